This design comes from an exercise in tuning for small area, a short achievable clock period and few clock cycles per item on the open sky130 flow, not from production work.
Where RTL was checked, it was by simulation tests only, not by an equivalence proof against the original.
Runs are listed by start time; runs that overlapped did not see each other's results, and the first one shown may already differ from the original design.
The series may have gaps, and a smaller design here may also do less where the tests do not look.
Only the layout flow was run in runs 7, 8, 10 and 11; the RTL was not checked for function there.

<file path="design.v">
module max(in0, in1, out);
  input  signed [11:0] in0, in1;
  output reg signed [11:0] out;
  always@ (*) begin
    out = (in0 >= in1) ? in0 : in1;
  end
endmodule
module unsigned_max(in0, in1, out);
  input  [11:0] in0, in1;
  output reg [11:0] out;
  always@ (*) begin
    out = (in0 >= in1) ? in0 : in1;
  end
endmodule
module PE(
    clk, rst, 
    s_in, t_in, max_in, v_in, f_in, valid_in,
    t_out, max_out, v_out, f_out, valid_out
);
input         clk, rst, valid_in;
input  [ 1:0] s_in, t_in;
input  [11:0] max_in, v_in, f_in;
output        valid_out;
output [ 1:0] t_out;
output [11:0] max_out, v_out, f_out;
parameter IDLE = 1'b0;
parameter BUSY = 1'b1;
parameter INVALID = 1'b0;
parameter VALID = 1'b1;
parameter MATCH_SCORE = 12'd8;      
parameter MISMATCH_SCORE = 12'd5;   
parameter OPEN_SCORE = -12'd7;       
parameter EXTENSION_SCORE = -12'd3;  
parameter NINF = 12'b111000000000;
reg         next_valid_out;
reg         state, next_state;
reg  [ 1:0] t_out, s_value, next_s_value;
reg  [11:0] v_diag, next_v_diag;
reg  [11:0] v_out, next_v_out;
reg  signed [11:0] f_out, next_f_out;
reg  signed [11:0] e_out, next_e_out;
reg  [11:0] max_out, next_max_out;
wire [11:0] candidate_0;
wire signed [11:0] result_00, result_01, result_10, result_11;
wire [ 1:0] s_LUT_in;
wire [11:0] max_out_0, max_out_1, max_out_2, max_out_3, max_out_4, max_out_5;
wire valid_out;
assign valid_out = next_valid_out;
assign s_LUT_in = (valid_in == VALID && state == IDLE) ? s_in : s_value;
assign result_00 = e_out + EXTENSION_SCORE;
assign result_01 = v_out + OPEN_SCORE;
assign result_10 = f_in + EXTENSION_SCORE;
assign result_11 = v_in + OPEN_SCORE;
LUT lut(
    .s(s_LUT_in),
    .t(t_in),
    .v_diag(v_diag),
    .out(candidate_0)
);
max max00(
    .in0 (max_in),
    .in1 (v_in),
    .out (max_out_0)
);
max max01(
    .in0 (max_out_0),
    .in1 (max_out),
    .out (max_out_1)
);
max max02(
    .in0 (result_00),
    .in1 (result_01),
    .out (max_out_2)
);
max max03(
    .in0 (result_10),
    .in1 (result_11),
    .out (max_out_3)
);
max max_04(
    .in0 (next_e_out),
    .in1 (next_f_out),
    .out (max_out_4)
);
max max_05(
    .in0 (candidate_0),
    .in1 (max_out_4),
    .out (max_out_5)
);
always@ (*) begin
    next_state = valid_in;
    next_v_diag = valid_in ? v_in : 12'd0;
    next_v_out = valid_in ? max_out_5 : 12'd0;
    next_f_out = valid_in ? max_out_3 : 12'd0;
    next_e_out = valid_in ? max_out_2 : 12'd0;
    next_max_out = valid_in ? max_out_1 : 12'd0;
    next_s_value = s_value;
    if (valid_in & !state) begin
        next_s_value = s_in;
        next_e_out = NINF;  
    end
end
always@ ( posedge clk or posedge rst ) begin
    if (rst) begin
        next_valid_out <= INVALID;
        state <= IDLE;
        t_out <= 2'd0;
        s_value <= 2'd0;
        v_diag <= 12'd0;
        v_out  <= 12'd0;
        f_out <= 12'd0;
        e_out <= 12'd0;
        max_out <= 12'd0;
    end
    else begin
        next_valid_out <= valid_in;
        state <= next_state;
        t_out <= t_in;
        s_value <= next_s_value;
        v_diag <= next_v_diag;
        v_out <= next_v_out;
        f_out <= next_f_out;
        e_out <= next_e_out;
        max_out <= next_max_out;
    end
end
endmodule
module LUT (
    s, t, v_diag, out
);
input      [ 1:0] s, t;
input      [11:0] v_diag;
output reg [11:0] out;
parameter MATCH_SCORE = 12'd8;      
parameter MISMATCH_SCORE = 12'd5;   
always@ (*) begin
    if (s == t) begin
        out = v_diag + MATCH_SCORE;
    end
    else begin
        if (v_diag < MISMATCH_SCORE) out = 12'd0;
        else out = v_diag - MISMATCH_SCORE;
    end
end
endmodule
module PE_array(
  clk, rst,
  s_in, t_in, max_in, v_in, f_in, valid_in,
  t_out, max_out, v_out, f_out, valid_out
);
input         clk, rst, valid_in;
input  [ 1:0] s_in, t_in;
input  [11:0] max_in, v_in, f_in;
output        valid_out;
output [ 1:0] t_out;
output [11:0] max_out, v_out, f_out;
parameter PE_LENGTH = 128;
wire        valid_outs [PE_LENGTH:0];
wire [ 1:0] t_outs     [PE_LENGTH:0];
wire [11:0] max_outs   [PE_LENGTH:0];
wire [11:0] v_outs     [PE_LENGTH:0];
wire [11:0] f_outs     [PE_LENGTH:0];
assign valid_outs[0] = valid_in;
assign t_outs[0] = t_in;
assign max_outs[0] = max_in;
assign v_outs[0] = v_in;
assign f_outs[0] = f_in;
assign valid_out = valid_outs[PE_LENGTH];
assign t_out = t_outs[PE_LENGTH];
assign max_out = max_outs[PE_LENGTH];
assign v_out = v_outs[PE_LENGTH];
assign f_out = f_outs[PE_LENGTH];
genvar i;
generate
  for (i = 1; i <= PE_LENGTH; i = i + 1) begin:pe_array
    PE pe(
      .clk(clk),
      .rst(rst),
      .s_in(s_in),
      .t_in(t_outs[i-1]),
      .f_in(f_outs[i-1]),
      .max_in(max_outs[i-1]),
      .v_in(v_outs[i-1]),
      .valid_in(valid_outs[i-1]),
      .t_out(t_outs[i]),
      .max_out(max_outs[i]),
      .v_out(v_outs[i]),
      .f_out(f_outs[i]),
      .valid_out(valid_outs[i])
    );
  end
endgenerate
endmodule
module sw(
    clk,
    reset,
    valid,
    data_s,
    data_t,
    finish,
    max
);
input  clk;
input  reset;
input  valid;
input  [1:0] data_t, data_s;
output finish;
output [11:0] max;
parameter INPUT_LENGTH = 256;
parameter PE_LENGTH = 32;
parameter MATCH_SCORE = 8;
parameter MISMATCH_SCORE = -5;
parameter OPEN_SCORE = -7;
parameter EXTENSION_SCORE = -3;
parameter IDLE = 3'd0;
parameter PROC = 3'd1;
parameter WAIT = 3'd2;
parameter END  = 3'd3;
reg  [1:0]  s_in, next_s_in;
reg  [1:0]  t_in, next_t_in;
reg         valid_in, next_valid_in;
reg  [ 2:0] state, next_state;
reg  [11:0] max, next_max, final_max, next_final_max;
wire [11:0] max_final_out, max_col_out;
wire        valid_pe_out, valid_sr_out;
wire [ 1:0] s_pe_out, t_pe_out, s_sr_out, t_sr_out;
wire [11:0] max_pe_out, v_pe_out, f_pe_out, max_sr_out, v_sr_out, f_sr_out;
reg  [15:0] counter, next_counter;
assign finish = (state == END);
PE_array #(.PE_LENGTH(PE_LENGTH)) pe_array(
    .clk(clk),
    .rst(reset),
    .valid_in(valid_in),
    .s_in(s_in),
    .t_in(t_in),
    .f_in(OPEN_SCORE),
    .max_in(0),
    .v_in(0),
    .t_out(t_pe_out),
    .max_out(max_pe_out),
    .v_out(v_pe_out),
    .f_out(f_pe_out),
    .valid_out(valid_pe_out)
);
unsigned_max max_final(
    .in0(v_pe_out),
    .in1(max_pe_out),
    .out(max_col_out)
);
unsigned_max max_running(
    .in0(max_col_out),
    .in1(max),
    .out(max_final_out)
);
always @(*) begin
    next_s_in = data_s;
    next_t_in = data_t;
    next_valid_in = valid;
end
always @(*) begin
    if (state == PROC || (state == IDLE && valid)) begin
        next_counter = counter + 1;
    end
    else begin
        next_counter = counter;
    end
end
always@(*) begin
    next_final_max = max_final_out;
    next_max = max_final_out;
    case (state)
        IDLE: begin
            if (valid) begin  
                next_state = PROC;
            end
            else next_state = IDLE;
        end
        PROC: begin  
            if (counter == 2*PE_LENGTH) begin  
                next_state = END;
            end
            else next_state = PROC;
        end
        END: begin
            next_max = max;
            next_state = END;
        end
        default: begin
            next_state = IDLE;
        end
    endcase
end
always@( posedge clk or posedge reset) begin
  if (reset) begin
    state <= IDLE;
    counter <= 0;
    final_max <= 12'd0;
    max <= 12'd0;
    s_in <= 0;
    t_in <= 0;
    valid_in <= 0;
  end
  else begin
    state <= next_state;
    counter <= next_counter;
    final_max <= next_final_max;
    max <= next_max;
    s_in <= next_s_in;
    t_in <= next_t_in;
    valid_in <= next_valid_in;
  end
end
endmodule
</file>
<file path="run.sh">
#!/bin/bash
# synth_recipe.tcl (not shown) runs the flow's synth.tcl, then flattens the netlist and writes it again
# the make line also repeats each setting of config.mk as NAME=value (left out here)
make -C /OpenROAD-flow-scripts/flow DESIGN_CONFIG=/design/flow/config.mk WORK_HOME=/design/flow/orfs CLKGATE_MAP_FILE= SYNTH_SCRIPT=/design/flow/synth_recipe.tcl finish
</file>
<file path="config.mk">
export PLATFORM = sky130hd
export DESIGN_NAME = sw
export DESIGN_NICKNAME = sw
export VERILOG_FILES = /design/flow/design.v
export SDC_FILE = /design/flow/constraint.sdc
export NUM_CORES = 4
export LEC_CHECK = 0
export CAP_MARGIN = 20
export CORE_MARGIN = 2
export CORE_UTILIZATION = 40
export SLEW_MARGIN = 20
</file>
<file path="constraint.sdc">
create_clock -name core_clock -period 11.0 [get_ports {clk}]
set_input_delay 2.2000 -clock core_clock [delete_from_list [all_inputs] [get_ports {clk}]]
set_output_delay 2.2000 -clock core_clock [all_outputs]
set_load 0.01 [all_outputs]
</file>
==> out/metrics.cfg, run 1 <==
[worst_setup_path]
slowest_stage=a2111oi_0
r2r_setup_slack_ns=1.29
critPathMaxFanout=20
r2r_end=pe_array.pe_array[16].pe.v_out[8]$_DFF_PP0_
cpMostUsedCell=ha_1
startpoint=pe_array.pe_array[15].pe.v_out[0]$_DFF_PP0_
rr_startpoint=pe_array.pe_array[15].pe.v_out[0]$_DFF_PP0_
critPathRequiredTime_ns=11.80
crit_type=reg2reg
start_kind=flip-flop
ff2ff_path_depth=35
setup.worst_path.end=pe_array.pe_array[16].pe.v_out[8]$_DFF_PP0_
worstPathArrival_ns=10.51
max_stage_delay_ns=0.82
end_kind=flip-flop

[floorplanning]
fp.dieArea_um2=423000
start_util_pct=40.2
ios=20
fp.dieH_um=651
core_um2=417000
die_w_um=651
rows=237

[clock_tree]
cts_resized=0
cts_buffer_depth=4
cts.sinks=2065
cts_buffers=263
ctsHoldBuffers=0
cts_root_buf=clkbuf_16
postCtsSetupBuffers=0
clk-insertion-delay-late_ns=0.94
cts_tree=yes
htree_levels=5
clk_pin_slew_ns=0.06

[synth]
synth_area_um2=167000
synth_warnings=9
synth-async-reset-ratio_pct=100
synth-simple-area-share_pct=15.4
synth.distinct_cells=106
synth_seq_area_share_pct=30.9
synth_edf_count=0
synth_top_family_by_area=compound AO/OA/AOI/OAI gates
ys.flop_type=dfrtp_1
synthXorXnorAreaFrac_pct=6.21
synthAdderAreaFrac_pct=17.9
muxShareOfSynthArea_pct=5.86
synth-compound-area-share_pct=18.5
syn_area_per_cell_um2=8.90
synth-seq-cells=2065
syn_inst=18800

[grt]
grt_pass1_vias=133000
grt_pass1_wl_mm=737
antenna_found_initial=6
grt_max_degree=171
overflow=0
grt_use_total_pct=21.2

[final_layout]
fillCellCount=40400
area_growth_pct=9.99
nets=21200
top_regs=pe_array.pe_array.pe.e_out: 384 flops, pe_array.pe_array.pe.v_out: 384 flops
ff_latch_area_um2=51700
multi_input_area_um2=107000
layout-drive-gt1-share_pct=5.70
final_common_cell=ha_1
final_cell_mix=ha_1 (2372), dfrtp_1 (2063), inv_1 (1774)

[placed_design]
place_ws_ns=1.36
post-dp-hpwl_mm=356
place.gp.congestion=0.877
port_buffers=19

[sta]
timing.final.crit_share_pct=88.3
rsz0062_at_grt=no
finalHoldViolations=0
period_needed_ns=9.71
setup_violations=0
slew_headroom_pct=18.7
drv_slew=0
fin_ws_ns=1.29
worst_pin_slew_ns=1.20
finalClockSkew_ns=0.0865
fmax_ghz=0.103
fin_tns_setup_ns=0

[routing]
wl_per_cell_um=18.7
antenna_left=0
viasPerCell=5.51
totalWireLength_mm=459
drc=0
firstDrtPassIters=6
first_iter_violations=8815
vias=135000

[hold_path]
hold_path.class=reg2reg

[outcome]
status=complete, no violations

[job]
max-cap-violations=0

cells by family after synthesis:
group,Yosys count
AO/OA/AOI/OAI,4621
XOR/XNOR,1185
adder cells (fa/ha/maj),2391
buffers and inverters,2350
flip-flops,2065
multiplexers,952
other,1
AND/OR/NAND/NOR,5239
metrics by stage:
| stage | instance area [um^2] | hold WS, ns | std cells | util, % |
|---|---|---|---|---|
| floorplan | 167000 | 0.352 | 18800 | - |
| global placement | 175000 | 0.380 | 24100 | 41.9 |
| detailed placement | 175000 | 0.380 | 24100 | 41.9 |
| CTS | 184000 | 0.393 | 24500 | 44.2 |
| global route | 184000 | 0.403 | 24500 | 44.2 |
| finish | 184000 | 0.390 | 24500 | 44.2 |
critical path: cells and delay by family, from the launching register on:
family	cells	cell delay [ns]
buf+inv	3	0.47
fa+ha+maj	5	1.53
flops	1	0.47
mux	2	0.70
simple gates	8	1.55
xor+xnor	1	0.41
compound gates	16	4.46
Yosys cell counts, types with 437 or more instances:
| cell | instances | area [um^2] |
|---|---|---|
| nand2_1 | 1004 | 3770 |
| inv_1 | 1775 | 6660 |
| xnor2_1 | 676 | 5920 |
| a21oi_1 | 1131 | 5660 |
| a21o_1 | 734 | 5510 |
| dfrtp_1 | 2065 | 51700 |
| xor2_1 | 507 | 4440 |
| o21ai_0 | 830 | 4150 |
| clkbuf_1 | 491 | 1840 |
| nand2b_1 | 437 | 2730 |
| mux2i_1 | 745 | 7460 |
| nor2_1 | 1599 | 6000 |
| ha_1 | 2372 | 29700 |
final cells by class:
class | count | share of cell area [%]
Multi-Input combinational cell | 14400 | 58.0
Sequential cell | 2065 | 28.1
Clock buffer | 341 | 3.98
Tap cell | 5497 | 3.74
Inverter | 1785 | 3.64
Timing Repair Buffer | 334 | 1.48
Clock inverter | 127 | 1.02
Antenna cell | 3 | 0.00408
layer usage:
layer / GRT usage, % / vias to the layer above / wire length, um
li1: - / 67300 / -
met1: 28.6 / 64700 / 212000
met2: 36.2 / 2473 / 218000
met3: 1.78 / 696 / 15900
met4: 6.14 / 2 / 13700
met5: 0 / - / 19
how the worst min path moves through the flow:
stage               slack [ns]                                                 to                                               from  depth (start not counted)
global placement          0.38        pe_array.pe_array[31].pe.t_out[0]$_DFF_PP0_        pe_array.pe_array[30].pe.t_out[0]$_DFF_PP0_                          0
floorplan                 0.35  pe_array.pe_array[13].pe.next_valid_out$_DFF_PP0_  pe_array.pe_array[12].pe.next_valid_out$_DFF_PP0_                          0
detailed placement        0.38        pe_array.pe_array[31].pe.t_out[0]$_DFF_PP0_        pe_array.pe_array[30].pe.t_out[0]$_DFF_PP0_                          0
finish                    0.39        pe_array.pe_array[31].pe.t_out[0]$_DFF_PP0_        pe_array.pe_array[30].pe.t_out[0]$_DFF_PP0_                          0
global route              0.40        pe_array.pe_array[30].pe.t_out[1]$_DFF_PP0_        pe_array.pe_array[29].pe.t_out[1]$_DFF_PP0_                          0
CTS                       0.39        pe_array.pe_array[31].pe.t_out[0]$_DFF_PP0_        pe_array.pe_array[30].pe.t_out[0]$_DFF_PP0_                          0
Testbench counts, summed over its fixed seeds: cycles 24,960, jobs 384.
Power of run 1 is left out: the tool's default activity adds up to more than one toggle a clock period on the data nets, which glitch-free logic cannot reach.
==> run 2: changes to the inputs <==
==> design.v (replaced) <==
module max2 #(parameter W = 9) (in0, in1, out);
  input  [W-1:0] in0, in1;
  output [W-1:0] out;
  assign out = (in0 >= in1) ? in0 : in1;
endmodule
module PE #(parameter J = 1) (
  input        clk,
  input        load,       
  input  [1:0] t_in,       
  input  [1:0] s_port,     
  input  [8:0] v_in,       
  input  [8:0] e_in,       
  input  [8:0] r_in,       
  output [8:0] v_out,
  output [8:0] e_out,
  output [8:0] r_out,
  output [8:0] v_comb      
);
  localparam W  = (J <= 1) ? 4 : (J <= 3) ? 5 : (J <= 7) ? 6 : (J <= 15) ? 7 : (J <= 31) ? 8 : 9;
  localparam WI = (J <= 2) ? 4 : (J <= 4) ? 5 : (J <= 8) ? 6 : (J <= 16) ? 7 : (J <= 32) ? 8 : 9;
  reg  [1:0]    s;
  reg  [W-1:0]  d, f, eo, vo;
  reg  [WI-1:0] ro;
  wire [W-1:0]  vi = (J == 1) ? {W{1'b0}} : v_in[W-1:0];
  wire [W-1:0]  e  = (J == 1) ? {W{1'b0}} : e_in[W-1:0];
  wire [WI-1:0] ri = (J == 1) ? {WI{1'b0}} : r_in[WI-1:0];
  wire [WI-1:0] vr = (J == 1) ? {WI{1'b0}} : v_in[WI-1:0];
  wire          m  = (t_in == s);
  wire [W-1:0]  dn = m ? vi + 4'd8 : ((vi > 3'd5) ? vi - 3'd5 : {W{1'b0}});
  wire [W-1:0]  h, v, de, e3, h7, f3, de7, en, fn;
  max2 #(W) mx_h (.in0(d),  .in1(f),  .out(h));
  max2 #(W) mx_v (.in0(h),  .in1(e),  .out(v));
  max2 #(W) mx_de(.in0(d),  .in1(e),  .out(de));
  assign e3  = (e  > 3'd3) ? e  - 3'd3 : {W{1'b0}};
  assign h7  = (h  > 3'd7) ? h  - 3'd7 : {W{1'b0}};
  assign f3  = (f  > 3'd3) ? f  - 3'd3 : {W{1'b0}};
  assign de7 = (de > 3'd7) ? de - 3'd7 : {W{1'b0}};
  max2 #(W) mx_e (.in0(e3), .in1(h7), .out(en));
  max2 #(W) mx_f (.in0(f3), .in1(de7), .out(fn));
  wire [WI-1:0] rn;
  max2 #(WI) mx_r (.in0(ri), .in1(vr), .out(rn));
  always @(posedge clk) begin
    if (load) begin
      s <= s_port;
      d <= (t_in == s_port) ? 4'd8 : 4'd0;
      f <= {W{1'b0}};
    end else begin
      d <= dn;
      f <= fn;
    end
    eo <= en;
    vo <= v;
    ro <= rn;
  end
  assign v_out  = vo;
  assign e_out  = eo;
  assign r_out  = ro;
  assign v_comb = v;
endmodule
module PE_array #(parameter N = 32) (
  input        clk,
  input        rst,
  input        valid,       
  input  [1:0] data_s,
  input  [1:0] data_t,
  output       act_last,    
  output       done_last,   
  output [8:0] r_last,      
  output [8:0] vin_last,    
  output [8:0] v_last       
);
  reg  [N:1] vr;
  wire [N:0] vr_w = {vr, valid};
  reg  [1:0] tp [1:N-1];
  wire [1:0] tw [0:N-1];
  wire [8:0] vw [0:N];
  wire [8:0] ew [0:N];
  wire [8:0] rw [0:N];
  wire [8:0] vc [1:N];
  assign tw[0] = data_t;
  assign vw[0] = 9'd0;
  assign ew[0] = 9'd0;
  assign rw[0] = 9'd0;
  always @(posedge clk or posedge rst) begin
    if (rst) vr <= {N{1'b0}};
    else     vr <= vr_w[N-1:0];
  end
  genvar j;
  generate
    for (j = 1; j <= N-1; j = j + 1) begin : tpipe
      always @(posedge clk) tp[j] <= tw[j-1];
      assign tw[j] = tp[j];
    end
    for (j = 1; j <= N; j = j + 1) begin : pe
      PE #(.J(j)) u (
        .clk(clk),
        .load(vr_w[j-1] & ~vr_w[j]),
        .t_in(tw[j-1]),
        .s_port(data_s),
        .v_in(vw[j-1]), .e_in(ew[j-1]), .r_in(rw[j-1]),
        .v_out(vw[j]), .e_out(ew[j]), .r_out(rw[j]),
        .v_comb(vc[j])
      );
    end
  endgenerate
  assign act_last  = vr[N];
  assign done_last = vr[N] & ~vr[N-1];
  assign r_last    = rw[N-1];
  assign vin_last  = vw[N-1];
  assign v_last    = vc[N];
endmodule
module sw(
    clk,
    reset,
    valid,
    data_s,
    data_t,
    finish,
    max
);
input  clk;
input  reset;
input  valid;
input  [1:0] data_t, data_s;
output finish;
output [11:0] max;
parameter PE_LENGTH = 32;
wire       act_last, done_last;
wire [8:0] r_last, vin_last, v_last;
PE_array #(.N(PE_LENGTH)) pe_array(
    .clk(clk),
    .rst(reset),
    .valid(valid),
    .data_s(data_s),
    .data_t(data_t),
    .act_last(act_last),
    .done_last(done_last),
    .r_last(r_last),
    .vin_last(vin_last),
    .v_last(v_last)
);
reg  [8:0] best;
reg        fin;
wire [8:0] m0, m1, m2;
max2 #(9) mx0 (.in0(r_last), .in1(vin_last), .out(m0));
max2 #(9) mx1 (.in0(m0),     .in1(best),     .out(m1));
max2 #(9) mx2 (.in0(m1),     .in1(v_last),   .out(m2));
always @(posedge clk or posedge reset) begin
    if (reset) begin
        best <= 9'd0;
        fin  <= 1'b0;
    end else begin
        if (act_last) best <= m2;
        if (done_last) fin <= 1'b1;
    end
end
assign finish = fin;
assign max    = {3'd0, best};
endmodule
==> run 2 against run 1 <==
  * Still clean on timing, DRC and antenna
  * Wire length fell by 44%
  * Core utilization fell by 0.32 points
  * Non-clock buffer count fell by 271
==> out/metrics.cfg, run 2 <==
[synth]
ys.flop_type=dfxtp_1
yosysMostFrequentCell=ha_1
synth_seq_area_share_pct=25.7  ; -5.2 points
synth_top_area_share_pct=22.8  ; -8.1 points
synth_area_um2=103000  ; -38%
synth-async-reset-ratio_pct=3.27  ; -97 points
synth_top_cells_by_count=ha_1 (1600), dfxtp_1 (1179), nand2_1 (999), nor2_1 (964), inv_1 (938)
synth-compound-area-share_pct=17.8  ; -0.65 points
muxShareOfSynthArea_pct=9.64  ; +3.8 points
synth_top_area_cell=dfxtp_1
synth-seq-cells=1285  ; -38%
synthTopCellsByArea=dfxtp_1 (23%), ha_1 (19%), mux2_2 (5.8%), mux2i_1 (3.8%), a21oi_1 (3.8%)
synth.distinct_cells=107  ; +0.94%
synthXorXnorAreaFrac_pct=4.59  ; -1.6 points
synth_warnings=36  ; +27
synthAdderAreaFrac_pct=19.4  ; +1.5 points
syn_area_per_cell_um2=8.31  ; -6.6%
synth_top_family_by_area=adder cells
syn_inst=12400  ; -34%
synth-simple-area-share_pct=18.0  ; +2.7 points
synth_edf_count=64  ; +64

[hold_path]
hp-start=pe_array.vr[5]$_DFF_PP0_
hold_end=pe_array.vr[6]$_DFF_PP0_
whs_path_depth=0  ; unchanged
hold_path.class=reg2reg

[final_layout]
ff_latch_area_um2=26600  ; -49%
nets=13900  ; -34%
top_register=pe_array.pe.u.f
area_growth_pct=8.96
final_cell_mix=ha_1 (1600), dfxtp_1 (1179), nand2_1 (999)
layout-drive-gt1-share_pct=8.54  ; +2.8 points
stdcell_count=15900  ; -35%
final_common_cell=ha_1
fillCellCount=25600  ; -37%
multi_input_area_um2=72000  ; -33%
postLayoutCoreUtil_pct=43.8  ; -0.32 points
top_regs=pe_array.pe.u.f: 231 flops, pe_array.pe.u.d: 228 flops
largest_reg_flops=231

[sta]
fin_tns_setup_ns=0  ; unchanged
timing.final.crit_share_pct=55.6  ; -33 points
slew_headroom_pct=32.4  ; +14 points
period_needed_ns=6.12  ; -3.59 ns
finalClockSkew_ns=0.0392  ; -0.0472 ns
fmax_ghz=0.163  ; +59%
rsz0062_at_grt=no
setup_violations=0  ; unchanged
fin_hold_ws_ns=0.386  ; -0.00471 ns
worst_pin_slew_ns=1.00  ; -0.200 ns
drv_slew=0  ; unchanged
finalHoldViolations=0  ; unchanged

[grt]
grt_pass1_vias=82600  ; -38%
overflow=0  ; unchanged
grt_max_degree=36  ; -79%
grt_use_total_pct=19.1  ; -2.1 points
grt_pass1_wl_mm=427  ; -42%
antenna_found_initial=1  ; -5

[worst_setup_path]
critPathMaxFanout=15  ; -25%
end_kind=flip-flop
crit_type=reg2reg
r2r_end=best[0]$_DFFE_PP0P_
worstPathArrival_ns=6.89  ; -3.62 ns
critPathRequiredTime_ns=11.77  ; -0.03 ns
ff2ff_path_depth=23  ; -34%
rr_startpoint=pe_array.pe[32].u.f[4]$_SDFF_PP0_
start_kind=flip-flop
r2r_setup_slack_ns=4.88  ; +3.59 ns

[routing]
first_iter_violations=4934  ; -44%
drc=0  ; unchanged
firstDrtPassIters=8  ; +2
vias=85900  ; -36%
wl_per_cell_um=16.1  ; -14%
totalWireLength_mm=256  ; -44%
viasPerCell=5.42  ; -1.6%
antenna_left=0  ; unchanged

[clock_tree]
clk-insertion-delay-late_ns=0.84  ; -0.10 ns
ctsHoldBuffers=0  ; unchanged
postCtsSetupBuffers=0  ; unchanged
clk_pin_slew_ns=0.06  ; about the same
cts_tree=yes
cts_buffer_depth=3  ; -1
cts_buffers=159  ; -40%
cts.sinks=1285  ; -38%
htree_levels=4  ; -1
cts_resized=0  ; unchanged
cts_root_buf=clkbuf_16

[floorplanning]
core_um2=257000  ; -38%
ios=20  ; unchanged
start_util_pct=40.2  ; +0.091 points
fp.dieH_um=512  ; -21%
rows=186  ; -22%
die_w_um=512  ; -21%
fp.dieArea_um2=263000  ; -38%

[placed_design]
post-dp-hpwl_mm=198  ; -44%
port_buffers=16  ; -3
place.gp.congestion=0.883  ; +0.74%
dp_cells=15600  ; -35%

[job]
max-cap-violations=0  ; unchanged

[outcome]
status=complete, no violations

run 2: cell count changes in the layout (fill, tap and decap cells not counted), sizes merged, moves of 266 or more:
| cell | delta |
|---|---|
| mux2 | +326 |
| ha | -772 |
| dfrtp | -2023 |
| xnor2 | -315 |
| dfxtp | +1179 |
| buf | -266 |
| mux2i | -352 |
| a21o | -379 |
| nor2 | -635 |
| a21oi | -331 |
| xor2 | -328 |
| a22o | -325 |
| inv | -836 |
run 2: kinds of logic (layout without fill, tap and decap cells):
logic type,after synthesis,in the layout
buf+inv,1298,1311
fa+ha+maj,1600,1600
flops,1285,1285
simple gates,3884,3884
compound gates,2912,2912
mux,927,927
xor+xnor,542,542
other cells,1,8
run 2: per-stage QoR:
stage / worst slack, ns / cell area, um^2
detailed placement: 4.96 / 107000
global placement: 4.96 / 107000
global route: 4.42 / 113000
CTS: 4.90 / 113000
floorplan: 5.52 / 103000
finish: 4.88 / 113000
run 2: critical path: stages, from the launching register on:
cell       delay [ns]
dfxtp_1          0.38
inv_1            0.09
ha_1             0.29
and4_1           0.20
a2111oi_2        0.37
o21ai_1          0.18
a21oi_2          0.45
mux2i_1          0.33
ha_1             0.27
nand2b_1         0.15
a21o_1           0.18
a21o_1           0.17
a21o_1           0.17
a31oi_1          0.17
o211a_2          0.38
mux2i_1          0.32
ha_1             0.28
nand2b_1         0.14
a21o_1           0.17
a21o_1           0.18
a21oi_1          0.19
o31ai_1          0.13
nor2_1           0.57
a221o_1          0.27
run 2: worst max-delay path by stage:
stage / cells past startpoint / start / endpoint
2_1_floorplan: 27 / pe_array.pe[31].u.vo[5]$_DFF_P_ / best[1]$_DFFE_PP0P_
3_3_place_gp: 23 / pe_array.pe[32].u.f[4]$_SDFF_PP0_ / best[0]$_DFFE_PP0P_
3_5_place_dp: 23 / pe_array.pe[32].u.f[4]$_SDFF_PP0_ / best[0]$_DFFE_PP0P_
4_1_cts: 23 / pe_array.pe[32].u.f[4]$_SDFF_PP0_ / best[0]$_DFFE_PP0P_
5_1_grt: 24 / pe_array.pe[32].u.f[4]$_SDFF_PP0_ / best[8]$_DFFE_PP0P_
6_report: 23 / pe_array.pe[32].u.f[4]$_SDFF_PP0_ / best[0]$_DFFE_PP0P_
run 2: layout make-up:
| class | instances | share of cell area [%] |
|---|---|---|
| clock inverter | 77 | 1.11 |
| multi-input combinational | 9870 | 63.9 |
| antenna | 3 | 0.00666 |
| inverter | 953 | 3.18 |
| timing repair buffer | 63 | 0.451 |
| clock buffer | 218 | 4.03 |
| sequential | 1285 | 23.6 |
| tap | 3384 | 3.76 |
run 2: per-layer routing:
metal  vias to the layer above  global-route usage [%]  wire length (um)  share of wire, %
met2                      1483                    31.8            117000                46
met1                     39700                    26.0            124000                49
li1                      44300                       -                 -                 -
met4                         0                    4.83              5610               2.2
met5                         -                       0                 0                 0
met3                       379                    2.23              9230               3.6
Testbench counts for the RTL of run 2, summed over its fixed seeds: cycles 24,576, jobs 384.
Power of run 2 is left out for the same reason.
==> run 3: changes to the inputs <==
==> design.v (replaced) <==
module ge #(parameter W = 8, parameter K = 0) (a, b, out);
  input  [W-1:0] a, b;
  output         out;
  function automatic cout16(input [15:0] g, input [15:0] p, input cin);
    reg [15:0] gg, pp;
    integer l, i;
    begin
      gg = g; pp = p;
      for (l = 1; l < 16; l = l * 2)
        for (i = 0; i < 16; i = i + 2 * l) begin
          gg[i+2*l-1] = gg[i+2*l-1] | (pp[i+2*l-1] & gg[i+l-1]);
          pp[i+2*l-1] = pp[i+2*l-1] & pp[i+l-1];
        end
      cout16 = gg[15] | (pp[15] & cin);
    end
  endfunction
  generate
    if (K == 0) begin : k0
      wire [15:0] g = {{(16-W){1'b0}}, a & ~b};
      wire [15:0] p = {{(16-W){1'b1}}, a | ~b};
      assign out = cout16(g, p, 1'b1);
    end else begin : k4
      wire [W:0] x = {1'b0, a};
      wire [W:0] y = {1'b1, ~b};
      wire [W:0] k = 5;
      wire [W:0]   s  = x ^ y ^ k;
      wire [W+1:0] cc = {(x & y) | (k & (x | y)), 1'b0};
      wire [15:0] g = {{(15-W){1'b0}}, s & cc[W:0]};
      wire [15:0] p = {{(15-W){1'b1}}, s | cc[W:0]};
      assign out = cc[W+1] | cout16(g, p, 1'b0);
    end
  endgenerate
endmodule
module PE #(parameter J = 1) (
  input        clk,
  input        load,       
  input  [1:0] t_in,       
  input  [1:0] s_port,     
  input  [8:0] v_in,       
  input  [8:0] e_in,       
  input  [8:0] r_in,       
  output [8:0] v_out,
  output [8:0] e_out,
  output [8:0] r_out,
  output [8:0] d_reg,      
  output [8:0] f_reg       
);
  localparam W  = (J <= 1) ? 4 : (J <= 3) ? 5 : (J <= 7) ? 6 : (J <= 15) ? 7 : (J <= 31) ? 8 : 9;
  localparam WI = (J <= 2) ? 4 : (J <= 4) ? 5 : (J <= 8) ? 6 : (J <= 16) ? 7 : (J <= 32) ? 8 : 9;
  function automatic [8:0] subsat(input [8:0] x, input integer k);
    reg [8:0] y;
    reg       lt;
    integer   n;
    begin
      lt = (x < k);
      y  = x;
      subsat = lt ? 9'd0 : (x - k[8:0]);
    end
  endfunction
  reg  [1:0]    s;
  reg  [W-1:0]  d, f, eo, vo;
  reg  [WI-1:0] ro;
  wire [W-1:0]  vi = (J == 1) ? {W{1'b0}} : v_in[W-1:0];
  wire [W-1:0]  e  = (J == 1) ? {W{1'b0}} : e_in[W-1:0];
  wire [WI-1:0] ri = (J == 1) ? {WI{1'b0}} : r_in[WI-1:0];
  wire [WI-1:0] vr = (J == 1) ? {WI{1'b0}} : v_in[WI-1:0];
  wire c_de, c_df, c_ef, c_e4d, c_e4f, c_f4d, c_f4e, c_r;
  ge #(W, 0) g_de (.a(d), .b(e), .out(c_de));
  ge #(W, 0) g_df (.a(d), .b(f), .out(c_df));
  ge #(W, 0) g_ef (.a(e), .b(f), .out(c_ef));
  ge #(W, 4) g_e4d(.a(e), .b(d), .out(c_e4d));
  ge #(W, 4) g_e4f(.a(e), .b(f), .out(c_e4f));
  ge #(W, 4) g_f4d(.a(f), .b(d), .out(c_f4d));
  ge #(W, 4) g_f4e(.a(f), .b(e), .out(c_f4e));
  ge #(WI, 0) g_r (.a(ri), .b(vr), .out(c_r));
  wire sel_d = c_de & c_df;
  wire sel_e = ~c_de & c_ef;
  wire sel_f = ~c_df & ~c_ef;
  wire [W-1:0] v = ({W{sel_d}} & d) | ({W{sel_e}} & e) | ({W{sel_f}} & f);
  wire [W-1:0] e3 = subsat(e, 3);
  wire [W-1:0] f3 = subsat(f, 3);
  wire [W-1:0] d7 = subsat(d, 7);
  wire [W-1:0] e7 = subsat(e, 7);
  wire [W-1:0] f7 = subsat(f, 7);
  wire keep_e = c_e4d & c_e4f;
  wire keep_f = c_f4d & c_f4e;
  wire [W-1:0] en = keep_e ? e3 : (c_df ? d7 : f7);
  wire [W-1:0] fn = keep_f ? f3 : (c_de ? d7 : e7);
  wire          m  = (t_in == s);
  wire [W-1:0]  dn = m ? vi + 4'd8 : subsat(vi, 5);
  wire [WI-1:0] rn = c_r ? ri : vr;
  always @(posedge clk) begin
    if (load) begin
      s <= s_port;
      d <= (t_in == s_port) ? 4'd8 : 4'd0;
      f <= {W{1'b0}};
    end else begin
      d <= dn;
      f <= fn;
    end
    eo <= en;
    vo <= v;
    ro <= rn;
  end
  assign v_out  = vo;
  assign e_out  = eo;
  assign r_out  = ro;
  assign d_reg  = d;
  assign f_reg  = f;
endmodule
module PE_array #(parameter N = 32) (
  input        clk,
  input        rst,
  input        valid,       
  input  [1:0] data_s,
  input  [1:0] data_t,
  output       act_last,    
  output       done_last,   
  output [8:0] r_last,      
  output [8:0] vin_last,    
  output [8:0] e_last,      
  output [8:0] d_last,      
  output [8:0] f_last       
);
  reg  [N:1] vr;
  wire [N:0] vr_w = {vr, valid};
  reg  [1:0] tp [1:N-1];
  wire [1:0] tw [0:N-1];
  wire [8:0] vw [0:N];
  wire [8:0] ew [0:N];
  wire [8:0] rw [0:N];
  wire [8:0] dr [1:N];
  wire [8:0] fr [1:N];
  assign tw[0] = data_t;
  assign vw[0] = 9'd0;
  assign ew[0] = 9'd0;
  assign rw[0] = 9'd0;
  always @(posedge clk or posedge rst) begin
    if (rst) vr <= {N{1'b0}};
    else     vr <= vr_w[N-1:0];
  end
  genvar j;
  generate
    for (j = 1; j <= N-1; j = j + 1) begin : tpipe
      always @(posedge clk) tp[j] <= tw[j-1];
      assign tw[j] = tp[j];
    end
    for (j = 1; j <= N; j = j + 1) begin : pe
      PE #(.J(j)) u (
        .clk(clk),
        .load(vr_w[j-1] & ~vr_w[j]),
        .t_in(tw[j-1]),
        .s_port(data_s),
        .v_in(vw[j-1]), .e_in(ew[j-1]), .r_in(rw[j-1]),
        .v_out(vw[j]), .e_out(ew[j]), .r_out(rw[j]),
        .d_reg(dr[j]), .f_reg(fr[j])
      );
    end
  endgenerate
  assign act_last  = vr[N];
  assign done_last = vr[N] & ~vr[N-1];
  assign r_last    = rw[N-1];
  assign vin_last  = vw[N-1];
  assign e_last    = ew[N-1];
  assign d_last    = dr[N];
  assign f_last    = fr[N];
endmodule
module sw(
    clk,
    reset,
    valid,
    data_s,
    data_t,
    finish,
    max
);
input  clk;
input  reset;
input  valid;
input  [1:0] data_t, data_s;
output finish;
output [11:0] max;
parameter PE_LENGTH = 32;
wire       act_last, done_last;
wire [8:0] r_last, vin_last, e_last, d_last, f_last;
PE_array #(.N(PE_LENGTH)) pe_array(
    .clk(clk),
    .rst(reset),
    .valid(valid),
    .data_s(data_s),
    .data_t(data_t),
    .act_last(act_last),
    .done_last(done_last),
    .r_last(r_last),
    .vin_last(vin_last),
    .e_last(e_last),
    .d_last(d_last),
    .f_last(f_last)
);
reg  [8:0] best, best_out;
reg        fin;
wire [8:0] x [0:5];
assign x[0] = best;
assign x[1] = r_last;
assign x[2] = vin_last;
assign x[3] = d_last;
assign x[4] = e_last;
assign x[5] = f_last;
wire [5:0] c [0:5];    
wire [5:0] win;
reg  [8:0] m6;
genvar gi, gj;
generate
  for (gi = 0; gi < 6; gi = gi + 1) begin : cmp_i
    for (gj = 0; gj < 6; gj = gj + 1) begin : cmp_j
      if (gi < gj) begin : lt
        ge #(9, 0) u (.a(x[gi]), .b(x[gj]), .out(c[gi][gj]));
      end else begin : nlt
        assign c[gi][gj] = 1'b0;
      end
    end
  end
endgenerate
integer i, j;
reg w;
reg [5:0] win_r;
always @(*) begin
  for (i = 0; i < 6; i = i + 1) begin
    w = 1'b1;
    for (j = 0; j < 6; j = j + 1) begin
      if (j > i) w = w & c[i][j];
      if (j < i) w = w & ~c[j][i];
    end
    win_r[i] = w;
  end
  m6 = 9'd0;
  for (i = 0; i < 6; i = i + 1)
    m6 = m6 | ({9{win_r[i]}} & x[i]);
end
always @(posedge clk or posedge reset) begin
    if (reset) begin
        best     <= 9'd0;
        best_out <= 9'd0;
        fin      <= 1'b0;
    end else begin
        if (act_last) begin
            best     <= m6;
            best_out <= m6;
        end
        if (done_last) fin <= 1'b1;
    end
end
assign finish = fin;
assign max    = {3'd0, best_out};
endmodule
==> run 3 against run 2 <==
  * Core utilization shrank 0.31 points
  * Non-clock buffer count up 10
  * Area after synthesis up 3.0%
  * Wire length up 15%
  * Via count grew 7.4%
  * Global-route usage increased by 1.9 points
  * Cell count grew 5.2%
  * Die area up 3.0%
  * Maximum frequency grew 41%
  * First-iteration DRC count up 47%
  * Critical path type is now reg2out
  * Critical endpoint is now max[4]
  * Largest cell class unchanged
  * Highest routed layer is now met5
==> out/metrics.cfg, run 3 <==
[clock_tree]
cts_buffer_depth=3  ; unchanged
cts_buffers=154  ; -3.1%
postCtsSetupBuffers=0  ; unchanged
cts.sinks=1285  ; unchanged
clk-insertion-delay-late_ns=0.82  ; -0.02 ns
cts_root_buf=clkbuf_16
cts_tree=yes
htree_levels=4  ; unchanged
cts_resized=0  ; unchanged
ctsHoldBuffers=0  ; unchanged
clk_pin_slew_ns=0.06  ; about the same

[sta]
finalClockSkew_ns=0.0416  ; +0.00238 ns
worst_pin_slew_ns=1.17  ; +0.167 ns
period_needed_ns=4.34  ; -1.78 ns
drv_slew=0  ; unchanged
timing.final.crit_share_pct=39.4  ; -16 points
fin_ws_ns=6.66  ; +1.78 ns
fin_tns_setup_ns=0  ; unchanged
slew_headroom_pct=21.9  ; -11 points
rsz0062_at_grt=no
setup_violations=0  ; unchanged
finalHoldViolations=0  ; unchanged
fmax_ghz=0.231  ; +41%

[final_layout]
final_cell_mix=inv_1 (1425), ha_1 (1363), dfxtp_1 (1179)
layout-drive-gt1-share_pct=6.43  ; -2.1 points
fillCellCount=26600  ; +3.8%
multi_input_area_um2=72800  ; +1.2%
postLayoutCoreUtil_pct=43.5  ; -0.31 points
ff_latch_area_um2=26600  ; unchanged
final_common_cell=inv_1
nets=14400  ; +3.1%
area_growth_pct=8.29
largest_reg_flops=231  ; unchanged
finalInstanceArea_um2=115000  ; +2.4%

[hold_path]
hold_path.class=reg2reg

[synth]
synth_edf_count=64  ; unchanged
synth_top_area_cell=dfxtp_1
synth_area_um2=106000  ; +3.0%
synth_warnings=48  ; +33%
synth_seq_area_share_pct=25.0  ; -0.74 points
synth.distinct_cells=109  ; +1.9%
synth_top_area_share_pct=22.2  ; -0.66 points
synth-seq-cells=1285  ; unchanged
synth_top_cells_by_count=inv_1 (1426), ha_1 (1363), dfxtp_1 (1179), a21oi_1 (1064), nor2_1 (1024)
synth-async-reset-ratio_pct=3.27  ; unchanged
synthTopCellsByArea=dfxtp_1 (22%), ha_1 (16%), inv_1 (5.0%), a21oi_1 (5.0%), mux2i_1 (4.5%)
ys.flop_type=dfxtp_1
syn_area_per_cell_um2=8.07  ; -2.8%
yosysMostFrequentCell=inv_1
syn_inst=13200  ; +5.9%

[grt]
grt_max_degree=44  ; +22%
grt_pass1_vias=87500  ; +5.9%
grt_use_total_pct=21.0  ; +1.9 points
antenna_found_initial=3  ; +2
grt_pass1_wl_mm=474  ; +11%
overflow=0  ; unchanged

[worst_setup_path]
start_kind=flip-flop
critPathRequiredTime_ns=8.80  ; -2.97 ns
end_kind=output port
path_delay_family=flip-flops
crit_path_cell_trace=clkdlybuf4s50_1
max_stage_delay_ns=0.67  ; +0.10 ns
worst-path-buf-inv=1  ; unchanged
critPathMaxFanout=12  ; -3
crit_type=reg2out
slowest_stage=dfrtp_1
worstPathArrival_ns=2.14  ; -4.75 ns

[placed_design]
place_ws_ns=7.04  ; +2.08 ns
post-dp-hpwl_mm=223  ; +13%
port_buffers=16  ; unchanged
dpl_cell_area_um2=110000  ; +2.8%
place.gp.congestion=0.926  ; +4.9%

[routing]
first_iter_violations=7254  ; +47%
totalWireLength_mm=294  ; +15%
antenna_left=0  ; unchanged
wl_per_cell_um=17.6  ; +9.3%
viasPerCell=5.53  ; +2.1%
drc=0  ; unchanged
firstDrtPassIters=9  ; +1
vias=92200  ; +7.4%

[floorplanning]
die_w_um=520  ; +1.5%
start_util_pct=40.2  ; -0.041 points
rows=189  ; +1.6%
core_um2=265000  ; +3.1%
fp.dieArea_um2=270000  ; +3.0%
fp.dieH_um=520  ; +1.5%
ios=20  ; unchanged

[outcome]
status=complete, no violations

[job]
max-cap-violations=0  ; unchanged

[run 3: cells by family after synthesis]
kind of cell,count (synthesis),synth area share (%)
and+or+nand+nor,3785,16.7
AOI/OAI and AO/OA,3198,19.9
buffers and inverters,1867,6.70
adders and majority gates,1768,19.9
DFF,1285,25.0
muxes,727,7.25
xor gates and xnor gates,558,4.59
other,1,0.00352
[run 3: final cells by class]
| type | instances | area share, % |
|---|---|---|
| antenna | 2 | 0.00434 |
| clock buffer | 212 | 3.85 |
| clock inverter | 76 | 0.875 |
| inverter | 1452 | 4.73 |
| multi-input combinational | 10000 | 63.2 |
| sequential | 1285 | 23.0 |
| tap | 3533 | 3.83 |
| timing repair buffer | 73 | 0.506 |
[run 3: path summary, 6_finish.rpt]
check / start / end / slack [ns] / cells past startpoint
max reg2reg: pe_array.pe[10].u.f[2]$_SDFF_PP0_ / pe_array.pe[10].u.f[5]$_SDFF_PP0_ / 7.19 / 11
min: pe_array.vr[11]$_DFF_PP0_ / pe_array.vr[12]$_DFF_PP0_ / 0.37 / 0
max in group asynchronous: reset / pe_array.vr[6]$_DFF_PP0_ / 8.20 / 3
min in group asynchronous: reset / pe_array.vr[24]$_DFF_PP0_ / 1.75 / 2
max: best_out[4]$_DFFE_PP0P_ / max[4] / 6.66 / 1
min reg2reg: pe_array.vr[11]$_DFF_PP0_ / pe_array.vr[12]$_DFF_PP0_ / 0.37 / 0
[run 3: metal layers]
metal | track usage, % | vias up | share of wire (%)
li1 | - | 46500 | -
met1 | 29.2 | 42800 | 48
met2 | 34.4 | 2427 | 45
met3 | 2.24 | 442 | 4.8
met4 | 5.30 | 2 | 2.1
met5 | 0 | - | 0.0041
[run 3: worst reg2reg max path, delay by kind of cell, from the launching register on]
family / cells / cell delay [ns]
buffers and inverters: 2 / 0.25
DFF: 1 / 0.59
adders and majority gates: 4 / 1.41
AOI/OAI and AO/OA: 5 / 1.48
[run 3: per-stage QoR]
| step | instances | hold WS [ns] |
|---|---|---|
| 3_3_place_gp | 16400 | 0.371 |
| 2_1_floorplan | 13200 | 0.359 |
| 6_report | 16700 | 0.370 |
| 4_1_cts | 16700 | 0.376 |
| 5_1_grt | 16700 | 0.395 |
| 3_5_place_dp | 16400 | 0.372 |
Testbench counts for the RTL of run 3, summed over its fixed seeds: cycles 24,576, jobs 384.
Power of run 3 is not shown: the default activity estimate is doubtful for this run.
==> run 4: changes to the inputs <==
==> flow/run.sh (new file) <==
#!/bin/bash
# The standard layout, with port buffers of a fixed, stronger cell
# (buffer_ports otherwise picks a slow delay buffer for every port).
set -euo pipefail
export BUFFER_PORTS_ARGS="-buffer_cell sky130_fd_sc_hd__buf_4"
bash standard.sh > standard.log 2>&1
==> standard.sh (new file) <==
#!/bin/bash
# synth_recipe.tcl (not shown) runs the flow's synth.tcl, then flattens the netlist and writes it again
# the make line also repeats each setting of config.mk as NAME=value (left out here)
make -C /OpenROAD-flow-scripts/flow DESIGN_CONFIG=/design/flow/config.mk WORK_HOME=/design/flow/orfs CLKGATE_MAP_FILE= SYNTH_SCRIPT=/design/flow/synth_recipe.tcl "${@:-finish}"
removed: run.sh
==> run 4 against run 3 <==
  * Critical endpoint unchanged
  * Sequential share of layout area about the same
  * Worst hold slack lost 0.0096 ns
  * Highest routed layer unchanged
  * Clock-buffer cell count increased by 9
  * Cell count barely moved
==> out/metrics.cfg, run 4 <==
[placed_design]
post-dp-hpwl_mm=224  ; +0.58%
port_buffers=16  ; unchanged
place.gp.congestion=0.932  ; +0.63%

[routing]
drc=0  ; unchanged
viasPerCell=5.55  ; +0.44%
first_iter_violations=7307  ; +0.73%
wl_per_cell_um=17.7  ; +0.36%
totalWireLength_mm=295  ; +0.38%
antenna_left=0  ; unchanged
firstDrtPassIters=6  ; -3
vias=92600  ; +0.46%

[sta]
period_needed_ns=3.90  ; -0.435 ns
fin_tns_setup_ns=0  ; unchanged
fmax_ghz=0.256  ; +11%
worst_pin_slew_ns=1.09  ; -0.0786 ns
finalClockSkew_ns=0.0889  ; +0.0473 ns
setup_violations=0  ; unchanged
drv_slew=0  ; unchanged
rsz0062_at_grt=no
finalHoldViolations=0  ; unchanged
slew_headroom_pct=26.2  ; +4.3 points
timing.final.crit_share_pct=35.5  ; -4.0 points

[synth]
yosysMostFrequentCell=inv_1
synth_seq_area_share_pct=25.0  ; unchanged
synth-seq-cells=1285  ; unchanged
synth.distinct_cells=109  ; unchanged
syn_area_per_cell_um2=8.07  ; unchanged
synth_edf_count=64  ; unchanged
synthTopCellsByArea=dfxtp_1 (22%), ha_1 (16%), inv_1 (5.0%), a21oi_1 (5.0%), mux2i_1 (4.5%)
synth_area_um2=106000  ; unchanged
synth_top_cells_by_count=inv_1 (1426), ha_1 (1363), dfxtp_1 (1179), a21oi_1 (1064), nor2_1 (1024)
synth_top_area_cell=dfxtp_1
synth_top_area_share_pct=22.2  ; unchanged
synth_warnings=48  ; unchanged
ys.flop_type=dfxtp_1
synth-async-reset-ratio_pct=3.27  ; unchanged
syn_inst=13200  ; unchanged

[clock_tree]
cts.sinks=1285  ; unchanged
cts_buffers=164  ; +6.5%
clk-insertion-delay-late_ns=0.84  ; +0.02 ns
htree_levels=4  ; unchanged
cts_resized=0  ; unchanged
cts_root_buf=clkbuf_16
cts_tree=yes
postCtsSetupBuffers=0  ; unchanged
cts_buffer_depth=4  ; +1
clk_pin_slew_ns=0.06  ; about the same
ctsHoldBuffers=0  ; unchanged

[final_layout]
largest_reg_flops=231  ; unchanged
nets=14400  ; +0.042%
area_growth_pct=8.16
final_common_cell=inv_1
layout-drive-gt1-share_pct=6.41  ; -0.023 points
final_cell_mix=inv_1 (1425), ha_1 (1363), dfxtp_1 (1179)

[worst_setup_path]
crit_path_cell_trace=buf_4
critPathRequiredTime_ns=8.80  ; about the same
critPathMaxFanout=12  ; unchanged
path_delay_family=flip-flops
path_depth=1  ; unchanged
ff2ff_path_depth=11  ; unchanged
start_kind=flip-flop
slowest_stage=dfrtp_1
max_stage_delay_ns=0.65  ; -0.02 ns
worst-path-buf-inv=1  ; unchanged
crit_type=reg2out
worstPathArrival_ns=1.70  ; -0.44 ns
end_kind=output port

[floorplanning]
core_um2=265000  ; unchanged
ios=20  ; unchanged
fp.dieArea_um2=270000  ; unchanged
fp.dieH_um=520  ; unchanged
start_util_pct=40.2  ; unchanged
rows=189  ; unchanged
die_w_um=520  ; unchanged

[grt]
grt_use_total_pct=21.0  ; about the same
antenna_found_initial=5  ; +2
overflow=0  ; unchanged
grt_max_degree=48  ; +9.1%
grt_pass1_wl_mm=477  ; +0.50%
grt_pass1_vias=88600  ; +1.2%

[hold_path]
hold_path.class=reg2reg
whs_path_depth=0  ; unchanged

[job]
max-cap-violations=0  ; unchanged

[outcome]
status=complete, no violations

## run 4: cell counts after synthesis
No cell type changed its count.
## run 4: layout make-up
| type | instances | area, um^2 |
|---|---|---|
| Clock inverter | 71 | 790 |
| Tap cell | 3533 | 4420 |
| Antenna cell | 5 | 12.5 |
| Fill cell | 26700 | 150000 |
| Multi-Input combinational cell | 10000 | 72800 |
| Inverter | 1452 | 5450 |
| Timing Repair Buffer | 69 | 515 |
| Clock buffer | 221 | 4560 |
| Sequential cell | 1285 | 26600 |
## run 4: cell families after synthesis
family | after synthesis | share of synthesized area [%]
AOI/OAI and AO/OA | 3198 | 19.9
xor gates and xnor gates | 558 | 4.59
adders and majority gates | 1768 | 19.9
buffers and inverters | 1867 | 6.70
DFF | 1285 | 25.0
muxes | 727 | 7.25
other | 1 | 0.00352
and+or+nand+nor | 3785 | 16.7
## run 4: final timing paths
| check | startpoint | end | slack [ns] |
|---|---|---|---|
| setup / recovery | best_out[4]$_DFFE_PP0P_ | max[4] | 7.10 |
| setup reg to reg | pe_array.pe[29].u.f[2]$_SDFF_PP0_ | pe_array.pe[29].u.eo[7]$_DFF_P_ | 7.29 |
| min in group asynchronous | reset | pe_array.vr[22]$_DFF_PP0_ | 1.64 |
| max in group asynchronous | reset | pe_array.vr[8]$_DFF_PP0_ | 8.64 |
| hold / removal | pe_array.tp[13][1]$_DFF_P_ | pe_array.tp[14][1]$_DFF_P_ | 0.36 |
| hold reg to reg | pe_array.tp[13][1]$_DFF_P_ | pe_array.tp[14][1]$_DFF_P_ | 0.36 |
## run 4: stage by stage
step	setup slack, ns	instances	hold WS (ns)	cell area, um^2	util [%]
after global placement	7.11	16400	0.370	110000	41.4
after CTS	7.03	16700	0.345	115000	43.5
after global routing	6.98	16700	0.356	115000	43.5
after floorplan	7.63	13200	0.359	106000	-
final	7.10	16700	0.360	115000	43.5
after detailed placement	7.11	16400	0.370	110000	41.4
## run 4: routing by layer
layer | vias to the layer above | part of all wire [%] | GRT usage (%)
met4 | 4 | 2.5 | 5.74
li1 | 46500 | - | -
met2 | 2512 | 46 | 34.9
met5 | - | 0.013 | 0
met1 | 43200 | 47 | 28.8
met3 | 493 | 4.8 | 2.03
Power of run 4 is not shown: the default activity estimate is doubtful for this run.
==> run 5: changes to the inputs <==
--- a/design.v
+++ b/design.v
@@ -197,10 +197,10 @@
     .d_last(d_last),
     .f_last(f_last)
 );
-reg  [8:0] best, best_out;
+reg  [8:0] best_n, best_out;    
 reg        fin;
 wire [8:0] x [0:5];
-assign x[0] = best;
+assign x[0] = ~best_n;
 assign x[1] = r_last;
 assign x[2] = vin_last;
 assign x[3] = d_last;
@@ -239,12 +239,12 @@
 end
 always @(posedge clk or posedge reset) begin
     if (reset) begin
-        best     <= 9'd0;
+        best_n   <= 9'h1ff;
         best_out <= 9'd0;
         fin      <= 1'b0;
     end else begin
         if (act_last) begin
-            best     <= m6;
+            best_n   <= ~m6;
             best_out <= m6;
         end
         if (done_last) fin <= 1'b1;
==> run 5 against run 4 <==
  * Via count is 3.5% higher
  * First-iteration DRC count is 7.4% higher
  * Cell count is 1.6% higher
  * Global-route usage is 0.62 points higher
  * Synthesized cell count is 2.4% higher
  * Register-to-register slack hardly changed
  * Clock-buffer cell count is 16 lower
  * Final area is 1.3% higher
  * Critical endpoint is now best_n[7]$_DFFE_PP1P_
  * Highest routed layer is now met4
==> out/metrics.cfg, run 5 <==
[final_layout]
final_common_cell=inv_1
postLayoutCoreUtil_pct=43.5  ; about the same
layout-drive-gt1-share_pct=5.59  ; -0.82 points
nets=14600  ; +1.8%
largest_reg_flops=231  ; unchanged
area_growth_pct=7.94
final_cell_mix=inv_1 (1408), ha_1 (1363), nor2_1 (1197)

[synth]
synth-async-reset-ratio_pct=3.94  ; +0.67 points
synth_top_cells_by_count=inv_1 (1409), ha_1 (1363), nor2_1 (1197), dfxtp_1 (1179), a21oi_1 (1031)
synth_warnings=48  ; unchanged
syn_area_per_cell_um2=8.00  ; -0.86%
synth_edf_count=64  ; unchanged
synthTopCellsByArea=dfxtp_1 (22%), ha_1 (16%), inv_1 (4.9%), a21oi_1 (4.8%), mux2i_1 (4.7%)
synth.distinct_cells=102  ; -6.4%
synth-seq-cells=1294  ; +0.70%
synth_seq_area_share_pct=24.8  ; -0.14 points
syn_inst=13500  ; +2.4%
ys.flop_type=dfxtp_1
synth_top_area_cell=dfxtp_1
yosysMostFrequentCell=inv_1
synth_area_um2=108000  ; +1.5%
synth_top_area_share_pct=21.8  ; -0.32 points

[clock_tree]
cts_root_buf=clkbuf_16
cts_buffers=160  ; -2.4%
cts_tree=yes
cts_buffer_depth=4  ; unchanged
clk_pin_slew_ns=0.06  ; about the same
clk-insertion-delay-late_ns=0.85  ; about the same
cts.sinks=1294  ; +0.70%
postCtsSetupBuffers=0  ; unchanged
cts_resized=0  ; unchanged
ctsHoldBuffers=0  ; unchanged
htree_levels=4  ; unchanged

[routing]
first_iter_violations=7850  ; +7.4%
antenna_left=0  ; unchanged
drc=0  ; unchanged
totalWireLength_mm=308  ; +4.2%
viasPerCell=5.66  ; +1.8%
vias=95800  ; +3.5%
wl_per_cell_um=18.2  ; +2.6%
firstDrtPassIters=9  ; +3

[floorplanning]
core_um2=268000  ; +1.3%
fp.dieArea_um2=274000  ; +1.5%
fp.dieH_um=524  ; +0.73%
start_util_pct=40.3  ; +0.055 points
rows=190  ; +0.53%
ios=20  ; unchanged
die_w_um=524  ; +0.73%

[worst_setup_path]
end_kind=flip-flop
start_kind=flip-flop
critPathRequiredTime_ns=11.76  ; +2.96 ns
worstPathArrival_ns=4.47  ; +2.77 ns
critPathMaxFanout=14  ; +2
crit_type=reg2reg

[sta]
setup_violations=0  ; unchanged
slew_headroom_pct=21.1  ; -5.1 points
fmax_ghz=0.270  ; +5.2%
fin_tns_setup_ns=0  ; unchanged
drv_slew=0  ; unchanged
finalClockSkew_ns=0.0480  ; -0.0408 ns
timing.final.crit_share_pct=33.7  ; -1.8 points
worst_pin_slew_ns=1.18  ; +0.0823 ns
finalHoldViolations=0  ; unchanged
period_needed_ns=3.71  ; -0.193 ns
rsz0062_at_grt=no

[grt]
grt_pass1_vias=90800  ; +2.5%
overflow=0  ; unchanged
antenna_found_initial=3  ; -2
grt_pass1_wl_mm=493  ; +3.5%
grt_max_degree=52  ; +8.3%
grt_use_total_pct=21.6  ; +0.62 points

[hold_path]
hold_path.class=reg2reg

[placed_design]
port_buffers=16  ; unchanged
place.gp.congestion=0.952  ; +2.2%
post-dp-hpwl_mm=231  ; +3.2%

[outcome]
status=complete, no violations

[job]
max-cap-violations=0  ; unchanged

## run 5: worst paths after layout
path | start | end | slack (ns) | depth (start not counted)
setup / recovery | pe_array.pe[32].u.f[6]$_SDFF_PP0_ | best_n[7]$_DFFE_PP1P_ | 7.29 | 8
hold / removal | pe_array.tp[29][0]$_DFF_P_ | pe_array.tp[30][0]$_DFF_P_ | 0.36 | 0
setup reg to reg | pe_array.pe[32].u.f[6]$_SDFF_PP0_ | best_n[7]$_DFFE_PP1P_ | 7.29 | 8
hold reg to reg | pe_array.tp[29][0]$_DFF_P_ | pe_array.tp[30][0]$_DFF_P_ | 0.36 | 0
max in group asynchronous | reset | pe_array.vr[6]$_DFF_PP0_ | 9.01 | 3
min in group asynchronous | reset | best_out[0]$_DFFE_PP0P_ | 1.33 | 2
## run 5: layout make-up
cell class	instances	area, um^2
Fill cell	26800	152000
Multi-Input combinational cell	10300	74200
Sequential cell	1294	26800
Inverter	1424	5350
Tap cell	3552	4440
Clock buffer	205	4340
Clock inverter	77	915
Timing Repair Buffer	68	532
Antenna cell	6	15.0
## run 5: kinds of logic (layout without fill, tap and decap cells)
logic type	after synthesis	in the layout	share of synthesized area, %
multiplexers	766	766	7.42
flip-flops	1294	1294	24.8
other	1	9	0.00347
XOR/XNOR	560	560	4.54
adder cells (fa/ha/maj)	1620	1620	18.2
AO/OA/AOI/OAI	3322	3322	20.7
buffers and inverters	1885	1774	6.58
AND/OR/NAND/NOR	4052	4052	17.8
## run 5: metal layers
layer | up-vias | track usage, % | share of wire, %
li1 | 47700 | - | -
met1 | 44800 | 29.2 | 46
met2 | 2741 | 35.9 | 46
met3 | 608 | 2.40 | 5.2
met4 | 0 | 6.59 | 3.0
met5 | - | 0 | 0
## run 5: worst max-delay path: stages (launching register included)
cell      delay [ns]
dfxtp_1         0.74
inv_1           0.18
ha_1            0.24
a2111o_1        0.40
o32ai_1         0.60
nor4b_2         0.84
a32oi_1         0.21
o2111a_1        0.23
a22o_1          0.19
## run 5: per-stage QoR
step / instances / area, um^2 / hold WS, ns / setup slack [ns]
2_1_floorplan: 13500 / 108000 / 0.359 / 7.59
3_3_place_gp: 16700 / 111000 / 0.367 / 7.06
3_5_place_dp: 16700 / 111000 / 0.370 / 7.03
4_1_cts: 16900 / 117000 / 0.358 / 7.31
5_1_grt: 16900 / 117000 / 0.369 / 7.13
6_report: 16900 / 117000 / 0.356 / 7.29
Testbench counts for the RTL of run 5, summed over its fixed seeds: cycles 24,576, jobs 384.
Power of run 5 is not shown: the default activity estimate is doubtful for this run.
==> run 6: changes to the inputs <==
--- a/config.mk
+++ b/config.mk
@@ -8,4 +8,6 @@
 export CAP_MARGIN = 20
 export CORE_MARGIN = 2
 export CORE_UTILIZATION = 40
+export CTS_CLUSTER_DIAMETER = 100
+export CTS_CLUSTER_SIZE = 24
 export SLEW_MARGIN = 20
==> run 6 against run 5 <==
  * Final area shrank 2.1%
  * Still clean on timing, DRC and antenna
  * Global-route usage shrank 0.15 points
  * Core utilization shrank 0.90 points
  * Largest cell class unchanged
  * Worst hold slack gained 0.032 ns
  * First-iteration DRC count shrank 1.3%
  * Die area is the same
  * Cell count shrank 0.80%
  * Critical path depth is the same
  * Clock-buffer cell count shrank 98
  * Register-to-register slack gained 0.03 ns
==> out/metrics.cfg, run 6 <==
[worst_setup_path]
path_depth=8  ; unchanged
setup.worst_path.end=best_n[6]$_DFFE_PP1P_
start_kind=flip-flop
ff2ff_path_depth=8  ; unchanged
critPathMaxFanout=14  ; unchanged
critPathRequiredTime_ns=11.71  ; -0.05 ns
path_delay_family=compound AO/OA/AOI/OAI gates
worstPathArrival_ns=4.39  ; -0.08 ns
r2r_end=best_n[6]$_DFFE_PP1P_
worst-path-buf-inv=1  ; unchanged
crit_path_cell_trace=inv_1, ha_1, a2111o_1, o32ai_1, nor4b_2, a31oi_1, o311a_1, a32o_1
max_stage_delay_ns=0.84  ; about the same
slowest_stage=nor4b_2
crit_type=reg2reg
r2r_setup_slack_ns=7.32  ; +0.03 ns
startpoint=pe_array.pe[32].u.f[6]$_SDFF_PP0_
rr_startpoint=pe_array.pe[32].u.f[6]$_SDFF_PP0_
end_kind=flip-flop

[grt]
overflow=0  ; unchanged
grt_use_total_pct=21.4  ; -0.15 points
grt_max_degree=52  ; unchanged
antenna_found_initial=3  ; unchanged
grt_pass1_wl_mm=490  ; -0.66%
grt_pass1_vias=90000  ; -0.85%

[floorplanning]
die_w_um=524  ; unchanged
start_util_pct=40.3  ; unchanged
ios=20  ; unchanged
rows=190  ; unchanged
fp.dieH_um=524  ; unchanged
core_um2=268000  ; unchanged
fp.dieArea_um2=274000  ; unchanged

[synth]
synth-simple-area-share_pct=17.8  ; unchanged
synth-compound-area-share_pct=20.7  ; unchanged
synth-async-reset-ratio_pct=3.94  ; unchanged
ys.flop_type=dfxtp_1
synthAdderAreaFrac_pct=18.2  ; unchanged
synth_top_family_by_area=compound AO/OA/AOI/OAI gates
synth_top_area_share_pct=21.8  ; unchanged
yosysMostFrequentCell=inv_1
synthXorXnorAreaFrac_pct=4.54  ; unchanged
synth_top_cells_by_count=inv_1 (1409), ha_1 (1363), nor2_1 (1197), dfxtp_1 (1179), a21oi_1 (1031)
synth_warnings=48  ; unchanged
synth.distinct_cells=102  ; unchanged
synthTopCellsByArea=dfxtp_1 (22%), ha_1 (16%), inv_1 (4.9%), a21oi_1 (4.8%), mux2i_1 (4.7%)
synth-seq-cells=1294  ; unchanged
synth_edf_count=64  ; unchanged
synth_top_area_cell=dfxtp_1
syn_inst=13500  ; unchanged
muxShareOfSynthArea_pct=7.42  ; unchanged
synth_seq_area_share_pct=24.8  ; unchanged
synth_area_um2=108000  ; unchanged
syn_area_per_cell_um2=8.00  ; unchanged

[clock_tree]
cts_resized=0  ; unchanged
cts_buffer_depth=3  ; -1
clk-insertion-delay-late_ns=0.77  ; -0.08 ns
cts_root_buf=clkbuf_16
postCtsSetupBuffers=0  ; unchanged
ctsHoldBuffers=0  ; unchanged
cts_tree=yes
clk_pin_slew_ns=0.10  ; +0.04 ns
cts_buffers=82  ; -49%
cts.sinks=1294  ; unchanged
htree_levels=3  ; -1

[final_layout]
final_common_cell=inv_1
largest_reg_flops=231  ; unchanged
nets=14600  ; -0.54%
fillCellCount=27100  ; +0.85%
area_growth_pct=5.70
layout-drive-gt1-share_pct=4.74  ; -0.85 points
final_cell_mix=inv_1 (1408), ha_1 (1363), nor2_1 (1197)

[routing]
drc=0  ; unchanged
vias=95200  ; -0.68%
wl_per_cell_um=18.2  ; about the same
antenna_left=0  ; unchanged
viasPerCell=5.66  ; +0.13%
firstDrtPassIters=10  ; +1
first_iter_violations=7751  ; -1.3%
totalWireLength_mm=305  ; -0.75%

[sta]
drv_slew=0  ; unchanged
fin_tns_setup_ns=0  ; unchanged
finalHoldViolations=0  ; unchanged
finalClockSkew_ns=0.0397  ; -0.00833 ns
worst_pin_slew_ns=1.20  ; +0.0214 ns
timing.final.crit_share_pct=33.5  ; -0.25 points
slew_headroom_pct=19.7  ; -1.4 points
period_needed_ns=3.68  ; -0.0274 ns
setup_violations=0  ; unchanged
rsz0062_at_grt=no
fmax_ghz=0.272  ; +0.74%

[hold_path]
hold_path.class=reg2reg

[placed_design]
post-dp-hpwl_mm=231  ; unchanged
port_buffers=16  ; unchanged
place.gp.congestion=0.952  ; unchanged

[job]
max-cap-violations=0  ; unchanged

[outcome]
status=complete, no violations

[run 6: cell counts after synthesis]
No cell type changed its count.
[run 6: metrics by stage]
stage	hold slack (ns)	instances	utilization, %	worst slack [ns]	area [um^2]
global placement	0.367	16700	41.5	7.06	111000
global route	0.403	16800	42.6	7.12	114000
floorplan	0.359	13500	-	7.59	108000
finish	0.388	16800	42.6	7.32	114000
CTS	0.390	16800	42.5	7.35	114000
detailed placement	0.370	16700	41.5	7.03	111000
[run 6: cell type report]
cell class | count | area [um^2] | share of cell area [%]
clock buffers | 107 | 2220 | 1.94
well taps | 3552 | 4440 | 3.89
diodes | 2 | 5.00 | 0.00438
clock inverters | 44 | 642 | 0.562
multi-input cells | 10300 | 74200 | 65.0
flip-flops and latches | 1294 | 26800 | 23.5
repair buffers | 67 | 527 | 0.461
inverters | 1424 | 5350 | 4.68
[run 6: worst min-delay path by stage]
stage                               startpoint                    endpoint  cells after the start
CTS                 pe_array.tp[29][0]$_DFF_P_  pe_array.tp[30][0]$_DFF_P_                      0
finish              pe_array.tp[29][0]$_DFF_P_  pe_array.tp[30][0]$_DFF_P_                      0
global placement     pe_array.vr[12]$_DFF_PP0_   pe_array.vr[13]$_DFF_PP0_                      0
global route        pe_array.tp[29][0]$_DFF_P_  pe_array.tp[30][0]$_DFF_P_                      0
floorplan             pe_array.vr[9]$_DFF_PP0_   pe_array.vr[10]$_DFF_PP0_                      0
detailed placement   pe_array.vr[12]$_DFF_PP0_   pe_array.vr[13]$_DFF_PP0_                      0
[run 6: layer usage]
metal	vias to the layer above	track usage, %	routed length, um
met5	-	0	0
li1	47500	-	-
met4	0	5.86	7880
met2	2650	36.0	140000
met3	522	2.18	15300
met1	44500	29.1	142000
[run 6: kinds of logic after synthesis]
group / after synthesis
AND/OR/NAND/NOR: 4052
AO/OA/AOI/OAI: 3322
buffers and inverters: 1885
adder cells (fa/ha/maj): 1620
flip-flops: 1294
multiplexers: 766
XOR/XNOR: 560
other: 1
Power of run 6 is not shown: the default activity estimate is doubtful for this run.
==> run 7: changes to the inputs <==
--- a/design.v
+++ b/design.v
@@ -20,14 +20,19 @@
       wire [15:0] p = {{(16-W){1'b1}}, a | ~b};
       assign out = cout16(g, p, 1'b1);
     end else begin : k4
-      wire [W:0] x = {1'b0, a};
-      wire [W:0] y = {1'b1, ~b};
-      wire [W:0] k = 5;
-      wire [W:0]   s  = x ^ y ^ k;
-      wire [W+1:0] cc = {(x & y) | (k & (x | y)), 1'b0};
-      wire [15:0] g = {{(15-W){1'b0}}, s & cc[W:0]};
-      wire [15:0] p = {{(15-W){1'b1}}, s | cc[W:0]};
-      assign out = cc[W+1] | cout16(g, p, 1'b0);
+      wire [W-3:0] ah = a[W-1:2], bh = b[W-1:2];
+      wire [15:0] g = {{(18-W){1'b0}}, ah & ~bh};
+      wire [15:0] p = {{(18-W){1'b1}}, ah | ~bh};
+      wire hge = cout16(g, p, 1'b1);
+      reg  [W-3:0] t;
+      integer n;
+      always @(*) begin
+        t[0] = 1'b1;
+        for (n = 1; n < W-2; n = n + 1) t[n] = t[n-1] & ah[n-1];
+      end
+      wire inc = &((ah ^ bh) ~^ t);
+      wire lge = (a[1] & ~b[1]) | ((a[1] | ~b[1]) & (a[0] | ~b[0]));
+      assign out = hge | (inc & lge);
     end
   endgenerate
 endmodule
--- a/config.mk
+++ b/config.mk
@@ -8,6 +8,4 @@
 export CAP_MARGIN = 20
 export CORE_MARGIN = 2
 export CORE_UTILIZATION = 40
-export CTS_CLUSTER_DIAMETER = 100
-export CTS_CLUSTER_SIZE = 24
 export SLEW_MARGIN = 20
==> run 7 against run 6 <==
  * Critical path type is now reg2out
  * Setup slack gained 0.095 ns
  * Clock skew grew 0.027 ns
  * Die area shrank 0.26%
  * Area after synthesis decreased by 0.26%
  * Synthesized cell count up 5.6%
  * Via count increased by 5.4%
  * Register-to-register slack gained 0.12 ns
  * Worst hold slack lost 0.021 ns
==> out/metrics.cfg, run 7 <==
[routing]
vias=100000  ; +5.4%
antenna_left=0  ; unchanged
first_iter_violations=9078  ; +17%
firstDrtPassIters=10  ; unchanged
totalWireLength_mm=320  ; +4.9%
wl_per_cell_um=18.3  ; +0.52%
drc=0  ; unchanged
viasPerCell=5.72  ; +1.0%

[synth]
synthXorXnorAreaFrac_pct=6.74  ; +2.2 points
synth_edf_count=64  ; unchanged
synth.distinct_cells=99  ; -2.9%
yosysMostFrequentCell=a21oi_1
synth_top_area_share_pct=21.9  ; +0.057 points
synth-simple-area-share_pct=19.8  ; +2.0 points
synth_area_um2=108000  ; -0.26%
synthAdderAreaFrac_pct=15.2  ; -3.0 points
synth_top_cells_by_count=a21oi_1 (1411), nor2_1 (1279), inv_1 (1253), dfxtp_1 (1179), ha_1 (1148)
synth_warnings=48  ; unchanged
synth-compound-area-share_pct=22.4  ; +1.8 points
synth_seq_area_share_pct=24.9  ; +0.065 points
muxShareOfSynthArea_pct=3.88  ; -3.5 points
synth_top_area_cell=dfxtp_1
ys.flop_type=dfxtp_1
syn_inst=14300  ; +5.6%
synth-async-reset-ratio_pct=3.94  ; unchanged
synth_top_family_by_area=compound AO/OA/AOI/OAI gates
synthTopCellsByArea=dfxtp_1 (22%), ha_1 (13%), a21oi_1 (6.6%), xnor2_1 (5.6%), nor2_1 (4.5%)
synth-seq-cells=1294  ; unchanged
syn_area_per_cell_um2=7.56  ; -5.6%

[floorplanning]
fp.dieArea_um2=274000  ; -0.26%
start_util_pct=40.2  ; about the same
die_w_um=523  ; -0.13%
core_um2=268000  ; -0.18%
ios=20  ; unchanged
rows=190  ; unchanged
fp.dieH_um=523  ; -0.13%

[placed_design]
place.gp.congestion=0.935  ; -1.8%
port_buffers=16  ; unchanged
post-dp-hpwl_mm=238  ; +3.2%

[grt]
overflow=0  ; unchanged
antenna_found_initial=3  ; unchanged
grt_pass1_vias=93900  ; +4.4%
grt_max_degree=40  ; -23%
grt_use_total_pct=22.4  ; +1.0 points
grt_pass1_wl_mm=512  ; +4.5%

[clock_tree]
cts_tree=yes
clk-insertion-delay-late_ns=0.85  ; +0.08 ns
cts_resized=0  ; unchanged
htree_levels=4  ; +1
cts_buffer_depth=4  ; +1
cts.sinks=1294  ; unchanged
clk_pin_slew_ns=0.06  ; -0.04 ns
cts_buffers=161  ; +96%
ctsHoldBuffers=0  ; unchanged
postCtsSetupBuffers=0  ; unchanged
cts_root_buf=clkbuf_16

[worst_setup_path]
worst-path-buf-inv=1  ; unchanged
critPathMaxFanout=2  ; -12
worstPathArrival_ns=1.39  ; -3.00 ns
start_kind=flip-flop
end_kind=output port
crit_type=reg2out
slowest_stage=dfrtp_1
max_stage_delay_ns=0.40  ; -0.44 ns
path_delay_family=flip-flops
crit_path_cell_trace=buf_4
critPathRequiredTime_ns=8.80  ; -2.91 ns

[final_layout]
nets=15000  ; +3.2%
area_growth_pct=7.63
layout-drive-gt1-share_pct=4.43  ; -0.31 points
fillCellCount=27200  ; +0.61%
postLayoutCoreUtil_pct=43.3  ; +0.74 points
final_common_cell=a21oi_1
multi_input_area_um2=73500  ; -0.99%
ff_latch_area_um2=26800  ; unchanged
largest_reg_flops=231  ; unchanged
final_cell_mix=a21oi_1 (1406), nor2_1 (1279), inv_1 (1252)

[sta]
worst_pin_slew_ns=1.10  ; -0.0945 ns
period_needed_ns=3.59  ; -0.0951 ns
fmax_ghz=0.279  ; +2.7%
finalClockSkew_ns=0.0664  ; +0.0267 ns
fin_tns_setup_ns=0  ; unchanged
rsz0062_at_grt=no
timing.final.crit_share_pct=32.6  ; -0.86 points
slew_headroom_pct=26.5  ; +6.8 points
setup_violations=0  ; unchanged
drv_slew=0  ; unchanged
finalHoldViolations=0  ; unchanged

[job]
max-cap-violations=0  ; unchanged

[hold_path]
hold_path.class=reg2reg

[outcome]
status=complete, no violations

run 7: changes by cell type after synthesis, sizes merged, moves of 170 or more:
cell and change:
mux2i -237, a221o -207, ha -215, o21ai +170
a21oi +379, nand2 +183, clkbuf +172, xnor2 +203
run 7: cells by family after synthesis:
group | after synthesis
AOI/OAI and AO/OA | 3851
and+or+nand+nor | 4505
xor gates and xnor gates | 829
DFF | 1294
muxes | 399
other | 1
adders and majority gates | 1347
buffers and inverters | 2035
run 7: stage by stage:
| stage | cell area (um^2) | std cells | setup slack, ns | hold slack, ns |
|---|---|---|---|---|
| 2_1_floorplan | 108000 | 14300 | 7.59 | 0.359 |
| 3_3_place_gp | 111000 | 17300 | 7.05 | 0.366 |
| 3_5_place_dp | 111000 | 17300 | 7.06 | 0.379 |
| 4_1_cts | 116000 | 17500 | 7.34 | 0.373 |
| 5_1_grt | 116000 | 17500 | 7.21 | 0.392 |
| 6_report | 116000 | 17500 | 7.41 | 0.367 |
run 7: final timing paths:
path / endpoint / startpoint / slack (ns) / cells after the start
max: max[2] / best_out[2]$_DFFE_PP0P_ / 7.41 / 1
min: pe_array.vr[30]$_DFF_PP0_ / pe_array.vr[29]$_DFF_PP0_ / 0.37 / 0
max reg2reg: best_n[1]$_DFFE_PP1P_ / pe_array.pe[32].u.f[6]$_SDFF_PP0_ / 7.44 / 8
min reg2reg: pe_array.vr[30]$_DFF_PP0_ / pe_array.vr[29]$_DFF_PP0_ / 0.37 / 0
max in group asynchronous: pe_array.vr[29]$_DFF_PP0_ / reset / 8.57 / 3
min in group asynchronous: pe_array.vr[2]$_DFF_PP0_ / reset / 1.31 / 2
run 7: final cells by class:
cell class	count	area share [%]
multi-input combinational	10900	63.4
clock buffer	194	3.71
timing repair buffer	90	0.582
antenna	1	0.00216
inverter	1388	4.49
clock inverter	88	0.914
sequential	1294	23.1
tap	3552	3.83
run 7: metal layers:
metal | wire (um) | global-route usage, % | part of all wire [%]
met1 | 148000 | 31.1 | 46
met2 | 146000 | 36.9 | 45
met3 | 18500 | 2.34 | 5.8
met4 | 8160 | 6.24 | 2.5
met5 | 0 | 0 | 0
Power of run 7 is not shown: the default activity estimate is doubtful for this run.
==> run 8: changes to the inputs <==
==> flow/run.sh (replaced) <==
#!/bin/bash
# The standard layout, with two changes to how it is optimised (the SDC, and
# so the clock period and I/O constraints, stay as given):
#  - port buffers of a fixed, stronger cell (buffer_ports otherwise picks a
#    slow delay buffer for every port);
#  - timing repair aims for a setup slack margin of 7.6 ns instead of 0, so
#    the resizer works on the paths that set the achieved period.
set -euo pipefail
export BUFFER_PORTS_ARGS="-buffer_cell sky130_fd_sc_hd__buf_4"
export SETUP_SLACK_MARGIN=7.6
bash standard.sh > standard.log 2>&1
==> run 8 against run 7 <==
  * Register-to-register slack improved by 0.24 ns
  * Maximum frequency increased by 0.21%
  * Highest routed layer unchanged
  * Still clean
  * Non-clock buffer count increased by 14
  * Via count about the same
==> out/metrics.cfg, run 8 <==
[outcome]
status=complete, no violations

[sta]
finalHoldViolations=0  ; unchanged
fin_ws_ns=7.42  ; +0.00736 ns
worst_pin_slew_ns=1.12  ; +0.0176 ns
finalClockSkew_ns=0.0326  ; -0.0338 ns
setup_violations=0  ; unchanged
fin_tns_setup_ns=0  ; unchanged
fmax_ghz=0.279  ; +0.21%
period_needed_ns=3.58  ; -0.00736 ns
timing.final.crit_share_pct=32.5  ; -0.067 points
slew_headroom_pct=25.1  ; -1.4 points
drv_slew=0  ; unchanged
rsz0062_at_grt=yes

[floorplanning]
start_util_pct=40.2  ; unchanged
rows=190  ; unchanged
ios=20  ; unchanged
core_um2=268000  ; unchanged
fp.dieH_um=523  ; unchanged
die_w_um=523  ; unchanged
fp.dieArea_um2=274000  ; unchanged

[clock_tree]
clk-insertion-delay-late_ns=0.81  ; -0.04 ns
clk_pin_slew_ns=0.06  ; about the same
cts_root_buf=clkbuf_16
cts_buffer_depth=3  ; -1
cts_buffers=152  ; -5.6%
ctsHoldBuffers=0  ; unchanged
cts_tree=yes
cts.sinks=1294  ; unchanged
htree_levels=4  ; unchanged

[routing]
antenna_left=0  ; unchanged
vias=100000  ; +0.0060%
firstDrtPassIters=10  ; unchanged
wl_per_cell_um=18.2  ; -0.32%
first_iter_violations=9325  ; +2.7%
viasPerCell=5.72  ; about the same
totalWireLength_mm=320  ; -0.22%
drc=0  ; unchanged

[hold_path]
whs_path_depth=0  ; unchanged
hold_end=pe_array.tp[31][0]$_DFF_P_
hp-start=pe_array.tp[30][0]$_DFF_P_
hold_path.class=reg2reg

[synth]
synth-async-reset-ratio_pct=3.94  ; unchanged
synth_warnings=48  ; unchanged
synth_top_area_share_pct=21.9  ; unchanged
yosysMostFrequentCell=a21oi_1
synth_edf_count=64  ; unchanged
synth.distinct_cells=99  ; unchanged
syn_area_per_cell_um2=7.56  ; unchanged
synth_top_cells_by_count=a21oi_1 (1411), nor2_1 (1279), inv_1 (1253), dfxtp_1 (1179), ha_1 (1148)
synth_seq_area_share_pct=24.9  ; unchanged
syn_inst=14300  ; unchanged
synth_top_area_cell=dfxtp_1
synth_area_um2=108000  ; unchanged
ys.flop_type=dfxtp_1
synthTopCellsByArea=dfxtp_1 (22%), ha_1 (13%), a21oi_1 (6.6%), xnor2_1 (5.6%), nor2_1 (4.5%)
synth-seq-cells=1294  ; unchanged

[final_layout]
nets=15000  ; +0.033%
area_growth_pct=7.78
finalInstanceArea_um2=116000  ; +0.14%
layout-drive-gt1-share_pct=4.63  ; +0.21 points
largest_reg_flops=231  ; unchanged
final_cell_mix=a21oi_1 (1404), nor2_1 (1279), inv_1 (1252)
final_common_cell=a21oi_1
stdcell_count=17600  ; +0.097%

[placed_design]
place.gp.congestion=0.938  ; +0.30%
dpl_cell_area_um2=111000  ; about the same
dp_cells=17300  ; +0.023%
port_buffers=16  ; unchanged
post-dp-hpwl_mm=238  ; -0.24%
place_ws_ns=7.11  ; +0.0554 ns

[worst_setup_path]
crit_type=reg2out
ff2ff_path_depth=9  ; +1
worst-path-buf-inv=1  ; unchanged
critPathRequiredTime_ns=8.80  ; about the same
slowest_stage=dfrtp_1
crit_path_cell_trace=buf_6
rr_startpoint=pe_array.pe[31].u.vo[4]$_DFF_P_
worstPathArrival_ns=1.38  ; about the same
max_stage_delay_ns=0.42  ; +0.02 ns
start_kind=flip-flop
r2r_setup_slack_ns=7.68  ; +0.24 ns
startpoint=best_out[0]$_DFFE_PP0P_
path_delay_family=flip-flops
critPathMaxFanout=2  ; unchanged
r2r_end=best_n[2]$_DFFE_PP1P_
end_kind=output port

[grt]
grt_use_total_pct=22.5  ; about the same
grt_pass1_wl_mm=512  ; about the same
overflow=0  ; unchanged
antenna_found_initial=1  ; -2
grt_max_degree=40  ; unchanged
grt_pass1_vias=94300  ; +0.46%

[job]
max-cap-violations=0  ; unchanged

## run 8: cell type report
cell class,count,area [um^2]
diodes,1,2.50
flip-flops and latches,1294,26800
fillers,27200,152000
inverters,1388,5210
clock buffers,195,4220
well taps,3552,4440
repair buffers,104,818
multi-input cells,10900,73500
clock inverters,90,1100
## run 8: timing repair
item	in CTS	in global routing
buffers inserted	7	3
endpoints found under the setup margin	20	121
gates resized for setup	15	26
## run 8: kinds of logic after synthesis
kind of cell    Yosys count  share of synthesized area [%]
fa+ha+maj              1347                           15.2
xor+xnor                829                           6.74
other cells               1                        0.00348
buf+inv                2035                           7.10
flops                  1294                           24.9
compound gates         3851                           22.4
mux                     399                           3.88
simple gates           4505                           19.8
## run 8: metrics by stage
step	hold WS, ns	utilization (%)
after floorplan	0.359	-
after global placement	0.366	41.3
after detailed placement	0.370	41.3
after CTS	0.374	43.3
after global routing	0.382	43.4
final	0.373	43.4
## run 8: worst max path at each step
stage | endpoint | slack [ns] | cells past startpoint
2_1_floorplan | pe_array.pe[1].u.d[3]$_DFF_P_ | 7.72 | 5
3_3_place_gp | pe_array.pe[29].u.d[3]$_DFF_P_ | 7.11 | 5
3_5_place_dp | pe_array.pe[30].u.d[3]$_DFF_P_ | 7.11 | 5
4_1_cts | max[0] | 7.37 | 1
5_1_grt | max[1] | 7.36 | 1
6_report | max[0] | 7.42 | 1
## run 8: metal layers
metal | routed length (um) | up-vias | track usage, %
met1 | 146000 | 46500 | 30.5
met5 | 0 | - | 0
met3 | 19500 | 581 | 2.76
met2 | 146000 | 3324 | 37.0
li1 | - | 49900 | -
met4 | 8620 | 0 | 6.62
Power of run 8 is not shown: the default activity estimate is doubtful for this run.
==> run 9: changes to the inputs <==
--- a/design.v
+++ b/design.v
@@ -52,23 +52,13 @@
 );
   localparam W  = (J <= 1) ? 4 : (J <= 3) ? 5 : (J <= 7) ? 6 : (J <= 15) ? 7 : (J <= 31) ? 8 : 9;
   localparam WI = (J <= 2) ? 4 : (J <= 4) ? 5 : (J <= 8) ? 6 : (J <= 16) ? 7 : (J <= 32) ? 8 : 9;
-  function automatic [8:0] subsat(input [8:0] x, input integer k);
-    reg [8:0] y;
-    reg       lt;
-    integer   n;
-    begin
-      lt = (x < k);
-      y  = x;
-      subsat = lt ? 9'd0 : (x - k[8:0]);
-    end
-  endfunction
   reg  [1:0]    s;
   reg  [W-1:0]  d, f, eo, vo;
   reg  [WI-1:0] ro;
-  wire [W-1:0]  vi = (J == 1) ? {W{1'b0}} : v_in[W-1:0];
-  wire [W-1:0]  e  = (J == 1) ? {W{1'b0}} : e_in[W-1:0];
-  wire [WI-1:0] ri = (J == 1) ? {WI{1'b0}} : r_in[WI-1:0];
-  wire [WI-1:0] vr = (J == 1) ? {WI{1'b0}} : v_in[WI-1:0];
+  wire [W-1:0]  vi = (J == 1) ? 7 : v_in[W-1:0];
+  wire [W-1:0]  e  = (J == 1) ? 0 : e_in[W-1:0];
+  wire [WI-1:0] ri = (J == 1) ? 7 : r_in[WI-1:0];
+  wire [WI-1:0] vr = (J == 1) ? 7 : v_in[WI-1:0];
   wire c_de, c_df, c_ef, c_e4d, c_e4f, c_f4d, c_f4e, c_r;
   ge #(W, 0) g_de (.a(d), .b(e), .out(c_de));
   ge #(W, 0) g_df (.a(d), .b(f), .out(c_df));
@@ -82,22 +72,22 @@
   wire sel_e = ~c_de & c_ef;
   wire sel_f = ~c_df & ~c_ef;
   wire [W-1:0] v = ({W{sel_d}} & d) | ({W{sel_e}} & e) | ({W{sel_f}} & f);
-  wire [W-1:0] e3 = subsat(e, 3);
-  wire [W-1:0] f3 = subsat(f, 3);
-  wire [W-1:0] d7 = subsat(d, 7);
-  wire [W-1:0] e7 = subsat(e, 7);
-  wire [W-1:0] f7 = subsat(f, 7);
+  wire [W-1:0] e3 = e - 2'd3;
+  wire [W-1:0] f3 = f - 2'd3;
+  wire [W-1:0] d7 = d - 3'd7;
+  wire [W-1:0] e7 = e - 3'd7;
+  wire [W-1:0] f7 = f - 3'd7;
   wire keep_e = c_e4d & c_e4f;
   wire keep_f = c_f4d & c_f4e;
   wire [W-1:0] en = keep_e ? e3 : (c_df ? d7 : f7);
   wire [W-1:0] fn = keep_f ? f3 : (c_de ? d7 : e7);
   wire          m  = (t_in == s);
-  wire [W-1:0]  dn = m ? vi + 4'd8 : subsat(vi, 5);
+  wire [W-1:0]  dn = m ? vi + 4'd8 : ((vi > 4'd12) ? vi - 3'd5 : 4'd7);
   wire [WI-1:0] rn = c_r ? ri : vr;
   always @(posedge clk) begin
     if (load) begin
       s <= s_port;
-      d <= (t_in == s_port) ? 4'd8 : 4'd0;
+      d <= (t_in == s_port) ? 4'd15 : 4'd7;
       f <= {W{1'b0}};
     end else begin
       d <= dn;
@@ -107,11 +97,11 @@
     vo <= v;
     ro <= rn;
   end
-  assign v_out  = vo;
-  assign e_out  = eo;
-  assign r_out  = ro;
-  assign d_reg  = d;
-  assign f_reg  = f;
+  assign v_out = vo;
+  assign e_out = eo;
+  assign r_out = ro;
+  assign d_reg = d;
+  assign f_reg = f;
 endmodule
 module PE_array #(parameter N = 32) (
   input        clk,
@@ -137,9 +127,9 @@
   wire [8:0] dr [1:N];
   wire [8:0] fr [1:N];
   assign tw[0] = data_t;
-  assign vw[0] = 9'd0;
+  assign vw[0] = 9'd7;
   assign ew[0] = 9'd0;
-  assign rw[0] = 9'd0;
+  assign rw[0] = 9'd7;
   always @(posedge clk or posedge rst) begin
     if (rst) vr <= {N{1'b0}};
     else     vr <= vr_w[N-1:0];
@@ -202,10 +192,10 @@
     .d_last(d_last),
     .f_last(f_last)
 );
-reg  [8:0] best_n, best_out;    
+reg  [8:0] best, best_out;
 reg        fin;
 wire [8:0] x [0:5];
-assign x[0] = ~best_n;
+assign x[0] = best;
 assign x[1] = r_last;
 assign x[2] = vin_last;
 assign x[3] = d_last;
@@ -213,7 +203,7 @@
 assign x[5] = f_last;
 wire [5:0] c [0:5];    
 wire [5:0] win;
-reg  [8:0] m6;
+reg  [8:0] m6, m6u;
 genvar gi, gj;
 generate
   for (gi = 0; gi < 6; gi = gi + 1) begin : cmp_i
@@ -239,18 +229,21 @@
     win_r[i] = w;
   end
   m6 = 9'd0;
-  for (i = 0; i < 6; i = i + 1)
-    m6 = m6 | ({9{win_r[i]}} & x[i]);
+  m6u = 9'd0;
+  for (i = 0; i < 6; i = i + 1) begin
+    m6  = m6  | ({9{win_r[i]}} & x[i]);
+    m6u = m6u | ({9{win_r[i]}} & (x[i] - 9'd7));    
+  end
 end
 always @(posedge clk or posedge reset) begin
     if (reset) begin
-        best_n   <= 9'h1ff;
+        best     <= 9'd7;
         best_out <= 9'd0;
         fin      <= 1'b0;
     end else begin
         if (act_last) begin
-            best_n   <= ~m6;
-            best_out <= m6;
+            best     <= m6;
+            best_out <= m6u;
         end
         if (done_last) fin <= 1'b1;
     end
--- a/config.mk
+++ b/config.mk
@@ -8,4 +8,6 @@
 export CAP_MARGIN = 20
 export CORE_MARGIN = 2
 export CORE_UTILIZATION = 40
+export CTS_CLUSTER_DIAMETER = 100
+export CTS_CLUSTER_SIZE = 24
 export SLEW_MARGIN = 20
==> run 9 against run 8 <==
  * Still clean on timing, DRC and antenna
  * Non-clock buffer count decreased by 2
  * Register-to-register slack improved by 0.09 ns
  * Global-route usage decreased by 1.5 points
  * Sequential share of layout area increased by 1.6 points
  * Cell count decreased by 9.8%
  * Synthesized cell count decreased by 10%
  * Critical endpoint is now max[2]
  * Largest cell class unchanged
==> out/metrics.cfg, run 9 <==
[floorplanning]
start_util_pct=40.2  ; about the same
ios=20  ; unchanged
fp.dieArea_um2=263000  ; -4.0%
fp.dieH_um=512  ; -2.0%
rows=186  ; -2.1%
die_w_um=512  ; -2.0%
core_um2=257000  ; -4.1%

[clock_tree]
htree_levels=3  ; -1
cts_buffer_depth=3  ; unchanged
cts_tree=yes
clk_pin_slew_ns=0.10  ; +0.04 ns
cts_root_buf=clkbuf_16
cts_buffers=70  ; -54%
clk-insertion-delay-late_ns=0.75  ; -0.06 ns
cts.sinks=1294  ; unchanged

[grt]
grt_max_degree=44  ; +10%
antenna_found_initial=2  ; +1
overflow=0  ; unchanged
grt_use_total_pct=21.0  ; -1.5 points
grt_pass1_wl_mm=460  ; -10%
grt_pass1_vias=84200  ; -11%

[worst_setup_path]
rr_startpoint=pe_array.pe[31].u.eo[4]$_DFF_P_
worstPathArrival_ns=1.34  ; -0.04 ns
start_kind=flip-flop
slowest_stage=dfrtp_2
r2r_setup_slack_ns=7.77  ; +0.09 ns
critPathMaxFanout=2  ; unchanged
crit_path_cell_trace=buf_6
crit_type=reg2out
max_stage_delay_ns=0.46  ; +0.04 ns
critPathRequiredTime_ns=8.80  ; about the same
startpoint=best_out[2]$_DFFE_PP0P_
end_kind=output port
path_delay_family=flip-flops
worst-path-buf-inv=1  ; unchanged

[sta]
slew_headroom_pct=25.7  ; +0.61 points
finalHoldViolations=0  ; unchanged
worst_pin_slew_ns=1.11  ; -0.00569 ns
timing.final.crit_share_pct=32.2  ; -0.33 points
fin_tns_setup_ns=0  ; unchanged
period_needed_ns=3.54  ; -0.0367 ns
finalClockSkew_ns=0.0322  ; -0.000437 ns
rsz0062_at_grt=yes
fmax_ghz=0.282  ; +1.0%
drv_slew=0  ; unchanged
setup_violations=0  ; unchanged

[synth]
synth_area_um2=103000  ; -4.1%
syn_inst=12800  ; -10%
synth.distinct_cells=100  ; +1.0%
yosysMostFrequentCell=inv_1
synth_top_cells_by_count=inv_1 (1335), ha_1 (1183), dfxtp_1 (1179), xnor2_1 (1104), nor2_1 (1012)
synthTopCellsByArea=dfxtp_1 (23%), ha_1 (14%), xnor2_1 (9.4%), inv_1 (4.8%), a21oi_1 (4.5%)
synth_edf_count=64  ; unchanged
synth-async-reset-ratio_pct=3.94  ; unchanged
syn_area_per_cell_um2=8.07  ; +6.8%
synth-seq-cells=1294  ; unchanged
synth_seq_area_share_pct=25.9  ; +1.1 points
synth_top_area_cell=dfxtp_1
synth_top_area_share_pct=22.8  ; +0.93 points
synth_warnings=48  ; unchanged
ys.flop_type=dfxtp_1

[placed_design]
post-dp-hpwl_mm=213  ; -10%
place.gp.congestion=0.927  ; -1.1%
port_buffers=16  ; unchanged

[final_layout]
nets=13600  ; -9.6%
final_common_cell=inv_1
multi_input_area_um2=69300  ; -5.8%
area_growth_pct=4.94
final_cell_mix=inv_1 (1334), ha_1 (1183), dfxtp_1 (1163)
fillCellCount=26200  ; -3.6%
largest_reg_flops=231  ; unchanged
ff_latch_area_um2=26800  ; about the same
layout-drive-gt1-share_pct=4.47  ; -0.17 points

[hold_path]
hold_path.class=reg2reg
hp-start=pe_array.vr[15]$_DFF_PP0_

[routing]
antenna_left=0  ; unchanged
firstDrtPassIters=10  ; unchanged
drc=0  ; unchanged
first_iter_violations=7574  ; -19%
wl_per_cell_um=18.1  ; -0.72%
viasPerCell=5.55  ; -2.9%
vias=87900  ; -12%
totalWireLength_mm=286  ; -10%

[job]
max-cap-violations=0  ; unchanged

[outcome]
status=complete, no violations

[run 9: changes by cell type in the layout (fill, tap and decap cells not counted), sizes merged, moves of 69 or more]
cell    previous run  this run
nor2            1279      1022
nand3            416       320
nand2           1056       848
or3              121        52
a31oi            315       150
a211oi           130       209
xnor2            687      1104
clkbuf           195       100
nor3             626       373
o21ai            674       545
a21oi           1411       937
mux2i            274       387
[run 9: logic make-up after synthesis]
logic type	count (synthesis)	share of synthesized area, %
XOR/XNOR	1228	10.4
multiplexers	544	5.51
AO/OA/AOI/OAI	3022	19.3
flip-flops	1294	25.9
other	1	0.00363
adder cells (fa/ha/maj)	1380	16.3
buffers and inverters	1945	7.21
AND/OR/NAND/NOR	3395	15.4
[run 9: area by class of cell]
| class | count | share of cell area [%] |
|---|---|---|
| clock buffers | 99 | 1.79 |
| flip-flops and latches | 1294 | 24.7 |
| inverters | 1353 | 4.69 |
| multi-input cells | 9572 | 63.9 |
| well taps | 3384 | 3.90 |
| clock inverters | 25 | 0.262 |
| repair buffers | 102 | 0.756 |
| diodes | 1 | 0.00231 |
[run 9: routing by layer]
| metal | global-route usage [%] | vias to the layer above | wire length (um) |
|---|---|---|---|
| li1 | - | 43900 | - |
| met1 | 28.2 | 40900 | 130000 |
| met2 | 35.6 | 2588 | 134000 |
| met3 | 1.89 | 505 | 14300 |
| met4 | 5.91 | 0 | 7800 |
| met5 | 0 | - | 0 |
[run 9: worst paths after layout]
check	end	depth (start not counted)
max in group asynchronous	best_out[2]$_DFFE_PP0P_	3
max	max[2]	1
min	pe_array.vr[16]$_DFF_PP0_	0
min in group asynchronous	pe_array.vr[22]$_DFF_PP0_	2
min reg2reg	pe_array.vr[16]$_DFF_PP0_	0
max reg2reg	best[6]$_DFFE_PP0P_	8
[run 9: stage by stage]
step	cell area, um^2	util, %	worst slack [ns]	hold slack [ns]	instances
3_5_place_dp	106000	41.2	6.84	0.378	15700
5_1_grt	108000	42.2	7.39	0.403	15800
2_1_floorplan	103000	-	7.68	0.354	12800
3_3_place_gp	106000	41.2	6.87	0.368	15700
6_report	108000	42.2	7.46	0.394	15800
4_1_cts	108000	42.2	7.38	0.393	15800
[run 9: repair_timing]
action	in CTS	in global routing
resized for setup	20	29
setup buffers	6	5
pin swaps	1	0
endpoints found under the setup margin	36	99
hold buffers	0	0
Testbench counts for the RTL of run 9, summed over its fixed seeds: cycles 24,576, jobs 384.
Power of run 9 is not shown: default switching activity piles up to over one toggle a cycle in this logic, so the estimate is an artifact.
==> run 10: changes to the inputs <==
--- a/design.v
+++ b/design.v
@@ -193,7 +193,7 @@
     .f_last(f_last)
 );
 reg  [8:0] best, best_out;
-reg        fin;
+reg        fin_n, fin;    
 wire [8:0] x [0:5];
 assign x[0] = best;
 assign x[1] = r_last;
@@ -238,15 +238,16 @@
 always @(posedge clk or posedge reset) begin
     if (reset) begin
         best     <= 9'd7;
-        best_out <= 9'd0;
+        fin_n    <= 1'b1;
         fin      <= 1'b0;
     end else begin
-        if (act_last) begin
-            best     <= m6;
-            best_out <= m6u;
-        end
-        if (done_last) fin <= 1'b1;
-    end
+        if (act_last) best <= m6;
+        fin_n <= ~done_last & fin_n;
+        fin   <= done_last | ~fin_n;
+    end
+end
+always @(posedge clk) begin
+    if (act_last) best_out <= m6u;
 end
 assign finish = fin;
 assign max    = {3'd0, best_out};
==> run 10 against run 9 <==
  * Clock skew increased by 0.0093 ns
  * Wire length increased by 6.0%
  * Global-route usage increased by 1.1 points
  * Still clean
  * Sequential share of layout area decreased by 0.32 points
  * Flip-flop and latch count increased by 1
  * Clock-buffer cell count increased by 2
  * Synthesized cell count increased by 0.68%
==> out/metrics.cfg, run 10 <==
[routing]
antenna_left=0  ; unchanged
first_iter_violations=7735  ; +2.1%
totalWireLength_mm=303  ; +6.0%
firstDrtPassIters=10  ; unchanged
wl_per_cell_um=18.9  ; +4.8%
vias=90300  ; +2.8%
drc=0  ; unchanged
viasPerCell=5.64  ; +1.6%

[synth]
synth_top_area_cell=dfxtp_1
synth_edf_count=73  ; +14%
synth_top_family_by_area=compound AO/OA/AOI/OAI gates
syn_inst=12900  ; +0.68%
synth-async-reset-ratio_pct=3.32  ; -0.62 points
synthTopCellsByArea=dfxtp_1 (23%), ha_1 (14%), xnor2_1 (9.1%), a21oi_1 (4.9%), inv_1 (4.6%)
synth_seq_area_share_pct=25.7  ; -0.19 points
synth_top_cells_by_count=inv_1 (1293), ha_1 (1183), dfxtp_1 (1179), xnor2_1 (1086), a21oi_1 (1027)
synth-compound-area-share_pct=20.0  ; +0.72 points
synth_area_um2=104000  ; +1.0%
synthAdderAreaFrac_pct=16.1  ; -0.14 points
synth_warnings=48  ; unchanged
synth_top_area_share_pct=22.6  ; -0.23 points
yosysMostFrequentCell=inv_1
syn_area_per_cell_um2=8.10  ; +0.32%
synth.distinct_cells=93  ; -7.0%
synth-simple-area-share_pct=15.3  ; -0.023 points
ys.flop_type=dfxtp_1
synthXorXnorAreaFrac_pct=10.2  ; -0.16 points
synth-seq-cells=1295  ; +0.077%
muxShareOfSynthArea_pct=5.82  ; +0.31 points

[clock_tree]
cts.sinks=1295  ; +0.077%
htree_levels=3  ; unchanged
ctsHoldBuffers=0  ; unchanged
clk_pin_slew_ns=0.10  ; about the same
cts_tree=yes
cts_buffers=75  ; +7.1%
cts_root_buf=clkbuf_16
clk-insertion-delay-late_ns=0.74  ; about the same
cts_buffer_depth=3  ; unchanged

[worst_setup_path]
max_stage_delay_ns=0.59  ; +0.13 ns
worst-path-buf-inv=1  ; unchanged
critPathRequiredTime_ns=8.80  ; about the same
path_delay_family=flip-flops
worstPathArrival_ns=1.54  ; +0.20 ns
slowest_stage=edfxtp_1
end_kind=output port
critPathMaxFanout=1  ; -1
start_kind=flip-flop
crit_type=reg2out
crit_path_cell_trace=buf_6

[sta]
finalHoldViolations=0  ; unchanged
period_needed_ns=3.74  ; +0.195 ns
setup_violations=0  ; unchanged
fin_tns_setup_ns=0  ; unchanged
worst_pin_slew_ns=1.12  ; +0.00861 ns
fmax_ghz=0.268  ; -5.2%
rsz0062_at_grt=yes
finalClockSkew_ns=0.0415  ; +0.00929 ns
drv_slew=0  ; unchanged
slew_headroom_pct=25.1  ; -0.57 points
timing.final.crit_share_pct=34.0  ; +1.8 points

[final_layout]
multi_input_area_um2=70800  ; +2.1%
layout-drive-gt1-share_pct=4.73  ; +0.26 points
finalInstanceArea_um2=110000  ; +1.6%
area_growth_pct=5.54
final_common_cell=inv_1
ff_latch_area_um2=26900  ; +0.28%
final_cell_mix=inv_1 (1292), ha_1 (1183), dfxtp_1 (1160)
largest_reg_flops=231  ; unchanged
fillCellCount=26200  ; -0.10%
nets=13700  ; +1.2%

[floorplanning]
start_util_pct=40.2  ; about the same
die_w_um=515  ; +0.50%
fp.dieH_um=515  ; +0.50%
fp.dieArea_um2=265000  ; +1.0%
rows=187  ; +0.54%
ios=20  ; unchanged
core_um2=260000  ; +1.1%

[hold_path]
hold_path.class=reg2reg

[grt]
antenna_found_initial=4  ; +2
grtUsageMet1_pct=28.9  ; +0.66 points
grt_use_total_pct=22.1  ; +1.1 points
met2_usage_pct=37.7  ; +2.1 points
grt_pass1_wl_mm=481  ; +4.7%
use_met3_pct=2.26  ; +0.37 points
grt_pass1_vias=86100  ; +2.3%
grt_max_degree=34  ; -23%
grt-busiest-layer=met2
overflow=0  ; unchanged

[outcome]
status=complete, no violations

[job]
max-cap-violations=0  ; unchanged

[placed_design]
dpl_cell_area_um2=107000  ; +1.4%
port_buffers=16  ; unchanged
place.gp.congestion=0.936  ; +0.93%
post-dp-hpwl_mm=228  ; +7.0%

==> run 10: cell type report <==
type                       count  area share [%]
tap                         3402            3.86
clock buffer                 101            1.85
clock inverter                32           0.393
multi-input combinational   9759            64.2
timing repair buffer         108           0.793
inverter                    1313            4.48
antenna                        2         0.00454
sequential                  1295            24.4
==> run 10: per-stage QoR <==
stage | hold WS (ns) | util [%] | cells | setup slack [ns]
after CTS | 0.394 | 42.4 | 16000 | 7.23
after floorplan | 0.359 | - | 12900 | 7.68
after global routing | 0.404 | 42.4 | 16000 | 7.21
after detailed placement | 0.380 | 41.4 | 15900 | 6.95
after global placement | 0.378 | 41.4 | 15900 | 6.94
final | 0.393 | 42.4 | 16000 | 7.26
==> run 10: final timing paths <==
check	startpoint	to	slack, ns	cells after the start
max reg2reg	pe_array.pe[31].u.eo[3]$_DFF_P_	best_out[2]$_DFFE_PP_	7.72	8
max in group asynchronous	reset	best[6]$_DFFE_PP0P_	8.48	3
max	best_out[8]$_DFFE_PP_	max[8]	7.26	1
min in group asynchronous	reset	pe_array.vr[9]$_DFF_PP0_	1.39	2
min reg2reg	pe_array.vr[16]$_DFF_PP0_	pe_array.vr[17]$_DFF_PP0_	0.39	0
min	pe_array.vr[16]$_DFF_PP0_	pe_array.vr[17]$_DFF_PP0_	0.39	0
==> run 10: timing repair <==
item                                    in CTS  in global routing
resized for setup                           22                 30
setup buffers                                2                  1
pin swaps                                    1                  1
endpoints found under the setup margin      28                 68
==> run 10: cells by family after synthesis <==
logic type	count (synthesis)
simple gates	3370
mux	584
fa+ha+maj	1377
compound gates	3204
buf+inv	1844
other cells	1
flops	1295
xor+xnor	1221
==> run 10: metal layers <==
layer	vias up	share of wire [%]
met1	42400	45
met3	556	4.9
li1	44700	-
met2	2666	47
met5	-	0.0043
met4	2	3.3
Power of run 10 is left out for the same reason.
==> run 11: changes to the inputs <==
--- a/config.mk
+++ b/config.mk
@@ -7,7 +7,7 @@
 export LEC_CHECK = 0
 export CAP_MARGIN = 20
 export CORE_MARGIN = 2
-export CORE_UTILIZATION = 40
+export CORE_UTILIZATION = 55
 export CTS_CLUSTER_DIAMETER = 100
 export CTS_CLUSTER_SIZE = 24
 export SLEW_MARGIN = 20
==> run 11 against run 10 <==
  * Setup slack improved by 0.22 ns
  * Via count rose by 2.5%
  * Cell count fell by 5.7%
  * Wire length rose by 1.7%
  * Register-to-register slack barely moved
  * Area after synthesis did not move
  * First-iteration DRC count rose by 3.6%
  * Global-route usage rose by 8.7 points
  * Sequential share of layout area rose by 0.30 points
  * Clock skew fell by 0.011 ns
  * Critical path depth did not move
==> out/metrics.cfg, run 11 <==
[grt]
grt_pass1_vias=89400  ; +3.9%
grt_max_degree=44  ; +29%
grt_pass1_wl_mm=490  ; +1.9%
antenna_found_initial=5  ; +1
grt_use_total_pct=30.8  ; +8.7 points
overflow=0  ; unchanged

[worst_setup_path]
path_delay_family=flip-flops
worstPathArrival_ns=1.32  ; -0.22 ns
startpoint=best_out[0]$_DFFE_PP_
critPathRequiredTime_ns=8.80  ; about the same
crit_path_cell_trace=buf_6
rr_startpoint=pe_array.pe[32].u.d[3]$_DFF_P_
crit_type=reg2out
slowest_stage=edfxtp_1
start_kind=flip-flop
worst-path-buf-inv=1  ; unchanged
end_kind=output port
critPathMaxFanout=1  ; unchanged
r2r_setup_slack_ns=7.71  ; about the same
max_stage_delay_ns=0.43  ; -0.16 ns

[clock_tree]
cts.sinks=1295  ; unchanged
clk_pin_slew_ns=0.09  ; about the same
htree_levels=3  ; unchanged
cts_buffers=74  ; -1.3%
clk-insertion-delay-late_ns=0.73  ; about the same
cts_tree=yes
cts_root_buf=clkbuf_16
cts_buffer_depth=3  ; unchanged

[placed_design]
port_buffers=16  ; unchanged
post-dp-hpwl_mm=230  ; +0.88%
place.gp.congestion=0.975  ; +4.2%

[floorplanning]
start_util_pct=55.5  ; +15 points
rows=159  ; -15%
fp.dieArea_um2=193000  ; -27%
ios=20  ; unchanged
core_um2=188000  ; -28%
fp.dieH_um=440  ; -15%
die_w_um=440  ; -15%

[synth]
ys.flop_type=dfxtp_1
synth.distinct_cells=93  ; unchanged
synth_warnings=48  ; unchanged
syn_area_per_cell_um2=8.10  ; unchanged
synth-seq-cells=1295  ; unchanged
synthTopCellsByArea=dfxtp_1 (23%), ha_1 (14%), xnor2_1 (9.1%), a21oi_1 (4.9%), inv_1 (4.6%)
synth_seq_area_share_pct=25.7  ; unchanged
yosysMostFrequentCell=inv_1
synth_top_area_cell=dfxtp_1
synth-async-reset-ratio_pct=3.32  ; unchanged
synth_top_cells_by_count=inv_1 (1293), ha_1 (1183), dfxtp_1 (1179), xnor2_1 (1086), a21oi_1 (1027)
syn_inst=12900  ; unchanged
synth_edf_count=73  ; unchanged
synth_area_um2=104000  ; unchanged
synth_top_area_share_pct=22.6  ; unchanged

[outcome]
status=complete, no violations

[routing]
antenna_left=0  ; unchanged
viasPerCell=6.14  ; +8.8%
drc=0  ; unchanged
vias=92600  ; +2.5%
first_iter_violations=8014  ; +3.6%
firstDrtPassIters=14  ; +4
totalWireLength_mm=308  ; +1.7%
wl_per_cell_um=20.4  ; +7.9%

[sta]
fmax_ghz=0.284  ; +6.1%
period_needed_ns=3.52  ; -0.216 ns
fin_tns_setup_ns=0  ; unchanged
worst_pin_slew_ns=1.18  ; +0.0537 ns
timing.final.crit_share_pct=32.0  ; -2.0 points
drv_slew=0  ; unchanged
setup_violations=0  ; unchanged
finalClockSkew_ns=0.0305  ; -0.0110 ns
slew_headroom_pct=20.8  ; -4.3 points
finalHoldViolations=0  ; unchanged
rsz0062_at_grt=yes

[job]
max-cap-violations=0  ; unchanged

[hold_path]
hold_path.class=reg2reg
hp-start=pe_array.tp[13][1]$_DFF_P_

[final_layout]
area_growth_pct=4.27
nets=13700  ; -0.073%
final_common_cell=inv_1
largest_reg_flops=231  ; unchanged
layout-drive-gt1-share_pct=4.66  ; -0.067 points
final_cell_mix=inv_1 (1292), ha_1 (1183), dfxtp_1 (1160)

run 11: cell counts after synthesis:
Identical to the previous run, type by type.
run 11: stage by stage:
step / area, um^2 / hold slack (ns) / util, % / setup slack (ns) / cells
finish: 109000 / 0.390 / 57.8 / 7.48 / 15100
global route: 109000 / 0.403 / 57.8 / 7.41 / 15100
CTS: 109000 / 0.391 / 57.8 / 7.42 / 15100
detailed placement: 106000 / 0.382 / 56.5 / 6.88 / 15000
global placement: 106000 / 0.378 / 56.5 / 6.91 / 15000
floorplan: 104000 / 0.359 / - / 7.68 / 12900
run 11: logic make-up (layout without fill, tap and decap cells):
kind of cell	Yosys count	in the layout	synth area share, %
DFF	1295	1295	25.7
other	1	4	0.00359
and+or+nand+nor	3370	3370	15.3
buffers and inverters	1844	1542	6.70
xor gates and xnor gates	1221	1221	10.2
adders and majority gates	1377	1377	16.1
muxes	584	584	5.82
AOI/OAI and AO/OA	3204	3204	20.0
run 11: final timing paths:
path                                                     end  cells past startpoint
max in group asynchronous          pe_array.vr[23]$_DFF_PP0_                      3
max reg2reg                pe_array.pe[32].u.f[0]$_SDFF_PP0_                     12
min in group asynchronous           pe_array.vr[1]$_DFF_PP0_                      3
min reg2reg                       pe_array.tp[14][1]$_DFF_P_                      0
min                               pe_array.tp[14][1]$_DFF_P_                      0
max                                                   max[0]                      1
run 11: routing by layer:
metal,track usage (%),share of wire (%)
met1,41.3,44
met3,3.31,6.0
met5,0,0.011
met4,9.90,3.3
met2,51.5,46
run 11: final cells by class:
class                           instances  area, um^2
Timing Repair Buffer                   99         793
Clock inverter                         30         360
Clock buffer                          100        2030
Fill cell                           17400       79300
Multi-Input combinational cell       9759       70700
Sequential cell                      1295       26900
Antenna cell                            1        2.50
Tap cell                             2495        3120
Inverter                             1313        4930
run 11: what timing repair did:
item,in CTS,in global routing
resized for setup,27,25
setup buffers,1,1
endpoints found under the setup margin,28,57
pin swaps,1,1
hold buffers,0,0
Power of run 11 is left out for the same reason.
==> run 12: changes to the inputs <==
--- a/design.v
+++ b/design.v
@@ -41,6 +41,7 @@
   input        load,       
   input  [1:0] t_in,       
   input  [1:0] s_port,     
+  input        m_load,     
   input  [8:0] v_in,       
   input  [8:0] e_in,       
   input  [8:0] r_in,       
@@ -87,7 +88,7 @@
   always @(posedge clk) begin
     if (load) begin
       s <= s_port;
-      d <= (t_in == s_port) ? 4'd15 : 4'd7;
+      d <= m_load ? 4'd15 : 4'd7;
       f <= {W{1'b0}};
     end else begin
       d <= dn;
@@ -134,6 +135,10 @@
     if (rst) vr <= {N{1'b0}};
     else     vr <= vr_w[N-1:0];
   end
+  reg  [1:0] t1;
+  always @(posedge clk) if (valid & ~vr[1]) t1 <= data_t;
+  wire m_first = (data_t == data_s);    
+  wire m_rest  = (t1 == data_s);
   genvar j;
   generate
     for (j = 1; j <= N-1; j = j + 1) begin : tpipe
@@ -146,6 +151,7 @@
         .load(vr_w[j-1] & ~vr_w[j]),
         .t_in(tw[j-1]),
         .s_port(data_s),
+        .m_load((j == 1) ? m_first : m_rest),
         .v_in(vw[j-1]), .e_in(ew[j-1]), .r_in(rw[j-1]),
         .v_out(vw[j]), .e_out(ew[j]), .r_out(rw[j]),
         .d_reg(dr[j]), .f_reg(fr[j])
@@ -247,7 +253,7 @@
     end
 end
 always @(posedge clk) begin
-    if (act_last) best_out <= m6u;
+    best_out <= act_last ? m6u : best - 9'd7;
 end
 assign finish = fin;
 assign max    = {3'd0, best_out};
==> flow/run.sh (replaced) <==
#!/bin/bash
# The standard layout, with two changes to how it is optimised (the SDC, and
# so the clock period and I/O constraints, stay as given):
#  - port buffers of a fixed, stronger cell (buffer_ports otherwise picks a
#    slow delay buffer for every port);
#  - timing repair aims for a setup slack margin of 7.8 ns instead of 0, so
#    the resizer works on the paths that set the achieved period.
set -euo pipefail
export BUFFER_PORTS_ARGS="-buffer_cell sky130_fd_sc_hd__buf_4"
export SETUP_SLACK_MARGIN=7.8
bash standard.sh > standard.log 2>&1
==> run 12 against run 11 <==
  * Still clean on timing, DRC and antenna
  * Clock skew shrank 0.0070 ns
  * First-iteration DRC count rose by 5.9%
  * Sequential share of layout area rose by 0.35 points
  * Setup slack barely moved
  * Clock-buffer cell count down 2
  * Global-route usage decreased by 0.66 points
  * Critical path type unchanged
==> out/metrics.cfg, run 12 <==
[outcome]
status=complete, no violations

[grt]
grt_pass1_vias=87300  ; -2.3%
grt_use_total_pct=30.1  ; -0.66 points
overflow=0  ; unchanged
grt_max_degree=44  ; unchanged
antenna_found_initial=2  ; -3
grt_pass1_wl_mm=476  ; -2.9%

[worst_setup_path]
path_delay_family=flip-flops
critPathMaxFanout=1  ; unchanged
end_kind=output port
crit_path_cell_trace=buf_6
critPathRequiredTime_ns=8.80  ; about the same
max_stage_delay_ns=0.46  ; +0.03 ns
worstPathArrival_ns=1.32  ; about the same
worst-path-buf-inv=1  ; unchanged
start_kind=flip-flop
crit_type=reg2out
slowest_stage=dfrtp_2

[clock_tree]
cts.sinks=1297  ; +0.15%
cts_tree=yes
cts_buffers=74  ; unchanged
ctsHoldBuffers=0  ; unchanged
cts_buffer_depth=3  ; unchanged
clk-insertion-delay-late_ns=0.74  ; about the same
clk_pin_slew_ns=0.10  ; about the same
htree_levels=3  ; unchanged
cts_root_buf=clkbuf_16

[sta]
period_needed_ns=3.52  ; -0.000380 ns
drv_slew=0  ; unchanged
timing.final.crit_share_pct=32.0  ; about the same
fmax_ghz=0.284  ; about the same
worst_pin_slew_ns=1.09  ; -0.0881 ns
rsz0062_at_grt=yes
finalHoldViolations=0  ; unchanged
slew_headroom_pct=27.4  ; +6.6 points
fin_tns_setup_ns=0  ; unchanged
setup_violations=0  ; unchanged
fin_ws_ns=7.48  ; +0.000380 ns
fin_hold_ws_ns=0.352  ; -0.0382 ns
finalClockSkew_ns=0.0235  ; -0.00698 ns

[synth]
synth_seq_area_share_pct=26.1  ; +0.31 points
synth_warnings=48  ; unchanged
synthTopCellsByArea=dfxtp_1 (23%), ha_1 (14%), xnor2_1 (8.2%), a21oi_1 (4.9%), inv_1 (4.8%)
synth_top_cells_by_count=inv_1 (1322), dfxtp_1 (1188), ha_1 (1183), a21oi_1 (1002), nor2_1 (992)
synth-seq-cells=1297  ; +0.15%
synth.distinct_cells=85  ; -8.6%
synth_edf_count=66  ; -9.6%
syn_inst=12900  ; -0.31%
yosysMostFrequentCell=inv_1
synth_top_area_cell=dfxtp_1
synth-async-reset-ratio_pct=3.32  ; -0.0051 points
syn_area_per_cell_um2=8.02  ; -1.0%
ys.flop_type=dfxtp_1
synth_top_area_share_pct=23.1  ; +0.47 points
synth_area_um2=103000  ; -1.3%

[floorplanning]
fp.dieH_um=437  ; -0.65%
rows=158  ; -0.63%
ios=20  ; unchanged
fp.dieArea_um2=191000  ; -1.3%
core_um2=186000  ; -1.3%
start_util_pct=55.5  ; about the same
die_w_um=437  ; -0.65%

[routing]
drc=0  ; unchanged
vias=90500  ; -2.3%
viasPerCell=6.04  ; -1.6%
totalWireLength_mm=299  ; -3.1%
first_iter_violations=8490  ; +5.9%
wl_per_cell_um=19.9  ; -2.4%
antenna_left=0  ; unchanged
firstDrtPassIters=13  ; -1

[placed_design]
dp_cells=14800  ; -0.89%
place.gp.congestion=0.988  ; +1.3%
port_buffers=16  ; unchanged
place_ws_ns=7.05  ; +0.171 ns
post-dp-hpwl_mm=223  ; -2.8%

[final_layout]
final_cell_mix=inv_1 (1320), ha_1 (1183), dfxtp_1 (1103)
area_growth_pct=4.44
final_common_cell=inv_1
largest_reg_flops=231  ; unchanged
fillCellCount=17200  ; -1.2%
n_antenna_cell=0  ; -1
nets=13600  ; -0.66%
multi_input_area_um2=69200  ; -2.2%
layout-drive-gt1-share_pct=5.38  ; +0.72 points
ff_latch_area_um2=27000  ; +0.27%
stdcell_count=15000  ; -0.69%

[hold_path]
hold_path.class=reg2reg

[job]
max-cap-violations=0  ; unchanged

run 12: repair_timing:
action | 4_1_cts | 5_1_grt
pin swaps | 6 | 29
cloned | 0 | 0
buffers inserted | 5 | 24
endpoints found under the setup margin | 134 | 280
hold endpoints to repair | 0 | 0
gates resized for setup | 68 | 129
run 12: cell families (layout without fill, tap and decap cells):
group                    after synthesis  after routing  share of synthesized area (%)
AO/OA/AOI/OAI                       3038           3038                           19.0
XOR/XNOR                            1096           1096                           9.32
adder cells (fa/ha/maj)             1396           1396                           16.5
buffers and inverters               1938           1588                           7.07
flip-flops                          1297           1297                           26.1
multiplexers                         639            639                           6.46
other                                  1              3                        0.00364
AND/OR/NAND/NOR                     3451           3451                           15.6
run 12: cell type report:
cell class | count | share of cell area, %
multi-input cells | 9623 | 64.3
inverters | 1344 | 4.71
flip-flops and latches | 1297 | 25.1
repair buffers | 111 | 0.810
clock inverters | 35 | 0.383
well taps | 2480 | 2.88
clock buffers | 98 | 1.87
run 12: routing by layer:
layer | wire (um) | share of wire, % | GRT usage (%)
met1 | 132000 | 44 | 40.2
met2 | 138000 | 46 | 50.5
met3 | 18800 | 6.3 | 3.16
met4 | 10100 | 3.4 | 10.0
met5 | 9 | 0.0030 | 0
run 12: path summary, 6_finish.rpt:
path | start | endpoint | slack [ns] | cells after the start
max | fin$_DFF_PP0_ | finish | 7.48 | 1
min | pe_array.tp[29][0]$_DFF_P_ | pe_array.tp[30][0]$_DFF_P_ | 0.35 | 0
max reg2reg | pe_array.pe[20].u.vo[0]$_DFF_P_ | pe_array.pe[21].u.ro[0]$_DFF_P_ | 7.86 | 9
min reg2reg | pe_array.tp[29][0]$_DFF_P_ | pe_array.tp[30][0]$_DFF_P_ | 0.35 | 0
max in group asynchronous | reset | fin$_DFF_PP0_ | 8.48 | 3
min in group asynchronous | reset | pe_array.vr[26]$_DFF_PP0_ | 1.79 | 3
run 12: per-stage QoR:
step	area (um^2)	util, %
2_1_floorplan	103000	-
6_report	108000	57.9
4_1_cts	107000	57.7
3_3_place_gp	105000	56.3
5_1_grt	108000	57.9
3_5_place_dp	105000	56.3
Testbench counts for the RTL of run 12, summed over its fixed seeds: cycles 24,576, jobs 384.
Power of run 12 is left out for the same reason.
==> run 13: changes to the inputs <==
==> flow/run.sh (replaced) <==
#!/bin/bash
# The standard layout, with two changes to how it is optimised (the SDC, and
# so the clock period and I/O constraints, stay as given):
#  - port buffers of a fixed, stronger cell (buffer_ports otherwise picks a
#    slow delay buffer for every port);
#  - timing repair aims for a setup slack margin of 7.6 ns instead of 0, so
#    the resizer works on the paths that set the achieved period.
set -euo pipefail
export BUFFER_PORTS_ARGS="-buffer_cell sky130_fd_sc_hd__buf_4"
export SETUP_SLACK_MARGIN=7.6
bash standard.sh > standard.log 2>&1
==> run 13 against run 12 <==
  * Still clean
  * Via count decreased by 0.24%
  * Worst hold slack gained 0.0060 ns
  * Register-to-register slack lost 0.18 ns
  * Critical path depth stayed put
  * Maximum frequency decreased by 0.19%
  * Wire length decreased by 0.24%
  * Global-route usage barely moved
  * First-iteration DRC count down 1.1%
  * Setup slack got worse by 0.0067 ns
  * Final area is 0.42% lower
  * Cell count down 0.19%
  * Sequential share of layout area about the same
  * Critical path type unchanged
  * Critical endpoint unchanged
==> out/metrics.cfg, run 13 <==
[worst_setup_path]
path_delay_family=flip-flops
crit_type=reg2out
critPathRequiredTime_ns=8.80  ; about the same
slowest_stage=dfrtp_2
worst-path-buf-inv=1  ; unchanged
start_kind=flip-flop
max_stage_delay_ns=0.47  ; about the same
end_kind=output port
crit_path_cell_trace=buf_6
critPathMaxFanout=1  ; unchanged
worstPathArrival_ns=1.33  ; about the same

[sta]
timing.final.crit_share_pct=32.1  ; +0.061 points
drv_slew=0  ; unchanged
period_needed_ns=3.53  ; +0.00673 ns
fin_tns_setup_ns=0  ; unchanged
slew_headroom_pct=27.5  ; +0.085 points
finalHoldViolations=0  ; unchanged
worst_pin_slew_ns=1.09  ; -0.00127 ns
fmax_ghz=0.283  ; -0.19%
setup_violations=0  ; unchanged
rsz0062_at_grt=yes
finalClockSkew_ns=0.0239  ; +0.000344 ns

[grt]
grtUsageMet1_pct=40.2  ; about the same
grt_max_degree=44  ; unchanged
met2_usage_pct=50.4  ; about the same
grt_pass1_wl_mm=476  ; about the same
grt_use_total_pct=30.1  ; about the same
grt_pass1_vias=87300  ; -0.015%
overflow=0  ; unchanged
use_met3_pct=3.14  ; -0.017 points
grt-busiest-layer=met2
antenna_found_initial=2  ; unchanged

[floorplanning]
die_w_um=437  ; unchanged
rows=158  ; unchanged
core_um2=186000  ; unchanged
start_util_pct=55.5  ; unchanged
ios=20  ; unchanged
fp.dieH_um=437  ; unchanged
fp.dieArea_um2=191000  ; unchanged

[hold_path]
hold_path.class=reg2reg

[synth]
ys.flop_type=dfxtp_1
yosysMostFrequentCell=inv_1
synth_top_cells_by_count=inv_1 (1322), dfxtp_1 (1188), ha_1 (1183), a21oi_1 (1002), nor2_1 (992)
synth_warnings=48  ; unchanged
synth-seq-cells=1297  ; unchanged
syn_area_per_cell_um2=8.02  ; unchanged
syn_inst=12900  ; unchanged
synth-async-reset-ratio_pct=3.32  ; unchanged
synth.distinct_cells=85  ; unchanged
synth_edf_count=66  ; unchanged
synthTopCellsByArea=dfxtp_1 (23%), ha_1 (14%), xnor2_1 (8.2%), a21oi_1 (4.9%), inv_1 (4.8%)
synth_area_um2=103000  ; unchanged
synth_seq_area_share_pct=26.1  ; unchanged
synth_top_area_cell=dfxtp_1
synth_top_area_share_pct=23.1  ; unchanged

[placed_design]
port_buffers=16  ; unchanged
dp_cells=14800  ; unchanged
place.gp.congestion=0.988  ; unchanged
post-dp-hpwl_mm=223  ; unchanged

[clock_tree]
cts_buffers=74  ; unchanged
cts_buffer_depth=3  ; unchanged
clk_pin_slew_ns=0.10  ; about the same
cts_root_buf=clkbuf_16
cts_tree=yes
cts.sinks=1297  ; unchanged
htree_levels=3  ; unchanged
clk-insertion-delay-late_ns=0.73  ; about the same

[final_layout]
area_growth_pct=3.99
stdcell_count=15000  ; -0.19%
final_cell_mix=inv_1 (1321), ha_1 (1183), dfxtp_1 (1154)
largest_reg_flops=231  ; unchanged
fillCellCount=17200  ; +0.19%
layout-drive-gt1-share_pct=4.38  ; -1.0 points
final_common_cell=inv_1
nets=13600  ; -0.21%

[routing]
viasPerCell=6.04  ; about the same
drc=0  ; unchanged
first_iter_violations=8393  ; -1.1%
firstDrtPassIters=14  ; +1
antenna_left=0  ; unchanged
totalWireLength_mm=298  ; -0.24%
vias=90300  ; -0.24%
wl_per_cell_um=19.9  ; about the same

[job]
max-cap-violations=0  ; unchanged

[outcome]
status=complete, no violations

[run 13: changes by cell type in the layout (fill, tap and decap cells not counted), moves of 4 or more]
cell	delta
and2_0	+4
dfxtp_4	-5
dfxtp_2	-46
buf_4	-28
a221o_2	-6
mux2_1	+12
a2111oi_2	-4
o32a_1	+5
dfxtp_1	+51
a221o_1	+6
mux2_4	-12
clkinv_1	+4
o32a_2	-5
[run 13: cell type report]
class                           instances  area (um^2)  area share (%)
Clock inverter                         35          412           0.384
Multi-Input combinational cell       9623        69000            64.4
Tap cell                             2480         3100            2.90
Timing Repair Buffer                   82          651           0.607
Clock buffer                           98         2020            1.88
Antenna cell                            1         2.50         0.00234
Sequential cell                      1297        26900            25.1
Inverter                             1344         5060            4.72
[run 13: cells by family (layout without fill, tap and decap cells)]
logic type	count (synthesis)	after routing	synth area share, %
fa+ha+maj	1396	1396	16.5
mux	639	639	6.46
xor+xnor	1096	1096	9.32
flops	1297	1297	26.1
compound gates	3038	3038	19.0
buf+inv	1938	1559	7.07
simple gates	3451	3451	15.6
other cells	1	4	0.00364
[run 13: metal layers]
metal  vias up  part of all wire, %
li1      43900                    -
met1     42500                   44
met2      3227                   46
met3       631                  6.3
met4         2                  3.4
met5         -               0.0030
[run 13: stage by stage]
stage | hold slack, ns | instance area (um^2) | setup WS [ns] | utilization (%)
finish | 0.358 | 107000 | 7.47 | 57.7
global placement | 0.353 | 105000 | 7.06 | 56.3
global route | 0.362 | 107000 | 7.42 | 57.7
CTS | 0.359 | 107000 | 7.41 | 57.6
detailed placement | 0.354 | 105000 | 7.05 | 56.3
floorplan | 0.349 | 103000 | 7.80 | -
[run 13: what timing repair did]
action	CTS	global route
endpoints found under the setup margin	40	137
resized for setup	34	47
hold buffers	0	0
buffers inserted	0	0
pin swaps	1	1
[run 13: final timing paths]
check                      slack [ns]  depth (start not counted)                               from                          to
max                              7.47                          1                      fin$_DFF_PP0_                      finish
min                              0.36                          0         pe_array.tp[23][1]$_DFF_P_  pe_array.tp[24][1]$_DFF_P_
max reg2reg                      7.68                         12  pe_array.pe[32].u.f[4]$_SDFF_PP0_         best_out[8]$_DFF_P_
min reg2reg                      0.36                          0         pe_array.tp[23][1]$_DFF_P_  pe_array.tp[24][1]$_DFF_P_
max in group asynchronous        8.47                          3                              reset               fin$_DFF_PP0_
min in group asynchronous        1.79                          3                              reset   pe_array.vr[26]$_DFF_PP0_
Power of run 13 is left out for the same reason.
==> run 14: changes to the inputs <==
--- a/config.mk
+++ b/config.mk
@@ -7,7 +7,7 @@
 export LEC_CHECK = 0
 export CAP_MARGIN = 20
 export CORE_MARGIN = 2
-export CORE_UTILIZATION = 55
-export CTS_CLUSTER_DIAMETER = 100
-export CTS_CLUSTER_SIZE = 24
+export CORE_UTILIZATION = 65
+export CTS_CLUSTER_DIAMETER = 90
+export CTS_CLUSTER_SIZE = 30
 export SLEW_MARGIN = 20
==> run 14 against run 13 <==
  * Maximum frequency rose by 3.3%
  * Global-route usage rose by 4.0 points
  * Critical path type unchanged
  * Still clean
  * Cell count fell by 2.8%
  * Core utilization rose by 10 points
  * Area after synthesis did not move
  * Flip-flop and latch count did not move
  * Die area fell by 15%
  * Critical path depth did not move
  * Final area fell by 0.41%
  * Highest routed layer is now met4
==> out/metrics.cfg, run 14 <==
[clock_tree]
cts_tree=yes
clk_pin_slew_ns=0.11  ; about the same
ctsHoldBuffers=0  ; unchanged
cts.sinks=1297  ; unchanged
cts_buffer_depth=3  ; unchanged
postCtsSetupBuffers=0  ; unchanged
cts_buffers=69  ; -6.8%
htree_levels=3  ; unchanged
clk-insertion-delay-late_ns=0.72  ; about the same
cts_root_buf=clkbuf_16

[synth]
synth_top_cells_by_count=inv_1 (1322), dfxtp_1 (1188), ha_1 (1183), a21oi_1 (1002), nor2_1 (992)
synth_area_um2=103000  ; unchanged
synth-simple-area-share_pct=15.6  ; unchanged
synth_edf_count=66  ; unchanged
synthTopCellsByArea=dfxtp_1 (23%), ha_1 (14%), xnor2_1 (8.2%), a21oi_1 (4.9%), inv_1 (4.8%)
ys.flop_type=dfxtp_1
synth_top_area_cell=dfxtp_1
syn_inst=12900  ; unchanged
yosysMostFrequentCell=inv_1
synth.distinct_cells=85  ; unchanged
synth_top_area_share_pct=23.1  ; unchanged
synth_seq_area_share_pct=26.1  ; unchanged
synthAdderAreaFrac_pct=16.5  ; unchanged
muxShareOfSynthArea_pct=6.46  ; unchanged
synth_top_family_by_area=compound AO/OA/AOI/OAI gates
synth-async-reset-ratio_pct=3.32  ; unchanged
syn_area_per_cell_um2=8.02  ; unchanged
synth-seq-cells=1297  ; unchanged
synth-compound-area-share_pct=19.0  ; unchanged
synthXorXnorAreaFrac_pct=9.32  ; unchanged
synth_warnings=48  ; unchanged

[routing]
totalWireLength_mm=286  ; -4.2%
first_iter_violations=8924  ; +6.3%
wl_per_cell_um=19.7  ; -1.4%
vias=91500  ; +1.3%
firstDrtPassIters=10  ; -4
antenna_left=0  ; unchanged
viasPerCell=6.29  ; +4.2%
drc=0  ; unchanged

[sta]
finalHoldViolations=0  ; unchanged
rsz0062_at_grt=yes
finalClockSkew_ns=0.0357  ; +0.0119 ns
setup_violations=0  ; unchanged
fin_ws_ns=7.58  ; +0.111 ns
fin_tns_setup_ns=0  ; unchanged
drv_slew=0  ; unchanged
fin_hold_ws_ns=0.357  ; -0.000648 ns
worst_pin_slew_ns=1.01  ; -0.0766 ns
timing.final.crit_share_pct=31.1  ; -1.0 points
period_needed_ns=3.42  ; -0.111 ns
slew_headroom_pct=32.6  ; +5.1 points
fmax_ghz=0.293  ; +3.3%

[floorplanning]
rows=146  ; -7.6%
die_w_um=402  ; -7.9%
ios=20  ; unchanged
start_util_pct=65.3  ; +9.8 points
fp.dieH_um=402  ; -7.9%
core_um2=158000  ; -15%
fp.dieArea_um2=162000  ; -15%

[grt]
grt_pass1_wl_mm=462  ; -3.0%
overflow=0  ; unchanged
grt_use_total_pct=34.1  ; +4.0 points
grt_max_degree=44  ; unchanged
grt_pass1_vias=88600  ; +1.5%
antenna_found_initial=1  ; -1

[outcome]
status=complete, no violations

[final_layout]
nets=13600  ; -0.081%
layout-drive-gt1-share_pct=4.29  ; -0.098 points
area_growth_pct=3.57
final_common_cell=inv_1
final_cell_mix=inv_1 (1321), ha_1 (1183), dfxtp_1 (1161)
largest_reg_flops=231  ; unchanged

[worst_setup_path]
critPathRequiredTime_ns=8.80  ; about the same
end_kind=output port
worstPathArrival_ns=1.22  ; -0.11 ns
crit_type=reg2out
crit_path_cell_trace=buf_6
start_kind=flip-flop
max_stage_delay_ns=0.39  ; -0.08 ns
worst-path-buf-inv=1  ; unchanged
slowest_stage=dfrtp_1
path_delay_family=flip-flops
critPathMaxFanout=1  ; unchanged

[placed_design]
place.gp.congestion=1.01  ; +2.4%
post-dp-hpwl_mm=215  ; -3.7%
port_buffers=16  ; unchanged
place_ws_ns=6.84  ; -0.209 ns

[hold_path]
hold_path.class=reg2reg

[job]
max-cap-violations=0  ; unchanged

-- run 14: worst paths after layout --
path / start / cells past startpoint / end / slack, ns
worst max-delay path: fin$_DFF_PP0_ / 1 / finish / 7.58
worst min-delay path: pe_array.tp[4][0]$_DFF_P_ / 0 / pe_array.tp[5][0]$_DFF_P_ / 0.36
worst max register to register: pe_array.pe[31].u.eo[6]$_DFF_P_ / 9 / best_out[8]$_DFF_P_ / 7.65
worst min register to register: pe_array.tp[4][0]$_DFF_P_ / 0 / pe_array.tp[5][0]$_DFF_P_ / 0.36
max in group asynchronous: reset / 3 / pe_array.vr[22]$_DFF_PP0_ / 8.54
min in group asynchronous: reset / 3 / pe_array.vr[23]$_DFF_PP0_ / 1.79
-- run 14: final cells by class --
class / instances / area [um^2]
antenna: 2 / 5.00
clock buffer: 83 / 1860
clock inverter: 39 / 656
fill: 13300 / 51100
inverter: 1344 / 5050
multi-input combinational: 9623 / 69100
sequential: 1297 / 26900
tap: 2072 / 2590
timing repair buffer: 76 / 601
-- run 14: per-stage QoR --
stage,cell area (um^2),utilization (%),instances
after global routing,107000,67.6,14500
after global placement,104000,65.9,14400
after CTS,107000,67.5,14500
final,107000,67.6,14500
after floorplan,103000,-,12900
after detailed placement,104000,65.9,14400
-- run 14: per-layer routing --
metal  GRT usage, %  vias to the layer above  routed length, um
met3           3.25                      842              17900
li1               -                    44000                  -
met2           58.7                     3651             135000
met4           15.3                        0              12900
met5              0                        -                  0
met1           43.2                    43000             120000
-- run 14: timing repair --
item	in CTS	in global routing
resized for setup	33	37
endpoints found under the setup margin	28	111
pin swaps	1	0
-- run 14: kinds of logic after synthesis --
logic type	Yosys count
flip-flops	1297
multiplexers	639
AND/OR/NAND/NOR	3451
buffers and inverters	1938
other	1
XOR/XNOR	1096
adder cells (fa/ha/maj)	1396
AO/OA/AOI/OAI	3038
Power of run 14 is left out for the same reason.
==> run 15: changes to the inputs <==
--- a/design.v
+++ b/design.v
@@ -36,6 +36,47 @@
     end
   endgenerate
 endmodule
+module pairc #(parameter W = 8) (a, b, ab, a4b, b4a);
+  input  [W-1:0] a, b;
+  output         ab, a4b, b4a;
+  localparam H = W - 2;
+  wire [H-1:0] ah = a[W-1:2], bh = b[W-1:2];
+  wire [1:0]   al = a[1:0],   bl = b[1:0];
+  reg  gt, eq;
+  reg  [15:0] g, e;
+  integer l, i;
+  always @(*) begin
+    g = 16'd0; e = 16'hffff;
+    for (i = 0; i < H; i = i + 1) begin
+      g[i] = ah[i] & ~bh[i];
+      e[i] = ~(ah[i] ^ bh[i]);
+    end
+    for (l = 1; l < 16; l = l * 2)
+      for (i = 0; i < 16; i = i + 2 * l) begin
+        g[i+2*l-1] = g[i+2*l-1] | (e[i+2*l-1] & g[i+l-1]);
+        e[i+2*l-1] = e[i+2*l-1] & e[i+l-1];
+      end
+    gt = g[15];
+    eq = e[15];
+  end
+  reg [H-1:0] ta, tb;
+  integer n;
+  always @(*) begin
+    ta[0] = 1'b1; tb[0] = 1'b1;
+    for (n = 1; n < H; n = n + 1) begin
+      ta[n] = ta[n-1] & ah[n-1];
+      tb[n] = tb[n-1] & bh[n-1];
+    end
+  end
+  wire [H-1:0] x = ah ^ bh;
+  wire inc_ab = &(x ~^ ta);
+  wire inc_ba = &(x ~^ tb);
+  wire lge = (al[1] & ~bl[1]) | ((al[1] | ~bl[1]) & (al[0] | ~bl[0]));   
+  wire lle = (bl[1] & ~al[1]) | ((bl[1] | ~al[1]) & (bl[0] | ~al[0]));   
+  assign ab  = gt | (eq & lge);
+  assign a4b = gt | eq | (inc_ab & lge);
+  assign b4a = ~gt | (inc_ba & lle);
+endmodule
 module PE #(parameter J = 1) (
   input        clk,
   input        load,       
@@ -61,13 +102,10 @@
   wire [WI-1:0] ri = (J == 1) ? 7 : r_in[WI-1:0];
   wire [WI-1:0] vr = (J == 1) ? 7 : v_in[WI-1:0];
   wire c_de, c_df, c_ef, c_e4d, c_e4f, c_f4d, c_f4e, c_r;
-  ge #(W, 0) g_de (.a(d), .b(e), .out(c_de));
-  ge #(W, 0) g_df (.a(d), .b(f), .out(c_df));
-  ge #(W, 0) g_ef (.a(e), .b(f), .out(c_ef));
-  ge #(W, 4) g_e4d(.a(e), .b(d), .out(c_e4d));
-  ge #(W, 4) g_e4f(.a(e), .b(f), .out(c_e4f));
-  ge #(W, 4) g_f4d(.a(f), .b(d), .out(c_f4d));
-  ge #(W, 4) g_f4e(.a(f), .b(e), .out(c_f4e));
+  wire u_de, u_df;    
+  pairc #(W) p_de (.a(d), .b(e), .ab(c_de), .a4b(u_de), .b4a(c_e4d));
+  pairc #(W) p_df (.a(d), .b(f), .ab(c_df), .a4b(u_df), .b4a(c_f4d));
+  pairc #(W) p_ef (.a(e), .b(f), .ab(c_ef), .a4b(c_e4f), .b4a(c_f4e));
   ge #(WI, 0) g_r (.a(ri), .b(vr), .out(c_r));
   wire sel_d = c_de & c_df;
   wire sel_e = ~c_de & c_ef;
--- a/config.mk
+++ b/config.mk
@@ -7,7 +7,7 @@
 export LEC_CHECK = 0
 export CAP_MARGIN = 20
 export CORE_MARGIN = 2
-export CORE_UTILIZATION = 65
-export CTS_CLUSTER_DIAMETER = 90
-export CTS_CLUSTER_SIZE = 30
+export CORE_UTILIZATION = 55
+export CTS_CLUSTER_DIAMETER = 100
+export CTS_CLUSTER_SIZE = 24
 export SLEW_MARGIN = 20
==> run 15 against run 14 <==
  * Still clean on timing, DRC and antenna
  * Non-clock buffer count down 9
  * Maximum frequency about the same
  * First-iteration DRC count down 11%
  * Core utilization down 10 points
  * Flip-flop and latch count unchanged
  * Clock-buffer cell count up 16
  * Sequential share of layout area up 2.4 points
  * Worst hold slack better by 0.0012 ns
  * Cell count down 6.6%
  * Area after synthesis down 9.0%
  * Synthesized cell count down 8.4%
  * Critical path type unchanged
  * Critical endpoint unchanged
  * Largest cell class unchanged
==> out/metrics.cfg, run 15 <==
[routing]
totalWireLength_mm=270  ; -5.7%
first_iter_violations=7965  ; -11%
antenna_left=0  ; unchanged
drc=0  ; unchanged
wl_per_cell_um=19.9  ; +1.0%
firstDrtPassIters=10  ; unchanged
vias=83500  ; -8.7%
viasPerCell=6.15  ; -2.3%

[worst_setup_path]
worst-path-buf-inv=1  ; unchanged
crit_type=reg2out
critPathMaxFanout=1  ; unchanged
crit_path_cell_trace=buf_6
path_delay_family=flip-flops
end_kind=output port
max_stage_delay_ns=0.38  ; about the same
r2r_setup_slack_ns=7.61  ; -0.04 ns
critPathRequiredTime_ns=8.80  ; about the same
slowest_stage=dfrtp_1
worstPathArrival_ns=1.21  ; about the same
start_kind=flip-flop

[synth]
synth_warnings=48  ; unchanged
synth-async-reset-ratio_pct=3.32  ; unchanged
synth_top_family_by_area=compound AO/OA/AOI/OAI gates
synth-compound-area-share_pct=20.4  ; +1.3 points
synth_top_area_cell=dfxtp_1
muxShareOfSynthArea_pct=5.24  ; -1.2 points
synth_seq_area_share_pct=28.6  ; +2.6 points
synthAdderAreaFrac_pct=11.7  ; -4.8 points
syn_area_per_cell_um2=7.96  ; -0.67%
synthXorXnorAreaFrac_pct=10.1  ; +0.77 points
synth_top_area_share_pct=25.4  ; +2.3 points
yosysMostFrequentCell=dfxtp_1
ys.flop_type=dfxtp_1
synth.distinct_cells=94  ; +11%
synth-seq-cells=1297  ; unchanged
synth-simple-area-share_pct=18.2  ; +2.6 points
syn_inst=11800  ; -8.4%
synth_edf_count=66  ; unchanged
synth_area_um2=93800  ; -9.0%
synth_top_cells_by_count=dfxtp_1 (1188), nand2_1 (1027), a21oi_1 (973), xnor2_1 (927), nor2_1 (847)
synthTopCellsByArea=dfxtp_1 (25%), ha_1 (9.7%), xnor2_1 (8.7%), a21oi_1 (5.2%), mux2i_1 (4.1%)

[placed_design]
place.gp.congestion=0.968  ; -4.3%
place_ws_ns=6.97  ; +0.129 ns
post-dp-hpwl_mm=198  ; -8.1%
dp_cells=13400  ; -6.7%
port_buffers=16  ; unchanged

[sta]
timing.final.crit_share_pct=31.0  ; about the same
finalClockSkew_ns=0.0285  ; -0.00722 ns
fin_ws_ns=7.59  ; +0.00316 ns
worst_pin_slew_ns=1.12  ; +0.105 ns
fmax_ghz=0.293  ; about the same
period_needed_ns=3.41  ; -0.00316 ns
setup_violations=0  ; unchanged
slew_headroom_pct=25.0  ; -7.6 points
drv_slew=0  ; unchanged
rsz0062_at_grt=yes
fin_tns_setup_ns=0  ; unchanged
finalHoldViolations=0  ; unchanged

[final_layout]
final_cell_mix=dfxtp_1 (1160), nand2_1 (1023), a21oi_1 (968)
nets=12000  ; -12%
postLayoutCoreUtil_pct=57.5  ; -10 points
final_common_cell=dfxtp_1
area_growth_pct=3.75
stdcell_count=13600  ; -6.6%
layout-drive-gt1-share_pct=4.05  ; -0.23 points
largest_reg_flops=231  ; unchanged

[grt]
grt_max_degree=44  ; unchanged
grt_pass1_wl_mm=432  ; -6.4%
grt_use_total_pct=29.9  ; -4.2 points
overflow=0  ; unchanged
antenna_found_initial=3  ; +2
grt_pass1_vias=79600  ; -10%

[hold_path]
hold_path.class=reg2reg

[clock_tree]
cts_root_buf=clkbuf_16
clk_pin_slew_ns=0.10  ; about the same
cts_buffers=71  ; +2.9%
ctsHoldBuffers=0  ; unchanged
cts_buffer_depth=3  ; unchanged
htree_levels=3  ; unchanged
clk-insertion-delay-late_ns=0.72  ; about the same
cts_tree=yes
cts.sinks=1297  ; unchanged

[floorplanning]
die_w_um=417  ; +3.7%
core_um2=169000  ; +7.3%
fp.dieArea_um2=174000  ; +7.4%
start_util_pct=55.4  ; -9.9 points
ios=20  ; unchanged
fp.dieH_um=417  ; +3.7%
rows=151  ; +3.4%

[outcome]
status=complete, no violations

[job]
max-cap-violations=0  ; unchanged

## run 15: changes by cell type in the layout (fill, tap and decap cells not counted), sizes merged, moves of 71 or more
cell | before | now
inv | 1348 | 829
ha | 1183 | 728
o21bai | 159 | 4
nor2 | 992 | 847
a21o | 94 | 197
o21ai | 588 | 683
mux2 | 181 | 91
nand2 | 945 | 1030
mux2i | 458 | 387
## run 15: cell families (layout without fill, tap and decap cells)
kind of cell,Yosys count,in the layout
buffers and inverters,1437,1012
DFF,1297,1297
adders and majority gates,911,911
other,1,4
and+or+nand+nor,3560,3560
muxes,478,478
AOI/OAI and AO/OA,3012,3012
xor gates and xnor gates,1080,1080
## run 15: cell type report
| cell class | instances | area, um^2 |
|---|---|---|
| well taps | 2218 | 2780 |
| repair buffers | 67 | 554 |
| diodes | 1 | 2.50 |
| fillers | 15800 | 72000 |
| clock inverters | 27 | 310 |
| inverters | 819 | 3080 |
| clock buffers | 99 | 1970 |
| flip-flops and latches | 1297 | 26900 |
| multi-input cells | 9044 | 61700 |
## run 15: per-stage QoR
stage	instance area, um^2	hold WS [ns]
after floorplan	93800	0.349
after global placement	94600	0.356
after detailed placement	94700	0.355
after CTS	97100	0.359
after global routing	97300	0.367
final	97300	0.358
## run 15: repair_timing
| item | in CTS | in global routing |
|---|---|---|
| pin swaps | 1 | 1 |
| gates resized for setup | 26 | 52 |
| gates cloned | 0 | 0 |
| setup endpoints to repair | 75 | 165 |
| setup buffers | 2 | 0 |
## run 15: worst reg2reg max path, delay by kind of cell (launching register included)
| family | cells | cell delay (ns) |
|---|---|---|
| buffers and inverters | 2 | 0.34 |
| DFF | 1 | 0.63 |
| AOI/OAI and AO/OA | 7 | 1.73 |
| adders and majority gates | 1 | 0.25 |
| and+or+nand+nor | 1 | 0.39 |
## run 15: final timing paths
check                                                    start                        end  cells after the start
worst min-delay path                 pe_array.tp[8][0]$_DFF_P_  pe_array.tp[9][0]$_DFF_P_                      0
worst min register to register       pe_array.tp[8][0]$_DFF_P_  pe_array.tp[9][0]$_DFF_P_                      0
min in group asynchronous                                reset  pe_array.vr[22]$_DFF_PP0_                      3
worst max register to register  pe_array.pe[32].u.d[3]$_DFF_P_        best_out[5]$_DFF_P_                     11
max in group asynchronous                                reset   pe_array.vr[8]$_DFF_PP0_                      4
worst max-delay path                             fin$_DFF_PP0_                     finish                      1
## run 15: per-layer routing
metal  vias to the layer above  global-route usage, %  wire length, um
li1                      40800                      -                -
met1                     39300                   41.0           122000
met2                      2875                   48.9           123000
met3                       538                   3.12            16700
met4                         0                   9.92             7830
met5                         -                      0                0
Testbench counts for the RTL of run 15, summed over its fixed seeds: cycles 24,576, jobs 384.
Power of run 15 is left out for the same reason.
==> run 16: changes to the inputs <==
--- a/config.mk
+++ b/config.mk
@@ -7,7 +7,7 @@
 export LEC_CHECK = 0
 export CAP_MARGIN = 20
 export CORE_MARGIN = 2
-export CORE_UTILIZATION = 55
+export CORE_UTILIZATION = 65
 export CTS_CLUSTER_DIAMETER = 100
 export CTS_CLUSTER_SIZE = 24
 export SLEW_MARGIN = 20
==> run 16 against run 15 <==
  * Highest routed layer unchanged
  * Still clean on timing, DRC and antenna
  * Critical path type unchanged
  * Cell count fell by 2.4%
  * Final area fell by 0.62%
  * Setup slack better by 0.013 ns
  * Global-route usage grew 4.3 points
  * Clock-buffer cell count up 2
  * Flip-flop and latch count did not move
  * Core utilization increased by 10 points
  * Synthesized cell count unchanged
  * Non-clock buffer count increased by 2
  * Maximum frequency up 0.38%
  * Worst hold slack about the same
  * Die area is 15% lower
==> out/metrics.cfg, run 16 <==
[worst_setup_path]
path_delay_family=flip-flops
r2r_setup_slack_ns=7.63  ; +0.02 ns
setup.worst_path.end=finish
crit_type=reg2out
end_kind=output port
worstPathArrival_ns=1.20  ; about the same
r2r_end=best[0]$_DFFE_PP1P_
max_stage_delay_ns=0.39  ; about the same
rr_startpoint=pe_array.pe[32].u.d[5]$_SDFF_PP0_
start_kind=flip-flop
startpoint=fin$_DFF_PP0_
worst-path-buf-inv=1  ; unchanged
critPathRequiredTime_ns=8.80  ; about the same
slowest_stage=dfrtp_1
ff2ff_path_depth=10  ; -1
path_depth=1  ; unchanged
critPathMaxFanout=1  ; unchanged
crit_path_cell_trace=buf_6

[final_layout]
final_common_cell=dfxtp_1
largest_reg_flops=231  ; unchanged
fillCellCount=12200  ; -22%
final_cell_mix=dfxtp_1 (1166), nand2_1 (1022), a21oi_1 (969)
ff_latch_area_um2=26900  ; about the same
multi_input_area_um2=61700  ; about the same
n_antenna_cell=0  ; -1
stdcell_count=13300  ; -2.4%
nets=12000  ; -0.0083%
layout-drive-gt1-share_pct=3.95  ; -0.10 points
finalInstanceArea_um2=96700  ; -0.62%
area_growth_pct=3.10

[grt]
use_met3_pct=3.88  ; +0.76 points
grt-busiest-layer=met2
grt_max_degree=35  ; -20%
grt_pass1_wl_mm=422  ; -2.3%
overflow=0  ; unchanged
antenna_found_initial=2  ; -1
grtUsageMet1_pct=45.9  ; +4.9 points
grt_pass1_vias=80500  ; +1.1%
grt_use_total_pct=34.2  ; +4.3 points
met2_usage_pct=56.6  ; +7.7 points

[synth]
synthTopCellsByArea=dfxtp_1 (25%), ha_1 (9.7%), xnor2_1 (8.7%), a21oi_1 (5.2%), mux2i_1 (4.1%)
synth_area_um2=93800  ; unchanged
synth_edf_count=66  ; unchanged
synth-seq-cells=1297  ; unchanged
synth_warnings=48  ; unchanged
synth_top_cells_by_count=dfxtp_1 (1188), nand2_1 (1027), a21oi_1 (973), xnor2_1 (927), nor2_1 (847)
synth_seq_area_share_pct=28.6  ; unchanged
synth_top_area_cell=dfxtp_1
synth_top_area_share_pct=25.4  ; unchanged
yosysMostFrequentCell=dfxtp_1
syn_area_per_cell_um2=7.96  ; unchanged
syn_inst=11800  ; unchanged
ys.flop_type=dfxtp_1
synth.distinct_cells=94  ; unchanged
synth-async-reset-ratio_pct=3.32  ; unchanged

[routing]
drc=0  ; unchanged
antenna_left=0  ; unchanged
viasPerCell=6.41  ; +4.3%
wl_per_cell_um=19.8  ; -0.25%
totalWireLength_mm=262  ; -2.6%
vias=85000  ; +1.8%
firstDrtPassIters=14  ; +4
first_iter_violations=8350  ; +4.8%

[clock_tree]
htree_levels=3  ; unchanged
ctsHoldBuffers=0  ; unchanged
cts_buffer_depth=3  ; unchanged
cts_buffers=68  ; -4.2%
cts_tree=yes
clk-insertion-delay-late_ns=0.70  ; -0.02 ns
cts_root_buf=clkbuf_16
clk_pin_slew_ns=0.10  ; about the same
cts.sinks=1297  ; unchanged

[placed_design]
port_buffers=16  ; unchanged
post-dp-hpwl_mm=192  ; -3.0%
dp_cells=13100  ; -2.4%
place_ws_ns=6.89  ; -0.0783 ns
dpl_cell_area_um2=94200  ; -0.45%
place.gp.congestion=1.01  ; +4.1%

[hold_path]
hold_path.class=reg2reg

[sta]
fmax_ghz=0.294  ; +0.38%
setup_violations=0  ; unchanged
rsz0062_at_grt=yes
slew_headroom_pct=28.5  ; +3.5 points
period_needed_ns=3.40  ; -0.0129 ns
finalClockSkew_ns=0.0231  ; -0.00539 ns
fin_tns_setup_ns=0  ; unchanged
worst_pin_slew_ns=1.07  ; -0.0448 ns
drv_slew=0  ; unchanged
timing.final.crit_share_pct=30.9  ; -0.12 points
finalHoldViolations=0  ; unchanged
fin_ws_ns=7.60  ; +0.0129 ns

[floorplanning]
die_w_um=384  ; -7.9%
fp.dieH_um=384  ; -7.9%
core_um2=143000  ; -15%
rows=139  ; -7.9%
fp.dieArea_um2=147000  ; -15%
start_util_pct=65.4  ; +10 points
ios=20  ; unchanged

[outcome]
status=complete, no violations

[job]
max-cap-violations=0  ; unchanged

## run 16: metrics by stage
| step | hold slack, ns | utilization, % |
|---|---|---|
| final | 0.358 | 67.5 |
| after global routing | 0.363 | 67.5 |
| after CTS | 0.363 | 67.3 |
| after global placement | 0.353 | 65.8 |
| after floorplan | 0.349 | - |
| after detailed placement | 0.356 | 65.8 |
## run 16: how the worst min path moves through the flow
stage | to | cells after the start | from
final | pe_array.tp[12][1]$_DFF_P_ | 0 | pe_array.tp[11][1]$_DFF_P_
after CTS | pe_array.tp[12][1]$_DFF_P_ | 0 | pe_array.tp[11][1]$_DFF_P_
after detailed placement | pe_array.tp[4][0]$_DFF_P_ | 0 | pe_array.tp[3][0]$_DFF_P_
after floorplan | pe_array.tp[17][0]$_DFF_P_ | 0 | pe_array.tp[16][0]$_DFF_P_
after global placement | pe_array.tp[16][0]$_DFF_P_ | 0 | pe_array.tp[15][0]$_DFF_P_
after global routing | pe_array.tp[12][1]$_DFF_P_ | 0 | pe_array.tp[11][1]$_DFF_P_
## run 16: final cells by class
class	instances	area share (%)
clock buffer	101	2.00
clock inverter	18	0.195
inverter	819	3.19
multi-input combinational	9044	63.8
sequential	1297	27.8
tap	1903	2.46
timing repair buffer	69	0.548
## run 16: logic make-up after synthesis
| logic type | share of synthesized area (%) |
|---|---|
| AOI/OAI and AO/OA | 20.4 |
| xor gates and xnor gates | 10.1 |
| adders and majority gates | 11.7 |
| buffers and inverters | 5.82 |
| DFF | 28.6 |
| muxes | 5.24 |
| other | 0.00400 |
| and+or+nand+nor | 18.2 |
## run 16: metal layers
metal	up-vias	share of wire (%)
met2	3864	46
met4	0	3.6
met5	-	0
li1	40800	-
met1	39600	43
met3	741	7.7
## run 16: repair_timing
item,CTS,global route
setup endpoints to repair,59,189
cloned,0,0
resized for setup,21,46
setup buffers,4,4
hold endpoints to repair,0,0
pin swaps,1,1
Power of run 16 is left out for the same reason.
==> run 17: changes to the inputs <==
--- a/config.mk
+++ b/config.mk
@@ -7,7 +7,7 @@
 export LEC_CHECK = 0
 export CAP_MARGIN = 20
 export CORE_MARGIN = 2
-export CORE_UTILIZATION = 65
+export CORE_UTILIZATION = 70
 export CTS_CLUSTER_DIAMETER = 100
 export CTS_CLUSTER_SIZE = 24
 export SLEW_MARGIN = 20
==> run 17 against run 16 <==
  * Critical endpoint unchanged
  * Largest cell class unchanged
  * Flip-flop and latch count unchanged
  * Non-clock buffer count decreased by 7
  * Critical path type unchanged
  * Via count increased by 1.3%
  * Setup slack got worse by 0.041 ns
  * Worst hold slack got worse by 0.0013 ns
  * Still clean on timing, DRC and antenna
  * Final area decreased by 0.20%
==> out/metrics.cfg, run 17 <==
[routing]
drc=0  ; unchanged
viasPerCell=6.56  ; +2.3%
first_iter_violations=10300  ; +23%
firstDrtPassIters=10  ; -4
vias=86000  ; +1.3%
wl_per_cell_um=19.7  ; -0.31%
antenna_left=0  ; unchanged
totalWireLength_mm=259  ; -1.4%

[grt]
grt_pass1_wl_mm=416  ; -1.4%
overflow=0  ; unchanged
grt_pass1_vias=81000  ; +0.63%
grt_max_degree=44  ; +26%
antenna_found_initial=0  ; -2
grt_use_total_pct=36.3  ; +2.1 points

[placed_design]
post-dp-hpwl_mm=188  ; -2.0%
dpl_cell_area_um2=94100  ; -0.18%
dp_cells=13000  ; -1.0%
port_buffers=16  ; unchanged
place.gp.congestion=1.02  ; +1.2%

[sta]
finalHoldViolations=0  ; unchanged
fin_tns_setup_ns=0  ; unchanged
fmax_ghz=0.291  ; -1.2%
period_needed_ns=3.44  ; +0.0409 ns
slew_headroom_pct=26.8  ; -1.7 points
finalClockSkew_ns=0.0261  ; +0.00300 ns
worst_pin_slew_ns=1.10  ; +0.0280 ns
rsz0062_at_grt=yes
timing.final.crit_share_pct=31.3  ; +0.37 points
setup_violations=0  ; unchanged
drv_slew=0  ; unchanged

[floorplanning]
fp.dieArea_um2=137000  ; -7.1%
fp.dieH_um=370  ; -3.6%
ios=20  ; unchanged
start_util_pct=70.4  ; +5.0 points
core_um2=133000  ; -7.1%
die_w_um=370  ; -3.6%
rows=134  ; -3.6%

[final_layout]
n_antenna_cell=0  ; unchanged
nets=12000  ; -0.058%
finalInstanceArea_um2=96500  ; -0.20%
largest_reg_flops=231  ; unchanged
fillCellCount=10700  ; -13%
layout-drive-gt1-share_pct=3.91  ; -0.033 points
stdcell_count=13100  ; -1.1%
final_common_cell=dfxtp_1
final_cell_mix=dfxtp_1 (1162), nand2_1 (1022), a21oi_1 (970)
area_growth_pct=2.90

[worst_setup_path]
end_kind=output port
critPathRequiredTime_ns=8.80  ; about the same
worstPathArrival_ns=1.24  ; +0.04 ns
worst-path-buf-inv=1  ; unchanged
slowest_stage=dfrtp_1
crit_type=reg2out
start_kind=flip-flop
crit_path_cell_trace=buf_6
path_delay_family=flip-flops
max_stage_delay_ns=0.42  ; +0.03 ns
critPathMaxFanout=1  ; unchanged

[synth]
synth_warnings=48  ; unchanged
synth.distinct_cells=94  ; unchanged
synth-seq-cells=1297  ; unchanged
synth_top_cells_by_count=dfxtp_1 (1188), nand2_1 (1027), a21oi_1 (973), xnor2_1 (927), nor2_1 (847)
synth_top_area_share_pct=25.4  ; unchanged
synthTopCellsByArea=dfxtp_1 (25%), ha_1 (9.7%), xnor2_1 (8.7%), a21oi_1 (5.2%), mux2i_1 (4.1%)
synth_area_um2=93800  ; unchanged
yosysMostFrequentCell=dfxtp_1
synth_seq_area_share_pct=28.6  ; unchanged
syn_area_per_cell_um2=7.96  ; unchanged
ys.flop_type=dfxtp_1
synth-async-reset-ratio_pct=3.32  ; unchanged
synth_edf_count=66  ; unchanged
syn_inst=11800  ; unchanged
synth_top_area_cell=dfxtp_1

[clock_tree]
ctsHoldBuffers=0  ; unchanged
cts_root_buf=clkbuf_16
cts_buffer_depth=3  ; unchanged
htree_levels=3  ; unchanged
clk-insertion-delay-late_ns=0.70  ; about the same
cts_buffers=68  ; unchanged
cts_tree=yes
clk_pin_slew_ns=0.10  ; about the same
cts.sinks=1297  ; unchanged

[outcome]
status=complete, no violations

[job]
max-cap-violations=0  ; unchanged

[hold_path]
hold_path.class=reg2reg

-- run 17: cell counts after synthesis --
No cell type changed its count.
-- run 17: worst paths after layout --
| kind | from | endpoint | slack, ns | depth (start not counted) |
|---|---|---|---|---|
| setup reg to reg | pe_array.pe[31].u.vo[4]$_DFF_P_ | best_out[0]$_DFF_P_ | 7.64 | 9 |
| max in group asynchronous | reset | pe_array.vr[1]$_DFF_PP0_ | 8.49 | 3 |
| setup / recovery | fin$_DFF_PP0_ | finish | 7.56 | 1 |
| hold / removal | pe_array.tp[25][1]$_DFF_P_ | pe_array.tp[26][1]$_DFF_P_ | 0.36 | 0 |
| min in group asynchronous | reset | pe_array.vr[27]$_DFF_PP0_ | 1.83 | 3 |
| hold reg to reg | pe_array.tp[25][1]$_DFF_P_ | pe_array.tp[26][1]$_DFF_P_ | 0.36 | 0 |
-- run 17: layer usage --
| layer | track usage [%] | routed length [um] | vias up |
|---|---|---|---|
| met4 | 14.2 | 9830 | 0 |
| met3 | 4.51 | 21700 | 837 |
| met5 | 0 | 0 | - |
| li1 | - | - | 40700 |
| met2 | 59.4 | 118000 | 4337 |
| met1 | 48.7 | 109000 | 40100 |
-- run 17: cells by family after synthesis --
| family | share of synthesized area (%) |
|---|---|
| DFF | 28.6 |
| AOI/OAI and AO/OA | 20.4 |
| other | 0.00400 |
| adders and majority gates | 11.7 |
| and+or+nand+nor | 18.2 |
| muxes | 5.24 |
| buffers and inverters | 5.82 |
| xor gates and xnor gates | 10.1 |
-- run 17: cell type report --
| type | count | area (um^2) | area share (%) |
|---|---|---|---|
| Timing Repair Buffer | 62 | 508 | 0.527 |
| Multi-Input combinational cell | 9044 | 61700 | 64.0 |
| Sequential cell | 1297 | 26900 | 27.9 |
| Clock inverter | 20 | 239 | 0.248 |
| Clock buffer | 100 | 1850 | 1.92 |
| Inverter | 819 | 3080 | 3.19 |
| Tap cell | 1768 | 2210 | 2.29 |
-- run 17: through the flow --
stage / worst slack (ns) / util, % / hold slack (ns)
after floorplan: 7.80 / - / 0.349
after global placement: 6.94 / 70.7 / 0.353
after detailed placement: 6.89 / 70.7 / 0.356
after CTS: 7.53 / 72.3 / 0.366
after global routing: 7.48 / 72.5 / 0.374
final: 7.56 / 72.5 / 0.357
-- run 17: repair_timing --
action,CTS,global route
gates resized for setup,30,48
setup endpoints to repair,78,180
pin swaps,1,1
setup buffers,2,0
Power of run 17 is left out for the same reason.
==> run 18: changes to the inputs <==
--- a/design.v
+++ b/design.v
@@ -114,8 +114,8 @@
   wire [W-1:0] e3 = e - 2'd3;
   wire [W-1:0] f3 = f - 2'd3;
   wire [W-1:0] d7 = d - 3'd7;
-  wire [W-1:0] e7 = e - 3'd7;
-  wire [W-1:0] f7 = f - 3'd7;
+  wire [W-1:0] e7 = {e3[W-1:2] - 1'b1, e3[1:0]};    
+  wire [W-1:0] f7 = {f3[W-1:2] - 1'b1, f3[1:0]};    
   wire keep_e = c_e4d & c_e4f;
   wire keep_f = c_f4d & c_f4e;
   wire [W-1:0] en = keep_e ? e3 : (c_df ? d7 : f7);
==> run 18 against run 17 <==
  * Flip-flop and latch count did not move
  * Non-clock buffer count is the same
  * Sequential share of layout area about the same
  * Still clean
  * Critical endpoint unchanged
  * Synthesized cell count down 1.4%
  * Maximum frequency is 1.1% higher
==> out/metrics.cfg, run 18 <==
[grt]
grt_max_degree=44  ; unchanged
antenna_found_initial=1  ; +1
overflow=0  ; unchanged
grt_pass1_wl_mm=416  ; about the same
grt_pass1_vias=79900  ; -1.3%
grt_use_total_pct=36.5  ; +0.22 points

[routing]
antenna_left=0  ; unchanged
wl_per_cell_um=20.0  ; +1.1%
firstDrtPassIters=14  ; +4
totalWireLength_mm=260  ; +0.25%
first_iter_violations=8994  ; -12%
viasPerCell=6.51  ; -0.74%
vias=84700  ; -1.6%
drc=0  ; unchanged

[clock_tree]
cts_buffers=67  ; -1.5%
cts_buffer_depth=3  ; unchanged
htree_levels=3  ; unchanged
cts_tree=yes
ctsHoldBuffers=0  ; unchanged
clk-insertion-delay-late_ns=0.72  ; +0.02 ns
clk_pin_slew_ns=0.10  ; about the same
cts.sinks=1297  ; unchanged
cts_root_buf=clkbuf_16

[floorplanning]
ios=20  ; unchanged
core_um2=133000  ; unchanged
fp.dieArea_um2=137000  ; -0.15%
start_util_pct=70.3  ; -0.10 points
fp.dieH_um=370  ; about the same
die_w_um=370  ; about the same
rows=134  ; unchanged

[worst_setup_path]
end_kind=output port
worst-path-buf-inv=1  ; unchanged
slowest_stage=dfrtp_1
start_kind=flip-flop
max_stage_delay_ns=0.39  ; -0.03 ns
critPathRequiredTime_ns=8.80  ; about the same
path_delay_family=flip-flops
crit_type=reg2out
worstPathArrival_ns=1.20  ; -0.04 ns
critPathMaxFanout=1  ; unchanged
crit_path_cell_trace=buf_6

[synth]
synthTopCellsByArea=dfxtp_1 (25%), ha_1 (11%), xnor2_1 (7.0%), a21oi_1 (5.1%), nand2_1 (3.9%)
synth.distinct_cells=98  ; +4.3%
synth_top_cells_by_count=dfxtp_1 (1188), nand2_1 (970), a21oi_1 (948), nor2_1 (798), inv_1 (793)
syn_area_per_cell_um2=8.06  ; +1.3%
synth-seq-cells=1297  ; unchanged
synth_top_area_cell=dfxtp_1
synth_seq_area_share_pct=28.7  ; +0.042 points
synth_area_um2=93600  ; -0.15%
synth-async-reset-ratio_pct=3.32  ; unchanged
syn_inst=11600  ; -1.4%
ys.flop_type=dfxtp_1
synth_warnings=48  ; unchanged
synth_top_area_share_pct=25.4  ; +0.037 points
synth_edf_count=66  ; unchanged
yosysMostFrequentCell=dfxtp_1

[final_layout]
largest_reg_flops=231  ; unchanged
multi_input_area_um2=61700  ; about the same
final_common_cell=dfxtp_1
postLayoutCoreUtil_pct=72.5  ; about the same
fillCellCount=10600  ; -1.1%
ff_latch_area_um2=26900  ; about the same
nets=12000  ; -0.44%
area_growth_pct=3.04
final_cell_mix=dfxtp_1 (1168), nand2_1 (967), a21oi_1 (945)
layout-drive-gt1-share_pct=4.37  ; +0.46 points

[hold_path]
hold_path.class=reg2reg

[sta]
drv_slew=0  ; unchanged
finalHoldViolations=0  ; unchanged
rsz0062_at_grt=yes
fmax_ghz=0.294  ; +1.1%
slew_headroom_pct=22.1  ; -4.7 points
timing.final.crit_share_pct=31.0  ; -0.33 points
fin_hold_ws_ns=0.363  ; +0.00635 ns
worst_pin_slew_ns=1.16  ; +0.0636 ns
setup_violations=0  ; unchanged
finalClockSkew_ns=0.0393  ; +0.0132 ns
fin_tns_setup_ns=0  ; unchanged
period_needed_ns=3.40  ; -0.0365 ns

[outcome]
status=complete, no violations

[placed_design]
place.gp.congestion=1.01  ; -1.4%
port_buffers=16  ; unchanged
post-dp-hpwl_mm=191  ; +1.6%

[job]
max-cap-violations=0  ; unchanged

-- run 18: changes by cell type after synthesis, sizes merged, moves of 46 or more --
cell	before	now
nand3	258	332
ha	728	789
nand2	1030	974
and3	106	60
xnor2	927	745
xor2	153	304
mux2	91	173
nor2	847	799
-- run 18: repair_timing --
item                       CTS  global route
gates cloned                 0             0
pin swaps                    2             0
gates resized for setup     24            32
setup endpoints to repair   51           111
buffers inserted             4             0
-- run 18: cells by family after synthesis --
group	after synthesis	synth area share [%]
muxes	519	5.82
other	1	0.00401
and+or+nand+nor	3521	18.1
adders and majority gates	986	12.7
AOI/OAI and AO/OA	2867	19.3
xor gates and xnor gates	1049	9.81
DFF	1297	28.7
buffers and inverters	1371	5.58
-- run 18: worst paths after layout --
kind	start	to	slack, ns	cells past startpoint
hold reg to reg	pe_array.tp[19][1]$_DFF_P_	pe_array.tp[20][1]$_DFF_P_	0.36	0
hold / removal	pe_array.tp[19][1]$_DFF_P_	pe_array.tp[20][1]$_DFF_P_	0.36	0
setup reg to reg	pe_array.pe[31].u.vo[2]$_DFF_P_	best[1]$_DFFE_PP1P_	7.67	10
min in group asynchronous	reset	pe_array.vr[27]$_DFF_PP0_	1.83	3
max in group asynchronous	reset	pe_array.vr[14]$_DFF_PP0_	8.48	3
setup / recovery	fin$_DFF_PP0_	finish	7.60	1
-- run 18: area by class of cell --
type                            count  area share (%)
Antenna cell                        2         0.00519
Clock buffer                      110            2.04
Clock inverter                      8           0.132
Inverter                          805            3.15
Multi-Input combinational cell   8945            64.0
Sequential cell                  1297            27.9
Tap cell                         1768            2.29
Timing Repair Buffer               62           0.524
-- run 18: layer usage --
layer	vias up	share of wire [%]	global-route usage (%)
met5	-	0	0
met3	726	8.4	4.64
met2	3949	45	59.8
li1	40300	-	-
met4	0	3.5	12.7
met1	39700	43	49.4
-- run 18: through the flow --
step / area (um^2) / setup slack [ns] / instances
after global placement: 94100 / 6.89 / 12900
after detailed placement: 94100 / 6.81 / 12900
final: 96500 / 7.60 / 13000
after CTS: 96300 / 7.57 / 13000
after floorplan: 93600 / 7.80 / 11600
after global routing: 96500 / 7.56 / 13000
Testbench counts for the RTL of run 18, summed over its fixed seeds: cycles 24,576, jobs 384.
Power of run 18 is left out for the same reason.
==> run 19: changes to the inputs <==
--- a/design.v
+++ b/design.v
@@ -114,8 +114,8 @@
   wire [W-1:0] e3 = e - 2'd3;
   wire [W-1:0] f3 = f - 2'd3;
   wire [W-1:0] d7 = d - 3'd7;
-  wire [W-1:0] e7 = {e3[W-1:2] - 1'b1, e3[1:0]};    
-  wire [W-1:0] f7 = {f3[W-1:2] - 1'b1, f3[1:0]};    
+  wire [W-1:0] e7 = e - 3'd7;
+  wire [W-1:0] f7 = f - 3'd7;
   wire keep_e = c_e4d & c_e4f;
   wire keep_f = c_f4d & c_f4e;
   wire [W-1:0] en = keep_e ? e3 : (c_df ? d7 : f7);
--- a/config.mk
+++ b/config.mk
@@ -7,7 +7,7 @@
 export LEC_CHECK = 0
 export CAP_MARGIN = 20
 export CORE_MARGIN = 2
-export CORE_UTILIZATION = 70
+export CORE_UTILIZATION = 75
 export CTS_CLUSTER_DIAMETER = 100
 export CTS_CLUSTER_SIZE = 24
 export SLEW_MARGIN = 20
==> run 19 against run 18 <==
  * Cell count decreased by 0.17%
  * Flip-flop and latch count unchanged
  * Largest cell class unchanged
  * Non-clock buffer count increased by 3
  * First-iteration DRC count increased by 32%
  * Setup slack improved by 0.014 ns
  * Via count increased by 3.8%
  * Worst hold slack got worse by 0.015 ns
==> out/metrics.cfg, run 19 <==
[final_layout]
nets=12000  ; +0.46%
final_cell_mix=dfxtp_1 (1171), nand2_1 (1022), a21oi_1 (970)
final_common_cell=dfxtp_1
layout-drive-gt1-share_pct=3.74  ; -0.63 points
largest_reg_flops=231  ; unchanged
n_antenna_cell=0  ; -2
area_growth_pct=2.63

[sta]
setup_violations=0  ; unchanged
timing.final.crit_share_pct=30.8  ; -0.13 points
slew_headroom_pct=23.0  ; +0.92 points
period_needed_ns=3.39  ; -0.0145 ns
finalHoldViolations=0  ; unchanged
worst_pin_slew_ns=1.16  ; -0.00682 ns
drv_slew=0  ; unchanged
finalClockSkew_ns=0.0273  ; -0.0120 ns
fmax_ghz=0.295  ; +0.43%
fin_ws_ns=7.61  ; +0.0145 ns
rsz0062_at_grt=no
fin_tns_setup_ns=0  ; unchanged

[clock_tree]
cts_tree=yes
cts_buffer_depth=3  ; unchanged
cts.sinks=1297  ; unchanged
clk_pin_slew_ns=0.10  ; about the same
htree_levels=3  ; unchanged
cts_buffers=67  ; unchanged
cts_root_buf=clkbuf_16
clk-insertion-delay-late_ns=0.69  ; -0.03 ns

[floorplanning]
die_w_um=358  ; -3.3%
rows=129  ; -3.7%
fp.dieH_um=358  ; -3.3%
fp.dieArea_um2=128000  ; -6.5%
start_util_pct=75.7  ; +5.4 points
ios=20  ; unchanged
core_um2=124000  ; -7.0%

[grt]
grt_pass1_wl_mm=431  ; +3.6%
grt_pass1_vias=84100  ; +5.2%
use_met3_pct=6.85  ; +2.2 points
overflow=0  ; unchanged
grtUsageMet1_pct=52.9  ; +3.5 points
grt_use_total_pct=40.4  ; +3.9 points
grt-busiest-layer=met2
met2_usage_pct=65.0  ; +5.2 points
antenna_found_initial=2  ; +1
grt_max_degree=33  ; -25%

[routing]
firstDrtPassIters=13  ; -1
antenna_left=0  ; unchanged
vias=87900  ; +3.8%
wl_per_cell_um=20.7  ; +3.7%
viasPerCell=6.77  ; +4.0%
drc=0  ; unchanged
totalWireLength_mm=269  ; +3.5%
first_iter_violations=11800  ; +32%

[synth]
yosysMostFrequentCell=dfxtp_1
synthAdderAreaFrac_pct=11.7  ; -0.99 points
synth_area_um2=93800  ; +0.15%
syn_inst=11800  ; +1.4%
synthTopCellsByArea=dfxtp_1 (25%), ha_1 (9.7%), xnor2_1 (8.7%), a21oi_1 (5.2%), mux2i_1 (4.1%)
synth_seq_area_share_pct=28.6  ; -0.042 points
muxShareOfSynthArea_pct=5.24  ; -0.58 points
synth-seq-cells=1297  ; unchanged
synth_top_area_cell=dfxtp_1
synth.distinct_cells=94  ; -4.1%
ys.flop_type=dfxtp_1
synth-async-reset-ratio_pct=3.32  ; unchanged
synth-simple-area-share_pct=18.2  ; +0.064 points
synth-compound-area-share_pct=20.4  ; +1.0 points
synth_top_area_share_pct=25.4  ; -0.037 points
synth_top_family_by_area=compound AO/OA/AOI/OAI gates
synth_top_cells_by_count=dfxtp_1 (1188), nand2_1 (1027), a21oi_1 (973), xnor2_1 (927), nor2_1 (847)
synth_edf_count=66  ; unchanged
synthXorXnorAreaFrac_pct=10.1  ; +0.28 points
synth_warnings=48  ; unchanged
syn_area_per_cell_um2=7.96  ; -1.3%

[hold_path]
whs_path_depth=0  ; unchanged
hold_path.class=reg2reg

[worst_setup_path]
crit_path_cell_trace=buf_4
path_depth=1  ; unchanged
crit_type=reg2out
path_delay_family=flip-flops
slowest_stage=dfxtp_2
worst-path-buf-inv=1  ; unchanged
max_stage_delay_ns=0.37  ; -0.02 ns
ff2ff_path_depth=12  ; +2
worstPathArrival_ns=1.19  ; about the same
critPathMaxFanout=1  ; unchanged
end_kind=output port
start_kind=flip-flop
critPathRequiredTime_ns=8.80  ; about the same

[placed_design]
place_ws_ns=7.21  ; +0.396 ns
place.gp.congestion=1.01  ; +0.93%
port_buffers=16  ; unchanged
post-dp-hpwl_mm=194  ; +1.5%

[job]
max-cap-violations=0  ; unchanged

[outcome]
status=complete, no violations

-- run 19: cell types whose count changed after synthesis, moves of 57 or more --
cell	change
xor2_1	-151
nand2_1	+57
ha_1	-61
mux2_2	-72
nand3_1	-74
xnor2_1	+182
-- run 19: path summary, 6_finish.rpt --
check / startpoint / endpoint / slack, ns
setup / recovery: best_out[1]$_DFF_P_ / max[1] / 7.61
hold / removal: pe_array.tp[8][0]$_DFF_P_ / pe_array.tp[9][0]$_DFF_P_ / 0.35
setup reg to reg: pe_array.pe[24].u.f[3]$_SDFF_PP0_ / pe_array.pe[24].u.vo[7]$_DFF_P_ / 7.69
hold reg to reg: pe_array.tp[8][0]$_DFF_P_ / pe_array.tp[9][0]$_DFF_P_ / 0.35
max in group asynchronous: reset / pe_array.vr[10]$_DFF_PP0_ / 8.35
min in group asynchronous: reset / best[7]$_DFFE_PP0P_ / 1.49
-- run 19: final cells by class --
class / instances / area [um^2]
Tap cell: 1637 / 2050
Sequential cell: 1297 / 26900
Multi-Input combinational cell: 9044 / 61700
Fill cell: 8749 / 27600
Inverter: 819 / 3080
Clock inverter: 12 / 148
Clock buffer: 101 / 1900
Timing Repair Buffer: 65 / 517
-- run 19: per-layer routing --
layer,part of all wire [%],vias up
met2,45,5310
li1,-,40700
met3,10,1163
met5,0.0048,-
met1,40,40700
met4,4.9,2
-- run 19: timing repair --
item                                    CTS  global route
buffers inserted                          1             4
pin swaps                                 0             2
hold buffers                              0             0
cloned                                    0             0
resized for setup                        16            40
endpoints found under the setup margin   49           150
-- run 19: cells by family (layout without fill, tap and decap cells) --
kind of cell	count (synthesis)	after routing
simple gates	3560	3560
compound gates	3012	3012
buf+inv	1437	997
flops	1297	1297
xor+xnor	1080	1080
fa+ha+maj	911	911
mux	478	478
other cells	1	3
-- run 19: metrics by stage --
stage          instances  util [%]  hold slack [ns]  instance area [um^2]
2_1_floorplan      11800         -            0.349                 93800
3_3_place_gp       12900      75.8            0.352                 93900
3_5_place_dp       12900      75.8            0.356                 93900
4_1_cts            13000      77.6            0.345                 96000
5_1_grt            13000      77.7            0.361                 96200
6_report           13000      77.7            0.348                 96200
Testbench counts for the RTL of run 19, summed over its fixed seeds: cycles 24,576, jobs 384.
Power of run 19 is left out for the same reason.
==> run 20: changes to the inputs <==
--- a/config.mk
+++ b/config.mk
@@ -7,7 +7,7 @@
 export LEC_CHECK = 0
 export CAP_MARGIN = 20
 export CORE_MARGIN = 2
-export CORE_UTILIZATION = 75
+export CORE_UTILIZATION = 80
 export CTS_CLUSTER_DIAMETER = 100
 export CTS_CLUSTER_SIZE = 24
 export SLEW_MARGIN = 20
==> run 20 against run 19 <==
  * Still clean
  * First-iteration DRC count rose by 0.54%
  * Die area fell by 6.2%
  * Area after synthesis did not move
  * Worst hold slack got worse by 0.0032 ns
  * Synthesized cell count did not move
  * Critical path type unchanged
  * Highest routed layer unchanged
==> out/metrics.cfg, run 20 <==
[outcome]
status=complete, no violations

[routing]
antenna_left=0  ; unchanged
firstDrtPassIters=13  ; unchanged
first_iter_violations=11900  ; +0.54%
drc=0  ; unchanged
wl_per_cell_um=20.9  ; +0.76%
totalWireLength_mm=268  ; about the same
vias=89400  ; +1.7%
viasPerCell=6.95  ; +2.6%

[floorplanning]
core_um2=116000  ; -6.1%
start_util_pct=80.7  ; +4.9 points
fp.dieArea_um2=120000  ; -6.2%
ios=20  ; unchanged
rows=125  ; -3.1%
die_w_um=346  ; -3.1%
fp.dieH_um=346  ; -3.1%

[synth]
synth_warnings=48  ; unchanged
ys.flop_type=dfxtp_1
syn_inst=11800  ; unchanged
synth_seq_area_share_pct=28.6  ; unchanged
yosysMostFrequentCell=dfxtp_1
synthTopCellsByArea=dfxtp_1 (25%), ha_1 (9.7%), xnor2_1 (8.7%), a21oi_1 (5.2%), mux2i_1 (4.1%)
synth.distinct_cells=94  ; unchanged
synth_edf_count=66  ; unchanged
synth-async-reset-ratio_pct=3.32  ; unchanged
synth_top_area_cell=dfxtp_1
synth-seq-cells=1297  ; unchanged
synth_top_cells_by_count=dfxtp_1 (1188), nand2_1 (1027), a21oi_1 (973), xnor2_1 (927), nor2_1 (847)
syn_area_per_cell_um2=7.96  ; unchanged
synth_top_area_share_pct=25.4  ; unchanged
synth_area_um2=93800  ; unchanged

[clock_tree]
clk_pin_slew_ns=0.11  ; about the same
cts_root_buf=clkbuf_16
cts_buffers=67  ; unchanged
htree_levels=3  ; unchanged
ctsHoldBuffers=0  ; unchanged
cts_tree=yes
cts.sinks=1297  ; unchanged
clk-insertion-delay-late_ns=0.70  ; about the same
cts_buffer_depth=3  ; unchanged

[worst_setup_path]
end_kind=output port
r2r_setup_slack_ns=7.63  ; -0.06 ns
start_kind=flip-flop
slowest_stage=dfrtp_1
critPathMaxFanout=1  ; unchanged
worstPathArrival_ns=1.21  ; +0.02 ns
rr_startpoint=pe_array.pe[18].u.f[3]$_SDFF_PP0_
worst-path-buf-inv=1  ; unchanged
startpoint=fin$_DFF_PP0_
crit_path_cell_trace=buf_6
max_stage_delay_ns=0.39  ; +0.02 ns
path_delay_family=flip-flops
ff2ff_path_depth=11  ; -1
crit_type=reg2out
critPathRequiredTime_ns=8.80  ; about the same
path_depth=1  ; unchanged
r2r_end=pe_array.pe[18].u.vo[3]$_DFF_P_
setup.worst_path.end=finish

[final_layout]
final_common_cell=dfxtp_1
area_growth_pct=2.49
multi_input_area_um2=61700  ; about the same
ff_latch_area_um2=26900  ; about the same
largest_reg_flops=231  ; unchanged
fillCellCount=7375  ; -16%
layout-drive-gt1-share_pct=3.82  ; +0.079 points
final_cell_mix=dfxtp_1 (1166), nand2_1 (1021), a21oi_1 (970)
nets=12000  ; -0.025%

[placed_design]
place.gp.congestion=1.04  ; +2.1%
post-dp-hpwl_mm=192  ; -0.88%
port_buffers=16  ; unchanged

[grt]
grt_max_degree=44  ; +33%
grt_pass1_wl_mm=431  ; -0.11%
antenna_found_initial=6  ; +4
overflow=0  ; unchanged
grt_use_total_pct=42.6  ; +2.2 points
grt_pass1_vias=84900  ; +1.0%

[sta]
period_needed_ns=3.41  ; +0.0198 ns
rsz0062_at_grt=yes
timing.final.crit_share_pct=31.0  ; +0.18 points
worst_pin_slew_ns=1.13  ; -0.0240 ns
finalHoldViolations=0  ; unchanged
fin_tns_setup_ns=0  ; unchanged
slew_headroom_pct=24.4  ; +1.4 points
setup_violations=0  ; unchanged
finalClockSkew_ns=0.0269  ; -0.000356 ns
fmax_ghz=0.293  ; -0.58%
drv_slew=0  ; unchanged

[job]
max-cap-violations=0  ; unchanged

[hold_path]
hold_path.class=reg2reg

==> run 20: changes by cell type in the layout (fill, tap and decap cells not counted), moves of 4 or more <==
cell	previous run	this run
a21boi_1	7	3
buf_4	61	57
clkbuf_1	29	34
dfxtp_1	1171	1166
dfxtp_2	17	22
inv_8	5	1
==> run 20: cell type report <==
cell class	count	area share, %
multi-input cells	9044	64.2
flip-flops and latches	1297	28.0
inverters	819	3.20
well taps	1524	1.98
clock buffers	104	1.94
repair buffers	62	0.503
clock inverters	14	0.176
diodes	2	0.00521
==> run 20: cell families after synthesis <==
logic type,Yosys count,synth area share [%]
flops,1297,28.6
simple gates,3560,18.2
other cells,1,0.00400
buf+inv,1437,5.82
xor+xnor,1080,10.1
mux,478,5.24
compound gates,3012,20.4
fa+ha+maj,911,11.7
==> run 20: worst min path at each step <==
stage / from / endpoint / cells past startpoint
2_1_floorplan: pe_array.tp[16][0]$_DFF_P_ / pe_array.tp[17][0]$_DFF_P_ / 0
3_3_place_gp: pe_array.tp[2][1]$_DFF_P_ / pe_array.tp[3][1]$_DFF_P_ / 0
3_5_place_dp: pe_array.tp[2][0]$_DFF_P_ / pe_array.tp[3][0]$_DFF_P_ / 0
4_1_cts: pe_array.tp[11][1]$_DFF_P_ / pe_array.tp[12][1]$_DFF_P_ / 0
5_1_grt: pe_array.tp[23][1]$_DFF_P_ / pe_array.tp[24][1]$_DFF_P_ / 0
6_report: pe_array.tp[11][1]$_DFF_P_ / pe_array.tp[12][1]$_DFF_P_ / 0
==> run 20: through the flow <==
| step | setup WS (ns) | hold slack (ns) | instance area [um^2] | utilization, % | std cells |
|---|---|---|---|---|---|
| 6_report | 7.59 | 0.345 | 96100 | 82.7 | 12900 |
| 2_1_floorplan | 7.80 | 0.349 | 93800 | - | 11800 |
| 3_3_place_gp | 7.28 | 0.353 | 93700 | 80.7 | 12700 |
| 3_5_place_dp | 7.15 | 0.357 | 93700 | 80.7 | 12700 |
| 4_1_cts | 7.57 | 0.353 | 95800 | 82.5 | 12900 |
| 5_1_grt | 7.57 | 0.367 | 96100 | 82.7 | 12900 |
==> run 20: routing by layer <==
layer  global-route usage, %  wire length [um]  vias up
met2                    69.1            121000     6079
met5                       0                39        -
met3                    7.20             29700     1418
li1                        -                 -    40800
met1                    55.0            103000    41100
met4                    20.6             14200        6
==> run 20: what timing repair did <==
item,4_1_cts,5_1_grt
setup endpoints to repair,79,165
pin swaps,1,2
gates resized for setup,19,50
gates cloned,0,0
setup buffers,2,2
Power of run 20 is left out for the same reason.

==> what the ideal ports hide <==
The results above use ideal ports. As a check the final layouts listed here were re-extracted and re-timed, cells and wires unchanged.
Step 1 assumes that a clkbuf_16 drives the clock port and a buf_2 every other input.
Step 2, shift: input delay + t, output delay - t, t = (earliest + latest rising clock arrival at the registers) / 2. This alone moves slack from input paths to output paths.
a / b / c = ideal ports / drivers / drivers and shift; a / b = the first two.
run | shift t [ns] | setup slack, ns | latest minus earliest clock arrival (ns) | slew at the worst register clock pin (ns) | cell pins on the clock port's net
run 1 | 1.014 | 1.288 / 1.288 / 1.288 | 0.093 / 0.093 | 0.07 / 0.07 | 1
run 2 | 0.913 | 4.883 / 4.883 / 4.883 | 0.046 / 0.046 | 0.06 / 0.06 | 1
run 3 | 0.894 | 6.663 / 6.575 / 7.023 | 0.050 / 0.050 | 0.07 / 0.07 | 1
run 4 | 0.908 | 7.098 / 6.997 / 7.133 | 0.111 / 0.111 | 0.07 / 0.07 | 1
run 5 | 0.921 | 7.290 / 7.290 / 7.048 | 0.048 / 0.049 | 0.08 / 0.08 | 1
run 6 | 0.838 | 7.318 / 7.318 / 7.046 | 0.057 / 0.057 | 0.10 / 0.10 | 1
run 7 | 0.913 | 7.413 / 7.318 / 7.073 | 0.073 / 0.074 | 0.07 / 0.07 | 1
run 8 | 0.885 | 7.420 / 7.332 / 7.099 | 0.048 / 0.049 | 0.08 / 0.08 | 1
run 9 | 0.825 | 7.457 / 7.363 / 7.026 | 0.044 / 0.044 | 0.11 / 0.11 | 1
run 10 | 0.829 | 7.262 / 7.165 / 6.970 | 0.056 / 0.056 | 0.10 / 0.10 | 1
run 11 | 0.805 | 7.479 / 7.395 / 6.972 | 0.037 / 0.037 | 0.11 / 0.11 | 1
run 12 | 0.816 | 7.479 / 7.389 / 7.196 | 0.031 / 0.031 | 0.10 / 0.10 | 1
run 13 | 0.815 | 7.472 / 7.383 / 7.194 | 0.032 / 0.032 | 0.10 / 0.10 | 1
run 14 | 0.799 | 7.583 / 7.490 / 7.036 | 0.041 / 0.041 | 0.12 / 0.12 | 1
run 15 | 0.799 | 7.587 / 7.490 / 6.992 | 0.036 / 0.036 | 0.10 / 0.10 | 1
run 16 | 0.766 | 7.599 / 7.522 / 6.909 | 0.030 / 0.031 | 0.10 / 0.10 | 1
run 17 | 0.772 | 7.559 / 7.474 / 6.876 | 0.034 / 0.034 | 0.11 / 0.11 | 1
run 18 | 0.780 | 7.595 / 7.515 / 6.953 | 0.042 / 0.042 | 0.11 / 0.11 | 1
run 19 | 0.760 | 7.610 / 7.531 / 7.160 | 0.037 / 0.036 | 0.11 / 0.11 | 1
run 20 | 0.770 | 7.590 / 7.509 / 7.210 | 0.029 / 0.029 | 0.11 / 0.11 | 1
After both steps every run listed still meets setup and hold. For run 16, which loses most, drivers alone change the setup slack by -0.077 ns; drivers and shift together by -0.690 ns.
